This design comes from an exercise in tuning for small area, a short achievable clock period and few clock cycles on the open sky130 flow, not from production work. Where RTL was checked, it was by simulation tests only, not by an equivalence proof against the original. Runs are listed by start time; runs that overlapped did not see each other's results, and the first one shown may already differ from the original design. Not every run is shown, and edits may drop behaviour that the tests do not exercise. No functional check of the RTL was part of runs 3 to 10, 12, 13 and 18. Power and IR drop assume default switching activity.

==> flow/design.v <==
module MPQ(
    input clk,
    input rst,
    input data_valid,
    input [7:0] data,
    input cmd_valid,
    input [2:0] cmd,
    input [7:0] index,
    input [7:0] value,
    output reg busy,
    output reg RAM_valid,
    output reg [7:0] RAM_A,
    output reg [7:0] RAM_D,
    output reg done
);
    reg [7:0] array [1:15];
    reg [2:0] state, next_state;
    reg [2:0] cmd_reg;
    reg [3:0] heapify_idx, build_idx;
    reg [3:0] idx_reg;
    reg [3:0] array_size;
    reg [4:0] l, r, largest;
    reg [2:0] cnt;
    reg [3:0] out_cnt;
    reg cal_done;
    reg heap;
    integer i;
    parameter 
        IDLE    = 3'd0,
        READ    = 3'd1,
        CMD     = 3'd2,
        CAL     = 3'd3,
        HEAPIFY = 3'd4,
        OUT     = 3'd5;
    always @(posedge clk or posedge rst) begin
        if (rst)
            state <= IDLE;
        else 
            state <= next_state;
    end
    always @(*) begin
        if (rst)
            next_state = IDLE;
        else begin
            case(state)
                IDLE: begin
                    if (data_valid)
                        next_state = READ;
                    else
                        next_state = IDLE;
                end
                READ: begin
                    if (!data_valid)
                        next_state = CMD;
                    else
                        next_state = READ;
                end
                CMD: begin
                    if (cmd_reg == 3'd4) 
                        next_state = OUT;
                    else if (cmd_reg < 3'd4) 
                        next_state = CAL;
                    else
                        next_state = CMD;
                end 
                CAL: begin
                    if (cal_done) 
                        next_state = CMD;
                    else if(heap)
                        next_state = HEAPIFY;
                    else
                        next_state = CAL;
                end
                HEAPIFY: begin
                    if (!heap) 
                        next_state = CAL;
                    else
                        next_state = HEAPIFY;
                end
                OUT: begin
                    if (done)
                        next_state = CMD;
                    else
                        next_state = OUT;
                end
                default:    
                    next_state = IDLE;
            endcase
        end 
    end
    always @(posedge clk or posedge rst) begin
        if (rst) begin
            busy <= 0;
            RAM_valid <= 0;
            RAM_A <= 8'd0;
            RAM_D <= 8'd0;
            cmd_reg <= 3'd5;
            done <= 0;
            array_size <= 0;
            for (i = 1; i <= 15; i = i + 1) begin
                array[i] <= 8'd0;
            end
            heapify_idx <= 0;
            build_idx <= 0;
            idx_reg <= 0;
            array_size <= 0;
            l <= 0;
            r <= 0;
            largest <= 0;
            cnt <= 0;
            cal_done <= 0;
            heap <= 0;
            out_cnt <= 0;
        end
        else begin
            case(next_state)
                IDLE: begin
                    busy <= 0;
                    done <= 0;
                end
                READ: begin
                    if (data_valid) begin
                        array[array_size+1] <= data;
                        array_size <= array_size + 1;
                    end
                end
                CMD: begin
                    cal_done <= 0;
                    done <= 0;
                    busy <= 0;
                    cmd_reg <= 3'd5;
                    if(cmd_valid && !busy)begin
                        busy <= 1;
                        cmd_reg <= cmd;
                        case(cmd)
                            3'd0: begin 
                                build_idx <= array_size>>1;
                            end
                            3'd1: begin 
                                array_size <= array_size - 1;
                                array[1] <= array[array_size];
                                array[array_size] <= 8'd0;
                                heapify_idx <= 1;
                                heap <= 1;
                            end
                            3'd2: begin 
                                array[index] <= value;
                                idx_reg <= index;
                            end
                            3'd3: begin  
                                array[array_size+1] <= value;
                                array_size <= array_size + 1;
                                idx_reg <= array_size + 1;                                
                            end
                            3'd4: begin  
                                RAM_A <= 8'd0;
                                out_cnt <= 0;
                            end
                        endcase
                    end    
                end
                CAL: begin
                    case(cmd_reg)
                        3'd0: begin  
                            if(build_idx > 0) begin
                                heap <= 1;
                                cnt <= 0;
                                build_idx <= build_idx - 1;
                                heapify_idx <= build_idx;
                            end
                            else begin
                                cal_done <= 1;
                                busy <= 0;
                            end
                        end
                        3'd1: begin  
                            if(heap==0)
                            begin
                                cal_done <= 1;
                                busy <= 0;
                            end
                        end
                        3'd2, 3'd3: begin 
                            if(idx_reg > 1 && array[(idx_reg>>1)] < array[idx_reg])begin
                                array[idx_reg] <= array[(idx_reg>>1)];
                                array[(idx_reg>>1)] <= array[idx_reg];
                                idx_reg <= idx_reg >> 1;
                            end
                            else begin
                                cal_done <= 1;
                                busy <= 0;
                            end
                        end
                    endcase
                end
                HEAPIFY: begin
                    case(cnt)
                        0: begin
                            l <= heapify_idx << 1;
                            r <= (heapify_idx << 1) + 1;
                            largest <= heapify_idx; 
                            cnt <= 1;
                        end
                        1:begin
                            if(l <= array_size && array[l] > array[heapify_idx])
                                largest <= l;
                            cnt <= 2;
                        end
                        2:begin
                            if(r <= array_size && array[r] > array[largest])
                                largest <= r;
                            cnt <= 3;
                        end
                        3: begin
                            if(largest != heapify_idx) begin
                                array[heapify_idx] <= array[largest];
                                array[largest] <= array[heapify_idx];
                                heapify_idx <= largest;
                            end
                            else begin
                                heap <= 0;
                            end
                            cnt <= 0;
                        end
                    endcase
                end
                OUT: begin
                    if(out_cnt < array_size) 
                    begin
                        RAM_valid <= 1;
                        RAM_D <= array[out_cnt+1];
                        out_cnt <= out_cnt + 1;
                        RAM_A <= out_cnt;
                    end
                    else begin
                        RAM_valid <= 0;
                        done <= 1;
                        busy <= 0;
                    end
                end
            endcase
        end
    end
endmodule
==> flow/run.sh <==
#!/bin/bash
# synth_recipe.tcl (not shown) runs the flow's synth.tcl, then flattens the netlist and writes it again
# the make line also repeats each setting of config.mk as NAME=value (left out here)
make -C /OpenROAD-flow-scripts/flow DESIGN_CONFIG=/design/flow/config.mk WORK_HOME=/design/flow/orfs CLKGATE_MAP_FILE= SYNTH_SCRIPT=/design/flow/synth_recipe.tcl finish
==> flow/config.mk <==
export PLATFORM = sky130hd
export DESIGN_NAME = MPQ
export DESIGN_NICKNAME = MPQ
export VERILOG_FILES = /design/flow/design.v
export SDC_FILE = /design/flow/constraint.sdc
export NUM_CORES = 4
export LEC_CHECK = 0
export CAP_MARGIN = 20
export CORE_MARGIN = 2
export CORE_UTILIZATION = 35
export SLEW_MARGIN = 20
==> flow/constraint.sdc <==
create_clock -name core_clock -period 10.0 [get_ports {clk}]
set_input_delay 2.0000 -clock core_clock [delete_from_list [all_inputs] [get_ports {clk}]]
set_output_delay 2.0000 -clock core_clock [all_outputs]
set_load 0.01 [all_outputs]
==> flow_summary.toml, run 1 <==
[synth]
synth_ff_type = "dfrtp_1"
ys_seq_area_share_pct = 22.1
yosys_warnings = 2
ys_ff_latch = 183
avgSynthCellArea_um2 = 8.01
synth-edff-count = 8
synthCells = 2607
netlist_area_um2 = 20900
async_flop_share_pct = 95.6
synthDistinctLibCells = 102

[route]
via_per_inst = 7.67
drc_errors = 0
wl_per_cell_um = 42.5
vias = 25800
drt_iter0_drc = 4567
drt_first_pass_iters = 11
postRouteWirelength_um = 143000
ant_nets = 0

[setup_path]
critPathBufInv = 1
cp_cell_sequence = "buf_4, or3b_2, o221ai_1, nor2_1, o22ai_1, o21ai_0, ha_1, a2111oi_0, nand3_1, nor4_2, o22ai_2, nor4_4, mux2_2"
critPathMaxStageDelay_ps = 1160
startpoint = "idx_reg[2]"
slowest_stage = "nor4_4"
required_ps = 10400
worstSetupStartpointType = "flip-flop"
cp.arrival_ps = 7970
critPathKind = "reg -> reg"
path_max_fanout = 25
crit_family = "simple AND/OR/NAND/NOR gates"
r2r-start = "idx_reg[2]"
end_kind = "flip-flop"

[global_routing]
grt_max_degree = 73
gr-total-overflow = 0
grt_first_pass_wirelength_um = 194000
grt_pass1_vias = 23700
grt.total_usage_pct = 45.6
grt_antenna_before_repair = 10

[floorplan]
initial_core_util_pct = 35.4
die_w_um = 248
coreArea_um2 = 59000
rows = 89
pin_count = 50
dieArea_um2 = 61600
die_h_um = 248

[place]
portBuffers = 41
placed_area_um2 = 22500
hpwl_um = 102000
gp_congestion = 1.11

[clock_network]
cts_sinks = 183
cts_resized = 0
post-cts-setup-buffer-count = 0
cts_tree = "yes"
cts.path.max_buffers = 2
path_clk_slew_ps = 80
postCtsHoldBufs = 0
clock_latency_ps = 530
cts_made_buffers = 17
ctsRootBufferMaster = "clkbuf_16"
htreeDepth = 4

[timing]
fmax_mhz = 132
layout_min_cycle_time_ps = 7570
setup_tns_ps = 0
tightest_slew_ps = 1270
finClkSkew_ps = 20.2
finalCritPeriodShare_pct = 75.7
rsz0062_at_grt = "false"
setup_viol = 0
hold_viol_final = 0
relSlewSlack_pct = 14.5
drv_slew = 0

[worst_hold_path]
hold_start = "RAM_valid"
hold_path_class = "reg -> reg"

[final_layout]
fin_area_um2 = 23100
largest_reg_flops = 128
largest-register = "array"
final_cell_mix = "nand2_1, nor2_1, dfrtp_1"
area_growth_pct = 10.9
layout_commonest_cell = "nand2_1"
drive_gt1_share_pct = 15.5
reg_top3 = "array: 128 flops, RAM_D: 8 flops"
fillers = 6113
nNetsFinal = 2639

[outcome]
status = "timing/DRC/antenna clean"

[run]
max-cap-violations = 0
synthesized netlist by cell type (12+ instances only):
| library cell | count | share of area, % |
|---|---|---|
| a21oi_1 | 138 | 3.3 |
| a22oi_1 | 114 | 4.1 |
| and2_1 | 18 | 0.54 |
| nand2b_1 | 37 | 1.1 |
| nor2_1 | 176 | 3.2 |
| buf_2 | 36 | 0.86 |
| a32oi_1 | 24 | 1.0 |
| a221o_1 | 16 | 0.77 |
| ha_1 | 49 | 2.9 |
| nor2b_1 | 40 | 1.2 |
| mux4_2 | 13 | 1.4 |
| o2111ai_1 | 16 | 0.67 |
| o22ai_1 | 43 | 1.3 |
| nand3_1 | 89 | 2.1 |
| inv_1 | 66 | 1.2 |
| and3_1 | 43 | 1.3 |
| a222oi_1 | 18 | 0.86 |
| o211ai_1 | 61 | 2.2 |
| dfrtp_1 | 173 | 21 |
| nor3_1 | 45 | 1.1 |
| o221ai_1 | 20 | 0.84 |
| and3b_1 | 13 | 0.55 |
| nor4_1 | 13 | 0.39 |
| a21o_1 | 13 | 0.47 |
| o21ai_0 | 157 | 3.8 |
| a211oi_1 | 27 | 0.97 |
| mux2i_1 | 134 | 6.4 |
| nand2_1 | 200 | 3.6 |
| buf_1 | 40 | 0.72 |
| a22o_1 | 49 | 2.1 |
| a31oi_1 | 49 | 1.5 |
| a221oi_1 | 31 | 1.3 |
| clkbuf_1 | 170 | 3.1 |
| nand3b_1 | 31 | 1.1 |
| mux2_2 | 132 | 7.1 |
| o22a_1 | 12 | 0.50 |
| nand4_1 | 27 | 0.81 |
worst reg2reg max path, cell delays in order (launching register included):
cell       delay, ps
dfrtp_2          570
buf_4            330
or3b_2           760
o221ai_1         280
nor2_1            60
o22ai_1          690
o21ai_0          400
ha_1             420
a2111oi_0        410
nand3_1          350
nor4_2          1010
o22ai_2          550
nor4_4          1170
mux2_2           450
path summary, 6_finish.rpt:
check	slack, ps	to	cells past startpoint
worst max-delay path	2430	array[10][6]	13
worst min-delay path	490	RAM_valid	1
worst max register to register	2430	array[10][6]	13
worst min register to register	490	RAM_valid	1
max in group asynchronous	6570	array[4][6]	3
min in group asynchronous	2030	build_idx[0]	2
cell families after synthesis:
kind of cell    count (synthesis)  share of synthesized area (%)
buf+inv                       323                           6.14
fa+ha+maj                      49                           2.94
other cells                     1                         0.0180
compound gates                949                           32.6
mux                           280                           15.0
xor+xnor                       15                          0.629
simple gates                  807                           20.5
flops                         183                           22.1
area by class of cell:
| type | count | area [um2] | area share [%] |
|---|---|---|---|
| multi-input combinational | 2104 | 15100 | 65.3 |
| sequential | 183 | 4630 | 20.0 |
| timing repair buffer | 183 | 1470 | 6.36 |
| tap | 773 | 967 | 4.18 |
| clock buffer | 17 | 425 | 1.84 |
| inverter | 70 | 270 | 1.17 |
| clock inverter | 15 | 215 | 0.930 |
| antenna | 15 | 37.5 | 0.162 |
per-stage QoR:
stage	std cells	setup WS [ps]	hold slack, ps	util [%]
final	3360	2430	486	39.2
after global routing	3347	2490	507	39.2
after CTS	3345	2900	493	39.1
after detailed placement	3313	2930	471	38.1
after global placement	3311	2940	468	38.0
after floorplan	2610	1510	464	-
per-layer routing:
layer | GRT usage (%) | share of wire [%] | up-vias | wire length [um]
met5 | 1.67 | 0.19 | - | 277
met4 | 32.4 | 8.5 | 6 | 12200
met3 | 17.7 | 14 | 624 | 20000
met2 | 64.3 | 40 | 2458 | 57700
met1 | 56.3 | 37 | 12600 | 52600
li1 | - | - | 10100 | -
Testbench counts, summed over its fixed seeds: cycles 54,574.
Power of run 1 is not shown: the default activity estimate is doubtful for this run.
==> run 2, diff against run 1 <==
==> flow/design.v (replaced) <==
module MPQ(
    input clk,
    input rst,
    input data_valid,
    input [7:0] data,
    input cmd_valid,
    input [2:0] cmd,
    input [7:0] index,
    input [7:0] value,
    output reg busy,
    output reg RAM_valid,
    output [7:0] RAM_A,
    output [7:0] RAM_D,
    output reg done
);
    reg [7:0] A [1:15];
    reg [3:0] size;
    reg       started;
    reg       cv;
    reg [2:0] c;
    reg [3:0] pos;      
    reg [7:0] vv;
    reg [1:0] bph;      
    reg [3:0] ptr;      
    integer j;
    wire accept = cmd_valid & ~busy & started & ~data_valid;
    wire ext = cv & (c == 3'd1);
    wire stA = cv & (c == 3'd0);
    wire stB = (bph == 2'd1);
    wire stC = (bph == 2'd2);
    wire sup = cv & ((c == 3'd2) | (c == 3'd3));
    wire ins = cv & (c == 3'd3);
    wire sdn = ext | stA | stB | stC;
    reg [3:0] size_n;
    always @(*) begin
        if (data_valid)
            size_n = size + 4'd1;
        else if (ext)
            size_n = size - 4'd1;
        else if (ins)
            size_n = size + 4'd1;
        else
            size_n = size;
    end
    wire wr_acc  = accept & (cmd == 3'd4);
    wire wr_cont = RAM_valid & (ptr > 4'd1);
    always @(posedge clk or posedge rst) begin
        if (rst) begin
            size <= 4'd0;
            started <= 1'b0;
            cv <= 1'b0;
            bph <= 2'd0;
            busy <= 1'b0;
            RAM_valid <= 1'b0;
            done <= 1'b0;
        end else begin
            size <= size_n;
            if (data_valid)
                started <= 1'b1;
            cv <= accept;
            bph <= stA ? 2'd1 : (stB ? 2'd2 : 2'd0);
            busy <= (accept & (cmd == 3'd0)) | stA |
                    (wr_acc & (size_n > 4'd1)) | (RAM_valid & (ptr > 4'd2));
            RAM_valid <= (wr_acc & (size_n != 4'd0)) | wr_cont;
            done <= (wr_acc & (size_n <= 4'd1)) | (RAM_valid & (ptr == 4'd2));
        end
    end
    always @(posedge clk) begin
        c <= cmd;
        vv <= value;
        pos <= (cmd == 3'd3) ? size_n + 4'd1 : index[3:0];
        if (wr_cont)
            ptr <= ptr - 4'd1;
        else if (stB)
            ptr <= 4'd1;
        else
            ptr <= size_n;
    end
    assign RAM_A = {4'd0, ptr - 4'd1};
    assign RAM_D = A[ptr];
    wire [3:0] sz = ext ? size - 4'd1 : size;
    wire [7:0] X  = A[ptr];
    reg        rs  [1:7];    
    reg        lv  [1:7];    
    reg [7:0]  mcv [1:7];    
    reg [7:0]  xv  [1:7];    
    reg        root[1:7];
    reg        onc [1:15];   
    reg        go  [1:7];    
    reg        cmpv[1:7];
    always @(*) begin
        for (j = 1; j <= 7; j = j + 1) begin
            lv[j]  = (2*j <= sz);
            rs[j]  = (2*j+1 <= sz) && (A[2*j+1] > A[2*j]);
            mcv[j] = rs[j] ? A[2*j+1] : A[2*j];
        end
        xv[1] = X;
        xv[2] = stB ? A[2] : X;
        xv[3] = stB ? A[3] : X;
        for (j = 4; j <= 7; j = j + 1)
            xv[j] = stA ? A[j] : xv[j/2];
        root[1] = ext | stC;
        root[2] = stB;
        root[3] = stB;
        for (j = 4; j <= 7; j = j + 1)
            root[j] = stA;
        for (j = 1; j <= 7; j = j + 1)
            cmpv[j] = mcv[j] > xv[j];
        onc[1] = root[1];
        go[1]  = onc[1] & lv[1] & cmpv[1];
        for (j = 2; j <= 15; j = j + 1) begin
            if (j <= 7) begin
                onc[j] = root[j] | (go[j/2] & (rs[j/2] == j[0]));
                go[j]  = onc[j] & lv[j] & cmpv[j];
            end else begin
                onc[j] = go[j/2] & (rs[j/2] == j[0]);
            end
        end
    end
    reg        su [1:7];
    reg        m1, m2, m3;
    wire [3:0] a1 = {1'b0, pos[3:1]};
    wire [3:0] a2 = {2'b0, pos[3:2]};
    wire [3:0] a3 = {3'b0, pos[3]};
    always @(*) begin
        for (j = 1; j <= 7; j = j + 1)
            su[j] = vv > A[j];
        m1 = (a1 != 4'd0) && su[a1];
        m2 = m1 && (a2 != 4'd0) && su[a2];
        m3 = m2 && (a3 != 4'd0) && su[a3];
    end
    always @(posedge clk) begin
        for (j = 1; j <= 15; j = j + 1) begin
            if (data_valid) begin
                if (size + 4'd1 == j)
                    A[j] <= data;
            end else if (sup) begin
                if (pos == j || (m1 && a1 == j) || (m2 && a2 == j) || (m3 && a3 == j)) begin
                    if (j > 1 && ((pos == j && m1) || (a1 == j && m2) || (a2 == j && m3)))
                        A[j] <= A[j/2];
                    else
                        A[j] <= vv;
                end
            end else if (sdn) begin
                if (onc[j]) begin
                    if (j <= 7) begin
                        if (go[j])
                            A[j] <= mcv[j];
                        else
                            A[j] <= xv[j];
                    end else
                        A[j] <= xv[j/2];
                end
            end
        end
    end
endmodule
==> run 2 against run 1 <==
  * Via count decreased by 39%
  * Still clean on timing, DRC and antenna
  * Non-clock buffer count decreased by 95
  * Synthesized area decreased by 26%
  * Worst setup slack improved by 900 ps
  * Maximum frequency increased by 13%
  * Routed wire length decreased by 51%
  * Cell count decreased by 27%
==> flow_summary.toml, run 2 <==
[route]
postRouteWirelength_um = 69700
drt_first_pass_iters = 8
drt_iter0_drc = 2272
via_per_inst = 6.38
ant_nets = 0
vias = 15700
drc_errors = 0
wl_per_cell_um = 28.3

[setup_path]
cp.arrival_ps = 6750
end_kind = "flip-flop"
path_max_fanout = 13
required_ps = 10090
worstSetupStartpointType = "flip-flop"
critPathKind = "reg -> reg"

[synth]
ys_ff_latch = 150
async_flop_share_pct = 7.33
synth_top_area_cell = "edfxtp_1"
synth-edff-count = 120
synthDistinctLibCells = 92
synth_ff_type = "edfxtp_1"
synth_common_cells = "nand2_1, o21ai_0, ha_1, a21oi_1, inv_1"
ys_seq_area_share_pct = 27.6
netlist_area_um2 = 15400
synth_area_leaders = "edfxtp_1, ha_1, o21ai_0, nand2_1, a21oi_1"
yosys_warnings = 20
synth_top_area_share_pct = 23.4
avgSynthCellArea_um2 = 8.24
synthCells = 1871
synth_most_common_cell = "nand2_1"

[timing]
setup_tns_ps = 0
setup_viol = 0
tightest_slew_ps = 1170
finClkSkew_ps = 17.8
layout_min_cycle_time_ps = 6670
finalCritPeriodShare_pct = 66.7
drv_slew = 0
hold_viol_final = 0
relSlewSlack_pct = 21.7
fmax_mhz = 150
rsz0062_at_grt = "false"

[clock_network]
cts_resized = 0
postCtsHoldBufs = 0
ctsRootBufferMaster = "clkbuf_16"
clock_latency_ps = 470
cts_tree = "yes"
path_clk_slew_ps = 60
htreeDepth = 4
cts_made_buffers = 17
cts_sinks = 150
post-cts-setup-buffer-count = 0
cts.path.max_buffers = 2

[final_layout]
largest-register = "A"
reg_top3 = "A: 120 flops, vv: 8 flops"
final_cell_mix = "nand2_1, o21ai_0, ha_1"
layout_commonest_cell = "nand2_1"
nNetsFinal = 2072
drive_gt1_share_pct = 9.56
largest_reg_flops = 120
fin_cells = 2459
area_growth_pct = 10.8
fillers = 4409

[global_routing]
grt.total_usage_pct = 29.7
grt_antenna_before_repair = 2
grt_pass1_vias = 14700
grt_first_pass_wirelength_um = 100000
grt_max_degree = 75
gr-total-overflow = 0

[place]
portBuffers = 41
hpwl_um = 52000
gp_congestion = 0.993
dp.cells = 2426

[outcome]
status = "timing/DRC/antenna clean"

[power_and_ir_drop]
max-vdd-ir-drop_mv = 0.170
pwr_density_cell_nw_per_um2 = 324
power_leakage_nw = 7.07
power_mw = 5.53

[floorplan]
pin_count = 50
coreArea_um2 = 43300
die_w_um = 214
die_h_um = 214
initial_core_util_pct = 35.6
dieArea_um2 = 45800
rows = 76

[run]
max-cap-violations = 0

[worst_hold_path]
hold_path_class = "reg -> reg"
run 2: layout make-up:
type	instances	area [um2]	share of cell area, %
antenna	1	2.50	0.0146
clock buffer	24	543	3.18
clock inverter	8	56.3	0.330
inverter	136	510	2.99
multi-input combinational	1467	10200	59.8
sequential	150	4260	24.9
tap	585	732	4.28
timing repair buffer	88	758	4.44
run 2: kinds of logic after synthesis:
kind of cell,count (synthesis),synth area share (%)
AOI/OAI and AO/OA,643,26.8
xor gates and xnor gates,11,0.625
adders and majority gates,181,14.7
buffers and inverters,257,6.52
DFF,150,27.6
muxes,111,7.91
other,1,0.0243
and+or+nand+nor,517,15.9
run 2: where the power goes:
group | switching, mW | internal [mW] | leakage [nW]
registers | 0.180 | 0.864 | 1.41
logic | 2.42 | 1.39 | 5.36
clock network | 0.299 | 0.382 | 0.300
run 2: final timing paths:
| path | start | end | slack [ps] | cells after the start |
|---|---|---|---|---|
| min in group asynchronous | rst | done | 1840 | 2 |
| worst max register to register | size[0] | A[10][2] | 3330 | 19 |
| worst max-delay path | size[0] | A[10][2] | 3330 | 19 |
| worst min-delay path | started | started | 470 | 1 |
| max in group asynchronous | rst | started | 7850 | 2 |
| worst min register to register | started | started | 470 | 1 |
run 2: per-layer routing:
metal | routed length (um) | global-route usage [%] | share of wire, % | vias to the layer above
li1 | - | - | - | 6919
met1 | 27900 | 39.9 | 40 | 7485
met2 | 29500 | 44.6 | 42 | 1051
met3 | 8010 | 6.29 | 11 | 227
met4 | 4180 | 15.5 | 6.0 | 2
met5 | 12 | 0 | 0.017 | -
run 2: stage by stage:
| stage | area, um2 | hold WS (ps) | setup slack [ps] | utilization (%) |
|---|---|---|---|---|
| 2_1_floorplan | 15400 | 430 | 4670 | - |
| 3_3_place_gp | 16500 | 449 | 3290 | 38.0 |
| 3_5_place_dp | 16500 | 455 | 3110 | 38.0 |
| 4_1_cts | 17100 | 477 | 3090 | 39.4 |
| 5_1_grt | 17100 | 497 | 3080 | 39.5 |
| 6_report | 17100 | 472 | 3330 | 39.5 |
run 2: worst max-delay path: stages (launching register included):
cell and delay [ps]:
dfrtp_1 640, inv_1 240, ha_1 480, o21ai_0 860, nor2_1 70, a21oi_1 150
o22ai_1 300, nor4_4 700, mux2_2 450, ha_1 300, nor2b_1 120, o21ai_0 90
nand2b_1 80, a21oi_1 70, o21ai_0 430, nand3_1 160, o31ai_2 220, buf_4 230
a21oi_1 90, nor3_2 620
Testbench counts for the RTL of run 2, summed over its fixed seeds: cycles 12,469.
==> run 3, diff against run 2 <==
==> flow/design.v (replaced) <==
module MPQ(
    input clk,
    input rst,
    input data_valid,
    input [7:0] data,
    input cmd_valid,
    input [2:0] cmd,
    input [7:0] index,
    input [7:0] value,
    output reg busy,
    output reg RAM_valid,
    output [7:0] RAM_A,
    output [7:0] RAM_D,
    output reg done
);
    function gt8;
        input [7:0] a, b;
        reg [7:0] g, ge;
        reg [3:0] g2, ge2;
        reg [1:0] g4, ge4;
        integer k;
        begin
            g  = a & ~b;
            ge = a | ~b;
            for (k = 0; k < 4; k = k + 1) begin
                g2[k]  = g[2*k+1] | (ge[2*k+1] & g[2*k]);
                ge2[k] = g[2*k+1] | (ge[2*k+1] & ge[2*k]);
            end
            for (k = 0; k < 2; k = k + 1) begin
                g4[k]  = g2[2*k+1] | (ge2[2*k+1] & g2[2*k]);
                ge4[k] = g2[2*k+1] | (ge2[2*k+1] & ge2[2*k]);
            end
            gt8 = g4[1] | (ge4[1] & g4[0]);
        end
    endfunction
    reg [7:0] A [1:15];
    reg [3:0] size;
    reg       started;
    reg       ld;       
    reg       cv;
    reg [2:0] c;
    reg [3:0] pos;      
    reg [7:0] vv;
    reg [1:0] bph;      
    reg [3:0] ptr;      
    integer j;
    wire accept = cmd_valid & ~busy & started & ~data_valid;
    wire ext = cv & (c == 3'd1);
    wire stA = cv & (c == 3'd0);
    wire hp  = (bph != 2'd0);
    wire sup = cv & ((c == 3'd2) | (c == 3'd3));
    wire ins = cv & (c == 3'd3);
    wire sdn = ext | stA | hp;
    reg [3:0] size_n;
    always @(*) begin
        if (data_valid)
            size_n = size + 4'd1;
        else if (ext)
            size_n = size - 4'd1;
        else if (ins)
            size_n = size + 4'd1;
        else
            size_n = size;
    end
    wire wr_acc  = accept & (cmd == 3'd4);
    wire wr_cont = RAM_valid & (ptr > 4'd1);
    always @(posedge clk or posedge rst) begin
        if (rst) begin
            size <= 4'd0;
            started <= 1'b0;
            ld <= 1'b0;
            cv <= 1'b0;
            bph <= 2'd0;
            busy <= 1'b0;
            RAM_valid <= 1'b0;
            done <= 1'b0;
        end else begin
            size <= size_n;
            if (data_valid)
                started <= 1'b1;
            ld <= data_valid;
            cv <= accept;
            bph <= stA ? 2'd1 : (bph == 2'd1) ? 2'd2 : (bph == 2'd2) ? 2'd3 : 2'd0;
            busy <= (accept & (cmd == 3'd0)) | stA | (bph == 2'd1) |
                    (wr_acc & (size_n > 4'd1)) | (RAM_valid & (ptr > 4'd2));
            RAM_valid <= (wr_acc & (size_n != 4'd0)) | wr_cont;
            done <= (wr_acc & (size_n <= 4'd1)) | (RAM_valid & (ptr == 4'd2));
        end
    end
    always @(posedge clk) begin
        c <= cmd;
        vv <= data_valid ? data : value;
        pos <= data_valid ? size_n : (cmd == 3'd3) ? size_n + 4'd1 : index[3:0];
        if (wr_cont)
            ptr <= ptr - 4'd1;
        else if (data_valid | (accept & ((cmd == 3'd2) | (cmd == 3'd3))))
            ptr <= 4'd0;
        else if (stA)
            ptr <= 4'd3;
        else if (bph == 2'd1)
            ptr <= 4'd2;
        else if (bph == 2'd2)
            ptr <= 4'd1;
        else
            ptr <= size_n;
    end
    assign RAM_A = {4'd0, ptr - 4'd1};
    reg [7:0] NV;
    always @(*) begin
        NV = vv;
        for (j = 1; j <= 15; j = j + 1)
            if (ptr == j)
                NV = A[j];
    end
    assign RAM_D = NV;
    wire [3:0] sz = ext ? size - 4'd1 : size;
    wire [7:0] X  = NV;
    reg        rs  [1:7];    
    reg        lv  [1:7];    
    reg [7:0]  mcv [1:7];    
    reg        root[1:7];
    reg        onc [1:15];   
    reg        go  [1:7];    
    always @(*) begin
        for (j = 1; j <= 7; j = j + 1) begin
            lv[j]  = (2*j <= sz);
            rs[j]  = (2*j+1 <= sz) && gt8(A[2*j+1], A[2*j]);
            mcv[j] = rs[j] ? A[2*j+1] : A[2*j];
        end
        root[1] = ext | (hp & (ptr == 4'd1));
        root[2] = hp & (ptr == 4'd2);
        root[3] = hp & (ptr == 4'd3);
        onc[1]  = root[1];
        go[1]   = onc[1] & lv[1] & gt8(mcv[1], X);
        onc[2]  = root[2] | (go[1] & ~rs[1]);
        go[2]   = onc[2] & lv[2] & gt8(mcv[2], X);
        onc[3]  = root[3] | (go[1] & rs[1]);
        go[3]   = onc[3] & lv[3] & gt8(mcv[3], X);
        for (j = 4; j <= 7; j = j + 1) begin
            onc[j] = stA | (go[j/2] & (rs[j/2] == j[0]));
            go[j]  = onc[j] & lv[j] & gt8(mcv[j], stA ? A[j] : X);
        end
        for (j = 8; j <= 15; j = j + 1)
            onc[j] = go[j/2] & (rs[j/2] == j[0]);
    end
    reg        su [1:7];
    reg        m1, m2, m3;
    wire [3:0] a1 = {1'b0, pos[3:1]};
    wire [3:0] a2 = {2'b0, pos[3:2]};
    wire       a3 = pos[3];
    always @(*) begin
        for (j = 1; j <= 7; j = j + 1)
            su[j] = gt8(vv, A[j]);
        m1 = sup && (a1 != 4'd0) && su[a1];
        m2 = m1 && (a2 != 4'd0) && su[a2];
        m3 = m2 && a3 && su[1];
    end
    always @(posedge clk) begin
        for (j = 1; j <= 15; j = j + 1) begin
            if (ld | sup) begin
                if (pos == j || (m1 && a1 == j) || (m2 && a2 == j) || (m3 && j == 1)) begin
                    if (j > 1 && ((pos == j && m1) || (a1 == j && m2) || (a2 == j && m3)))
                        A[j] <= A[j/2];
                    else
                        A[j] <= NV;
                end
            end else if (sdn) begin
                if (j <= 7) begin
                    if (onc[j] && go[j])
                        A[j] <= mcv[j];
                    else if (onc[j] && !(stA && j >= 4) && !(hp && root[j]))
                        A[j] <= X;
                end else if (onc[j]) begin
                    A[j] <= stA ? A[j/2] : X;
                end
            end
        end
    end
endmodule
--- a/flow/config.mk
+++ b/flow/config.mk
@@ -5,7 +5,9 @@
 export SDC_FILE = /design/flow/constraint.sdc
 export NUM_CORES = 4
 export LEC_CHECK = 0
+export ABC_AREA = 1
 export CAP_MARGIN = 20
 export CORE_MARGIN = 2
 export CORE_UTILIZATION = 35
+export SETUP_SLACK_MARGIN = 5
 export SLEW_MARGIN = 20
==> run 3 against run 2 <==
  * Still clean on timing, DRC and antenna
  * Maximum frequency is 30% higher
  * Sequential cell count is 1 higher
  * Critical path type is now reg -> out
  * Clock-buffer cell count is 1 higher
  * Non-clock buffer count is 34 higher
==> flow_summary.toml, run 3 <==
[setup_path]
critPathBufInv = 6
end_kind = "output pin"
slowest_stage = "dfxtp_4"
cp_cell_sequence = "inv_6, ha_4, nand2_4, nor2_4, inv_4, o21ai_0, inv_1, nand2_1, nand2_1, nand3_1, nand3_2, nand3_2, nand3_2, nand3_1, nand3_2, nand2_2, nand2_2, nand2_4, nand2_4, inv_2, buf_12, clkdlybuf4s15_2"
path_max_fanout = 6
critPathMaxStageDelay_ps = 380
worstSetupStartpointType = "flip-flop"
critPathMostFrequentCell = "nand3_2"
crit_family = "simple AND/OR/NAND/NOR gates"
cp.arrival_ps = 3130
required_ps = 8000
critPathKind = "reg -> out"

[synth]
synth_common_cells = "nand2_1, o21ai_0, inv_1, nand3_1, nor2_1"
yosys.area_share.simple_pct = 31.7
synth-edff-count = 120
synth_top_family_by_area = "simple AND/OR/NAND/NOR gates"
avgSynthCellArea_um2 = 6.28
synth-xor-area-share_pct = 0.510
ys_seq_area_share_pct = 31.2
synth_compound_area_share_pct = 23.9
synth_top_area_cell = "edfxtp_1"
synth_ff_type = "edfxtp_1"
synth-adder-area-share_pct = 1.42
synthCells = 2186
netlist_area_um2 = 13700
synth_top_area_share_pct = 26.2
synth_mux_area_share_pct = 0
synth_area_leaders = "edfxtp_1, nand2_1, o21ai_0, inv_1, nand3_1"
async_flop_share_pct = 7.95
ys_ff_latch = 151
synth_most_common_cell = "nand2_1"
synthDistinctLibCells = 50
yosys_warnings = 14

[global_routing]
grt_max_degree = 76
grt-busiest-layer = "met2"
grt.total_usage_pct = 30.7
grt_antenna_before_repair = 2
grt_pass1_vias = 14700
use_met1_pct = 40.4
use_met2_pct = 44.9
grtUsageMet3_pct = 8.43
grt_first_pass_wirelength_um = 92900
gr-total-overflow = 0

[final_layout]
final_cell_mix = "nand2_1, o21ai_0, inv_1"
layout_commonest_cell = "nand2_1"
largest-register = "A"
area_growth_pct = 19.9
nNetsFinal = 2283
drive_gt1_share_pct = 13.2
largest_reg_flops = 120
reg_top3 = "A: 120 flops, vv: 8 flops"

[clock_network]
cts_sinks = 151
ctsRootBufferMaster = "clkbuf_16"
cts_made_buffers = 17
clock_latency_ps = 470
path_clk_slew_ps = 60
htreeDepth = 4
cts_tree = "yes"
cts.path.max_buffers = 2

[timing]
finClkSkew_ps = 12.2
setup_tns_ps = 0
tightest_slew_ps = 962
fmax_mhz = 195
rsz0062_at_grt = "true"
hold_viol_final = 0
setup_viol = 0
layout_min_cycle_time_ps = 5130
relSlewSlack_pct = 35.9
drv_slew = 0
finalCritPeriodShare_pct = 51.3
hold_slack_ps = 466

[place]
hpwl_um = 45000
portBuffers = 41
gp_congestion = 1.00

[floorplan]
die_w_um = 202
die_h_um = 202
rows = 72
dieArea_um2 = 40800
pin_count = 50
initial_core_util_pct = 35.5
coreArea_um2 = 38600

[route]
via_per_inst = 5.84
ant_nets = 0
vias = 16200
wl_per_cell_um = 23.0
drc_errors = 0
drt_iter0_drc = 2272
drt_first_pass_iters = 6
postRouteWirelength_um = 63700

[outcome]
status = "timing/DRC/antenna clean"

[worst_hold_path]
hold_path_class = "reg -> reg"

[run]
max-cap-violations = 0
==> run 3: repair_timing <==
action / in CTS / in global routing
pin swaps: 17 / 21
setup endpoints to repair: 161 / 161
gates resized for setup: 132 / 100
hold buffers: 0 / 0
cloned: 6 / 0
buffers inserted: 42 / 20
==> run 3: worst reg2reg max path: cells and delay by family, from the launching register on <==
family          cells  cell delay, ps
simple gates       21            2290
compound gates      2             470
flops               1             380
fa+ha+maj           1             150
buf+inv             8            1240
==> run 3: final cells by class <==
cell class / instances / area [um2]
flip-flops and latches: 151 / 4310
well taps: 518 / 648
repair buffers: 122 / 1210
repair inverters: 1 / 7.51
multi-input cells: 1673 / 8600
diodes: 1 / 2.50
clock inverters: 7 / 71.3
fillers: 4093 / 22200
clock buffers: 25 / 551
inverters: 272 / 1060
==> run 3: cells by family after synthesis <==
| kind of cell | count (synthesis) |
|---|---|
| AND/OR/NAND/NOR | 1045 |
| XOR/XNOR | 8 |
| AO/OA/AOI/OAI | 598 |
| buffers and inverters | 367 |
| adder cells (fa/ha/maj) | 16 |
| flip-flops | 151 |
| other | 1 |
==> run 3: path summary, 6_finish.rpt <==
check | from | end | slack [ps] | cells past startpoint
max reg2reg | ptr[0] | A[4][7] | 5150 | 32
min in group asynchronous | rst | RAM_valid | 1870 | 2
min | started | started | 470 | 2
min reg2reg | started | started | 470 | 2
max in group asynchronous | rst | size[1] | 7790 | 2
max | ptr[0] | RAM_D[1] | 4870 | 22
==> run 3: metal layers <==
| layer | up-vias | share of wire, % |
|---|---|---|
| li1 | 7435 | - |
| met1 | 7462 | 40 |
| met2 | 1056 | 41 |
| met3 | 225 | 12 |
| met4 | 0 | 6.3 |
| met5 | - | 0 |
==> run 3: through the flow <==
step | cells | area (um2) | worst slack [ps] | utilization, %
3_3_place_gp | 2669 | 14400 | 3890 | 37.3
5_1_grt | 2770 | 16500 | 4780 | 42.6
4_1_cts | 2749 | 15900 | 4850 | 41.1
2_1_floorplan | 2189 | 13700 | 5280 | -
3_5_place_dp | 2669 | 14400 | 3860 | 37.3
6_report | 2770 | 16500 | 4870 | 42.6
Power of run 3 is left out: the tool's default activity adds up to more than one toggle a clock period on the data nets, which glitch-free logic cannot reach.
==> run 4, diff against run 3 <==
--- a/flow/config.mk
+++ b/flow/config.mk
@@ -5,7 +5,6 @@
 export SDC_FILE = /design/flow/constraint.sdc
 export NUM_CORES = 4
 export LEC_CHECK = 0
-export ABC_AREA = 1
 export CAP_MARGIN = 20
 export CORE_MARGIN = 2
 export CORE_UTILIZATION = 35
==> run 4 against run 3 <==
  * Register-to-register slack worse by 130 ps
  * Clock-buffer cell count shrank 7
  * Routed wire length up 7.5%
  * Via count fell by 5.2%
  * Critical path type unchanged
  * Cell count fell by 17%
  * Final area is 2.6% higher
  * Still clean on timing, DRC and antenna
  * Clock skew is 2.1 ps higher
  * Synthesized cell count fell by 23%
  * Global-route usage rose by 1.9 points
==> flow_summary.toml, run 4 <==
[clock_network]
path_clk_slew_ps = 70
clock_latency_ps = 470
htreeDepth = 4
cts_tree = "yes"
cts_sinks = 151
cts.path.max_buffers = 2
cts_made_buffers = 17
ctsRootBufferMaster = "clkbuf_16"

[setup_path]
end_kind = "output pin"
slowest_stage = "or4_1"
cp.arrival_ps = 3110
worstSetupStartpointType = "flip-flop"
required_ps = 8000
critPathKind = "reg -> out"
path_max_fanout = 12
critPathBufInv = 5
r2r-start = "ptr[0]"
r2r-end = "A[15][2]"
reg2reg_depth = 20
critPathMaxStageDelay_ps = 520
r2r_setup_slack_ps = 5020
cp_cell_sequence = "buf_4, ha_4, clkbuf_16, nand2b_1, o221ai_1, a21oi_1, or4_1, nand2_2, buf_12, clkinvlp_4, buf_6"
crit_family = "simple AND/OR/NAND/NOR gates"

[timing]
hold_viol_final = 0
setup_viol = 0
hold_slack_ps = 486
setup_tns_ps = 0
layout_min_cycle_time_ps = 5110
finClkSkew_ps = 14.2
relSlewSlack_pct = 20.6
finalCritPeriodShare_pct = 51.1
setup_ws_ps = 4890
rsz0062_at_grt = "true"
tightest_slew_ps = 1190
fmax_mhz = 196
drv_slew = 0

[final_layout]
fillers = 3810
area_growth_pct = 23.9
reg_top3 = "A: 120 flops, vv: 8 flops"
final_cell_mix = "nand2_1, nor2_1, o21ai_0"
drive_gt1_share_pct = 20.8
nNetsFinal = 1818
fin_cells = 2306
largest-register = "A"
largest_reg_flops = 120
layout_commonest_cell = "nand2_1"

[route]
vias = 15300
wl_per_cell_um = 29.7
via_per_inst = 6.65
drc_errors = 0
drt_iter0_drc = 2555
postRouteWirelength_um = 68500
ant_nets = 0
drt_first_pass_iters = 8

[synth]
ys_seq_area_share_pct = 31.4
synth_area_leaders = "edfxtp_1, o21ai_0, a21oi_1, mux2i_1, nand2_1"
synthDistinctLibCells = 103
synth_top_area_share_pct = 26.4
async_flop_share_pct = 7.95
synth-edff-count = 120
synth_common_cells = "nand2_1, nor2_1, o21ai_0, a21oi_1, edfxtp_1"
ys_ff_latch = 151
netlist_area_um2 = 13600
yosys_warnings = 14
synthCells = 1689
synth_top_area_cell = "edfxtp_1"
avgSynthCellArea_um2 = 8.07
synth_most_common_cell = "nand2_1"
synth_ff_type = "edfxtp_1"

[outcome]
status = "timing/DRC/antenna clean"

[floorplan]
coreArea_um2 = 38600
die_w_um = 201
rows = 72
pin_count = 50
die_h_um = 201
dieArea_um2 = 40500
initial_core_util_pct = 35.4

[place]
dp.cells = 2169
hpwl_um = 45800
gp_congestion = 1.01
place_worst_setup_slack_ps = 3380
portBuffers = 41

[worst_hold_path]
min_path_cells = 1
whs_endpoint = "started"
hold_path_class = "reg -> reg"
hold_start = "started"

[global_routing]
gr-total-overflow = 0
grt.total_usage_pct = 32.5
grt_first_pass_wirelength_um = 96200
grt_pass1_vias = 14000
grt_max_degree = 44
grt_antenna_before_repair = 3

[run]
max-cap-violations = 0
-- run 4: worst max path at each step --
stage                       start       end  cells past startpoint
final                      ptr[0]  RAM_D[6]                     11
after global routing       ptr[0]  RAM_D[6]                     12
after CTS                  ptr[2]  RAM_D[6]                      9
after detailed placement   ptr[0]   A[5][3]                     18
after global placement     ptr[0]   A[5][3]                     18
after floorplan           size[1]  A[11][0]                     19
-- run 4: what timing repair did --
| action | CTS | global route |
|---|---|---|
| hold buffers | 0 | 0 |
| setup endpoints to repair | 206 | 160 |
| buffers inserted | 55 | 38 |
| gates cloned | 4 | 5 |
| resized for setup | 157 | 87 |
| pin swaps | 17 | 24 |
-- run 4: kinds of logic after synthesis --
kind of cell,count (synthesis),synth area share [%]
mux,93,7.09
simple gates,572,20.6
other cells,1,0.0275
flops,151,31.4
fa+ha+maj,56,4.47
compound gates,589,29.1
xor+xnor,12,0.771
buf+inv,215,6.60
-- run 4: final cells by class --
type	count	area, um2	share of cell area [%]
tap	518	648	3.84
clock buffer	18	439	2.60
timing repair inverter	1	6.26	0.0370
clock inverter	14	136	0.807
multi-input combinational	1327	9190	54.4
antenna	2	5.00	0.0296
inverter	105	452	2.67
timing repair buffer	170	1720	10.2
sequential	151	4300	25.4
-- run 4: through the flow --
stage	util (%)	instance area [um2]
finish	43.8	16900
global route	43.8	16900
CTS	41.8	16100
detailed placement	37.4	14400
global placement	37.4	14400
floorplan	-	13600
-- run 4: per-layer routing --
metal / share of wire (%) / GRT usage (%)
met1: 38 / 42.1
met2: 41 / 47.1
met3: 14 / 10.7
met4: 6.9 / 19.1
met5: 0.050 / 0
Power of run 4 is not shown: the default activity estimate is doubtful for this run.
==> run 5, diff against run 4 <==
==> flow/design.v (replaced) <==
module MPQ(
    input clk,
    input rst,
    input data_valid,
    input [7:0] data,
    input cmd_valid,
    input [2:0] cmd,
    input [7:0] index,
    input [7:0] value,
    output reg busy,
    output reg RAM_valid,
    output [7:0] RAM_A,
    output [7:0] RAM_D,
    output reg done
);
    function gt8;
        input [7:0] a, b;
        reg [7:0] g, ge;
        reg [3:0] g2, ge2;
        reg [1:0] g4, ge4;
        integer k;
        begin
            g  = a & ~b;
            ge = a | ~b;
            for (k = 0; k < 4; k = k + 1) begin
                g2[k]  = g[2*k+1] | (ge[2*k+1] & g[2*k]);
                ge2[k] = g[2*k+1] | (ge[2*k+1] & ge[2*k]);
            end
            for (k = 0; k < 2; k = k + 1) begin
                g4[k]  = g2[2*k+1] | (ge2[2*k+1] & g2[2*k]);
                ge4[k] = g2[2*k+1] | (ge2[2*k+1] & ge2[2*k]);
            end
            gt8 = g4[1] | (ge4[1] & g4[0]);
        end
    endfunction
    reg [7:0] A [1:15];
    reg [3:0] size;
    reg       started;
    reg       m_upd;    
    reg       m_sup;    
    reg       m_ins;    
    reg       m_ext;    
    reg       m_stA;    
    reg [1:0] bph;      
    reg       m_hp;     
    reg       m_sdn;    
    reg [3:0]  pos;     
    reg [7:0]  vv;      
    reg [3:0]  sz;      
    reg [15:0] p;       
    integer j;
    wire accept = cmd_valid & ~busy & started & ~data_valid;
    reg [3:0] size_n;
    always @(*) begin
        if (data_valid | m_ins)
            size_n = size + 4'd1;
        else if (m_ext)
            size_n = size - 4'd1;
        else
            size_n = size;
    end
    wire wr_acc  = accept & (cmd == 3'd4);
    wire p_le1   = p[0] | p[1];
    wire wr_cont = RAM_valid & ~p_le1;
    always @(posedge clk or posedge rst) begin
        if (rst) begin
            size <= 4'd0;
            started <= 1'b0;
            m_upd <= 1'b0;
            m_sup <= 1'b0;
            m_ins <= 1'b0;
            m_ext <= 1'b0;
            m_stA <= 1'b0;
            bph <= 2'd0;
            m_hp <= 1'b0;
            m_sdn <= 1'b0;
            busy <= 1'b0;
            RAM_valid <= 1'b0;
            done <= 1'b0;
        end else begin
            size <= size_n;
            if (data_valid)
                started <= 1'b1;
            m_upd <= data_valid | (accept & ((cmd == 3'd2) | (cmd == 3'd3)));
            m_sup <= accept & ((cmd == 3'd2) | (cmd == 3'd3));
            m_ins <= accept & (cmd == 3'd3);
            m_ext <= accept & (cmd == 3'd1);
            m_stA <= accept & (cmd == 3'd0);
            bph <= m_stA ? 2'd1 : (bph == 2'd1) ? 2'd2 : (bph == 2'd2) ? 2'd3 : 2'd0;
            m_hp <= m_stA | (bph == 2'd1) | (bph == 2'd2);
            m_sdn <= (accept & ((cmd == 3'd0) | (cmd == 3'd1))) | m_stA |
                     (bph == 2'd1) | (bph == 2'd2);
            busy <= (accept & (cmd == 3'd0)) | m_stA | (bph == 2'd1) |
                    (wr_acc & (size_n > 4'd1)) | (RAM_valid & ~p_le1 & ~p[2]);
            RAM_valid <= (wr_acc & (size_n != 4'd0)) | wr_cont;
            done <= (wr_acc & (size_n <= 4'd1)) | (RAM_valid & p[2]);
        end
    end
    always @(posedge clk) begin
        vv <= data_valid ? data : value;
        pos <= data_valid ? size_n : (cmd == 3'd3) ? size_n + 4'd1 : index[3:0];
        sz <= (accept & (cmd == 3'd1)) ? size_n - 4'd1 : size_n;
        if (wr_cont)
            p <= {1'b0, p[15:1]};
        else if (data_valid | (accept & ((cmd == 3'd2) | (cmd == 3'd3))))
            p <= 16'd1;
        else if (m_stA)
            p <= 16'd1 << 3;
        else if (bph == 2'd1)
            p <= 16'd1 << 2;
        else if (bph == 2'd2)
            p <= 16'd1 << 1;
        else
            p <= 16'd1 << size_n;
    end
    reg [7:0] NV;
    reg [3:0] ra;
    always @(*) begin
        NV = {8{p[0]}} & vv;
        ra = 4'd0;
        for (j = 1; j <= 15; j = j + 1) begin
            NV = NV | ({8{p[j]}} & A[j]);
            ra = ra | ({4{p[j]}} & (j - 1));
        end
    end
    assign RAM_D = NV;
    assign RAM_A = {4'd0, ra};
    reg        rs  [1:7];    
    reg        lv  [1:7];    
    reg [7:0]  mcv [1:7];    
    reg        root[1:7];
    reg        onc [1:15];   
    reg        go  [1:7];    
    always @(*) begin
        for (j = 1; j <= 7; j = j + 1) begin
            lv[j]  = (2*j <= sz);
            rs[j]  = (2*j+1 <= sz) && gt8(A[2*j+1], A[2*j]);
            mcv[j] = rs[j] ? A[2*j+1] : A[2*j];
        end
        root[1] = m_ext | (m_hp & p[1]);
        root[2] = m_hp & p[2];
        root[3] = m_hp & p[3];
        onc[1]  = root[1];
        go[1]   = onc[1] & lv[1] & gt8(mcv[1], NV);
        onc[2]  = root[2] | (go[1] & ~rs[1]);
        go[2]   = onc[2] & lv[2] & gt8(mcv[2], NV);
        onc[3]  = root[3] | (go[1] & rs[1]);
        go[3]   = onc[3] & lv[3] & gt8(mcv[3], NV);
        for (j = 4; j <= 7; j = j + 1) begin
            root[j] = m_stA;
            onc[j]  = m_stA | (go[j/2] & (rs[j/2] == j[0]));
            go[j]   = onc[j] & lv[j] & gt8(mcv[j], m_stA ? A[j] : NV);
        end
        for (j = 8; j <= 15; j = j + 1)
            onc[j] = go[j/2] & (rs[j/2] == j[0]);
    end
    reg        su [1:7];
    reg        m1, m2, m3;
    wire [3:0] a1 = {1'b0, pos[3:1]};
    wire [3:0] a2 = {2'b0, pos[3:2]};
    wire       a3 = pos[3];
    always @(*) begin
        for (j = 1; j <= 7; j = j + 1)
            su[j] = gt8(vv, A[j]);
        m1 = m_sup && (a1 != 4'd0) && su[a1];
        m2 = m1 && (a2 != 4'd0) && su[a2];
        m3 = m2 && a3 && su[1];
    end
    reg        en   [1:15];
    reg        upch [1:15];   
    reg        dnpa [1:15];   
    always @(*) begin
        for (j = 1; j <= 15; j = j + 1) begin
            upch[j] = (j <= 7) && m_sdn && onc[j] && go[j];
            dnpa[j] = (j > 1) && ((m_sup && ((pos == j && m1) || (a1 == j && m2) || (a2 == j && m3))) ||
                                  (j >= 8 && m_stA && onc[j]));
            en[j]   = (m_upd && (pos == j || (m1 && a1 == j) || (m2 && a2 == j) || (m3 && j == 1))) ||
                      (m_sdn && onc[j] && (j >= 8 || go[j] || !root[j] || (j == 1 && m_ext)));
        end
    end
    always @(posedge clk) begin
        for (j = 1; j <= 15; j = j + 1)
            if (en[j])
                A[j] <= upch[j] ? mcv[j] : dnpa[j] ? A[j/2] : NV;
    end
endmodule
--- a/flow/config.mk
+++ b/flow/config.mk
@@ -5,6 +5,7 @@
 export SDC_FILE = /design/flow/constraint.sdc
 export NUM_CORES = 4
 export LEC_CHECK = 0
+export ABC_AREA = 1
 export CAP_MARGIN = 20
 export CORE_MARGIN = 2
 export CORE_UTILIZATION = 35
==> run 5 against run 4 <==
  * Still clean
  * Maximum frequency is 2.0% higher
  * Hold slack got worse by 37 ps
  * Worst setup slack better by 100 ps
  * Register-to-register slack improved by 110 ps
  * Utilization decreased by 4.5 points
  * Non-clock buffer count shrank 106
  * Global-route usage fell by 1.0 points
  * Final area shrank 10%
  * First-iteration DRC count shrank 13%
  * Cell count is 17% higher
  * Sequential cell count increased by 18
  * Critical path type unchanged
  * Critical endpoint is now RAM_D[0]
==> flow_summary.toml, run 5 <==
[outcome]
status = "timing/DRC/antenna clean"

[setup_path]
path_max_fanout = 7
cp_cell_sequence = "inv_1, o2111ai_1, nor2_1, nand2_1, clkdlybuf4s50_1"
cp.arrival_ps = 3010
critPathKind = "reg -> out"
critPathMaxStageDelay_ps = 650
required_ps = 8000
r2r_setup_slack_ps = 5130
reg2reg_depth = 18
end_kind = "output pin"
crit_family = "buffers and inverters"
r2r-start = "p[4]"
worstSetupStartpointType = "flip-flop"
critPathBufInv = 2
r2r-end = "A[5][3]"
slowest_stage = "clkdlybuf4s50_1"
path_depth = 5

[timing]
drv_slew = 0
tightest_slew_ps = 1080
layout_min_cycle_time_ps = 5010
finalCritPeriodShare_pct = 50.1
setup_viol = 0
fmax_mhz = 200
rsz0062_at_grt = "false"
setup_tns_ps = 0
relSlewSlack_pct = 27.5
finClkSkew_ps = 21.2
hold_viol_final = 0

[clock_network]
cts_sinks = 169
clock_latency_ps = 480
htreeDepth = 4
ctsRootBufferMaster = "clkbuf_16"
path_clk_slew_ps = 80
cts_tree = "yes"
cts.path.max_buffers = 2
postCtsHoldBufs = 0
cts_made_buffers = 17

[global_routing]
grt_pass1_vias = 14300
grt_first_pass_wirelength_um = 93500
gr-total-overflow = 0
grt_antenna_before_repair = 0
grt.total_usage_pct = 31.5
grt_max_degree = 49

[run]
max-cap-violations = 0

[synth]
synth-edff-count = 120
synthDistinctLibCells = 55
async_flop_share_pct = 10.1
avgSynthCellArea_um2 = 6.41
ys_seq_area_share_pct = 34.0
synth_area_leaders = "edfxtp_1, nand2_1, nand3_1, inv_1, o21ai_0"
ys_ff_latch = 169
synthCells = 2139
synth_top_area_cell = "edfxtp_1"
synth_most_common_cell = "nand2_1"
netlist_area_um2 = 13700
synth_common_cells = "nand2_1, inv_1, nand3_1, o21ai_0, edfxtp_1"
yosys_warnings = 13
synth_ff_type = "edfxtp_1"
synth_top_area_share_pct = 26.3

[route]
vias = 15600
ant_nets = 0
drt_iter0_drc = 2222
via_per_inst = 5.82
drc_errors = 0
postRouteWirelength_um = 65000
drt_first_pass_iters = 9
wl_per_cell_um = 24.2

[place]
hpwl_um = 49100
gp_congestion = 1.04
portBuffers = 41

[worst_hold_path]
min_path_cells = 2
whs_endpoint = "started"
hold_start = "started"
hold_path_class = "reg -> reg"

[final_layout]
reg_top3 = "A: 120 flops, p: 16 flops, vv: 8 flops"
nNetsFinal = 2199
area_growth_pct = 10.9
drive_gt1_share_pct = 6.69
final_cell_mix = "nand2_1, inv_1, nand3_1"
largest-register = "A"
largest_reg_flops = 120
layout_commonest_cell = "nand2_1"

[floorplan]
coreArea_um2 = 38600
rows = 72
die_w_um = 202
initial_core_util_pct = 35.5
die_h_um = 202
dieArea_um2 = 40800
pin_count = 50

[power_and_ir_drop]
power_leakage_nw = 7.21
power_mw = 5.04
pwr_density_cell_nw_per_um2 = 331
max-vdd-ir-drop_mv = 0.154
-- run 5: routing by layer --
layer	wire length [um]	up-vias	GRT usage [%]
met3	7920	247	8.71
met4	4170	0	18.6
met5	0	-	0
met2	28000	1052	48.2
met1	24900	7203	39.7
li1	-	7141	-
-- run 5: logic make-up (layout without fill, tap and decap cells) --
kind of cell,after synthesis,after routing,share of synthesized area [%]
compound gates,345,345,15.0
flops,169,169,34.0
xor+xnor,5,5,0.319
mux,2,2,0.146
other cells,1,5,0.0273
simple gates,1296,1296,40.1
fa+ha+maj,12,12,1.09
buf+inv,309,336,9.31
-- run 5: through the flow --
step           setup WS, ps  area (um2)  instances  hold WS, ps  util (%)
4_1_cts                5170       15200       2687          453      39.4
5_1_grt                5030       15200       2687          486      39.4
3_5_place_dp           4990       14500       2647          434      37.6
2_1_floorplan          6390       13700       2142          414         -
3_3_place_gp           5020       14500       2647          428      37.6
6_report               4990       15200       2688          449      39.4
-- run 5: where the power goes --
group / switching, mW / total [mW] / leakage [nW] / internal [mW]
registers: 0.215 / 1.23 / 1.57 / 1.01
clock network: 0.350 / 0.712 / 0.299 / 0.362
logic: 2.19 / 3.10 / 5.34 / 0.910
total: 2.75 / 5.04 / 7.21 / 2.29
-- run 5: worst max path at each step --
stage / endpoint / from / slack, ps
floorplan: sz[2] / data_valid / 6390
detailed placement: p[2] / data_valid / 4990
global route: RAM_D[0] / p[4] / 5030
finish: RAM_D[0] / p[4] / 4990
global placement: A[5][3] / p[2] / 5020
CTS: RAM_D[1] / p[2] / 5170
-- run 5: cell type report --
| cell class | instances | area, um2 |
|---|---|---|
| Antenna cell | 1 | 2.50 |
| Clock buffer | 17 | 425 |
| Clock inverter | 15 | 196 |
| Fill cell | 4162 | 23400 |
| Inverter | 240 | 901 |
| Multi-Input combinational cell | 1664 | 7780 |
| Sequential cell | 169 | 4670 |
| Tap cell | 518 | 648 |
| Timing Repair Buffer | 64 | 583 |
-- run 5: what timing repair did --
item,4_1_cts,5_1_grt
buffers inserted,8,0
gates resized for setup,1,0
setup endpoints to repair,13,0
-- run 5: tightest hold or removal path, cell delays in order, from the launching register on --
cell and delay, ps:
dfrtp_1 330, inv_1 40, nand2_1 50
==> run 6, diff against run 5 <==
--- a/flow/config.mk
+++ b/flow/config.mk
@@ -8,6 +8,6 @@
 export ABC_AREA = 1
 export CAP_MARGIN = 20
 export CORE_MARGIN = 2
-export CORE_UTILIZATION = 35
+export CORE_UTILIZATION = 60
 export SETUP_SLACK_MARGIN = 5
 export SLEW_MARGIN = 20
==> run 6 against run 5 <==
  * Total power is 1.1% lower
  * Clock power fell by 3.8%
  * First-iteration DRC count up 31%
  * Sequential power is essentially flat
  * Sequential share of layout area grew 0.78 points
  * Critical path depth unchanged
  * Via count rose by 3.9%
==> flow_summary.toml, run 6 <==
[floorplan]
pin_count = 50
dieArea_um2 = 24100
rows = 55
coreArea_um2 = 22600
die_h_um = 155
die_w_um = 155
initial_core_util_pct = 60.8

[synth]
synthDistinctLibCells = 55
synth-edff-count = 120
synthCells = 2139
netlist_area_um2 = 13700
ys_ff_latch = 169
synth_most_common_cell = "nand2_1"
synth_top_area_cell = "edfxtp_1"
ys_seq_area_share_pct = 34.0
synth_top_area_share_pct = 26.3
yosys_warnings = 13
synth_area_leaders = "edfxtp_1, nand2_1, nand3_1, inv_1, o21ai_0"
synth_ff_type = "edfxtp_1"
avgSynthCellArea_um2 = 6.41
synth_common_cells = "nand2_1, inv_1, nand3_1, o21ai_0, edfxtp_1"
async_flop_share_pct = 10.1

[timing]
fmax_mhz = 197
tightest_slew_ps = 1020
finalCritPeriodShare_pct = 50.8
drv_slew = 0
finClkSkew_ps = 16.1
setup_tns_ps = 0
rsz0062_at_grt = "false"
relSlewSlack_pct = 32.0
setup_viol = 0
hold_viol_final = 0
layout_min_cycle_time_ps = 5080

[worst_hold_path]
hold_path_class = "reg -> reg"

[power_and_ir_drop]
power_leakage_nw = 7.17
swShare_pct = 55.1
internal_power_mw = 2.24
pwr_density_cell_nw_per_um2 = 336
seq_power_share_pct = 24.9
p_switching_mw = 2.75
clkPwrFrac_pct = 13.7
comb_power_share_pct = 61.4
max-vdd-ir-drop_mv = 0.220

[final_layout]
regArea_um2 = 4670
largest-register = "A"
multi_input_area_um2 = 7780
reg_top3 = "A: 120 flops, p: 16 flops, vv: 8 flops"
largest_reg_flops = 120
layout_commonest_cell = "nand2_1"
final_cell_mix = "nand2_1, inv_1, nand3_1"
drive_gt1_share_pct = 6.42
area_growth_pct = 8.15
fin_area_um2 = 14800
fillers = 2105
nNetsFinal = 2194

[global_routing]
grt_max_degree = 49
grt.total_usage_pct = 49.0
grt_pass1_vias = 14500
gr-total-overflow = 0
grt_antenna_before_repair = 1
grt_first_pass_wirelength_um = 86900

[setup_path]
end_kind = "output pin"
required_ps = 8000
critPathKind = "reg -> out"
worstSetupStartpointType = "flip-flop"
cp.arrival_ps = 3080
path_max_fanout = 19

[clock_network]
cts.path.max_buffers = 2
htreeDepth = 4
path_clk_slew_ps = 70
cts_tree = "yes"
postCtsHoldBufs = 0
cts_made_buffers = 17
clock_latency_ps = 450
cts_sinks = 169
ctsRootBufferMaster = "clkbuf_16"

[place]
gp_congestion = 1.09
portBuffers = 41
placed_area_um2 = 14200
hpwl_um = 43800

[run]
max-cap-violations = 0

[route]
drt_iter0_drc = 2911
drc_errors = 0
ant_nets = 0
wl_per_cell_um = 24.2
drt_first_pass_iters = 10
postRouteWirelength_um = 59200
via_per_inst = 6.63
vias = 16300

[outcome]
status = "timing/DRC/antenna clean"
## run 6: cell types whose count changed in the layout (fill, tap and decap cells not counted), sizes merged
| cell | before | now |
|---|---|---|
| buf | 23 | 18 |
| bufinv | 1 | 0 |
| clkinv | 9 | 8 |
| clkinvlp | 1 | 0 |
| inv | 244 | 247 |
## run 6: cell type report
class	instances	share of cell area (%)
Antenna cell	1	0.0169
Clock buffer	17	2.87
Clock inverter	15	1.00
Inverter	240	6.07
Multi-Input combinational cell	1664	52.5
Sequential cell	169	31.5
Tap cell	285	2.40
Timing Repair Buffer	59	3.68
## run 6: path summary, 6_finish.rpt
kind	from	to	slack [ps]	cells past startpoint
worst max-delay path	p[2]	RAM_D[1]	4920	5
worst min-delay path	started	started	450	2
worst max register to register	p[2]	A[5][6]	5540	18
worst min register to register	started	started	450	2
max in group asynchronous	rst	started	7630	2
min in group asynchronous	rst	size[2]	1930	2
## run 6: power by group through the flow
stage                     clock [mW]  combinational, mW  sequential, mW
after floorplan                    0               1.98            1.11
after global placement             0               2.77            1.23
after detailed placement           0               2.84            1.23
after CTS                      0.665               2.86            1.22
after global routing           0.691               3.29            1.23
final                          0.685               3.06            1.24
## run 6: logic make-up after synthesis
logic type               synth area share (%)
XOR/XNOR                                0.319
multiplexers                            0.146
adder cells (fa/ha/maj)                  1.09
other                                  0.0273
AO/OA/AOI/OAI                            15.0
buffers and inverters                    9.31
AND/OR/NAND/NOR                          40.1
flip-flops                               34.0
## run 6: stage by stage
step           hold slack, ps  std cells  util, %  setup slack [ps]  power, mW
4_1_cts                   456       2445     65.6              5030       4.74
5_1_grt                   475       2449     65.7              5010       5.21
2_1_floorplan             414       2142        -              6390       3.09
3_5_place_dp              440       2412     63.0              4930       4.07
6_report                  454       2450     65.7              4920       4.99
3_3_place_gp              430       2412     63.0              5050       4.00
## run 6: per-layer routing
metal | routed length (um) | share of wire, % | GRT usage, %
met2 | 23400 | 40 | 70.6
met4 | 5030 | 8.5 | 30.8
met3 | 10300 | 17 | 17.4
met5 | 43 | 0.073 | 0
met1 | 20400 | 35 | 62.7
## run 6: critical path, stage by stage (launching register included)
cell and delay [ps]:
dfxtp_1 610, inv_1 380, o2111ai_1 290, nor2_1 70, nand2_2 580, clkdlybuf4s50_1 690
## run 6: repair_timing
action,in CTS,in global routing
resized for setup,0,1
gates cloned,0,0
setup buffers,1,4
setup endpoints to repair,1,9
==> run 7, diff against run 6 <==
--- a/flow/design.v
+++ b/flow/design.v
@@ -31,6 +31,26 @@
                 ge4[k] = g2[2*k+1] | (ge2[2*k+1] & ge2[2*k]);
             end
             gt8 = g4[1] | (ge4[1] & g4[0]);
+        end
+    endfunction
+    function [1:0] cmp8;
+        input [7:0] a, b;
+        reg [7:0] g, ge;
+        reg [3:0] g2, ge2;
+        reg [1:0] g4, ge4;
+        integer k;
+        begin
+            g  = a & ~b;
+            ge = a | ~b;
+            for (k = 0; k < 4; k = k + 1) begin
+                g2[k]  = g[2*k+1] | (ge[2*k+1] & g[2*k]);
+                ge2[k] = g[2*k+1] | (ge[2*k+1] & ge[2*k]);
+            end
+            for (k = 0; k < 2; k = k + 1) begin
+                g4[k]  = g2[2*k+1] | (ge2[2*k+1] & g2[2*k]);
+                ge4[k] = g2[2*k+1] | (ge2[2*k+1] & ge2[2*k]);
+            end
+            cmp8 = {g4[1] | (ge4[1] & g4[0]), g4[1] | (ge4[1] & ge4[0])};
         end
     endfunction
     reg [7:0] A [1:15];
@@ -99,7 +119,10 @@
     always @(posedge clk) begin
         vv <= data_valid ? data : value;
         pos <= data_valid ? size_n : (cmd == 3'd3) ? size_n + 4'd1 : index[3:0];
-        sz <= (accept & (cmd == 3'd1)) ? size_n - 4'd1 : size_n;
+        if (accept & ((cmd == 3'd2) | (cmd == 3'd3)))
+            sz <= 4'd0;
+        else
+            sz <= (accept & (cmd == 3'd1)) ? size_n - 4'd1 : size_n;
         if (wr_cont)
             p <= {1'b0, p[15:1]};
         else if (data_valid | (accept & ((cmd == 3'd2) | (cmd == 3'd3))))
@@ -131,25 +154,34 @@
     reg        root[1:7];
     reg        onc [1:15];   
     reg        go  [1:7];    
-    always @(*) begin
+    reg [1:0]  cm  [1:7];    
+    reg        fr  [1:7];    
+    always @(*) begin
+        fr[1] = m_sup & ((pos[3] & pos[2]) | (~pos[3] & pos[2] & pos[1]) | (~pos[3] & ~pos[2] & pos[1] & pos[0]));
+        fr[2] = m_sup & ((pos[3:2] == 2'b10) & pos[1] | (pos[3:1] == 3'b010) & pos[0]);
+        fr[3] = m_sup & ((pos[3:2] == 2'b11) & pos[1] | (pos[3:1] == 3'b011) & pos[0]);
+        for (j = 4; j <= 7; j = j + 1)
+            fr[j] = m_sup & (pos[3:1] == j) & pos[0];
         for (j = 1; j <= 7; j = j + 1) begin
             lv[j]  = (2*j <= sz);
-            rs[j]  = (2*j+1 <= sz) && gt8(A[2*j+1], A[2*j]);
+            rs[j]  = ((2*j+1 <= sz) && gt8(A[2*j+1], A[2*j])) || fr[j];
             mcv[j] = rs[j] ? A[2*j+1] : A[2*j];
         end
         root[1] = m_ext | (m_hp & p[1]);
         root[2] = m_hp & p[2];
         root[3] = m_hp & p[3];
+        for (j = 1; j <= 7; j = j + 1)
+            cm[j] = cmp8(mcv[j], (j >= 4 && m_stA) ? A[j] : NV);
         onc[1]  = root[1];
-        go[1]   = onc[1] & lv[1] & gt8(mcv[1], NV);
+        go[1]   = onc[1] & lv[1] & cm[1][1];
         onc[2]  = root[2] | (go[1] & ~rs[1]);
-        go[2]   = onc[2] & lv[2] & gt8(mcv[2], NV);
+        go[2]   = onc[2] & lv[2] & cm[2][1];
         onc[3]  = root[3] | (go[1] & rs[1]);
-        go[3]   = onc[3] & lv[3] & gt8(mcv[3], NV);
+        go[3]   = onc[3] & lv[3] & cm[3][1];
         for (j = 4; j <= 7; j = j + 1) begin
             root[j] = m_stA;
             onc[j]  = m_stA | (go[j/2] & (rs[j/2] == j[0]));
-            go[j]   = onc[j] & lv[j] & gt8(mcv[j], m_stA ? A[j] : NV);
+            go[j]   = onc[j] & lv[j] & cm[j][1];
         end
         for (j = 8; j <= 15; j = j + 1)
             onc[j] = go[j/2] & (rs[j/2] == j[0]);
@@ -160,8 +192,9 @@
     wire [3:0] a2 = {2'b0, pos[3:2]};
     wire       a3 = pos[3];
     always @(*) begin
-        for (j = 1; j <= 7; j = j + 1)
-            su[j] = gt8(vv, A[j]);
+        su[1] = gt8(vv, A[1]);
+        for (j = 2; j <= 7; j = j + 1)
+            su[j] = ~cm[j/2][0];
         m1 = m_sup && (a1 != 4'd0) && su[a1];
         m2 = m1 && (a2 != 4'd0) && su[a2];
         m3 = m2 && a3 && su[1];
--- a/flow/config.mk
+++ b/flow/config.mk
@@ -8,6 +8,6 @@
 export ABC_AREA = 1
 export CAP_MARGIN = 20
 export CORE_MARGIN = 2
-export CORE_UTILIZATION = 60
+export CORE_UTILIZATION = 35
 export SETUP_SLACK_MARGIN = 5
 export SLEW_MARGIN = 20
==> run 7 against run 6 <==
  * Die area grew 63%
  * Clock power decreased by 0.6%
  * Clock-buffer cell count is 4 higher
  * First-iteration DRC count fell by 19%
  * Cell count is 5.3% higher
  * Synthesized cell count shrank 5.2%
  * Critical endpoint is now A[2][1]
==> flow_summary.toml, run 7 <==
[outcome]
status = "timing/DRC/antenna clean"

[synth]
synth_common_cells = "nand2_1, nand3_1, inv_1, edfxtp_1, o21ai_0"
synth_top_area_cell = "edfxtp_1"
synth_most_common_cell = "nand2_1"
synthDistinctLibCells = 51
synthCells = 2028
synth_top_area_share_pct = 27.3
async_flop_share_pct = 10.1
synth_ff_type = "edfxtp_1"
yosys_warnings = 15
synth-edff-count = 120
avgSynthCellArea_um2 = 6.51
ys_ff_latch = 169
synth_area_leaders = "edfxtp_1, nand2_1, nand3_1, inv_1, dfxtp_1"
netlist_area_um2 = 13200
ys_seq_area_share_pct = 35.4

[route]
via_per_inst = 5.73
ant_nets = 0
met3_length_um = 7040
vias = 14800
drc_errors = 0
postRouteWirelength_um = 62300
wl_met1_um = 25200
drt_iter0_drc = 2360
top_layer = "met4"
wl_met2_um = 25800
drt_first_pass_iters = 6
wl_per_cell_um = 24.2

[final_layout]
area_growth_pct = 11.7
reg_top3 = "A: 120 flops, p: 16 flops, vv: 8 flops"
fillers = 4085
layout_commonest_cell = "nand2_1"
drive_gt1_share_pct = 6.87
nNetsFinal = 2098
largest_reg_flops = 120
fin_cells = 2579
final_cell_mix = "nand2_1, nand3_1, inv_1"
fin_area_um2 = 14700
diodes = 0
largest-register = "A"

[global_routing]
grt_pass1_vias = 13600
grt_antenna_before_repair = 0
grt.total_usage_pct = 32.2
gr-total-overflow = 0
grt_max_degree = 47
grt_first_pass_wirelength_um = 89400

[timing]
rsz0062_at_grt = "false"
setup_viol = 0
setup_ws_ps = 5060
hold_viol_final = 0
tightest_slew_ps = 1030
fmax_mhz = 202
finalCritPeriodShare_pct = 49.4
relSlewSlack_pct = 31.4
finClkSkew_ps = 20.6
drv_slew = 0
layout_min_cycle_time_ps = 4940
hold_slack_ps = 462
setup_tns_ps = 0

[power_and_ir_drop]
power_leakage_nw = 7.02
max-vdd-ir-drop_mv = 0.197
pwr_density_cell_nw_per_um2 = 296

[worst_hold_path]
hold_path_class = "reg -> reg"

[clock_network]
cts_sinks = 169
ctsRootBufferMaster = "clkbuf_16"
cts.path.max_buffers = 2
cts_tree = "yes"
clock_latency_ps = 480
htreeDepth = 4
cts_made_buffers = 17
path_clk_slew_ps = 60

[place]
hpwl_um = 47500
placed_area_um2 = 14100
place_worst_setup_slack_ps = 4460
gp_congestion = 1.10
portBuffers = 41
dp.cells = 2545

[setup_path]
end_kind = "flip-flop"
cp.arrival_ps = 5060
critPathKind = "reg -> reg"
required_ps = 10120
path_max_fanout = 12
worstSetupStartpointType = "flip-flop"
r2r_setup_slack_ps = 5060

[floorplan]
pin_count = 50
rows = 71
die_w_um = 198
initial_core_util_pct = 35.3
coreArea_um2 = 37400
die_h_um = 198
dieArea_um2 = 39300

[run]
max-cap-violations = 0
## run 7: worst paths after layout
kind | cells after the start | endpoint | start
max | 20 | A[2][1] | pos[0]
min | 2 | started | started
max reg2reg | 20 | A[2][1] | pos[0]
min reg2reg | 2 | started | started
max in group asynchronous | 2 | m_sup | rst
min in group asynchronous | 2 | done | rst
## run 7: layer usage
| layer | GRT usage [%] | vias up |
|---|---|---|
| li1 | - | 6744 |
| met5 | 0 | - |
| met3 | 5.96 | 216 |
| met2 | 47.4 | 961 |
| met4 | 20.3 | 0 |
| met1 | 43.4 | 6869 |
## run 7: repair_timing
action                                  4_1_cts  5_1_grt
buffers inserted                              2        0
hold buffers                                  0        0
gates resized for setup                       6        8
pin swaps                                     1        0
endpoints found under the setup margin       50       96
## run 7: worst max-delay path: stages (launching register included)
cell and delay, ps:
dfxtp_2 570, inv_2 260, nor2_1 440, nand2_1 250, nand2_1 190, nand2_1 300
nand2_2 330, nand2_1 80, nand2_1 130, nand2_1 110, nand2_1 90, nand2_1 70
a21oi_1 200, nand3_1 180, nand3_1 120, nand3_1 110, nor2_4 420, inv_1 180
nor2_1 110, o21ai_0 80, nand3_1 320
## run 7: area by class of cell
type	count	area (um2)	area share, %
multi-input cells	1577	7430	50.4
repair buffers	62	568	3.85
clock inverters	11	108	0.730
well taps	511	639	4.34
clock buffers	21	472	3.20
inverters	228	858	5.82
flip-flops and latches	169	4670	31.7
## run 7: cell families (layout without fill, tap and decap cells)
group,after synthesis,count (layout),share of synthesized area (%)
AOI/OAI and AO/OA,287,287,13.0
xor gates and xnor gates,1,1,0.0664
adders and majority gates,12,12,1.14
buffers and inverters,285,322,8.72
DFF,169,169,35.4
other,1,4,0.0284
and+or+nand+nor,1273,1273,41.6
## run 7: per-stage QoR
step / total power [mW] / utilization (%)
after floorplan: 2.63 / -
after global placement: 3.54 / 37.7
after detailed placement: 3.56 / 37.7
after CTS: 4.25 / 39.4
after global routing: 4.59 / 39.4
final: 4.36 / 39.4
## run 7: power by group
group	internal, mW	switching (mW)	total, mW
registers	0.961	0.168	1.13
clock network	0.368	0.313	0.681
logic	0.750	1.80	2.55
==> run 8, diff against run 7 <==
==> flow/flow/run.sh (new file) <==
#!/bin/bash
set -euo pipefail
bash standard.sh SETUP_SLACK_MARGIN=6 finish > make_finish.log 2>&1
==> flow/standard.sh (new file) <==
#!/bin/bash
# synth_recipe.tcl (not shown) runs the flow's synth.tcl, then flattens the netlist and writes it again
# the make line also repeats each setting of config.mk as NAME=value (left out here)
make -C /OpenROAD-flow-scripts/flow DESIGN_CONFIG=/design/flow/config.mk WORK_HOME=/design/flow/orfs CLKGATE_MAP_FILE= SYNTH_SCRIPT=/design/flow/synth_recipe.tcl "${@:-finish}"
--- a/flow/config.mk
+++ b/flow/config.mk
@@ -9,5 +9,4 @@
 export CAP_MARGIN = 20
 export CORE_MARGIN = 2
 export CORE_UTILIZATION = 35
-export SETUP_SLACK_MARGIN = 5
 export SLEW_MARGIN = 20
removed: flow/run.sh
==> run 8 against run 7 <==
  * Sequential cell count is the same
  * Register-to-register slack gained 990 ps
  * Cell count increased by 4.5%
  * First-iteration DRC count down 7.7%
  * Global-route usage up 1.8 points
  * Non-clock buffer count rose by 115
  * Worst setup slack better by 960 ps
  * Final area increased by 10%
  * Highest routed layer is now met5
==> flow_summary.toml, run 8 <==
[outcome]
status = "timing/DRC/antenna clean"

[worst_hold_path]
hold_path_class = "reg -> reg"
hold_start = "started"

[synth]
synth_common_cells = "nand2_1, nand3_1, inv_1, edfxtp_1, o21ai_0"
synth_top_area_share_pct = 27.3
synthDistinctLibCells = 51
synth_top_area_cell = "edfxtp_1"
netlist_area_um2 = 13200
synth_ff_type = "edfxtp_1"
ys_ff_latch = 169
synth_most_common_cell = "nand2_1"
ys_seq_area_share_pct = 35.4
async_flop_share_pct = 10.1
yosys_warnings = 15
synth_area_leaders = "edfxtp_1, nand2_1, nand3_1, inv_1, dfxtp_1"
synth-edff-count = 120
avgSynthCellArea_um2 = 6.51
synthCells = 2028

[setup_path]
path_max_fanout = 7
r2r-start = "A[1][2]"
cp.arrival_ps = 1980
end_kind = "output pin"
worstSetupStartpointType = "flip-flop"
required_ps = 8000
critPathKind = "reg -> out"
startpoint = "p[8]"

[clock_network]
cts_made_buffers = 17
postCtsHoldBufs = 0
clock_latency_ps = 470
cts.path.max_buffers = 2
ctsRootBufferMaster = "clkbuf_16"
htreeDepth = 4
path_clk_slew_ps = 70
cts_tree = "yes"
cts_sinks = 169

[power_and_ir_drop]
seq_power_share_pct = 23.6
clkPwrFrac_pct = 14.4
internal_power_mw = 2.29
power_leakage_nw = 7.76
swShare_pct = 51.8
p_switching_mw = 2.45
max-vdd-ir-drop_mv = 0.174
comb_power_share_pct = 62.1
pwr_density_cell_nw_per_um2 = 291

[final_layout]
layout_commonest_cell = "nand2_1"
largest_reg_flops = 120
largest-register = "A"
reg_top3 = "A: 120 flops, p: 16 flops, vv: 8 flops"
final_cell_mix = "nand2_1, nand3_1, inv_1"
multi_input_area_um2 = 7860
drive_gt1_share_pct = 16.6
nNetsFinal = 2213
fin_cells = 2696
regArea_um2 = 4710
fillers = 3972
area_growth_pct = 23.5

[global_routing]
grt_antenna_before_repair = 4
grt_max_degree = 47
grt_pass1_vias = 14100
grt.total_usage_pct = 34.0
grt_first_pass_wirelength_um = 94000
gr-total-overflow = 0

[timing]
fmax_mhz = 251
finClkSkew_ps = 17.8
drv_slew = 0
finalCritPeriodShare_pct = 39.8
tightest_slew_ps = 959
rsz0062_at_grt = "true"
setup_tns_ps = 0
setup_viol = 0
layout_min_cycle_time_ps = 3980
relSlewSlack_pct = 35.8
hold_viol_final = 0

[route]
ant_nets = 0
drt_first_pass_iters = 6
drc_errors = 0
drt_iter0_drc = 2178
wl_per_cell_um = 24.6
vias = 15400
via_per_inst = 5.73
postRouteWirelength_um = 66300

[floorplan]
dieArea_um2 = 39300
pin_count = 50
die_w_um = 198
initial_core_util_pct = 35.3
rows = 71
coreArea_um2 = 37400
die_h_um = 198

[place]
gp_congestion = 1.10
hpwl_um = 47500
dp.cells = 2545
portBuffers = 41

[run]
max-cap-violations = 0
-- run 8: cell families (layout without fill, tap and decap cells) --
logic type | count (synthesis) | in the layout | share of synthesized area [%]
adders and majority gates | 12 | 12 | 1.14
DFF | 169 | 169 | 35.4
other | 1 | 6 | 0.0284
xor gates and xnor gates | 1 | 1 | 0.0664
and+or+nand+nor | 1273 | 1273 | 41.6
buffers and inverters | 285 | 437 | 8.72
AOI/OAI and AO/OA | 287 | 287 | 13.0
-- run 8: path summary, 6_finish.rpt --
kind	end	slack [ps]	depth (start not counted)
worst max register to register	A[14][4]	6050	17
worst max-delay path	RAM_A[2]	6020	5
min in group asynchronous	done	1910	2
worst min-delay path	started	460	2
worst min register to register	started	460	2
max in group asynchronous	m_sup	7660	2
-- run 8: critical path, cell delays in order, from the launching register on --
cell and delay, ps:
dfxtp_4 450, clkinvlp_4 190, nand2_1 130, nor3_1 50, nand2_1 130, clkdlybuf4s50_1 560
-- run 8: timing repair --
action                                  4_1_cts  5_1_grt
endpoints found under the setup margin      269      249
gates resized for setup                     144       77
gates cloned                                  0        0
pin swaps                                    27       18
setup buffers                                72       45
-- run 8: power groups by stage --
stage	Combinational, mW	Clock, mW	Sequential [mW]
finish	2.94	0.681	1.12
global route	3.13	0.712	1.12
CTS	2.70	0.686	1.11
detailed placement	2.43	0	1.13
global placement	2.41	0	1.13
floorplan	1.59	0	1.04
-- run 8: cell type report --
type	instances	share of cell area, %
clock buffers	21	2.89
clock inverters	11	0.660
inverters	228	5.70
diodes	2	0.0307
well taps	511	3.92
flip-flops and latches	169	28.9
repair buffers	177	9.67
multi-input cells	1577	48.2
-- run 8: per-stage QoR --
step	area, um2	hold slack [ps]	worst slack [ps]	utilization [%]	power [mW]
floorplan	13200	422	6390	-	2.63
global placement	14100	442	4500	37.7	3.54
detailed placement	14100	454	4460	37.7	3.56
CTS	15700	471	5740	42.0	4.50
global route	16300	485	5980	43.6	4.96
finish	16300	462	6020	43.6	4.74
-- run 8: layer usage --
layer  GRT usage (%)  share of wire, %
met1            45.2                39
met2            48.9                41
met3            7.39                12
met4            23.7               7.9
met5               0             0.041
==> run 9, diff against run 8 <==
==> flow/flow/run.sh (replaced) <==
#!/bin/bash
set -euo pipefail
bash standard.sh SETUP_SLACK_MARGIN=6.5 finish > make_finish.log 2>&1
==> run 9 against run 8 <==
  * Via count up 7.3%
  * Worst setup slack got worse by 90 ps
  * Sequential power about the same
  * Routed wire length rose by 7.0%
  * Synthesized area did not move
  * Sequential share of layout area decreased by 4.5 points
  * Utilization rose by 8.3 points
  * Total power rose by 12%
  * Critical path depth decreased by 1
  * Clock-buffer cell count decreased by 4
  * Register-to-register slack is essentially flat
  * Critical path type unchanged
  * Largest power group unchanged
  * Highest routed layer unchanged
==> flow_summary.toml, run 9 <==
[setup_path]
critPathKind = "reg -> out"
cp.arrival_ps = 2070
path_max_fanout = 4
end_kind = "output pin"
required_ps = 8000
worstSetupStartpointType = "flip-flop"

[final_layout]
largest-register = "A"
layout_commonest_cell = "nand2_1"
diodes = 0
nNetsFinal = 2377
drive_gt1_share_pct = 33.2
fillers = 3576
final_cell_mix = "nand2_1, buf_4, inv_1"
reg_top3 = "A: 120 flops, p: 16 flops, vv: 8 flops"
area_growth_pct = 47.1
regArea_um2 = 4730
largest_reg_flops = 120
multi_input_area_um2 = 9430

[clock_network]
htreeDepth = 4
cts_sinks = 169
clock_latency_ps = 490
path_clk_slew_ps = 70
cts_tree = "yes"
cts_made_buffers = 17
cts.path.max_buffers = 2
ctsRootBufferMaster = "clkbuf_16"

[floorplan]
rows = 71
dieArea_um2 = 39300
coreArea_um2 = 37400
die_w_um = 198
pin_count = 50
initial_core_util_pct = 35.3
die_h_um = 198

[timing]
layout_min_cycle_time_ps = 4070
setup_ws_ps = 5930
rsz0062_at_grt = "true"
tightest_slew_ps = 1250
setup_viol = 0
relSlewSlack_pct = 15.9
setup_tns_ps = 0
finalCritPeriodShare_pct = 40.7
drv_slew = 0
hold_viol_final = 0
finClkSkew_ps = 24.9
fmax_mhz = 246

[global_routing]
grt.total_usage_pct = 35.7
grt_first_pass_wirelength_um = 99300
grt_max_degree = 47
grt_pass1_vias = 15000
gr-total-overflow = 0
grt_antenna_before_repair = 0

[place]
portBuffers = 41
place_worst_setup_slack_ps = 4410
gp_congestion = 1.05
hpwl_um = 47400

[route]
drt_iter0_drc = 2297
drt_first_pass_iters = 9
vias = 16600
postRouteWirelength_um = 70900
ant_nets = 0
drc_errors = 0
wl_per_cell_um = 24.8
via_per_inst = 5.80

[worst_hold_path]
hold_path_class = "reg -> reg"

[power_and_ir_drop]
pwr_density_cell_nw_per_um2 = 273
max-vdd-ir-drop_mv = 0.203
power_leakage_nw = 9.13

[synth]
yosys_warnings = 15
synth_common_cells = "nand2_1, nand3_1, inv_1, edfxtp_1, o21ai_0"
synthCells = 2028
ys_ff_latch = 169
synth_area_leaders = "edfxtp_1, nand2_1, nand3_1, inv_1, dfxtp_1"
synth_ff_type = "edfxtp_1"
synthDistinctLibCells = 51
synth_most_common_cell = "nand2_1"
async_flop_share_pct = 10.1
synth_top_area_share_pct = 27.3
avgSynthCellArea_um2 = 6.51
ys_seq_area_share_pct = 35.4
synth-edff-count = 120
synth_top_area_cell = "edfxtp_1"
netlist_area_um2 = 13200

[outcome]
status = "timing/DRC/antenna clean"

[run]
max-cap-violations = 0
run 9: cell counts after synthesis:
No cell type changed its count.
run 9: cells by family after synthesis:
kind of cell | synth area share [%]
adder cells (fa/ha/maj) | 1.14
XOR/XNOR | 0.0664
buffers and inverters | 8.72
AO/OA/AOI/OAI | 13.0
flip-flops | 35.4
AND/OR/NAND/NOR | 41.6
other | 0.0284
run 9: critical path, cell delays in order (launching register included):
cell      delay (ps)
edfxtp_1         540
a221oi_2         470
nand4_1          260
buf_6            210
buf_6            110
run 9: where the power goes:
part / internal (mW) / switching, mW
Clock: 0.332 / 0.346
Sequential: 0.963 / 0.159
Combinational: 1.26 / 2.24
Total: 2.56 / 2.75
run 9: metrics by stage:
step	total power, mW	std cells	instance area (um2)	hold WS (ps)	utilization, %
finish	5.31	2858	19400	477	51.9
global route	5.53	2858	19400	530	51.9
CTS	4.86	2792	17800	494	47.7
detailed placement	3.54	2541	14100	475	37.6
global placement	3.51	2540	14100	436	37.6
floorplan	2.63	2031	13200	422	-
run 9: worst paths after layout:
kind | depth (start not counted) | slack (ps) | startpoint | end
setup reg to reg | 26 | 6040 | A[5][0] | A[5][3]
setup / recovery | 4 | 5930 | A[2][3] | RAM_D[3]
min in group asynchronous | 2 | 1900 | rst | bph[1]
hold / removal | 2 | 480 | started | started
hold reg to reg | 2 | 480 | started | started
max in group asynchronous | 2 | 7630 | rst | m_sup
run 9: layout make-up:
type	instances	area share, %
sequential	169	24.3
timing repair inverter	1	0.0838
inverter	228	4.93
multi-input combinational	1594	48.6
clock inverter	15	0.780
timing repair buffer	323	15.8
tap	511	3.29
clock buffer	17	2.19
run 9: layer usage:
layer / share of wire, % / vias to the layer above / wire [um] / GRT usage, %
met1: 38 / 7747 / 26600 / 45.7
met4: 8.1 / 2 / 5760 / 23.1
met2: 41 / 1136 / 29200 / 51.8
li1: - / 7356 / - / -
met5: 0.079 / - / 56 / 0
met3: 13 / 333 / 9250 / 11.3
run 9: repair_timing:
item | 4_1_cts | 5_1_grt
pin swaps | 105 | 116
gates resized for setup | 437 | 260
gates cloned | 13 | 5
setup buffers | 206 | 61
hold buffers | 0 | 0
endpoints found under the setup margin | 277 | 261
==> run 10, diff against run 9 <==
==> flow/flow/run.sh (replaced) <==
#!/bin/bash
set -euo pipefail
bash standard.sh SETUP_SLACK_MARGIN=7 finish > make_finish.log 2>&1
==> run 10 against run 9 <==
  * Still clean
  * Combinational power up 12%
  * Sequential cell count unchanged
  * Global-route usage down 0.60 points
  * Largest power group unchanged
  * Worst setup slack better by 65 ps
  * Clock-buffer cell count up 2
  * First-iteration DRC count up 9.1%
  * Non-clock buffer count up 9
==> flow_summary.toml, run 10 <==
[global_routing]
grt-busiest-layer = "met2"
use_met1_pct = 44.6
grt_pass1_vias = 14900
grt.total_usage_pct = 35.1
grt_max_degree = 47
grt_antenna_before_repair = 1
use_met2_pct = 51.4
grt_first_pass_wirelength_um = 97900
grtUsageMet3_pct = 10.9
gr-total-overflow = 0

[setup_path]
required_ps = 8000
cp_cell_sequence = "inv_2, o21ai_0, nor2_1, nand4_1, buf_8, buf_6"
path_max_fanout = 8
critPathMaxStageDelay_ps = 450
slowest_stage = "dfxtp_2"
end_kind = "output pin"
cp.arrival_ps = 2010
critPathKind = "reg -> out"
worstSetupStartpointType = "flip-flop"

[synth]
synth_ff_type = "edfxtp_1"
synth_top_area_cell = "edfxtp_1"
synth_most_common_cell = "nand2_1"
synth_common_cells = "nand2_1, nand3_1, inv_1, edfxtp_1, o21ai_0"
synth_top_area_share_pct = 27.3
synth_area_leaders = "edfxtp_1, nand2_1, nand3_1, inv_1, dfxtp_1"
synthDistinctLibCells = 51
synth-edff-count = 120
avgSynthCellArea_um2 = 6.51
netlist_area_um2 = 13200
ys_ff_latch = 169
yosys_warnings = 15
async_flop_share_pct = 10.1
ys_seq_area_share_pct = 35.4
synthCells = 2028

[timing]
hold_viol_final = 0
rsz0062_at_grt = "true"
relSlewSlack_pct = 25.3
drv_slew = 0
fmax_mhz = 250
hold_slack_ps = 493
tightest_slew_ps = 1110
setup_ws_ps = 5990
finalCritPeriodShare_pct = 40.1
layout_min_cycle_time_ps = 4010
setup_viol = 0
finClkSkew_ps = 16.5
setup_tns_ps = 0

[final_layout]
drive_gt1_share_pct = 38.0
regArea_um2 = 4730
area_growth_pct = 53.2
reg_top3 = "A: 120 flops, p: 16 flops, vv: 8 flops"
largest_reg_flops = 120
largest-register = "A"
fillers = 3476
nNetsFinal = 2388
multi_input_area_um2 = 10100
final_core_util_pct = 54.1
final_cell_mix = "nand2_1, buf_4, inv_1"
diodes = 0
fin_area_um2 = 20200
layout_commonest_cell = "nand2_1"
fin_cells = 2869

[power_and_ir_drop]
p_switching_mw = 2.99
clkPwrFrac_pct = 12.4
power_leakage_nw = 9.38
internal_power_mw = 2.79
seq_power_share_pct = 19.7
power_mw = 5.77
comb_power_share_pct = 67.9
pwr_density_cell_nw_per_um2 = 285
max-vdd-ir-drop_mv = 0.149
swShare_pct = 51.7

[clock_network]
htreeDepth = 4
postCtsHoldBufs = 0
cts_tree = "yes"
cts_made_buffers = 17
ctsRootBufferMaster = "clkbuf_16"
clock_latency_ps = 480
path_clk_slew_ps = 80
cts.path.max_buffers = 2
cts_sinks = 169

[floorplan]
pin_count = 50
die_w_um = 198
initial_core_util_pct = 35.3
die_h_um = 198
coreArea_um2 = 37400
dieArea_um2 = 39300
rows = 71

[outcome]
status = "timing/DRC/antenna clean"

[route]
postRouteWirelength_um = 72000
vias = 16900
wl_per_cell_um = 25.1
drt_first_pass_iters = 8
via_per_inst = 5.88
drt_iter0_drc = 2507
ant_nets = 0
drc_errors = 0

[place]
dp.cells = 2539
gp_congestion = 1.08
hpwl_um = 46500
place_worst_setup_slack_ps = 5000
portBuffers = 41
placed_area_um2 = 14400

[run]
max-cap-violations = 0

[worst_hold_path]
hold_path_class = "reg -> reg"
-- run 10: path summary, 6_finish.rpt --
kind	from	slack, ps	cells after the start	end
max	p[15]	5990	6	RAM_D[7]
min	started	490	2	started
max reg2reg	A[6][2]	6130	26	A[15][7]
min reg2reg	started	490	2	started
max in group asynchronous	rst	7600	2	m_sup
min in group asynchronous	rst	1930	2	m_sup
-- run 10: worst max-delay path: cells and delay by family, from the launching register on --
family,cells,cell delay (ps)
and+or+nand+nor,2,330
AOI/OAI and AO/OA,1,330
DFF,1,450
buffers and inverters,3,410
-- run 10: final cells by class --
type | instances | area share (%)
sequential | 169 | 23.4
timing repair buffer | 332 | 15.3
clock buffer | 19 | 2.35
multi-input combinational | 1595 | 50.0
clock inverter | 13 | 0.668
tap | 511 | 3.16
inverter | 228 | 4.92
timing repair inverter | 2 | 0.229
-- run 10: repair_timing --
action	CTS	global route
pin swaps	117	128
endpoints found under the hold margin	0	0
cloned	11	10
setup endpoints to repair	301	276
resized for setup	488	326
setup buffers	166	111
-- run 10: cell families after synthesis --
group / share of synthesized area (%)
simple gates: 41.6
buf+inv: 8.72
compound gates: 13.0
fa+ha+maj: 1.14
other cells: 0.0284
xor+xnor: 0.0664
flops: 35.4
-- run 10: power groups by stage --
| stage | sequential [mW] | combinational, mW | clock (mW) |
|---|---|---|---|
| final | 1.14 | 3.92 | 0.715 |
| after global placement | 1.14 | 2.43 | 0 |
| after CTS | 1.12 | 3.15 | 0.713 |
| after global routing | 1.14 | 4.10 | 0.740 |
| after floorplan | 1.04 | 1.69 | 0 |
| after detailed placement | 1.14 | 2.47 | 0 |
-- run 10: metal layers --
layer | part of all wire (%) | routed length (um)
met4 | 8.7 | 6290
met1 | 36 | 26000
met2 | 41 | 29500
met5 | 0.015 | 11
met3 | 14 | 10200
==> run 11, diff against run 10 <==
--- a/flow/design.v
+++ b/flow/design.v
@@ -10,7 +10,7 @@
     output reg busy,
     output reg RAM_valid,
     output [7:0] RAM_A,
-    output [7:0] RAM_D,
+    output reg [7:0] RAM_D,
     output reg done
 );
     function gt8;
@@ -66,7 +66,8 @@
     reg       m_sdn;    
     reg [3:0]  pos;     
     reg [7:0]  vv;      
-    reg [3:0]  sz;      
+    reg [3:0]  sz;
+    wire [7:0] a1n;      
     reg [15:0] p;       
     integer j;
     wire accept = cmd_valid & ~busy & started & ~data_valid;
@@ -79,9 +80,10 @@
         else
             size_n = size;
     end
+    reg  [3:0] wa;
+    wire [4:0] wa2 = {1'b0, wa} + 5'd2;
     wire wr_acc  = accept & (cmd == 3'd4);
-    wire p_le1   = p[0] | p[1];
-    wire wr_cont = RAM_valid & ~p_le1;
+    wire wr_cont = RAM_valid & (wa2 <= {1'b0, size});
     always @(posedge clk or posedge rst) begin
         if (rst) begin
             size <= 4'd0;
@@ -111,9 +113,9 @@
             m_sdn <= (accept & ((cmd == 3'd0) | (cmd == 3'd1))) | m_stA |
                      (bph == 2'd1) | (bph == 2'd2);
             busy <= (accept & (cmd == 3'd0)) | m_stA | (bph == 2'd1) |
-                    (wr_acc & (size_n > 4'd1)) | (RAM_valid & ~p_le1 & ~p[2]);
+                    (wr_acc & (size_n > 4'd1)) | (wr_cont & (wa2 != {1'b0, size}));
             RAM_valid <= (wr_acc & (size_n != 4'd0)) | wr_cont;
-            done <= (wr_acc & (size_n <= 4'd1)) | (RAM_valid & p[2]);
+            done <= (wr_acc & (size_n <= 4'd1)) | (wr_cont & (wa2 == {1'b0, size}));
         end
     end
     always @(posedge clk) begin
@@ -123,8 +125,12 @@
             sz <= 4'd0;
         else
             sz <= (accept & (cmd == 3'd1)) ? size_n - 4'd1 : size_n;
+        wa <= wr_cont ? wa + 4'd1 : 4'd0;
+        RAM_D <= wr_cont ? NV : a1n;
         if (wr_cont)
-            p <= {1'b0, p[15:1]};
+            p <= {p[14:0], 1'b0};
+        else if (wr_acc)
+            p <= 16'd1 << 2;
         else if (data_valid | (accept & ((cmd == 3'd2) | (cmd == 3'd3))))
             p <= 16'd1;
         else if (m_stA)
@@ -137,17 +143,12 @@
             p <= 16'd1 << size_n;
     end
     reg [7:0] NV;
-    reg [3:0] ra;
     always @(*) begin
         NV = {8{p[0]}} & vv;
-        ra = 4'd0;
-        for (j = 1; j <= 15; j = j + 1) begin
+        for (j = 1; j <= 15; j = j + 1)
             NV = NV | ({8{p[j]}} & A[j]);
-            ra = ra | ({4{p[j]}} & (j - 1));
-        end
-    end
-    assign RAM_D = NV;
-    assign RAM_A = {4'd0, ra};
+    end
+    assign RAM_A = {4'd0, wa};
     reg        rs  [1:7];    
     reg        lv  [1:7];    
     reg [7:0]  mcv [1:7];    
@@ -211,9 +212,14 @@
                       (m_sdn && onc[j] && (j >= 8 || go[j] || !root[j] || (j == 1 && m_ext)));
         end
     end
+    reg [7:0] an [1:15];      
+    always @(*) begin
+        for (j = 1; j <= 15; j = j + 1)
+            an[j] = !en[j] ? A[j] : upch[j] ? mcv[j] : dnpa[j] ? A[j/2] : NV;
+    end
+    assign a1n = an[1];
     always @(posedge clk) begin
         for (j = 1; j <= 15; j = j + 1)
-            if (en[j])
-                A[j] <= upch[j] ? mcv[j] : dnpa[j] ? A[j/2] : NV;
+            A[j] <= an[j];
     end
 endmodule
==> flow/flow/run.sh (replaced) <==
#!/bin/bash
set -euo pipefail
bash standard.sh SETUP_SLACK_MARGIN=6.5 finish > make_finish.log 2>&1
==> run 11 against run 10 <==
  * Non-clock buffer count decreased by 51
  * Clock-buffer cell count decreased by 1
  * Total power increased by 15%
  * Final area decreased by 8.5%
  * Combinational power increased by 18%
  * Die area increased by 2.5%
  * Largest power group unchanged
  * Highest routed layer unchanged
==> flow_summary.toml, run 11 <==
[place]
hpwl_um = 47100
portBuffers = 41
gp_congestion = 1.02

[synth]
netlist_area_um2 = 13500
synth_common_cells = "nand2_1, nand3_1, inv_1, o21ai_0, edfxtp_1"
synth-edff-count = 112
synth_area_leaders = "edfxtp_1, nand2_1, nand3_1, dfxtp_1, inv_1"
synth_top_area_cell = "edfxtp_1"
ys_ff_latch = 181
synthCells = 2074
synth_ff_type = "edfxtp_1"
ys_seq_area_share_pct = 35.7
synth_most_common_cell = "nand2_1"
yosys_warnings = 16
avgSynthCellArea_um2 = 6.53
synthDistinctLibCells = 57
synth_top_area_share_pct = 24.8
async_flop_share_pct = 9.39

[floorplan]
initial_core_util_pct = 35.3
pin_count = 50
dieArea_um2 = 40300
die_w_um = 201
coreArea_um2 = 38400
rows = 72
die_h_um = 201

[power_and_ir_drop]
max-vdd-ir-drop_mv = 0.165
power_leakage_nw = 8.60
swShare_pct = 52.9
internal_power_mw = 3.12
p_switching_mw = 3.51
clkPwrFrac_pct = 10.4
seq_power_share_pct = 19.9
pwr_density_cell_nw_per_um2 = 358
comb_power_share_pct = 69.8

[worst_hold_path]
hold_path_class = "reg -> reg"

[timing]
hold_slack_ps = 450
fmax_mhz = 284
finClkSkew_ps = 15.1
rsz0062_at_grt = "true"
finalCritPeriodShare_pct = 35.3
setup_viol = 0
setup_tns_ps = 0
tightest_slew_ps = 918
relSlewSlack_pct = 38.7
layout_min_cycle_time_ps = 3530
hold_viol_final = 0
drv_slew = 0

[final_layout]
fillers = 3868
layout_commonest_cell = "nand2_1"
final_cell_mix = "nand2_1, nand3_1, buf_4"
drive_gt1_share_pct = 26.0
largest_reg_flops = 120
area_growth_pct = 36.7
largest-register = "A"
multi_input_area_um2 = 8990
regArea_um2 = 4860
nNetsFinal = 2380
reg_top3 = "A: 120 flops, p: 16 flops"

[outcome]
status = "timing/DRC/antenna clean"

[route]
vias = 16400
ant_nets = 0
drc_errors = 0
wl_per_cell_um = 24.0
drt_iter0_drc = 2114
drt_first_pass_iters = 7
postRouteWirelength_um = 68600
via_per_inst = 5.74

[setup_path]
worstSetupStartpointType = "flip-flop"
cp.arrival_ps = 3720
critPathKind = "reg -> reg"
end_kind = "flip-flop"
required_ps = 10190
r2r_setup_slack_ps = 6470
path_max_fanout = 8

[global_routing]
grt_max_degree = 37
grt_pass1_vias = 14400
gr-total-overflow = 0
grt.total_usage_pct = 32.3
grt_antenna_before_repair = 3
grt_first_pass_wirelength_um = 94900

[clock_network]
cts_sinks = 181
clock_latency_ps = 470
cts.path.max_buffers = 2
htreeDepth = 4
path_clk_slew_ps = 80
ctsRootBufferMaster = "clkbuf_16"
cts_made_buffers = 17
cts_tree = "yes"

[run]
max-cap-violations = 0
[run 11: cell count changes after synthesis, sizes merged, moves of 6 or more]
cell    previous run  this run
nor2             104       110
or2                4        10
nand2            861       906
and2               2         9
edfxtp           120       112
a31oi              2         8
ha                12        18
nor3              20        12
dfxtp             32        52
nand3            243       220
inv              226       197
o21ai            143       162
[run 11: area by class of cell]
class	instances	area share [%]
multi-input combinational	1647	48.6
clock inverter	14	0.805
antenna	2	0.0271
tap	518	3.50
inverter	201	4.53
timing repair buffer	281	13.9
clock buffer	18	2.32
sequential	181	26.3
timing repair inverter	2	0.0879
[run 11: final timing paths]
path	startpoint	end	cells past startpoint
max	A[6][4]	A[9][0]	17
min reg2reg	wa[0]	wa[0]	1
max reg2reg	A[6][4]	A[9][0]	17
min in group asynchronous	rst	size[3]	2
max in group asynchronous	rst	m_sup	2
min	wa[0]	wa[0]	1
[run 11: kinds of logic after synthesis]
group	count (synthesis)	synth area share, %
and+or+nand+nor	1301	40.7
xor gates and xnor gates	3	0.194
adders and majority gates	18	1.66
AOI/OAI and AO/OA	311	13.7
buffers and inverters	259	7.98
DFF	181	35.7
other	1	0.0277
[run 11: metal layers]
layer,track usage (%),wire [um],share of wire (%)
met4,20.2,5590,8.1
met1,41.6,26200,38
met5,0,13,0.019
met2,49.5,28900,42
met3,7.13,7920,12
[run 11: power by group through the flow]
| stage | clock [mW] | sequential [mW] | combinational (mW) |
|---|---|---|---|
| after floorplan | 0 | 1.20 | 2.08 |
| after global routing | 0.719 | 1.32 | 4.90 |
| after CTS | 0.691 | 1.30 | 3.66 |
| final | 0.688 | 1.32 | 4.62 |
| after global placement | 0 | 1.34 | 3.10 |
| after detailed placement | 0 | 1.34 | 3.12 |
[run 11: timing repair]
item / CTS / global route
gates cloned: 3 / 11
buffers inserted: 117 / 105
pin swaps: 37 / 95
endpoints found under the setup margin: 268 / 261
resized for setup: 170 / 273
hold buffers: 0 / 0
hold endpoints to repair: 0 / 0
[run 11: stage by stage]
step | cell area [um2] | setup WS (ps) | total power, mW | utilization, % | cells
6_report | 18500 | 6470 | 6.62 | 48.2 | 2864
5_1_grt | 18500 | 6320 | 6.94 | 48.2 | 2862
4_1_cts | 16600 | 6470 | 5.66 | 43.3 | 2746
3_5_place_dp | 14400 | 4420 | 4.46 | 37.6 | 2594
3_3_place_gp | 14400 | 4470 | 4.44 | 37.5 | 2593
2_1_floorplan | 13600 | 6500 | 3.28 | - | 2077
[run 11: critical path: stages (launching register included)]
cell and delay (ps):
edfxtp_1 540, nand2_1 130, nand2_1 70, a221oi_1 380, nand4_1 220, buf_4 240
nor2_1 110, nand2_1 50, nand2_1 100, a21oi_4 90, nand2_2 110, nand2_4 90
o21ai_4 170, nand3_2 110, a21oi_4 270, nand2_8 130, o21ai_4 250, buf_6 160
Testbench counts for the RTL of run 11, summed over its fixed seeds: cycles 12,800.
==> run 12, diff against run 11 <==
--- a/flow/design.v
+++ b/flow/design.v
@@ -151,54 +151,50 @@
     assign RAM_A = {4'd0, wa};
     reg        rs  [1:7];    
     reg        lv  [1:7];    
+    reg        rv  [1:7];    
     reg [7:0]  mcv [1:7];    
     reg        root[1:7];
     reg        onc [1:15];   
     reg        go  [1:7];    
-    reg [1:0]  cm  [1:7];    
-    reg        fr  [1:7];    
-    always @(*) begin
-        fr[1] = m_sup & ((pos[3] & pos[2]) | (~pos[3] & pos[2] & pos[1]) | (~pos[3] & ~pos[2] & pos[1] & pos[0]));
-        fr[2] = m_sup & ((pos[3:2] == 2'b10) & pos[1] | (pos[3:1] == 3'b010) & pos[0]);
-        fr[3] = m_sup & ((pos[3:2] == 2'b11) & pos[1] | (pos[3:1] == 3'b011) & pos[0]);
-        for (j = 4; j <= 7; j = j + 1)
-            fr[j] = m_sup & (pos[3:1] == j) & pos[0];
+    reg [1:0]  cn  [1:15];   
+    reg        ca  [4:7];    
+    always @(*) begin
+        for (j = 1; j <= 15; j = j + 1)
+            cn[j] = cmp8(A[j], NV);
         for (j = 1; j <= 7; j = j + 1) begin
             lv[j]  = (2*j <= sz);
-            rs[j]  = ((2*j+1 <= sz) && gt8(A[2*j+1], A[2*j])) || fr[j];
+            rv[j]  = (2*j+1 <= sz);
+            rs[j]  = rv[j] && gt8(A[2*j+1], A[2*j]);
             mcv[j] = rs[j] ? A[2*j+1] : A[2*j];
         end
+        for (j = 4; j <= 7; j = j + 1)
+            ca[j] = gt8(mcv[j], A[j]);
         root[1] = m_ext | (m_hp & p[1]);
         root[2] = m_hp & p[2];
         root[3] = m_hp & p[3];
-        for (j = 1; j <= 7; j = j + 1)
-            cm[j] = cmp8(mcv[j], (j >= 4 && m_stA) ? A[j] : NV);
         onc[1]  = root[1];
-        go[1]   = onc[1] & lv[1] & cm[1][1];
+        go[1]   = onc[1] & ((lv[1] & cn[2][1]) | (rv[1] & cn[3][1]));
         onc[2]  = root[2] | (go[1] & ~rs[1]);
-        go[2]   = onc[2] & lv[2] & cm[2][1];
+        go[2]   = onc[2] & ((lv[2] & cn[4][1]) | (rv[2] & cn[5][1]));
         onc[3]  = root[3] | (go[1] & rs[1]);
-        go[3]   = onc[3] & lv[3] & cm[3][1];
+        go[3]   = onc[3] & ((lv[3] & cn[6][1]) | (rv[3] & cn[7][1]));
         for (j = 4; j <= 7; j = j + 1) begin
             root[j] = m_stA;
             onc[j]  = m_stA | (go[j/2] & (rs[j/2] == j[0]));
-            go[j]   = onc[j] & lv[j] & cm[j][1];
+            go[j]   = m_stA ? (lv[j] & ca[j]) :
+                      (onc[j] & ((lv[j] & cn[2*j][1]) | (rv[j] & cn[2*j+1][1])));
         end
         for (j = 8; j <= 15; j = j + 1)
             onc[j] = go[j/2] & (rs[j/2] == j[0]);
     end
-    reg        su [1:7];
     reg        m1, m2, m3;
     wire [3:0] a1 = {1'b0, pos[3:1]};
     wire [3:0] a2 = {2'b0, pos[3:2]};
     wire       a3 = pos[3];
     always @(*) begin
-        su[1] = gt8(vv, A[1]);
-        for (j = 2; j <= 7; j = j + 1)
-            su[j] = ~cm[j/2][0];
-        m1 = m_sup && (a1 != 4'd0) && su[a1];
-        m2 = m1 && (a2 != 4'd0) && su[a2];
-        m3 = m2 && a3 && su[1];
+        m1 = m_sup && (a1 != 4'd0) && !cn[a1][0];
+        m2 = m1 && (a2 != 4'd0) && !cn[a2][0];
+        m3 = m2 && a3 && !cn[1][0];
     end
     reg        en   [1:15];
     reg        upch [1:15];   
==> run 12 against run 11 <==
  * Maximum frequency increased by 0.18%
  * Synthesized cell count rose by 13%
  * Hold slack improved by 34 ps
==> flow_summary.toml, run 12 <==
[timing]
hold_slack_ps = 484
fmax_mhz = 284
relSlewSlack_pct = 35.6
setup_ws_ps = 6480
rsz0062_at_grt = "true"
finClkSkew_ps = 12.9
finalCritPeriodShare_pct = 35.2
drv_slew = 0
setup_tns_ps = 0
layout_min_cycle_time_ps = 3520
hold_viol_final = 0
setup_viol = 0
tightest_slew_ps = 964

[power_and_ir_drop]
power_mw = 6.42
pwr_density_cell_nw_per_um2 = 347
power_leakage_nw = 8.60
max-vdd-ir-drop_mv = 0.212

[synth]
synth_common_cells = "nand2_1, inv_1, nor2_1, o21ai_0, nand3_1"
synthDistinctLibCells = 65
synth_top_area_cell = "nand2_1"
yosys_warnings = 17
synth_ff_type = "edfxtp_1"
netlist_area_um2 = 14700
avgSynthCellArea_um2 = 6.26
synthCells = 2340
ys_ff_latch = 181
synth_area_leaders = "nand2_1, edfxtp_1, dfxtp_1, o21ai_0, inv_1"
ys_seq_area_share_pct = 33.0
synth_top_area_share_pct = 24.0
synth_most_common_cell = "nand2_1"
async_flop_share_pct = 9.39
synth-edff-count = 112

[floorplan]
rows = 74
pin_count = 50
coreArea_um2 = 41100
initial_core_util_pct = 35.7
die_h_um = 209
die_w_um = 209
dieArea_um2 = 43500

[setup_path]
crit_family = "simple AND/OR/NAND/NOR gates"
critPathBufInv = 3
cp.arrival_ps = 3710
required_ps = 10190
slowest_stage = "edfxtp_1"
worstSetupStartpointType = "flip-flop"
end_kind = "flip-flop"
critPathMostFrequentCell = "nand2_1"
cp_cell_sequence = "nand2_1, nand3_1, nor2_2, nand3_4, buf_12, inv_16, nand2_1, o21ai_0, nand3_1, nand2_1, nand2_1, nand2_1, o21ai_1, nand2_2, nand2_4, o21ai_4, nand3_4, o21ai_4, nand3_2, o21ai_2, buf_6"
path_max_fanout = 13
critPathMaxStageDelay_ps = 470
critPathKind = "reg -> reg"

[run]
max-cap-violations = 0

[clock_network]
cts_made_buffers = 17
cts.path.max_buffers = 2
clock_latency_ps = 490
cts_tree = "yes"
htreeDepth = 4
cts_sinks = 181
postCtsHoldBufs = 0
ctsRootBufferMaster = "clkbuf_16"
path_clk_slew_ps = 80

[route]
drc_errors = 0
ant_nets = 0
wl_per_cell_um = 21.8
postRouteWirelength_um = 66300
vias = 17100
via_per_inst = 5.63
drt_first_pass_iters = 6
drt_iter0_drc = 2225

[final_layout]
largest_reg_flops = 120
drive_gt1_share_pct = 18.1
reg_top3 = "A: 120 flops, p: 16 flops"
layout_commonest_cell = "nand2_1"
largest-register = "A"
nNetsFinal = 2546
area_growth_pct = 26.2
multi_input_area_um2 = 9250
fin_area_um2 = 18500
final_cell_mix = "nand2_1, inv_1, nor2_1"
fillers = 4261
regArea_um2 = 4890

[place]
gp_congestion = 1.04
placed_area_um2 = 15300
hpwl_um = 44500
portBuffers = 41
place_worst_setup_slack_ps = 5090

[global_routing]
grt_pass1_vias = 15000
grt_antenna_before_repair = 0
grt_first_pass_wirelength_um = 92800
gr-total-overflow = 0
grt.total_usage_pct = 28.7
grt_max_degree = 33

[worst_hold_path]
hold_path_class = "reg -> reg"

[outcome]
status = "timing/DRC/antenna clean"
==> run 12: cell count changes in the layout (fill, tap and decap cells not counted), moves of 17 or more <==
cell,before,now
buf_6,34,5
o21ai_1,44,121
buf_4,188,168
nand3_2,23,6
nand3_1,192,114
o21ai_0,95,158
inv_1,147,198
nand2_1,780,883
inv_2,29,10
nor2_1,83,170
nand2_4,40,15
o211ai_1,8,26
nand2_2,84,64
==> run 12: area by class of cell <==
class	count	area share (%)
Clock buffer	18	2.32
Inverter	216	4.63
Clock inverter	14	0.994
Tap cell	532	3.60
Multi-Input combinational cell	1841	50.0
Sequential cell	181	26.4
Timing Repair Buffer	238	12.0
Antenna cell	2	0.0271
Timing Repair inverter	1	0.0473
==> run 12: stage by stage <==
step / utilization (%) / cells
finish: 45.0 / 3043
global route: 45.0 / 3041
CTS: 41.4 / 2944
detailed placement: 37.2 / 2825
global placement: 37.2 / 2824
floorplan: - / 2343
==> run 12: repair_timing <==
item	in CTS	in global routing
setup buffers	85	88
endpoints found under the setup margin	267	263
resized for setup	111	175
gates cloned	2	9
pin swaps	19	42
endpoints found under the hold margin	0	0
==> run 12: cells by family (layout without fill, tap and decap cells) <==
kind of cell	Yosys count	after routing	share of synthesized area (%)
xor gates and xnor gates	3	3	0.179
and+or+nand+nor	1344	1348	37.6
other	1	6	0.0256
buffers and inverters	325	487	9.64
DFF	181	181	33.0
AOI/OAI and AO/OA	467	467	18.0
adders and majority gates	19	19	1.62
==> run 12: path summary, 6_finish.rpt <==
kind / slack [ps] / from / end / cells past startpoint
setup / recovery: 6480 / A[3][1] / A[10][3] / 21
hold / removal: 480 / started / started / 1
setup reg to reg: 6480 / A[3][1] / A[10][3] / 21
hold reg to reg: 480 / started / started / 1
max in group asynchronous: 7640 / rst / size[3] / 2
min in group asynchronous: 1910 / rst / started / 2
==> run 12: power by group <==
| part | leakage (nW) | switching, mW | internal, mW |
|---|---|---|---|
| combinational | 6.63 | 2.82 | 1.58 |
| sequential | 1.67 | 0.204 | 1.10 |
| clock | 0.297 | 0.362 | 0.361 |
| total | 8.60 | 3.39 | 3.03 |
==> run 12: metal layers <==
layer	GRT usage [%]	wire length (um)
met5	0	0
met4	16.1	4450
met3	7.15	8300
met2	43.7	27900
met1	37.3	25700
==> run 13, diff against run 12 <==
==> flow/flow/run.sh (replaced) <==
#!/bin/bash
set -euo pipefail
bash standard.sh SETUP_SLACK_MARGIN=6 finish > make_finish.log 2>&1
==> run 13 against run 12 <==
  * Worst setup slack worse by 340 ps
  * Global-route usage shrank 0.45 points
  * Synthesized cell count unchanged
  * Sequential power is 3% higher
==> flow_summary.toml, run 13 <==
[run]
max-cap-violations = 0

[route]
wl_per_cell_um = 21.4
vias = 16300
drt_iter0_drc = 2110
drt_first_pass_iters = 5
ant_nets = 0
drc_errors = 0
postRouteWirelength_um = 62300
via_per_inst = 5.60

[setup_path]
path_max_fanout = 14
worstSetupStartpointType = "flip-flop"
critPathBufInv = 3
required_ps = 10100
end_kind = "flip-flop"
cp.arrival_ps = 3960
critPathMaxStageDelay_ps = 510
critPathMostFrequentCell = "nand2_1"
cp_cell_sequence = "nand2_1, nand2_1, nor2_1, nand2_1, nor2_2, buf_4, nor2_1, a21oi_2, nand2_1, clkinv_1, nand2_1, nand2_1, nand2_1, nand2_1, nand2_2, o21ai_4, nand3_1, o21ai_2, buf_4, nand3_1, o21ai_2"
r2r_setup_slack_ps = 6140
crit_family = "simple AND/OR/NAND/NOR gates"
slowest_stage = "edfxtp_1"
critPathKind = "reg -> reg"

[global_routing]
grt_antenna_before_repair = 2
grt_first_pass_wirelength_um = 91900
grt_pass1_vias = 14800
grt_max_degree = 30
gr-total-overflow = 0
grt.total_usage_pct = 28.3

[final_layout]
nNetsFinal = 2421
drive_gt1_share_pct = 9.69
largest_reg_flops = 120
final_cell_mix = "nand2_1, inv_1, nor2_1"
layout_commonest_cell = "nand2_1"
reg_top3 = "A: 120 flops, p: 16 flops"
area_growth_pct = 13.0
largest-register = "A"

[timing]
setup_viol = 0
tightest_slew_ps = 915
finClkSkew_ps = 17.5
finalCritPeriodShare_pct = 38.6
drv_slew = 0
fmax_mhz = 259
relSlewSlack_pct = 38.8
rsz0062_at_grt = "true"
layout_min_cycle_time_ps = 3860
setup_tns_ps = 0
hold_viol_final = 0
setup_ws_ps = 6140

[clock_network]
cts.path.max_buffers = 2
cts_made_buffers = 17
cts_tree = "yes"
path_clk_slew_ps = 70
htreeDepth = 4
ctsRootBufferMaster = "clkbuf_16"
cts_sinks = 181
postCtsHoldBufs = 0
clock_latency_ps = 470

[synth]
ys_seq_area_share_pct = 33.0
synth_mux_area_share_pct = 0
synth-adder-area-share_pct = 1.62
ys_ff_latch = 181
synth_top_area_share_pct = 24.0
async_flop_share_pct = 9.39
yosys.area_share.simple_pct = 37.6
synth_compound_area_share_pct = 18.0
yosys_warnings = 17
synth_ff_type = "edfxtp_1"
synthCells = 2340
synth_area_leaders = "nand2_1, edfxtp_1, dfxtp_1, o21ai_0, inv_1"
synth_top_family_by_area = "simple AND/OR/NAND/NOR gates"
synth_most_common_cell = "nand2_1"
netlist_area_um2 = 14700
avgSynthCellArea_um2 = 6.26
synth-xor-area-share_pct = 0.179
synthDistinctLibCells = 65
synth_common_cells = "nand2_1, inv_1, nor2_1, o21ai_0, nand3_1"
synth-edff-count = 112
synth_top_area_cell = "nand2_1"

[power_and_ir_drop]
power_leakage_nw = 7.68
max-vdd-ir-drop_mv = 0.183
pwr_density_cell_nw_per_um2 = 335

[worst_hold_path]
hold_path_class = "reg -> reg"

[place]
portBuffers = 41
place_worst_setup_slack_ps = 4780
gp_congestion = 1.03
hpwl_um = 45300

[floorplan]
initial_core_util_pct = 35.7
die_w_um = 209
die_h_um = 209
rows = 74
coreArea_um2 = 41100
dieArea_um2 = 43500
pin_count = 50

[outcome]
status = "timing/DRC/antenna clean"
run 13: logic make-up after synthesis:
group | after synthesis
AOI/OAI and AO/OA | 467
xor gates and xnor gates | 3
DFF | 181
other | 1
buffers and inverters | 325
adders and majority gates | 19
and+or+nand+nor | 1344
run 13: area by class of cell:
class | count | area (um2)
Antenna cell | 1 | 2.50
Clock buffer | 18 | 429
Clock inverter | 14 | 119
Fill cell | 4445 | 24500
Inverter | 216 | 836
Multi-Input combinational cell | 1837 | 8610
Sequential cell | 181 | 4850
Tap cell | 532 | 666
Timing Repair Buffer | 118 | 1060
run 13: what timing repair did:
action | in CTS | in global routing
resized for setup | 49 | 35
setup buffers | 14 | 42
pin swaps | 5 | 6
endpoints found under the setup margin | 264 | 256
run 13: final timing paths:
check | startpoint | to | cells past startpoint
min in group asynchronous | rst | m_hp | 2
hold reg to reg | wa[0] | wa[0] | 1
hold / removal | wa[0] | wa[0] | 1
setup reg to reg | A[15][6] | A[9][4] | 21
setup / recovery | A[15][6] | A[9][4] | 21
max in group asynchronous | rst | bph[0] | 2
run 13: routing by layer:
metal | vias up | track usage, % | routed length, um | part of all wire, %
met3 | 181 | 6.45 | 7230 | 12
met5 | - | 0 | 19 | 0.031
met2 | 936 | 42.4 | 26100 | 42
met4 | 4 | 15.0 | 3280 | 5.3
met1 | 7541 | 37.9 | 25700 | 41
li1 | 7683 | - | - | -
run 13: report_power, final:
part | total (mW) | internal (mW) | leakage, nW | switching, mW
registers | 1.34 | 1.09 | 1.67 | 0.247
logic | 3.53 | 1.08 | 5.74 | 2.45
clock network | 0.679 | 0.327 | 0.272 | 0.352
total | 5.55 | 2.50 | 7.68 | 3.04
run 13: per-stage QoR:
step	hold slack (ps)	area (um2)	util, %	power, mW	instances
after floorplan	438	14700	-	3.44	2343
after global placement	468	15300	37.2	4.52	2825
after detailed placement	481	15300	37.2	4.57	2828
after CTS	502	16200	39.3	5.32	2874
after global routing	525	16600	40.3	5.90	2916
final	495	16600	40.3	5.55	2917
==> run 14, diff against run 13 <==
==> flow/design.v: back to that of run 11 <==
==> run 14 against run 13 <==
  * Critical endpoint is now A[12][1]
  * Die area decreased by 7.5%
  * Total power is 1.3% higher
  * First-iteration DRC count increased by 5.7%
  * Synthesized cell count fell by 11%
  * Sequential power about the same
  * Via count decreased by 5.4%
==> flow_summary.toml, run 14 <==
[final_layout]
fillers = 4129
nNetsFinal = 2214
final_core_util_pct = 41.7
largest-register = "A"
area_growth_pct = 18.1
reg_top3 = "A: 120 flops, p: 16 flops"
layout_commonest_cell = "nand2_1"
regArea_um2 = 4840
largest_reg_flops = 120
multi_input_area_um2 = 7960
drive_gt1_share_pct = 12.1
final_cell_mix = "nand2_1, nand3_1, inv_1"

[timing]
finalCritPeriodShare_pct = 39.0
layout_min_cycle_time_ps = 3900
relSlewSlack_pct = 39.5
tightest_slew_ps = 907
rsz0062_at_grt = "false"
setup_tns_ps = 0
hold_viol_final = 0
drv_slew = 0
setup_ws_ps = 6100
hold_slack_ps = 459
fmax_mhz = 256
finClkSkew_ps = 20.0
setup_viol = 0

[synth]
ys_seq_area_share_pct = 35.7
synth_ff_type = "edfxtp_1"
async_flop_share_pct = 9.39
synthDistinctLibCells = 57
netlist_area_um2 = 13500
ys_ff_latch = 181
avgSynthCellArea_um2 = 6.53
synth_most_common_cell = "nand2_1"
synth-edff-count = 112
yosys_warnings = 16
synth_top_area_cell = "edfxtp_1"
synthCells = 2074
synth_area_leaders = "edfxtp_1, nand2_1, nand3_1, dfxtp_1, inv_1"
synth_common_cells = "nand2_1, nand3_1, inv_1, o21ai_0, edfxtp_1"
synth_top_area_share_pct = 24.8

[setup_path]
worstSetupStartpointType = "flip-flop"
cp.arrival_ps = 4100
end_kind = "flip-flop"
path_max_fanout = 12
r2r_setup_slack_ps = 6100
critPathKind = "reg -> reg"
required_ps = 10200

[route]
via_per_inst = 5.73
vias = 15500
drc_errors = 0
drt_first_pass_iters = 9
wl_per_cell_um = 23.5
ant_nets = 0
postRouteWirelength_um = 63400
drt_iter0_drc = 2230

[clock_network]
postCtsHoldBufs = 0
path_clk_slew_ps = 80
cts_sinks = 181
cts_tree = "yes"
clock_latency_ps = 480
cts.path.max_buffers = 2
ctsRootBufferMaster = "clkbuf_16"
cts_made_buffers = 17
htreeDepth = 4

[floorplan]
rows = 72
coreArea_um2 = 38400
dieArea_um2 = 40300
pin_count = 50
initial_core_util_pct = 35.3
die_h_um = 201
die_w_um = 201

[run]
max-cap-violations = 0

[global_routing]
grt_max_degree = 37
grt_first_pass_wirelength_um = 91100
grt_antenna_before_repair = 1
grt.total_usage_pct = 31.0
gr-total-overflow = 0
grt_pass1_vias = 13900

[place]
place_worst_setup_slack_ps = 4750
portBuffers = 41
gp_congestion = 1.04
hpwl_um = 46600

[worst_hold_path]
hold_path_class = "reg -> reg"

[outcome]
status = "timing/DRC/antenna clean"

[power_and_ir_drop]
power_mw = 5.62
pwr_density_cell_nw_per_um2 = 351
max-vdd-ir-drop_mv = 0.184
power_leakage_nw = 7.48
-- run 14: cell count changes after synthesis, moves of 9 or more --
cell / change
a221oi_1: +19
buf_2: -22
buf_4: -14
clkbuf_1: -13
inv_1: -19
nand2_1: -67
nand3_1: +91
nand3b_1: +14
nand4_1: +9
nor2_1: -90
o211ai_1: -18
o21ai_0: -60
o21ai_1: -90
-- run 14: layout make-up --
class / instances / share of cell area, %
Sequential cell: 181 / 30.3
Antenna cell: 1 / 0.0156
Multi-Input combinational cell: 1637 / 49.8
Tap cell: 518 / 4.05
Clock inverter: 14 / 1.21
Clock buffer: 18 / 2.68
Timing Repair Buffer: 127 / 7.01
Inverter: 201 / 4.96
-- run 14: metal layers --
metal  up-vias  global-route usage, %  part of all wire, %
met5         -                      0                    0
met4         0                   20.6                  7.5
met3       251                   7.71                   12
met2      1065                   45.9                   42
met1      7116                   40.0                   39
li1       7030                      -                    -
-- run 14: timing repair --
item,4_1_cts,5_1_grt
resized for setup,51,65
pin swaps,9,8
endpoints found under the hold margin,0,0
setup buffers,22,49
endpoints found under the setup margin,264,258
-- run 14: worst paths after layout --
| kind | start | end | depth (start not counted) |
|---|---|---|---|
| worst max-delay path | A[12][5] | A[12][1] | 21 |
| worst min-delay path | started | started | 2 |
| worst max register to register | A[12][5] | A[12][1] | 21 |
| worst min register to register | started | started | 2 |
| max in group asynchronous | rst | m_stA | 2 |
| min in group asynchronous | rst | size[2] | 2 |
-- run 14: cells by family after synthesis --
logic type                 synth area share [%]
AOI/OAI and AO/OA                          13.7
xor gates and xnor gates                  0.194
adders and majority gates                  1.66
and+or+nand+nor                            40.7
DFF                                        35.7
other                                    0.0277
buffers and inverters                      7.98
-- run 14: where the power goes --
| group | total [mW] | internal, mW | switching [mW] |
|---|---|---|---|
| Clock | 0.748 | 0.401 | 0.347 |
| Combinational | 3.54 | 1.08 | 2.46 |
| Sequential | 1.32 | 1.09 | 0.231 |
| Total | 5.62 | 2.58 | 3.04 |
-- run 14: metrics by stage --
| step | instance area, um2 | cells |
|---|---|---|
| finish | 16000 | 2697 |
| global route | 16000 | 2696 |
| CTS | 15400 | 2647 |
| detailed placement | 14400 | 2593 |
| floorplan | 13500 | 2077 |
| global placement | 14400 | 2593 |
-- run 14: worst max-delay path, cell delays in order (launching register included) --
cell	delay, ps
edfxtp_1	480
nand2_1	110
nand2_1	120
a221oi_2	280
nand4_1	170
buf_4	270
inv_1	100
buf_6	220
nor2_4	120
a21oi_1	200
or2_1	140
o21ai_0	80
nand2_1	80
nand2_1	50
nand2_1	50
nand2_1	40
nand2_1	80
nand2_1	150
nor2_4	280
nand2_4	190
o21ai_4	230
buf_4	160
Testbench counts for the RTL of run 14, summed over its fixed seeds: cycles 12,800.
==> run 15, diff against run 14 <==
==> flow/flow/run.sh (replaced) <==
#!/bin/bash
set -euo pipefail
bash standard.sh SETUP_SLACK_MARGIN=6 "BUFFER_PORTS_ARGS=-buffer_cell sky130_fd_sc_hd__buf_2" finish > make_finish.log 2>&1
==> run 15 against run 14 <==
  * Via count decreased by 0.41%
  * Die area is the same
  * Synthesized cell count is the same
  * Cell count rose by 0.67%
  * Largest power group unchanged
  * Clock power fell by 11%
  * Combinational power rose by 1%
  * Maximum frequency is 0.41% lower
  * Hold slack gained 9.2 ps
  * Sequential power barely moved
  * Global-route usage fell by 0.31 points
==> flow_summary.toml, run 15 <==
[global_routing]
grt_first_pass_wirelength_um = 90300
grt_antenna_before_repair = 1
gr-total-overflow = 0
grt_max_degree = 37
grt.total_usage_pct = 30.7
grt_pass1_vias = 14000

[synth]
synth_top_area_cell = "edfxtp_1"
synth_area_leaders = "edfxtp_1, nand2_1, nand3_1, dfxtp_1, inv_1"
netlist_area_um2 = 13500
synth_ff_type = "edfxtp_1"
async_flop_share_pct = 9.39
avgSynthCellArea_um2 = 6.53
synth_top_area_share_pct = 24.8
yosys_warnings = 16
synth-edff-count = 112
synthCells = 2074
synth_most_common_cell = "nand2_1"
synth_common_cells = "nand2_1, nand3_1, inv_1, o21ai_0, edfxtp_1"
synthDistinctLibCells = 57
ys_ff_latch = 181
ys_seq_area_share_pct = 35.7

[power_and_ir_drop]
power_leakage_nw = 7.53
p_switching_mw = 3.02
max-vdd-ir-drop_mv = 0.139
pwr_density_cell_nw_per_um2 = 351
comb_power_share_pct = 64.4
power_mw = 5.58
internal_power_mw = 2.56
clkPwrFrac_pct = 11.9
swShare_pct = 54.1
seq_power_share_pct = 23.7

[run]
max-cap-violations = 0

[clock_network]
htreeDepth = 4
cts.path.max_buffers = 2
cts_tree = "yes"
postCtsHoldBufs = 0
cts_made_buffers = 17
path_clk_slew_ps = 80
cts_sinks = 181
ctsRootBufferMaster = "clkbuf_16"
clock_latency_ps = 470

[final_layout]
fin_cells = 2715
fin_area_um2 = 15900
final_cell_mix = "nand2_1, nand3_1, inv_1"
largest-register = "A"
layout_commonest_cell = "nand2_1"
fillers = 4085
drive_gt1_share_pct = 14.9
reg_top3 = "A: 120 flops, p: 16 flops"
nNetsFinal = 2231
area_growth_pct = 17.4
largest_reg_flops = 120

[floorplan]
coreArea_um2 = 38400
die_h_um = 201
rows = 72
die_w_um = 201
dieArea_um2 = 40300
initial_core_util_pct = 35.3
pin_count = 50

[setup_path]
slowest_stage = "dfxtp_1"
worstSetupStartpointType = "flip-flop"
critPathMostFrequentCell = "nand2_1"
path_max_fanout = 12
critPathMaxStageDelay_ps = 660
end_kind = "flip-flop"
cp.arrival_ps = 4120
required_ps = 10210
cp_cell_sequence = "nand2_1, o21ai_2, nand2_4, nand2_4, nand2_1, nand2_1, nor2_1, a21boi_1, nand2_1, nor2_1, nand2_1, nand4_2, nand2_4, nor2_8, nand3_2, nand2_4, nand2_1, nand3_1, nand2_1"
critPathKind = "reg -> reg"

[timing]
relSlewSlack_pct = 38.6
setup_viol = 0
fmax_mhz = 255
tightest_slew_ps = 920
rsz0062_at_grt = "true"
layout_min_cycle_time_ps = 3920
finalCritPeriodShare_pct = 39.2
hold_viol_final = 0
setup_tns_ps = 0
drv_slew = 0
finClkSkew_ps = 17.4

[place]
hpwl_um = 46800
dp.cells = 2591
portBuffers = 41
gp_congestion = 1.03
placed_area_um2 = 14200

[route]
vias = 15400
drt_iter0_drc = 1962
postRouteWirelength_um = 62700
wl_per_cell_um = 23.1
drc_errors = 0
drt_first_pass_iters = 6
ant_nets = 0
via_per_inst = 5.67

[worst_hold_path]
hold_path_class = "reg -> reg"

[outcome]
status = "timing/DRC/antenna clean"
## run 15: worst paths after layout
kind                         start       to  slack, ps  depth (start not counted)
max                          sz[1]  A[3][2]       6080                         19
min in group asynchronous      rst   bph[0]       1640                          2
max in group asynchronous      rst     done       7910                          2
min                        started  started        470                          2
min reg2reg                started  started        470                          2
max reg2reg                  sz[1]  A[3][2]       6080                         19
## run 15: critical path: cells and delay by family, from the launching register on
family | cells | cell delay, ps
AOI/OAI and AO/OA | 2 | 510
and+or+nand+nor | 17 | 2480
DFF | 1 | 660
## run 15: per-layer routing
| metal | wire, um | vias to the layer above | global-route usage (%) |
|---|---|---|---|
| li1 | - | 7071 | - |
| met1 | 24400 | 7104 | 39.8 |
| met2 | 27100 | 1007 | 46.7 |
| met3 | 7480 | 216 | 7.68 |
| met4 | 3710 | 0 | 17.1 |
| met5 | 0 | - | 0 |
## run 15: power groups by stage
stage	clock network, mW	registers (mW)	logic, mW
6_report	0.666	1.32	3.59
2_1_floorplan	0	1.20	2.08
3_5_place_dp	0	1.34	3.07
5_1_grt	0.699	1.32	3.85
3_3_place_gp	0	1.34	3.04
4_1_cts	0.670	1.32	3.29
## run 15: final cells by class
class / count / area (um2) / area share (%)
sequential: 181 / 4840 / 30.4
clock inverter: 13 / 100 / 0.630
tap: 518 / 648 / 4.08
antenna: 2 / 5.00 / 0.0315
multi-input combinational: 1637 / 7980 / 50.2
inverter: 201 / 802 / 5.05
timing repair buffer: 144 / 1080 / 6.79
clock buffer: 19 / 443 / 2.79
## run 15: repair_timing
item	4_1_cts	5_1_grt
endpoints found under the setup margin	240	248
resized for setup	48	64
hold endpoints to repair	0	0
pin swaps	14	9
buffers inserted	34	56
## run 15: stage by stage
step	hold WS [ps]	setup WS (ps)	util [%]
finish	468	6080	41.4
global route	498	5930	41.4
CTS	477	6020	39.7
detailed placement	459	4290	36.9
global placement	442	4280	36.9
floorplan	422	6330	-
## run 15: kinds of logic (layout without fill, tap and decap cells)
family | Yosys count | after routing | share of synthesized area [%]
simple gates | 1301 | 1301 | 40.7
compound gates | 311 | 311 | 13.7
flops | 181 | 181 | 35.7
other cells | 1 | 6 | 0.0277
buf+inv | 259 | 377 | 7.98
xor+xnor | 3 | 3 | 0.194
fa+ha+maj | 18 | 18 | 1.66
==> run 16, diff against run 15 <==
==> flow/flow/run.sh (replaced) <==
#!/bin/bash
# The standard layout, with two changes to how it is made:
#  - synthesis maps the logic with ABC's default liberty script (area-oriented
#    &nf mapping) instead of ORFS's abc_area.script; every other synthesis step,
#    and so every register, is the standard synthesis's;
#  - timing repair aims at 6 ns setup slack, i.e. well below the 10 ns constraint.
set -euo pipefail
W=$PWD
cat > "$W/flow_synth.tcl" <<TCL
proc abc {args} {
  set out {}
  set skip 0
  foreach a \$args {
    if {\$skip} { set skip 0; continue }
    if {\$a eq "-script" || \$a eq "-constr"} { set skip 1; continue }
    lappend out \$a
  }
  yosys abc {*}\$out
}
source $W/synth_recipe.tcl
TCL
bash standard.sh "SYNTH_SCRIPT=$W/flow_synth.tcl" SETUP_SLACK_MARGIN=6 finish > make_finish.log 2>&1
==> run 16 against run 15 <==
  * Still clean
  * Synthesized cell count decreased by 42%
  * First-iteration DRC count decreased by 0.46%
  * Sequential share of layout area decreased by 2.0 points
  * Routed wire length decreased by 13%
  * Synthesized area decreased by 13%
  * Critical path depth increased by 1
  * Cell count decreased by 28%
  * Critical path type unchanged
  * Largest power group unchanged
==> flow_summary.toml, run 16 <==
[outcome]
status = "timing/DRC/antenna clean"

[timing]
rsz0062_at_grt = "true"
setup_viol = 0
layout_min_cycle_time_ps = 4620
setup_tns_ps = 0
hold_viol_final = 0
setup_ws_ps = 5380
relSlewSlack_pct = 26.6
tightest_slew_ps = 1100
finClkSkew_ps = 19.5
finalCritPeriodShare_pct = 46.2
fmax_mhz = 216
drv_slew = 0

[synth]
synth_ff_type = "edfxtp_1"
avgSynthCellArea_um2 = 9.76
yosys_warnings = 16
synthDistinctLibCells = 61
synthCells = 1208
ys_ff_latch = 181
synth_top_area_share_pct = 28.5
synth_common_cells = "mux2i_1, edfxtp_1, nand2_1, clkinv_1, a21oi_1"
synth_area_leaders = "edfxtp_1, mux2i_1, dfxtp_1, mux2_1, dfrtp_1"
async_flop_share_pct = 9.39
synth_most_common_cell = "mux2i_1"
netlist_area_um2 = 11800
ys_seq_area_share_pct = 41.0
synth_top_area_cell = "edfxtp_1"
synth-edff-count = 112

[clock_network]
postCtsHoldBufs = 0
ctsRootBufferMaster = "clkbuf_16"
cts_sinks = 181
cts_made_buffers = 17
htreeDepth = 4
clock_latency_ps = 470
cts_tree = "yes"
cts.path.max_buffers = 2
path_clk_slew_ps = 80

[final_layout]
fin_cells = 1957
layout_commonest_cell = "buf_4"
regArea_um2 = 4870
drive_gt1_share_pct = 33.4
area_growth_pct = 45.1
fillers = 2972
nNetsFinal = 1545
fin_area_um2 = 17100
final_cell_mix = "buf_4, mux2i_1, edfxtp_1"
final_core_util_pct = 51.3
largest-register = "A"
reg_top3 = "A: 120 flops, p: 16 flops"
multi_input_area_um2 = 8160
diodes = 0
largest_reg_flops = 120

[setup_path]
critPathKind = "reg -> reg"
critPathMaxStageDelay_ps = 550
cp.arrival_ps = 4970
r2r-end = "RAM_D[5]"
worstSetupStartpointType = "flip-flop"
end_kind = "flip-flop"
r2r_setup_slack_ps = 5380
required_ps = 10350
slowest_stage = "edfxtp_1"
r2r-start = "A[2][1]"
reg2reg_depth = 20
path_max_fanout = 5
startpoint = "A[2][1]"
cp_cell_sequence = "nor2b_1, o221ai_1, a21oi_1, o221ai_2, buf_4, a31oi_4, nor3_1, a21oi_1, a211oi_1, a311o_1, a211oi_2, o41ai_4, buf_6, buf_4, buf_6, buf_6, o32ai_4, o21ai_4, a221oi_4, o31ai_2"
critPathMostFrequentCell = "buf_6"

[place]
portBuffers = 41
hpwl_um = 36000
dp.cells = 1717
gp_congestion = 0.994
place_worst_setup_slack_ps = 4410
placed_area_um2 = 13200

[global_routing]
grt.total_usage_pct = 29.5
grt_pass1_vias = 11900
grt_antenna_before_repair = 1
grt_max_degree = 57
grt_first_pass_wirelength_um = 77000
gr-total-overflow = 0

[floorplan]
initial_core_util_pct = 35.3
die_w_um = 188
die_h_um = 188
coreArea_um2 = 33400
dieArea_um2 = 35200
pin_count = 50
rows = 67

[power_and_ir_drop]
clkPwrFrac_pct = 12.1
swShare_pct = 48.6
p_switching_mw = 2.90
pwr_density_cell_nw_per_um2 = 349
power_leakage_nw = 6.74
comb_power_share_pct = 63.4
max-vdd-ir-drop_mv = 0.179
internal_power_mw = 3.07
seq_power_share_pct = 24.5

[route]
drc_errors = 0
wl_per_cell_um = 28.0
ant_nets = 0
drt_iter0_drc = 1953
postRouteWirelength_um = 54800
via_per_inst = 6.53
vias = 12800
drt_first_pass_iters = 12

[worst_hold_path]
hold_path_class = "reg -> reg"
min_path_cells = 1
whs_endpoint = "bph[1]"
hold_start = "m_stA"

[run]
max-cap-violations = 0
run 16: changes by cell type after synthesis, sizes merged, moves of 88 or more:
cell / before / now
nand3: 220 / 28
mux2i: 0 / 139
nand2: 906 / 93
clkinv: 4 / 92
o21ai: 162 / 57
inv: 197 / 0
run 16: worst max-delay path by stage:
stage          endpoint  cells past startpoint
2_1_floorplan   A[7][6]                     15
3_3_place_gp    A[7][6]                     15
3_5_place_dp    A[7][6]                     15
4_1_cts         A[7][6]                     18
5_1_grt        RAM_D[3]                     20
6_report       RAM_D[5]                     20
run 16: worst max-delay path, delay by kind of cell, from the launching register on:
kind,cells,cell delay (ps)
AOI/OAI and AO/OA,13,2950
buffers and inverters,5,710
DFF,1,550
and+or+nand+nor,2,270
run 16: layer usage:
layer	track usage (%)	share of wire, %
met5	0	0
met4	19.5	8.6
met3	8.95	14
met2	44.4	42
met1	36.7	36
run 16: logic make-up (layout without fill, tap and decap cells):
family	count (synthesis)	count (layout)	synth area share [%]
AOI/OAI and AO/OA	391	392	23.0
xor gates and xnor gates	8	8	0.594
adders and majority gates	29	29	2.84
buffers and inverters	96	391	3.18
DFF	181	181	41.0
muxes	192	192	16.9
other	1	4	0.0318
and+or+nand+nor	310	312	12.5
run 16: metrics by stage:
step | power, mW | hold slack [ps]
global placement | 3.98 | 469
CTS | 5.34 | 491
floorplan | 3.00 | 440
finish | 5.98 | 533
global route | 6.14 | 554
detailed placement | 4.02 | 476
run 16: power by group through the flow:
stage	registers, mW	logic (mW)	clock network [mW]
floorplan	1.27	1.73	0
global route	1.46	3.93	0.751
finish	1.46	3.79	0.724
CTS	1.42	3.19	0.722
global placement	1.45	2.53	0
detailed placement	1.45	2.57	0
run 16: area by class of cell:
class                   count  area share (%)
flip-flops and latches    181            28.5
clock buffers              20            2.86
inverters                  92            2.10
clock inverters            12           0.710
repair buffers            267            14.9
well taps                 448            3.28
multi-input cells         937            47.7
run 16: repair_timing:
action,4_1_cts,5_1_grt
setup buffers,126,73
pin swaps,64,58
setup endpoints to repair,268,256
gates resized for setup,261,126
gates cloned,5,2
==> run 17, diff against run 16 <==
==> flow/flow/run.sh (replaced) <==
#!/bin/bash
# The standard layout, with two changes to how it is made:
#  - synthesis maps the logic with flow/abc_map.script instead of ORFS's
#    abc_area.script; every other synthesis step, and so every register, is
#    the standard synthesis's;
#  - timing repair aims at 6 ns setup slack, i.e. well below the 10 ns constraint.
set -euo pipefail
W=$PWD
cat > "$W/flow_synth.tcl" <<TCL
proc abc {args} {
  set out {}
  set skip 0
  foreach a \$args {
    if {\$skip} { set skip 0; continue }
    if {\$a eq "-script" || \$a eq "-constr"} { set skip 1; continue }
    lappend out \$a
  }
  yosys abc -script $W/flow/abc_map.script {*}\$out
}
source $W/synth_recipe.tcl
TCL
bash standard.sh "SYNTH_SCRIPT=$W/flow_synth.tcl" SETUP_SLACK_MARGIN=6 finish > make_finish.log 2>&1
==> flow/flow/abc_map.script (new file) <==
strash; &get -n; &fraig -x; &put; scorr; dc2; dretime; strash; &get -n; &dch -f; &nf; &put; topo; stime -c; buffer -c; upsize -c; dnsize -c
==> run 17 against run 16 <==
  * Largest cell class unchanged
  * Via count decreased by 3.8%
  * Clock-buffer cell count increased by 1
  * Critical path type unchanged
  * Maximum frequency increased by 0.47%
  * Die area increased by 3.1%
  * Still clean
  * Sequential cell count unchanged
==> flow_summary.toml, run 17 <==
[timing]
tightest_slew_ps = 985
drv_slew = 0
finClkSkew_ps = 13.1
layout_min_cycle_time_ps = 4600
rsz0062_at_grt = "true"
setup_viol = 0
setup_tns_ps = 0
hold_viol_final = 0
finalCritPeriodShare_pct = 46.0
relSlewSlack_pct = 34.4
fmax_mhz = 217
setup_ws_ps = 5400

[outcome]
status = "timing/DRC/antenna clean"

[floorplan]
die_h_um = 190
initial_core_util_pct = 35.4
die_w_um = 190
dieArea_um2 = 36300
rows = 68
pin_count = 50
coreArea_um2 = 34400

[setup_path]
path_max_fanout = 11
reg2reg_depth = 12
critPathKind = "reg -> reg"
cp.arrival_ps = 4810
required_ps = 10210
worstSetupStartpointType = "flip-flop"
end_kind = "flip-flop"

[final_layout]
reg_top3 = "A: 120 flops, p: 16 flops"
largest_reg_flops = 120
largest-register = "A"
final_cell_mix = "mux2i_1, edfxtp_1, buf_4"
drive_gt1_share_pct = 31.6
area_growth_pct = 33.7
final_core_util_pct = 47.3
nNetsFinal = 1478
layout_commonest_cell = "mux2i_1"

[place]
portBuffers = 41
gp_congestion = 1.01
place_worst_setup_slack_ps = 4000
hpwl_um = 35800

[clock_network]
cts_made_buffers = 17
ctsRootBufferMaster = "clkbuf_16"
clock_latency_ps = 460
path_clk_slew_ps = 80
postCtsHoldBufs = 0
cts_tree = "yes"
htreeDepth = 4
cts.path.max_buffers = 2
cts_sinks = 181

[synth]
synth_area_leaders = "edfxtp_1, mux2i_1, dfxtp_1, mux2_2, dfrtp_1"
yosys.area_share.simple_pct = 12.4
synth-edff-count = 112
synth_compound_area_share_pct = 23.5
avgSynthCellArea_um2 = 9.75
synthDistinctLibCells = 84
synth-xor-area-share_pct = 0.576
synth_common_cells = "mux2i_1, edfxtp_1, inv_1, nand2_1, a21oi_1"
synth_top_area_cell = "edfxtp_1"
netlist_area_um2 = 12200
yosys_warnings = 16
async_flop_share_pct = 9.39
synth-adder-area-share_pct = 2.80
synth_top_family_by_area = "compound AO/OA/AOI/OAI gates"
synth_top_area_share_pct = 27.6
synth_ff_type = "edfxtp_1"
ys_seq_area_share_pct = 39.7
ys_ff_latch = 181
synth_mux_area_share_pct = 16.3
synth_most_common_cell = "mux2i_1"
synthCells = 1248

[worst_hold_path]
min_path_cells = 1
hold_path_class = "reg -> reg"

[global_routing]
grt_max_degree = 62
grt.total_usage_pct = 28.2
grt_antenna_before_repair = 0
grt_first_pass_wirelength_um = 74900
gr-total-overflow = 0
grt_pass1_vias = 11700

[route]
via_per_inst = 6.48
wl_per_cell_um = 27.9
drt_iter0_drc = 2134
vias = 12300
drt_first_pass_iters = 11
ant_nets = 0
postRouteWirelength_um = 52900
drc_errors = 0

[run]
max-cap-violations = 0

[power_and_ir_drop]
max-vdd-ir-drop_mv = 0.245
pwr_density_cell_nw_per_um2 = 353
power_leakage_nw = 6.58
run 17: layout make-up:
class,count,area [um2]
repair buffers,200,1940
multi-input cells,937,7970
diodes,1,2.50
inverters,92,353
flip-flops and latches,181,4850
clock inverters,11,87.6
fillers,3146,18100
clock buffers,21,483
well taps,455,569
run 17: power by group:
group | switching, mW | leakage (nW) | total [mW] | internal (mW)
combinational | 2.13 | 4.63 | 3.60 | 1.48
sequential | 0.337 | 1.66 | 1.45 | 1.11
clock | 0.335 | 0.287 | 0.689 | 0.354
run 17: path summary, 6_finish.rpt:
kind / from / to / slack, ps
worst max register to register: sz[1] / A[5][1] / 5400
worst max-delay path: sz[1] / A[5][1] / 5400
worst min-delay path: started / started / 500
max in group asynchronous: rst / m_stA / 7500
worst min register to register: started / started / 500
min in group asynchronous: rst / done / 1990
run 17: kinds of logic after synthesis:
| logic type | after synthesis |
|---|---|
| AOI/OAI and AO/OA | 391 |
| xor gates and xnor gates | 8 |
| adders and majority gates | 29 |
| buffers and inverters | 136 |
| DFF | 181 |
| muxes | 192 |
| other | 1 |
| and+or+nand+nor | 310 |
run 17: critical path, stage by stage (launching register included):
cell and delay (ps):
dfxtp_1 750, nor3_1 160, a211oi_4 360, a21o_4 290
mux2i_2 400, maj3_2 270, a31o_1 190, a2111oi_4 110
o41ai_4 600, nor2_4 150, a32oi_4 440, mux2_4 340
mux2_4 260
run 17: routing by layer:
metal	global-route usage, %	share of wire (%)	up-vias
met2	41.6	43	952
met4	18.5	7.4	0
met5	0	0	-
met1	36.6	37	5903
met3	6.90	13	260
li1	-	-	5188
run 17: what timing repair did:
item                       CTS  global route
gates cloned                 2             3
setup endpoints to repair  266           251
resized for setup          156           122
pin swaps                   44            40
setup buffers              108            32
run 17: stage by stage:
step	cells	total power, mW	hold slack [ps]	area [um2]
2_1_floorplan	1251	3.08	437	12400
6_report	1898	5.74	498	16300
4_1_cts	1862	5.20	476	15400
3_3_place_gp	1720	3.99	464	13200
5_1_grt	1897	5.90	520	16300
3_5_place_dp	1720	4.05	452	13200
==> run 18, diff against run 17 <==
--- a/flow/design.v
+++ b/flow/design.v
@@ -108,11 +108,11 @@
             m_ins <= accept & (cmd == 3'd3);
             m_ext <= accept & (cmd == 3'd1);
             m_stA <= accept & (cmd == 3'd0);
-            bph <= m_stA ? 2'd1 : (bph == 2'd1) ? 2'd2 : (bph == 2'd2) ? 2'd3 : 2'd0;
-            m_hp <= m_stA | (bph == 2'd1) | (bph == 2'd2);
+            bph <= m_stA ? 2'd1 : (bph == 2'd1) ? 2'd2 : 2'd0;
+            m_hp <= m_stA | (bph == 2'd1);
             m_sdn <= (accept & ((cmd == 3'd0) | (cmd == 3'd1))) | m_stA |
-                     (bph == 2'd1) | (bph == 2'd2);
-            busy <= (accept & (cmd == 3'd0)) | m_stA | (bph == 2'd1) |
+                     (bph == 2'd1);
+            busy <= (accept & (cmd == 3'd0)) | m_stA |
                     (wr_acc & (size_n > 4'd1)) | (wr_cont & (wa2 != {1'b0, size}));
             RAM_valid <= (wr_acc & (size_n != 4'd0)) | wr_cont;
             done <= (wr_acc & (size_n <= 4'd1)) | (wr_cont & (wa2 == {1'b0, size}));
@@ -126,27 +126,38 @@
         else
             sz <= (accept & (cmd == 3'd1)) ? size_n - 4'd1 : size_n;
         wa <= wr_cont ? wa + 4'd1 : 4'd0;
-        RAM_D <= wr_cont ? NV : a1n;
+        RAM_D <= wr_cont ? NVL : a1n;
+        p  <= p_n;
+        p2 <= p_n[2] & ~pB_n;
+        p3 <= p_n[3] & ~pB_n;
+    end
+    reg [15:0] p_n;
+    reg        pB_n;
+    reg        p2, p3;    
+    always @(*) begin
+        pB_n = 1'b0;
         if (wr_cont)
-            p <= {p[14:0], 1'b0};
+            p_n = {p[14:0], 1'b0};
         else if (wr_acc)
-            p <= 16'd1 << 2;
+            p_n = 16'd1 << 2;
         else if (data_valid | (accept & ((cmd == 3'd2) | (cmd == 3'd3))))
-            p <= 16'd1;
-        else if (m_stA)
-            p <= 16'd1 << 3;
-        else if (bph == 2'd1)
-            p <= 16'd1 << 2;
-        else if (bph == 2'd2)
-            p <= 16'd1 << 1;
+            p_n = 16'd1;
+        else if (m_stA) begin
+            p_n = (16'd1 << 2) | (16'd1 << 3);
+            pB_n = 1'b1;
+        end else if (bph == 2'd1)
+            p_n = 16'd1 << 1;
         else
-            p <= 16'd1 << size_n;
-    end
-    reg [7:0] NV;
-    always @(*) begin
-        NV = {8{p[0]}} & vv;
+            p_n = 16'd1 << size_n;
+    end
+    reg [7:0] NVb, NVL, NVR;
+    always @(*) begin
+        NVb = {8{p[0]}} & vv;
         for (j = 1; j <= 15; j = j + 1)
-            NV = NV | ({8{p[j]}} & A[j]);
+            if (j != 2 && j != 3)
+                NVb = NVb | ({8{p[j]}} & A[j]);
+        NVL = NVb | ({8{p[2]}} & A[2]) | ({8{p3}} & A[3]);
+        NVR = NVb | ({8{p[3]}} & A[3]) | ({8{p2}} & A[2]);
     end
     assign RAM_A = {4'd0, wa};
     reg        rs  [1:7];    
@@ -172,7 +183,7 @@
         root[2] = m_hp & p[2];
         root[3] = m_hp & p[3];
         for (j = 1; j <= 7; j = j + 1)
-            cm[j] = cmp8(mcv[j], (j >= 4 && m_stA) ? A[j] : NV);
+            cm[j] = cmp8(mcv[j], (j >= 4 && m_stA) ? A[j] : (j == 3 || j >= 6) ? NVR : NVL);
         onc[1]  = root[1];
         go[1]   = onc[1] & lv[1] & cm[1][1];
         onc[2]  = root[2] | (go[1] & ~rs[1]);
@@ -215,7 +226,8 @@
     reg [7:0] an [1:15];      
     always @(*) begin
         for (j = 1; j <= 15; j = j + 1)
-            an[j] = !en[j] ? A[j] : upch[j] ? mcv[j] : dnpa[j] ? A[j/2] : NV;
+            an[j] = !en[j] ? A[j] : upch[j] ? mcv[j] : dnpa[j] ? A[j/2] :
+                    (j == 3 || j == 6 || j == 7 || j >= 12) ? NVR : NVL;
     end
     assign a1n = an[1];
     always @(posedge clk) begin
==> flow/flow/run.sh (replaced) <==
#!/bin/bash
set -euo pipefail
bash standard.sh SETUP_SLACK_MARGIN=6 finish > make_finish.log 2>&1
removed: flow/flow/abc_map.script
==> run 18 against run 17 <==
  * Utilization down 4.4 points
  * Global-route usage rose by 1.0 points
  * Largest cell class unchanged
  * Hold slack worse by 62 ps
  * First-iteration DRC count increased by 7.2%
  * Clock-buffer cell count decreased by 2
  * Die area rose by 13%
  * Critical path type unchanged
==> flow_summary.toml, run 18 <==
[setup_path]
cp.arrival_ps = 4140
critPathMaxStageDelay_ps = 550
cp_cell_sequence = "inv_1, o21ai_0, nand2_1, nand2_2, nand2_1, nand2_1, nor2_1, nand2_1, nand2_1, a21boi_0, nand2_1, nand4_1, nand2_2, nand2_1, nand2_1"
required_ps = 10220
path_max_fanout = 11
critPathKind = "reg -> reg"
crit_family = "simple AND/OR/NAND/NOR gates"
slowest_stage = "dfxtp_1"
worstSetupStartpointType = "flip-flop"
critPathBufInv = 1
critPathMostFrequentCell = "nand2_1"
end_kind = "flip-flop"

[timing]
fmax_mhz = 255
drv_slew = 0
hold_viol_final = 0
setup_viol = 0
layout_min_cycle_time_ps = 3920
rsz0062_at_grt = "true"
hold_slack_ps = 435
finClkSkew_ps = 17.2
relSlewSlack_pct = 36.8
finalCritPeriodShare_pct = 39.2
setup_tns_ps = 0
tightest_slew_ps = 949

[clock_network]
clock_latency_ps = 480
cts_made_buffers = 17
cts_sinks = 183
path_clk_slew_ps = 70
htreeDepth = 4
cts.path.max_buffers = 2
ctsRootBufferMaster = "clkbuf_16"
cts_tree = "yes"

[synth]
synth_top_area_share_pct = 24.3
yosys_warnings = 16
ys_ff_latch = 183
synth-edff-count = 112
synth_top_area_cell = "edfxtp_1"
netlist_area_um2 = 13800
synth_most_common_cell = "nand2_1"
synthDistinctLibCells = 59
async_flop_share_pct = 9.29
synthCells = 2134
synth_ff_type = "edfxtp_1"
avgSynthCellArea_um2 = 6.48
synth_area_leaders = "edfxtp_1, nand2_1, dfxtp_1, nand3_1, inv_1"
synth_common_cells = "nand2_1, inv_1, nand3_1, edfxtp_1"
ys_seq_area_share_pct = 35.2

[place]
hpwl_um = 45400
gp_congestion = 1.05
portBuffers = 41
dp.cells = 2661

[worst_hold_path]
hold_path_class = "reg -> reg"

[floorplan]
die_w_um = 203
coreArea_um2 = 38800
dieArea_um2 = 41100
initial_core_util_pct = 35.6
pin_count = 50
die_h_um = 203
rows = 72

[power_and_ir_drop]
power_mw = 5.50
pwr_density_cell_nw_per_um2 = 330
power_leakage_nw = 7.92
max-vdd-ir-drop_mv = 0.153

[final_layout]
fin_cells = 2807
layout_commonest_cell = "nand2_1"
area_growth_pct = 20.4
nNetsFinal = 2322
reg_top3 = "A: 120 flops, p: 16 flops"
drive_gt1_share_pct = 13.4
final_cell_mix = "nand2_1, nand3_1, inv_1"
largest_reg_flops = 120
fillers = 4037
largest-register = "A"

[run]
max-cap-violations = 0

[route]
wl_per_cell_um = 21.6
drc_errors = 0
postRouteWirelength_um = 60600
drt_iter0_drc = 2287
ant_nets = 0
vias = 15700
via_per_inst = 5.60
drt_first_pass_iters = 8

[outcome]
status = "timing/DRC/antenna clean"

[global_routing]
grt_pass1_vias = 14500
grt.total_usage_pct = 29.2
grt_first_pass_wirelength_um = 89100
grt_max_degree = 32
grt_antenna_before_repair = 1
gr-total-overflow = 0
run 18: cell families (layout without fill, tap and decap cells):
kind of cell | after synthesis | after routing | share of synthesized area (%)
XOR/XNOR | 4 | 4 | 0.253
buffers and inverters | 277 | 427 | 8.17
adder cells (fa/ha/maj) | 17 | 17 | 1.52
AND/OR/NAND/NOR | 1355 | 1356 | 42.0
flip-flops | 183 | 183 | 35.2
AO/OA/AOI/OAI | 297 | 297 | 12.8
other | 1 | 5 | 0.0271
run 18: power breakdown:
| part | total [mW] | internal, mW | switching [mW] |
|---|---|---|---|
| sequential | 1.22 | 1.07 | 0.146 |
| clock | 0.699 | 0.371 | 0.327 |
| combinational | 3.58 | 1.16 | 2.42 |
| total | 5.50 | 2.61 | 2.90 |
run 18: per-stage QoR:
step	cell area, um2	setup slack [ps]	utilization (%)
final	16700	6080	42.9
after global routing	16600	5970	42.9
after CTS	15900	6030	40.9
after detailed placement	14700	4810	37.9
after global placement	14700	4870	37.9
after floorplan	13800	6260	-
run 18: cell type report:
| cell class | count | area, um2 | area share (%) |
|---|---|---|---|
| inverter | 235 | 931 | 5.59 |
| sequential | 183 | 4870 | 29.3 |
| timing repair buffer | 160 | 1380 | 8.28 |
| antenna | 1 | 2.50 | 0.0150 |
| clock buffer | 19 | 433 | 2.60 |
| multi-input combinational | 1678 | 8240 | 49.5 |
| clock inverter | 13 | 146 | 0.879 |
| tap | 518 | 648 | 3.89 |
run 18: timing repair:
item,CTS,global route
gates cloned,0,1
buffers inserted,48,64
pin swaps,15,20
hold buffers,0,0
setup endpoints to repair,266,244
resized for setup,47,79
run 18: worst paths after layout:
kind	start	to	slack [ps]	cells past startpoint
max	sz[3]	A[9][2]	6080	15
min	bph[1]	bph[1]	440	1
max reg2reg	sz[3]	A[9][2]	6080	15
min reg2reg	bph[1]	bph[1]	440	1
max in group asynchronous	rst	bph[0]	7600	2
min in group asynchronous	rst	started	1930	2
run 18: layer usage:
metal	GRT usage, %	vias to the layer above	routed length [um]
li1	-	7309	-
met1	38.5	7234	24300
met2	45.3	968	26200
met3	4.94	215	6580
met4	16.3	2	3530
met5	0	-	8

[separate check: timing with driven ports]
The results above use ideal ports. As a check the final layouts listed here were re-extracted and re-timed, cells and wires unchanged. Step 1 (the two cells are an assumption about what drives the block):
set clk [get_ports {clk}]
set_driving_cell -lib_cell sky130_fd_sc_hd__clkbuf_16 $clk
set_driving_cell -lib_cell sky130_fd_sc_hd__buf_2 [delete_from_list [all_inputs] $clk]
Step 2 also shifts input and output timing later by t, the mid clock arrival at the registers, as if the neighbouring blocks saw the same clock. Slacks: ideal ports / drivers / drivers and shift; pairs: ideal ports / drivers.
run | t, ns | slack for setup (ns) | hold WS [ns]
run 1 | 0.574 | 2.434 / 2.434 / 2.434 | 0.486 / 0.486 / 0.486
run 2 | 0.510 | 3.331 / 3.331 / 3.331 | 0.472 / 0.472 / 0.472
run 3 | 0.514 | 4.870 / 4.815 / 5.155 | 0.466 / 0.466 / 0.466
run 4 | 0.516 | 4.894 / 4.844 / 5.023 | 0.486 / 0.486 / 0.486
run 5 | 0.526 | 4.994 / 4.939 / 4.967 | 0.449 / 0.449 / 0.449
run 6 | 0.496 | 4.915 / 4.864 / 4.784 | 0.454 / 0.454 / 0.454
run 7 | 0.518 | 5.061 / 5.021 / 5.061 | 0.462 / 0.462 / 0.462
run 8 | 0.516 | 6.018 / 5.964 / 5.695 | 0.462 / 0.462 / 0.462
run 9 | 0.534 | 5.928 / 5.875 / 6.036 | 0.477 / 0.477 / 0.477
run 10 | 0.520 | 5.992 / 5.939 / 6.128 | 0.493 / 0.493 / 0.493
run 11 | 0.528 | 6.474 / 6.474 / 6.103 | 0.450 / 0.450 / 0.450
run 12 | 0.534 | 6.480 / 6.480 / 6.151 | 0.484 / 0.484 / 0.484
run 13 | 0.516 | 6.140 / 6.140 / 5.899 | 0.495 / 0.495 / 0.495
run 14 | 0.534 | 6.099 / 6.099 / 5.751 | 0.459 / 0.459 / 0.459
run 15 | 0.512 | 6.083 / 6.083 / 5.793 | 0.468 / 0.468 / 0.468
run 16 | 0.507 | 5.378 / 5.378 / 5.378 | 0.533 / 0.533 / 0.533
run 17 | 0.492 | 5.400 / 5.400 / 5.400 | 0.498 / 0.498 / 0.498
run 18 | 0.522 | 6.078 / 6.078 / 5.793 | 0.435 / 0.435 / 0.435
After both steps every run listed still meets setup and hold. For run 11, which loses most, drivers alone change the setup slack by 0.000 ns; drivers and shift together by -0.371 ns.
